Context: an optimization exercise on an open-source flow, tuned for small area, a short achievable clock period and few clock cycles per item. The choices shown serve that exercise and are no tape-out recipe. At most, simulation tests tie the RTL to the original design; equivalence was not proved. The runs stand in the order in which they began. Some may have run side by side, so a run need not build on the results above it, and the first need not be the original design. The series may have gaps, and a smaller design here may also do less where the tests do not look. The RTL of runs 5 and 6 was laid out without a check of its function.

==> design.v <==
module dffhr (d, r, clk, q);
  parameter WIDTH = 1;
  input 			r;
  input 			clk;
  input 	[WIDTH-1:0] 	d;
  output 	[WIDTH-1:0] 	q;
  reg 		[WIDTH-1:0] 	q;
  always @ (posedge clk) 
    if ( r ) 
      q <= {WIDTH{1'b0}};
    else
      q <= d;
endmodule  
module sha1_round (cv_in, w, round, cv_out);
   input [159:0] cv_in;
   input [31:0]  w;
   input [6:0]   round;
   output [159:0] cv_out;
   reg [31:0]     k;
   reg [31:0]     f;
   wire [31:0]    a_shift;
   wire [31:0]    b_shift;
   wire [31:0]    add_result;
   wire [31:0]    a = cv_in[159:128];
   wire [31:0]    b = cv_in[127:96];
   wire [31:0]    c = cv_in[95:64];
   wire [31:0]    d = cv_in[63:32];
   wire [31:0]    e = cv_in[31:0];
   always @(round)
     begin
        k = 32'd0;
        if ((round >= 7'd0) && (round <= 7'd19))
          k = 32'h5A827999;
        if ((round >= 7'd20) && (round <= 7'd39))
          k = 32'h6ED9EBA1;
        if ((round >= 7'd40) && (round <= 7'd59))
          k = 32'h8F1BBCDC;
        if ((round >= 7'd60) && (round <= 7'd79))
          k = 32'hCA62C1D6;
     end  
   always @(round or b or c or d)
     begin
        f = 32'd0;
        if ((round >= 7'd0) && (round <= 7'd19))
          f = ((b & c) | (~b & d));
        if ((round >= 7'd20) && (round <= 7'd39))
          f = (b ^ c ^ d);
        if ((round >= 7'd40) && (round <= 7'd59))
          f = ((b & c) | (b & d) | (c & d));
        if ((round >= 7'd60) && (round <= 7'd79))
          f = (b ^ c ^ d);
     end  
   assign a_shift = {a[26:0], a[31:27]};
   assign b_shift = {b[1:0], b[31:2]};
   assign add_result = (a_shift + ((f + k) + (e + w)));
   assign cv_out = {add_result, a, b_shift, c, d};
endmodule  
module sha1_exec(clk, reset, start, data_in, load_in, cv, 
  use_prev_cv, busy, out_valid, cv_next);
   input clk, reset;     
   input start;
   input [31:0] data_in;
   input load_in;
   input [159:0] cv;
   input use_prev_cv;
   output        busy;
   output        out_valid;
   output [159:0] cv_next;  
   reg            busy;         
   reg            out_valid;    
   reg [6:0]      rnd_cnt_d;    
   wire [6:0]     rnd_cnt_q;    
   wire [159:0]   rnd_d;        
   wire [159:0]   rnd_q;
   wire [159:0]   sha1_round_wire;   
   wire [159:0]   cv_d;         
   wire [159:0]   cv_q;         
   wire [159:0]   cv_next_d;    
   wire [159:0]   cv_next_q;
   parameter      IDLE = 2'b00;
   parameter      CALC = 2'b01;
   parameter      VALID_OUT = 2'b10;
   parameter      VALID_OUT2 = 2'b11;
   wire [1:0]     state; 
   reg [1:0]      next_state;
   wire [511:0]   w_d;
   wire [511:0]   w_q;
   wire [511:0]   w_temp;
   wire [31:0]    w;    
   wire [31:0]    w_gen_temp = w_temp[511:480] ^ w_temp[447:416] ^ 
                  w_temp[255:224] ^ w_temp[95:64];  
   wire [31:0]    w_gen = {w_gen_temp[30:0], w_gen_temp[31]};
   assign         w_d = ((load_in == 1'b1) ? w_temp :
                  ((rnd_cnt_q < 7'd15) ? w_temp : 
                  {w_gen, w_temp[479:0]}));
   assign w_temp = (state == CALC) ? {w_q[479:0], w_q[511:480]} : 
     ((load_in == 1'b1) ? {w_q[479:0], data_in} : w_q);
   assign w = w_q[511:480];
   sha1_round sha1_round(.cv_in(rnd_q), .w(w), .round(rnd_cnt_q),
                           .cv_out(sha1_round_wire));
   assign         rnd_d = ((state == CALC) ? sha1_round_wire : 
     (use_prev_cv == 1'b1) ? cv_next_q : cv);
   assign         cv_d = ((state == CALC) ? cv_q : 
     (use_prev_cv == 1'b1) ? cv_next_q : cv);
   assign         cv_next_d = (state == VALID_OUT) ? 
                                ({cv_q[159:128] + rnd_q[159:128],
                                  cv_q[127:96] + rnd_q[127:96],
                                  cv_q[95:64] + rnd_q[95:64],
                                  cv_q[63:32] + rnd_q[63:32],
                                  cv_q[31:0] + rnd_q[31:0]}) :
                                  (cv_next_q);
   assign         cv_next = cv_next_q;
   always @(state or start or rnd_cnt_q)
     begin
        out_valid = 1'b0;       
        busy = 1'b0;
        rnd_cnt_d = 7'b0000000;
        case (state)
          IDLE : begin
             out_valid = 1'b0;
             rnd_cnt_d = 7'b0000000;
             if (start) begin
                busy = 1'b1;
                next_state = CALC;
             end
             else begin
                busy = 1'b1;
                next_state = IDLE;
             end
          end  
          CALC : begin
             busy = 1'b1;
             out_valid = 1'b0;
             if (start) begin
                next_state = IDLE;
                rnd_cnt_d = 7'd0000000;
             end
             else if (rnd_cnt_q == 7'd79) begin
                next_state = VALID_OUT;
                rnd_cnt_d = 7'd0000000;
             end
             else begin
                next_state = CALC;
                rnd_cnt_d = rnd_cnt_q + 7'd0000001;
             end
          end  
          VALID_OUT : begin
             busy = 1'b1;
             out_valid = 1'b0;       
             if (start) begin
                next_state = IDLE;
                rnd_cnt_d = 7'd0000000;
             end else begin
                next_state = VALID_OUT2;
             end
          end     
          VALID_OUT2 : begin
             busy = 1'b0;
             out_valid = 1'b1;
             if (start) begin
                next_state = CALC;
             end
             else begin
                next_state = IDLE;
             end
          end
          default : begin
             next_state = IDLE;
          end
        endcase
     end          
   dffhr #(7) rnd_cnt_reg (.d(rnd_cnt_d), .q(rnd_cnt_q),
                           .clk(clk), .r(reset));
   dffhr #(2) state_reg (.d(next_state), .q(state), 
                         .clk(clk), .r(reset)); 
   dffhr #(512) w_reg (.d(w_d), .q(w_q), .clk(clk), .r(reset));
   dffhr #(160) cv_reg (.d(cv_d), .q(cv_q), .clk(clk), .r(reset));
   dffhr #(160) rnd_reg (.d(rnd_d), .q(rnd_q), .clk(clk), .r(reset));
   dffhr #(160) cv_next_reg (.d(cv_next_d), .q(cv_next_q),
                             .clk(clk), .r(reset));   
endmodule  
==> run.sh <==
#!/bin/bash
# synth_recipe.tcl (not shown) runs the flow's synth.tcl, then flattens the netlist and writes it again
# the make line also repeats each setting of config.mk as NAME=value (left out here)
make -C /OpenROAD-flow-scripts/flow DESIGN_CONFIG=/design/flow/config.mk WORK_HOME=/design/flow/orfs CLKGATE_MAP_FILE= SYNTH_SCRIPT=/design/flow/synth_recipe.tcl finish
==> config.mk <==
export PLATFORM = sky130hd
export DESIGN_NAME = sha1_exec
export DESIGN_NICKNAME = sha1_exec
export VERILOG_FILES = /design/flow/design.v
export SDC_FILE = /design/flow/constraint.sdc
export NUM_CORES = 4
export LEC_CHECK = 0
export CAP_MARGIN = 20
export CORE_MARGIN = 2
export CORE_UTILIZATION = 40
export SLEW_MARGIN = 20
==> constraint.sdc <==
create_clock -name core_clock -period 8.0 [get_ports {clk}]
set_input_delay 1.6000 -clock core_clock [delete_from_list [all_inputs] [get_ports {clk}]]
set_output_delay 1.6000 -clock core_clock [all_outputs]
set_load 0.01 [all_outputs]
==> impl_metrics.csv, run 1 <==
group,metric,value,unit
status,status,"no timing/DRC/antenna violations",
setup_path,cp-start-kind,"flip-flop",
grt,grt_pass1_wl,245,mm
synth,syn_area,51200,sq um
flow_run,drv_cap,0,
clock_network,htreeDepth,3,
detailed_routing,final_antenna_net_count,0,
grt,gr-total-overflow,0,
timing,setup_viol,0,
timing,hold_viol,0,
setup_path,crit_start,"rnd_cnt_reg.q[2]$_SDFF_PP0_",
setup_path,crit_slowest_cell,"a222oi_1",
timing,relSlewSlack,0.242,
setup_path,cp-end-kind,"flip-flop",
synth,async_reset_ff_frac,0,
setup_path,path_max_fanout,18,
die,die_x,362,microns
layout,fin_nets,6905,
hold_path,hold_path_class,"flip-flop to flip-flop",
detailed_routing,finalWirelength,164,mm
synth,syn_nets,6753,
layout,drive_gt1_frac,0.0621,
clock_network,cts_tree,"done",
synth,ys_seq_area_frac,0.391,
synth,avgSynthCellArea,8.21,sq um
synth,yosysWarningCount,6,
detailed_routing,avgViaCountPerCell,5.27,
die,start_util,0.402,
synth,synthTopCellsByCount,"1148 x nand2_1, 1001 x dfxtp_1, 989 x a21oi_1, 442 x inv_1, 388 x nor2_1",
die,ios,359,
setup_path,r2r-end,"rnd_reg.q[157]$_SDFF_PP0_",
timing,worst_pin_slew,1.14,ns
timing,setup_tns,0,ns
timing,fmax,0.147,GHz
timing,final-max-slew-violation-count,0,
placement,io_buffers,358,
detailed_routing,drc,0,
setup_path,r2r.worst_path.cells,23,
detailed_routing,drt_pass1_iterations,6,
setup_path,critical-path-top-delay-family,"simple AND/OR/NAND/NOR gates",
clock_network,cts_resized,0,
detailed_routing,via_count,42896,
synth,synth_ff_type,"dfxtp_1",
grt,grtUsageTotal,0.243,
timing,period_minus_slack,6.82,ns
placement,dpl_cell_area,56000,sq um
die,die_h,362,microns
grt,antenna_found_initial,9,
setup_path,r2r_start,"rnd_cnt_reg.q[2]$_SDFF_PP0_",
setup_path,cp.depth,23,
clock_network,clkSinkCount,1001,
clock_network,clkTransAtPathRegs,0.06,ns
clock_network,clockBufferDepth,3,
clock_network,postCtsSetupRepairBufs,0,
setup_path,worstPathCellList,"nand3_1, o211ai_1, o21ai_0, nand2_1, nand2b_1, buf_4, a222oi_1, fa_1, inv_1, fa_1, inv_1, fa_1, inv_1, ha_1, and3_1, o31ai_1, a22oi_1, or3_1, or3_1, and3_1, or4_1, nand3_1, a21oi_1",
timing,finalCritPeriodShare,0.853,
layout,multiInputGateArea,28200,sq um
layout,area.growth.synth_to_final,16.4,%
synth,ys_types,89,
setup_path,arrival,7.37,ns
synth,yosysTopAreaCell,"dfxtp_1",
setup_path,max_stage_delay,0.68,ns
detailed_routing,first_iter_violations,3536,
placement,hpwl,120,mm
setup_path,crit_path_end,"rnd_reg.q[157]$_SDFF_PP0_",
placement,gp_congestion,0.949,
grt,grt_pass1_vias,40227,
synth,synth-seq-cells,1001,
setup_path,worst-setup-path-type,"flip-flop to flip-flop",
clock_network,insertion_delay,0.71,ns
synth,synth_edf_count,0,
timing,fin_skew,0.0418,ns
die,core,127000,sq um
grt,grt_max_degree,219,
synth,synth_cells,6234,
synth,ys_top_cells_by_area,"dfxtp_1 39%, a21oi_1 9.7%, nand2_1 8.4%",
layout,stdcell_area,59600,sq um
clock_network,root_buffer,"clkbuf_16",
synth,yosysTopAreaCellShare,0.391,
setup_path,required,8.55,ns
synth,yosysMostFrequentCell,"nand2_1",
setup_path,cp.buffers_inverters,4,
clock_network,postCtsHoldBufs,0,
layout,final.fill_count,12478,
die,rows,131,
setup_path,rrSetupSlack,1.18,ns
clock_network,cts_buffers,109,
layout,regArea,20000,sq um
die,dieArea,131000,sq um
detailed_routing,wl_per_cell,20.1,microns
timing,rsz0062_at_grt,"false",
## metrics by stage
stage                     std cells  hold WS (ns)  utilization  setup WS, ns
after floorplan                6234         0.431            -          2.38
after global placement         7937         0.438        0.440          1.33
after detailed placement       7937         0.443        0.440          1.20
after CTS                      8135         0.445        0.468          1.17
after global routing           8136         0.462        0.468         0.682
final                          8137         0.442        0.468          1.18
## sequential cells by signal (all words and copies together) (netlist names)
register,cells
state_reg.q,2
cv_reg.q,160
rnd_cnt_reg.q,7
rnd_reg.q,160
w_reg.q,512
cv_next_reg.q,160
## worst min-delay path by stage
stage	startpoint	end	cells after the start
6_report	w_reg.q[370]$_SDFFE_PP0P_	w_reg.q[402]$_SDFFE_PP0P_	2
5_1_grt	w_reg.q[120]$_SDFFE_PP0P_	w_reg.q[120]$_SDFFE_PP0P_	2
4_1_cts	w_reg.q[370]$_SDFFE_PP0P_	w_reg.q[402]$_SDFFE_PP0P_	2
3_5_place_dp	w_reg.q[262]$_SDFFE_PP0P_	w_reg.q[262]$_SDFFE_PP0P_	2
3_3_place_gp	w_reg.q[98]$_SDFFE_PP0P_	w_reg.q[98]$_SDFFE_PP0P_	2
2_1_floorplan	cv_reg.q[148]$_SDFFE_PP0N_	cv_reg.q[148]$_SDFFE_PP0N_	2
## layout make-up
type,count,area share
clock inverter,41,0.00705
sequential,1001,0.336
antenna,2,0.0000840
tap,1662,0.0349
timing repair buffer,397,0.0671
inverter,444,0.0280
multi-input combinational,4433,0.473
clock buffer,157,0.0537
## worst reg2reg max path: stages, from the launching register on
cell	delay (ns)
dfxtp_1	0.48
nand3_1	0.20
o211ai_1	0.18
o21ai_0	0.10
nand2_1	0.29
nand2b_1	0.58
buf_4	0.40
a222oi_1	0.68
fa_1	0.55
inv_1	0.08
fa_1	0.40
inv_1	0.08
fa_1	0.15
inv_1	0.04
ha_1	0.38
and3_1	0.22
o31ai_1	0.25
a22oi_1	0.15
or3_1	0.31
or3_1	0.33
and3_1	0.21
or4_1	0.41
nand3_1	0.10
a21oi_1	0.08
## cells by family after synthesis
| group | synth area share |
|---|---|
| buffers and inverters | 0.0589 |
| XOR/XNOR | 0.0515 |
| AND/OR/NAND/NOR | 0.151 |
| adder cells (fa/ha/maj) | 0.0972 |
| AO/OA/AOI/OAI | 0.195 |
| flip-flops | 0.391 |
| multiplexers | 0.0550 |
## placed cells by master (no fill, tap or decap), types with 15 or more instances in the layout
| master | Yosys | final |
|---|---|---|
| ha_1 | 196 | 194 |
| o21ai_1 | 15 | 15 |
| nor3_1 | 67 | 67 |
| nand2_1 | 1148 | 1148 |
| o21a_1 | 31 | 31 |
| fa_1 | 126 | 126 |
| xor2_1 | 117 | 117 |
| a21oi_1 | 989 | 989 |
| or3_1 | 35 | 35 |
| clkbuf_8 | 0 | 25 |
| dfxtp_1 | 1001 | 1001 |
| o21bai_1 | 155 | 155 |
| clkdlybuf4s50_1 | 0 | 355 |
| nand2b_1 | 24 | 23 |
| nor2b_1 | 60 | 60 |
| inv_1 | 442 | 442 |
| clkbuf_16 | 0 | 111 |
| mux2_2 | 137 | 137 |
| nor2_1 | 388 | 385 |
| a31oi_1 | 24 | 24 |
| nand3_1 | 37 | 37 |
| clkinv_2 | 0 | 19 |
| o211ai_1 | 20 | 20 |
| a211oi_1 | 71 | 71 |
| a311oi_1 | 36 | 36 |
| buf_4 | 1 | 29 |
| and3_1 | 22 | 22 |
| clkbuf_1 | 320 | 21 |
| mux2i_1 | 127 | 127 |
| xnor2_1 | 184 | 184 |
| o21ai_0 | 167 | 167 |
| a21o_1 | 56 | 56 |
## routing by layer
metal / vias to the layer above / GRT usage / wire length, microns
met3: 277 / 0.0328 / 7360
met4: 6 / 0.100 / 7120
li1: 21291 / - / -
met5: - / 0 / 43
met1: 20340 / 0.311 / 71500
met2: 982 / 0.410 / 77800
Testbench counts, summed over its fixed seeds: cycles 37,256, blocks 384.
Power of run 1 is not shown: the default activity estimate is doubtful for this run.
==> inputs of run 2 (changes only) <==
==> design.v (replaced) <==
module dffhr (d, r, clk, q);
  parameter WIDTH = 1;
  input 			r;
  input 			clk;
  input 	[WIDTH-1:0] 	d;
  output 	[WIDTH-1:0] 	q;
  reg 		[WIDTH-1:0] 	q;
  always @ (posedge clk) 
    if ( r ) 
      q <= {WIDTH{1'b0}};
    else
      q <= d;
endmodule  
module sha1_round (cv_in, w, round, cv_out);
   input [159:0] cv_in;
   input [31:0]  w;
   input [6:0]   round;
   output [159:0] cv_out;
   reg [31:0]     k;
   reg [31:0]     f;
   wire [31:0]    a_shift;
   wire [31:0]    b_shift;
   wire [31:0]    add_result;
   wire [31:0]    a = cv_in[159:128];
   wire [31:0]    b = cv_in[127:96];
   wire [31:0]    c = cv_in[95:64];
   wire [31:0]    d = cv_in[63:32];
   wire [31:0]    e = cv_in[31:0];
   always @(round)
     begin
        k = 32'd0;
        if ((round >= 7'd0) && (round <= 7'd19))
          k = 32'h5A827999;
        if ((round >= 7'd20) && (round <= 7'd39))
          k = 32'h6ED9EBA1;
        if ((round >= 7'd40) && (round <= 7'd59))
          k = 32'h8F1BBCDC;
        if ((round >= 7'd60) && (round <= 7'd79))
          k = 32'hCA62C1D6;
     end  
   always @(round or b or c or d)
     begin
        f = 32'd0;
        if ((round >= 7'd0) && (round <= 7'd19))
          f = ((b & c) | (~b & d));
        if ((round >= 7'd20) && (round <= 7'd39))
          f = (b ^ c ^ d);
        if ((round >= 7'd40) && (round <= 7'd59))
          f = ((b & c) | (b & d) | (c & d));
        if ((round >= 7'd60) && (round <= 7'd79))
          f = (b ^ c ^ d);
     end  
   assign a_shift = {a[26:0], a[31:27]};
   assign b_shift = {b[1:0], b[31:2]};
   assign add_result = (a_shift + ((f + k) + (e + w)));
   assign cv_out = {add_result, a, b_shift, c, d};
endmodule  
module sha1_exec(clk, reset, start, data_in, load_in, cv,
  use_prev_cv, busy, out_valid, cv_next);
   input clk, reset;
   input start;
   input [31:0] data_in;
   input load_in;
   input [159:0] cv;
   input use_prev_cv;
   output        busy;
   output        out_valid;
   output [159:0] cv_next;
   reg            run;         
   reg [6:0]      e;           
   reg            feed_q;      
   reg            valid_q, busy_q;
   reg            is0, is1, le15, ring_q, ysel_q, last_q;
   reg            g0, g1, g2;   
   wire           start_nc = start & ~use_prev_cv;
   wire           step = is0 | (le15 ? feed_q : run);
   reg [6:0]      e_n;
   reg            run_n;
   always @* begin
      run_n = run;
      e_n = e;
      if (start) begin
         run_n = 1'b1;
         if (start_nc) e_n = 7'd0;
         else if (step) e_n = e + 7'd1;
      end else if (last_q) begin
         run_n = 1'b0;
         e_n = 7'd0;
      end else if (step)
        e_n = e + 7'd1;
      if (reset) begin
         run_n = 1'b0;
         e_n = 7'd0;
      end
   end
   always @(posedge clk) begin
      run     <= run_n;
      e       <= e_n;
      is0     <= (e_n == 7'd0);
      is1     <= (e_n == 7'd1);
      le15    <= (e_n <= 7'd15);
      ring_q  <= (e_n >= 7'd78);
      ysel_q  <= (e_n >= 7'd81);
      last_q  <= (e_n == 7'd82);
      g0      <= (e_n <= 7'd20);
      g1      <= (e_n >= 7'd21) & (e_n <= 7'd40);
      g2      <= (e_n >= 7'd41) & (e_n <= 7'd60);
      if (reset) begin
         feed_q  <= 1'b0;
         valid_q <= 1'b0;
         busy_q  <= 1'b1;
      end else begin
         feed_q  <= load_in | (run & le15);
         valid_q <= last_q;
         busy_q  <= ~last_q;
      end
   end
   assign out_valid = valid_q;
   assign busy = busy_q;
   reg [511:0]    w_q;
   wire [31:0]    wx = w_q[511:480] ^ w_q[447:416] ^ w_q[255:224] ^ w_q[95:64];
   wire [31:0]    wgen = {wx[30:0], wx[31]};
   wire [31:0]    w_new = run ? (le15 ? w_q[511:480] : wgen) : data_in;
   always @(posedge clk)
     if (load_in | run)
       w_q <= {w_q[479:0], w_new};
   wire [31:0]    wt = w_q[31:0];
   reg [159:0]    h_q;
   wire [31:0]    h0 = h_q[159:128];
   wire [31:0]    h1 = h_q[127:96];
   wire [31:0]    h2 = h_q[95:64];
   wire [31:0]    h3 = h_q[63:32];
   wire [31:0]    h4 = h_q[31:0];
   reg [31:0]     a, b, c, d, F, P;
   wire [31:0]    b30 = {b[1:0], b[31:2]};
   wire [31:0]    fch  = (a & b30) | (~a & c);
   wire [31:0]    fpar = a ^ b30 ^ c;
   wire [31:0]    fmaj = (a & b30) | (a & c) | (b30 & c);
   wire [31:0]    f = g0 ? fch : (g2 ? fmaj : fpar);
   wire [31:0]    K = g0 ? 32'h5A827999 : g1 ? 32'h6ED9EBA1 :
                  g2 ? 32'h8F1BBCDC : 32'hCA62C1D6;
   wire [31:0]    p_n = d + K + wt;
   wire [31:0]    a_sum = {a[26:0], a[31:27]} + F + P;
   always @(posedge clk)
     if (step) begin
        if (is0) begin
           a <= h1;
           b <= {h2[29:0], h2[31:30]};
           c <= h3;
           d <= h4;
        end else begin
           a <= is1 ? h0 : a_sum;
           b <= a;
           c <= b30;
           d <= c;
        end
        F <= f;
        P <= p_n;
     end
   wire [31:0]    y = ysel_q ? a : {a[1:0], a[31:2]};
   wire [31:0]    r_sum = h4 + y;
   always @(posedge clk)
     if (start_nc)
       h_q <= cv;
     else if (ring_q)
       h_q <= {r_sum, h0, h1, h2, h3};
   assign cv_next = h_q;
endmodule  
==> run 2 against run 1 <==
Non-clock buffer count shrank 21. Clock skew is 0.020 ns lower. Worst setup slack improved by 2.1 ns. Core utilization up 1.9 points. Design area fell by 19%. Critical endpoint is now P[29]$_DFFE_PN_.
==> impl_metrics.csv, run 2 <==
group,metric,value,unit
timing,fmax,0.211,GHz
die,core,98600,sq um
clock_network,cts_resized,0,
die,ios,359,
detailed_routing,finalWirelength,98.1,mm
detailed_routing,via_count,22593,
detailed_routing,dr.max_layer_used,"met4",
synth,synth_edf_count,864,
layout,final.fill_count,8301,
layout,fin_nets,3325,
timing,hold_viol,0,
setup_path,cp-end-kind,"flip-flop",
synth,synth_top_family_by_area,"multiplexers",
layout,final_common_cell,"edfxtp_1",
placement,gp_congestion,0.861,
synth,synth-seq-cells,884,
detailed_routing,first_iter_violations,1889,
synth,synth_cells,2550,
timing,finalCritPeriodShare,0.593,
timing,setup_viol,0,
grt,gr-total-overflow,0,
synth,ys_seq_area_frac,0.662,
grt,grtUsageTotal,0.191,
clock_network,clockBufferDepth,3,
die,die_h,319,microns
timing,period_minus_slack,4.74,ns
timing,final-max-slew-violation-count,0,
hold_path,hold_path_class,"flip-flop to flip-flop",
layout,largest_register_ffs,512,
timing,relSlewSlack,0.278,
placement,hpwl,67.6,mm
layout,largest_register,"w_q",
clock_network,root_buffer,"clkbuf_16",
setup_path,worst-setup-path-type,"flip-flop to flip-flop",
grt,grt_pass1_vias,23291,
detailed_routing,wl_met1,44.9,mm
die,die_x,319,microns
synth,synth_mux_area_frac,0.0907,
grt,antenna_found_initial,0,
layout,finish.utilization,0.487,
synth,yosysWarningCount,1,
synth,yosysMostFrequentCell,"edfxtp_1",
synth,yosysTopAreaCell,"edfxtp_1",
synth,synth-compound-area-share,0.0724,
timing,setup_tns,0,ns
layout,stdcell_area,48000,sq um
timing,fin_skew,0.0214,ns
synth,syn_area,39800,sq um
synth,syn_nets,2936,
detailed_routing,drc,0,
layout,drive_gt1_frac,0.157,
timing,worst_pin_slew,1.08,ns
detailed_routing,avgViaCountPerCell,5.26,
status,status,"no timing/DRC/antenna violations",
grt,grt_pass1_wl,148,mm
detailed_routing,wl_per_cell,22.8,microns
clock_network,htreeDepth,3,
synth,synthTopCellsByCount,"864 x edfxtp_1, 285 x mux2_2, 147 x xnor2_1, 130 x nand2_1, 114 x a21oi_1",
clock_network,cts_buffers,95,
synth,synth-xor-area-share,0.0420,
flow_run,drv_cap,0,
die,dieArea,102000,sq um
clock_network,postCtsSetupRepairBufs,0,
detailed_routing,drt_pass1_iterations,5,
synth,yosysTopAreaCellShare,0.652,
setup_path,required,8.41,ns
layout,layoutNonFillerInstCount,4298,
clock_network,clkSinkCount,884,
die,rows,115,
grt,grt_max_degree,198,
placement,io_buffers,358,
detailed_routing,final_antenna_net_count,0,
layout,top_regs,"w_q: 512 flops, h_q: 160 flops",
placement,dpl_cell_area,44900,sq um
clock_network,cts_tree,"done",
layout,area.growth.synth_to_final,20.6,%
placement,dp_cells,4129,
die,start_util,0.404,
synth,ys_top_cells_by_area,"edfxtp_1 65%, mux2_2 8.1%, fa_1 4.4%",
setup_path,arrival,5.15,ns
detailed_routing,wl_met3,4.96,mm
clock_network,postCtsHoldBufs,0,
setup_path,path_max_fanout,8,
synth,synth_fa_ha_area_frac,0.0758,
synth,async_reset_ff_frac,0,
synth,ys_types,75,
setup_path,cp-start-kind,"flip-flop",
layout,insertedDiodeCount,0,
timing,rsz0062_at_grt,"false",
synth,synth-simple-area-share,0.0395,
clock_network,insertion_delay,0.66,ns
synth,avgSynthCellArea,15.6,sq um
layout,mostFrequentLayoutCells,"864 x edfxtp_1, 358 x clkdlybuf4s50_1, 285 x mux2_2",
clock_network,clkTransAtPathRegs,0.06,ns
detailed_routing,dr_wl_met2,46.4,mm
synth,synth_ff_type,"edfxtp_1",
[run 2: area by class of cell]
class	count	area, sq um	share of cell area
Multi-Input combinational cell	1487	12800	0.266
Timing Repair Buffer	376	3770	0.0785
Inverter	95	357	0.00743
Clock buffer	114	2470	0.0514
Sequential cell	884	26400	0.549
Clock inverter	55	677	0.0141
Tap cell	1287	1610	0.0335
[run 2: cells by family after synthesis]
| logic type | Yosys count |
|---|---|
| and+or+nand+nor | 333 |
| AOI/OAI and AO/OA | 449 |
| DFF | 884 |
| xor gates and xnor gates | 191 |
| buffers and inverters | 179 |
| adders and majority gates | 189 |
| muxes | 325 |
[run 2: worst max-delay path, stage by stage, from the launching register on]
cell and delay (ns):
dfxtp_1 0.36, nor2_1 0.73, and2_1 0.57, xor2_1 0.14, ha_1 0.21, a21o_1 0.15
ha_1 0.40, o21a_1 0.21, o21ai_0 0.19, a211o_1 0.18, a211o_1 0.10, o211ai_1 0.16
or4b_1 0.53, a31oi_2 0.27, o21bai_1 0.13, xor2_1 0.15
[run 2: path summary, 6_finish.rpt]
path | from | end | slack (ns) | cells after the start
worst min-delay path | w_q[57]$_DFFE_PP_ | w_q[89]$_DFFE_PP_ | 0.41 | 0
worst min register to register | w_q[57]$_DFFE_PP_ | w_q[89]$_DFFE_PP_ | 0.41 | 0
worst max-delay path | g1$_DFF_P_ | P[29]$_DFFE_PN_ | 3.26 | 15
worst max register to register | g1$_DFF_P_ | P[29]$_DFFE_PN_ | 3.26 | 15
[run 2: stage by stage]
step	setup slack (ns)	hold slack [ns]
after floorplan	1.62	0.400
after global placement	3.24	0.401
after detailed placement	3.22	0.405
after CTS	3.17	0.411
after global routing	3.05	0.418
final	3.26	0.411
[run 2: layer usage]
metal  vias up  GRT usage
met1     11433      0.272
li1      10392          -
met5         -          0
met2       649      0.307
met4         0     0.0450
met3       119     0.0315
Testbench counts for the RTL of run 2, summed over its fixed seeds: cycles 33,416, blocks 384.
Power of run 2 is not shown: the default activity estimate is doubtful for this run.
==> inputs of run 3 (changes only) <==
--- a/config.mk
+++ b/config.mk
@@ -7,2 +7,3 @@
 export LEC_CHECK = 0
+export ABC_CLOCK_PERIOD_IN_PS = 2500
 export CAP_MARGIN = 20
@@ -10,2 +11,3 @@
 export CORE_UTILIZATION = 40
+export SETUP_SLACK_MARGIN = 5
 export SLEW_MARGIN = 20
==> run 3 against run 2 <==
Global-route usage up 1.5 points. Final cell count rose by 7.5%. Via count up 8.3%. Area after synthesis unchanged. Register-to-register slack better by 0.99 ns. Critical endpoint unchanged. Die area unchanged. Non-clock buffer count up 320. Critical path type unchanged. Sequential share of layout area decreased by 4.4 points. Clock skew is 0.012 ns higher. Worst setup slack improved by 0.99 ns. Count of clock-buffer cells in the layout rose by 3. First-iteration DRC count up 3.0%.
==> impl_metrics.csv, run 3 <==
group,metric,value,unit
layout,final_common_cell,"edfxtp_1",
synth,ys_types,75,
synth,syn_nets,2936,
setup_path,required,8.41,ns
timing,period_minus_slack,3.75,ns
layout,area.growth.synth_to_final,31.1,%
setup_path,path_max_fanout,5,
detailed_routing,final_antenna_net_count,0,
timing,relSlewSlack,0.389,
grt,antenna_found_initial,5,
die,start_util,0.404,
detailed_routing,wl_per_cell,23.5,microns
die,rows,115,
layout,layoutNonFillerInstCount,4621,
synth,synth_cells,2550,
flow_run,drv_cap,0,
clock_network,htreeDepth,3,
timing,finalCritPeriodShare,0.469,
setup_path,worstPathCellList,"or3_4, xnor2_4, ha_4, ha_4, inv_2, fa_2, nor2b_2, o31a_1, o211ai_1, buf_4, a211o_1, o211ai_1, or4b_4, a31oi_4, o21bai_1, xor2_1",
timing,setup_viol,0,
setup_path,crit_slowest_cell,"or4b_4",
synth,synthTopCellsByCount,"864 x edfxtp_1, 285 x mux2_2, 147 x xnor2_1, 130 x nand2_1, 114 x a21oi_1",
synth,ys_top_cells_by_area,"edfxtp_1 65%, mux2_2 8.1%, fa_1 4.4%",
detailed_routing,drt_pass1_iterations,5,
grt,gr-total-overflow,0,
clock_network,cts_buffers,94,
clock_network,cts_tree,"done",
timing,setup_tns,0,ns
placement,dp_slack,3.46,ns
clock_network,clkSinkCount,884,
placement,hpwl,68.7,mm
synth,synth-seq-cells,884,
setup_path,arrival,4.16,ns
placement,io_buffers,358,
timing,fin_skew,0.0332,ns
layout,largest_register_ffs,512,
die,dieArea,102000,sq um
layout,drive_gt1_frac,0.309,
synth,yosysTopAreaCellShare,0.652,
detailed_routing,avgViaCountPerCell,5.29,
grt,grt_pass1_vias,25058,
clock_network,root_buffer,"clkbuf_16",
clock_network,insertion_delay,0.67,ns
timing,final-max-slew-violation-count,0,
layout,top_regs,"w_q: 512 flops, h_q: 160 flops",
synth,ys_seq_area_frac,0.662,
layout,mostFrequentLayoutCells,"864 x edfxtp_1, 278 x mux2_2, 271 x buf_4",
synth,yosysMostFrequentCell,"edfxtp_1",
synth,yosysWarningCount,1,
grt,grtUsageTotal,0.206,
die,core,98600,sq um
setup_path,worst-setup-path-type,"flip-flop to flip-flop",
timing,worst_pin_slew,0.916,ns
detailed_routing,via_count,24467,
setup_path,max_stage_delay,0.53,ns
synth,synth_ff_type,"edfxtp_1",
layout,largest_register,"w_q",
setup_path,cp-start-kind,"flip-flop",
placement,dpl_cell_area,45000,sq um
synth,synth_edf_count,864,
detailed_routing,first_iter_violations,1945,
status,status,"no timing/DRC/antenna violations",
setup_path,cp-end-kind,"flip-flop",
placement,gp_congestion,0.922,
synth,avgSynthCellArea,15.6,sq um
grt,grt_max_degree,108,
clock_network,clockBufferDepth,3,
layout,fin_nets,3648,
timing,hold_viol,0,
hold_path,hold_path_class,"flip-flop to flip-flop",
layout,stdcell_area,52200,sq um
synth,yosysTopAreaCell,"edfxtp_1",
detailed_routing,drc,0,
timing,fmax,0.267,GHz
clock_network,clkTransAtPathRegs,0.07,ns
timing,worst_slack,4.25,ns
synth,async_reset_ff_frac,0,
die,die_h,319,microns
placement,dp_cells,4129,
timing,rsz0062_at_grt,"true",
die,ios,359,
detailed_routing,finalWirelength,109,mm
synth,syn_area,39800,sq um
die,die_x,319,microns
grt,grt_pass1_wl,158,mm
==> run 3: repair_timing <==
| action | in CTS | in global routing |
|---|---|---|
| pin swaps | 88 | 101 |
| hold buffers | 0 | 0 |
| setup buffers | 263 | 52 |
| endpoints found under the setup margin | 1080 | 543 |
| gates cloned | 6 | 3 |
| resized for setup | 534 | 174 |
==> run 3: metal layers <==
layer  wire length [microns]  vias up  share of wire  track usage
met5                      13        -        0.00012            0
met4                    3940        2          0.036       0.0781
met3                    6250      193          0.058       0.0341
met2                   51700      863           0.48        0.333
met1                   46800    12355           0.43        0.279
li1                        -    11054              -            -
==> run 3: logic make-up (layout without fill, tap and decap cells) <==
kind of cell    Yosys count  count (layout)  share of synthesized area
other cells               0               1                          0
simple gates            333             336                     0.0395
compound gates          449             450                     0.0724
buf+inv                 179             958                     0.0175
fa+ha+maj               189             189                     0.0758
flops                   884             884                      0.662
mux                     325             325                     0.0907
xor+xnor                191             191                     0.0420
==> run 3: final cells by class <==
type / count / area, sq um
repair buffers: 696 / 6400
inverters: 95 / 362
fillers: 7917 / 46400
well taps: 1287 / 1610
flip-flops and latches: 884 / 26400
clock inverters: 50 / 488
clock buffers: 117 / 2490
diodes: 1 / 2.50
multi-input cells: 1491 / 14400
==> run 3: worst max-delay path: cells and delay by family, from the launching register on <==
family          cells  cell delay, ns
fa+ha+maj           3            0.59
flops               1            0.36
buf+inv             2            0.20
compound gates      6            1.04
simple gates        3            1.01
xor+xnor            2            0.31
==> run 3: final timing paths <==
path	to	slack [ns]	from	depth (start not counted)
worst min register to register	w_q[429]$_DFFE_PP_	0.41	w_q[397]$_DFFE_PP_	0
worst max register to register	P[29]$_DFFE_PN_	4.25	g2$_DFF_P_	16
worst min-delay path	w_q[429]$_DFFE_PP_	0.41	w_q[397]$_DFFE_PP_	0
worst max-delay path	P[29]$_DFFE_PN_	4.25	g2$_DFF_P_	16
==> run 3: metrics by stage <==
stage               hold WS [ns]  utilization
floorplan                  0.400            -
global placement           0.400        0.457
detailed placement         0.405        0.457
CTS                        0.414        0.518
global route               0.420        0.529
finish                     0.413        0.529
Power of run 3 is not shown: the default activity estimate is doubtful for this run.
==> inputs of run 4 (changes only) <==
--- a/config.mk
+++ b/config.mk
@@ -7,3 +7,3 @@
 export LEC_CHECK = 0
-export ABC_CLOCK_PERIOD_IN_PS = 2500
+export ABC_CLOCK_PERIOD_IN_PS = 3500
 export CAP_MARGIN = 20
@@ -11,3 +11,3 @@
 export CORE_UTILIZATION = 40
-export SETUP_SLACK_MARGIN = 5
+export SETUP_SLACK_MARGIN = 4
 export SLEW_MARGIN = 20
==> run 4 against run 3 <==
Still clean. Global-route usage shrank 0.81 points. Clock skew decreased by 0.0013 ns. Critical path depth unchanged. Wire length down 5.8%. Die area stayed put. Design area decreased by 6.5%. Fmax decreased by 6.9%. First-iteration DRC count grew 10%. Sequential share of layout area up 3.5 points. Worst setup slack got worse by 0.28 ns. Count of clock-buffer cells in the layout unchanged. Critical endpoint unchanged. Highest routed layer unchanged.
==> impl_metrics.csv, run 4 <==
group,metric,value,unit
status,status,"no timing/DRC/antenna violations",
setup_path,r2r_start,"g2$_DFF_P_",
placement,hpwl,68.0,mm
timing,setup_viol,0,
die,die_h,319,microns
clock_network,clkTransAtPathRegs,0.06,ns
flow_run,drv_cap,0,
grt,grtUsageTotal,0.198,
detailed_routing,via_count,23310,
clock_network,insertion_delay,0.68,ns
hold_path,hold_path_class,"flip-flop to flip-flop",
detailed_routing,finalWirelength,102,mm
detailed_routing,wl_per_cell,23.5,microns
timing,hold_viol,0,
clock_network,clkSinkCount,884,
placement,gp_congestion,0.916,
synth,syn_nets,2936,
timing,final-max-slew-violation-count,0,
die,start_util,0.404,
placement,io_buffers,358,
clock_network,postCtsHoldBufs,0,
layout,final_common_cell,"edfxtp_1",
synth,yosysWarningCount,1,
timing,worst_pin_slew,1.11,ns
setup_path,path_max_fanout,5,
synth,ys_types,75,
detailed_routing,drc,0,
synth,ys_seq_area_frac,0.662,
synth,yosysTopAreaCellShare,0.652,
layout,top_regs,"w_q: 512 flops, h_q: 160 flops",
grt,gr-total-overflow,0,
synth,async_reset_ff_frac,0,
synth,avgSynthCellArea,15.6,sq um
timing,whs,0.413,ns
placement,dp_slack,2.99,ns
setup_path,crit_start,"g2$_DFF_P_",
grt,grt_max_degree,225,
timing,fmax,0.248,GHz
detailed_routing,drt_pass1_iterations,6,
synth,synthTopCellsByCount,"864 x edfxtp_1, 285 x mux2_2, 147 x xnor2_1, 130 x nand2_1, 114 x a21oi_1",
clock_network,htreeDepth,3,
detailed_routing,final_antenna_net_count,0,
layout,largest_register_ffs,512,
layout,area.growth.synth_to_final,22.6,%
timing,worst_slack,3.97,ns
layout,fin_nets,3382,
layout,mostFrequentLayoutCells,"864 x edfxtp_1, 358 x clkdlybuf4s50_1, 285 x mux2_2",
synth,ys_top_cells_by_area,"edfxtp_1 65%, mux2_2 8.1%, fa_1 4.4%",
layout,largest_register,"w_q",
die,core,98600,sq um
timing,fin_skew,0.0319,ns
die,dieArea,102000,sq um
layout,insertedDiodeCount,0,
timing,period_minus_slack,4.03,ns
grt,grt_pass1_wl,153,mm
setup_path,cp-end-kind,"flip-flop",
timing,relSlewSlack,0.263,
die,rows,115,
grt,grt_pass1_vias,23829,
setup_path,required,8.41,ns
setup_path,worst-setup-path-type,"flip-flop to flip-flop",
die,die_x,319,microns
clock_network,cts_tree,"done",
timing,finalCritPeriodShare,0.504,
setup_path,arrival,4.44,ns
synth,synth_cells,2550,
detailed_routing,first_iter_violations,2141,
synth,yosysTopAreaCell,"edfxtp_1",
synth,synth_edf_count,864,
hold_path,hold_start,"w_q[50]$_DFFE_PP_",
synth,syn_area,39800,sq um
clock_network,clockBufferDepth,3,
die,ios,359,
grt,antenna_found_initial,5,
synth,yosysMostFrequentCell,"edfxtp_1",
clock_network,cts_buffers,94,
synth,synth_ff_type,"edfxtp_1",
timing,setup_tns,0,ns
setup_path,cp-start-kind,"flip-flop",
timing,rsz0062_at_grt,"true",
layout,drive_gt1_frac,0.185,
detailed_routing,avgViaCountPerCell,5.34,
synth,synth-seq-cells,884,
clock_network,root_buffer,"clkbuf_16",
## run 4: changes by cell type in the layout (fill, tap and decap cells not counted), moves of 22 or more
cell / before / now
buf_4: 271 / 59
clkdlybuf4s15_1: 78 / 0
ha_4: 34 / 0
dlygate4sd2_1: 48 / 0
clkdlybuf4s50_1: 195 / 358
a21oi_1: 86 / 112
buf_2: 22 / 0
o21ai_1: 29 / 6
o21ai_0: 74 / 110
buf_6: 56 / 2
ha_1: 62 / 96
## run 4: metrics by stage
| step | instances | instance area, sq um | utilization |
|---|---|---|---|
| finish | 4362 | 48800 | 0.495 |
| floorplan | 2550 | 39800 | - |
| detailed placement | 4127 | 44900 | 0.455 |
| global placement | 4127 | 44900 | 0.455 |
| CTS | 4333 | 48400 | 0.491 |
| global route | 4362 | 48800 | 0.495 |
## run 4: timing repair
action / CTS / global route
pin swaps: 12 / 21
endpoints found under the setup margin: 43 / 21
buffers inserted: 31 / 25
gates cloned: 0 / 2
resized for setup: 32 / 23
## run 4: final timing paths
check                       to  slack (ns)  depth (start not counted)
max reg2reg    P[29]$_DFFE_PN_        3.97                         16
max            P[29]$_DFFE_PN_        3.97                         16
min reg2reg  w_q[82]$_DFFE_PP_        0.41                          0
min          w_q[82]$_DFFE_PP_        0.41                          0
## run 4: cell type report
cell class	count	area (sq um)
multi-input combinational	1487	13000
clock buffer	117	2490
fill	8269	49800
inverter	95	357
tap	1287	1610
clock inverter	58	617
timing repair buffer	434	4370
sequential	884	26400
## run 4: cells by family after synthesis
logic type / synth area share
adders and majority gates: 0.0758
muxes: 0.0907
xor gates and xnor gates: 0.0420
buffers and inverters: 0.0175
and+or+nand+nor: 0.0395
AOI/OAI and AO/OA: 0.0724
DFF: 0.662
## run 4: routing by layer
layer	GRT usage	vias to the layer above	part of all wire
met1	0.277	11855	0.45
li1	-	10500	-
met5	0	-	0.00043
met2	0.321	786	0.48
met4	0.0454	6	0.020
met3	0.0369	163	0.057
## run 4: worst max-delay path: stages, from the launching register on
cell and delay [ns]:
dfxtp_4 0.37, buf_12 0.13, or3_4 0.38, xnor2_1 0.14, ha_1 0.30, ha_2 0.18, inv_2 0.05, fa_2 0.20
nor2b_1 0.06, o31a_1 0.27, o211ai_1 0.31, a211o_1 0.19, o211ai_1 0.16, or4b_4 0.54, a31oi_4 0.23, o21bai_1 0.10
xor2_1 0.14
Power of run 4 is not shown: the default activity estimate is doubtful for this run.
==> inputs of run 5 (changes only) <==
--- a/design.v
+++ b/design.v
@@ -13,46 +13,59 @@
 endmodule  
-module sha1_round (cv_in, w, round, cv_out);
-   input [159:0] cv_in;
-   input [31:0]  w;
-   input [6:0]   round;
-   output [159:0] cv_out;
-   reg [31:0]     k;
-   reg [31:0]     f;
-   wire [31:0]    a_shift;
-   wire [31:0]    b_shift;
-   wire [31:0]    add_result;
-   wire [31:0]    a = cv_in[159:128];
-   wire [31:0]    b = cv_in[127:96];
-   wire [31:0]    c = cv_in[95:64];
-   wire [31:0]    d = cv_in[63:32];
-   wire [31:0]    e = cv_in[31:0];
-   always @(round)
-     begin
-        k = 32'd0;
-        if ((round >= 7'd0) && (round <= 7'd19))
-          k = 32'h5A827999;
-        if ((round >= 7'd20) && (round <= 7'd39))
-          k = 32'h6ED9EBA1;
-        if ((round >= 7'd40) && (round <= 7'd59))
-          k = 32'h8F1BBCDC;
-        if ((round >= 7'd60) && (round <= 7'd79))
-          k = 32'hCA62C1D6;
-     end  
-   always @(round or b or c or d)
-     begin
-        f = 32'd0;
-        if ((round >= 7'd0) && (round <= 7'd19))
-          f = ((b & c) | (~b & d));
-        if ((round >= 7'd20) && (round <= 7'd39))
-          f = (b ^ c ^ d);
-        if ((round >= 7'd40) && (round <= 7'd59))
-          f = ((b & c) | (b & d) | (c & d));
-        if ((round >= 7'd60) && (round <= 7'd79))
-          f = (b ^ c ^ d);
-     end  
-   assign a_shift = {a[26:0], a[31:27]};
-   assign b_shift = {b[1:0], b[31:2]};
-   assign add_result = (a_shift + ((f + k) + (e + w)));
-   assign cv_out = {add_result, a, b_shift, c, d};
-endmodule  
+module sha1_add2 (x, y, s);
+   input [31:0]  x, y;
+   output [31:0] s;
+   wire [31:0] p0 = x ^ y;
+   wire [31:0] g0 = x & y;
+   wire [31:0] g1, p1, g2, p2, g3, p3, g4, p4, g5;
+   genvar i;
+   generate
+      for (i = 0; i < 32; i = i + 1) begin : l1
+         if (i < 1) begin
+            assign g1[i] = g0[i];  assign p1[i] = p0[i];
+         end else begin
+            assign g1[i] = g0[i] | (p0[i] & g0[i-1]);
+            assign p1[i] = p0[i] & p0[i-1];
+         end
+      end
+      for (i = 0; i < 32; i = i + 1) begin : l2
+         if (i < 2) begin
+            assign g2[i] = g1[i];  assign p2[i] = p1[i];
+         end else begin
+            assign g2[i] = g1[i] | (p1[i] & g1[i-2]);
+            assign p2[i] = p1[i] & p1[i-2];
+         end
+      end
+      for (i = 0; i < 32; i = i + 1) begin : l3
+         if (i < 4) begin
+            assign g3[i] = g2[i];  assign p3[i] = p2[i];
+         end else begin
+            assign g3[i] = g2[i] | (p2[i] & g2[i-4]);
+            assign p3[i] = p2[i] & p2[i-4];
+         end
+      end
+      for (i = 0; i < 32; i = i + 1) begin : l4
+         if (i < 8) begin
+            assign g4[i] = g3[i];  assign p4[i] = p3[i];
+         end else begin
+            assign g4[i] = g3[i] | (p3[i] & g3[i-8]);
+            assign p4[i] = p3[i] & p3[i-8];
+         end
+      end
+      for (i = 0; i < 32; i = i + 1) begin : l5
+         if (i < 16) begin
+            assign g5[i] = g4[i];
+         end else begin
+            assign g5[i] = g4[i] | (p4[i] & g4[i-16]);
+         end
+      end
+   endgenerate
+   assign s = p0 ^ {g5[30:0], 1'b0};
+endmodule
+module sha1_add3 (x, y, z, s);
+   input [31:0]  x, y, z;
+   output [31:0] s;
+   wire [31:0] cs_s = x ^ y ^ z;
+   wire [31:0] cs_c = (x & y) | (x & z) | (y & z);
+   sha1_add2 add (.x(cs_s), .y({cs_c[30:0], 1'b0}), .s(s));
+endmodule
 module sha1_exec(clk, reset, start, data_in, load_in, cv,
@@ -73,3 +86,3 @@
    reg            is0, is1, le15, ring_q, ysel_q, last_q;
-   reg            g0, g1, g2;   
+   reg            g0, g1, g2, g3;   
    wire           start_nc = start & ~use_prev_cv;
@@ -107,2 +120,3 @@
       g2      <= (e_n >= 7'd41) & (e_n <= 7'd60);
+      g3      <= (e_n >= 7'd61);
       if (reset) begin
@@ -139,6 +153,8 @@
    wire [31:0]    f = g0 ? fch : (g2 ? fmaj : fpar);
-   wire [31:0]    K = g0 ? 32'h5A827999 : g1 ? 32'h6ED9EBA1 :
-                  g2 ? 32'h8F1BBCDC : 32'hCA62C1D6;
-   wire [31:0]    p_n = d + K + wt;
-   wire [31:0]    a_sum = {a[26:0], a[31:27]} + F + P;
+   wire [31:0]    K = ({32{g0}} & 32'h5A827999) | ({32{g1}} & 32'h6ED9EBA1) |
+                  ({32{g2}} & 32'h8F1BBCDC) | ({32{g3}} & 32'hCA62C1D6);
+   wire [31:0]    p_n;
+   sha1_add3 add_p (.x(d), .y(wt), .z(K), .s(p_n));
+   wire [31:0]    a_sum;
+   sha1_add3 add_a (.x({a[26:0], a[31:27]}), .y(F), .z(P), .s(a_sum));
    always @(posedge clk)
@@ -160,3 +176,4 @@
    wire [31:0]    y = ysel_q ? a : {a[1:0], a[31:2]};
-   wire [31:0]    r_sum = h4 + y;
+   wire [31:0]    r_sum;
+   sha1_add2 add_r (.x(h4), .y(y), .s(r_sum));
    always @(posedge clk)
--- a/config.mk
+++ b/config.mk
@@ -7,3 +7,3 @@
 export LEC_CHECK = 0
-export ABC_CLOCK_PERIOD_IN_PS = 3500
+export ABC_CLOCK_PERIOD_IN_PS = 1500
 export CAP_MARGIN = 20
@@ -11,3 +11,3 @@
 export CORE_UTILIZATION = 40
-export SETUP_SLACK_MARGIN = 4
+export SETUP_SLACK_MARGIN = 5
 export SLEW_MARGIN = 20
==> run 5 against run 4 <==
Still clean on timing, DRC and antenna. Core utilization is 3.0 points higher. Final cell count is 13% higher. Count of clock-buffer cells in the layout is 7 lower. Register-to-register slack better by 0.43 ns. Non-clock buffer count is 245 higher. Hold slack worse by 0.0078 ns. Sequential share of layout area is 3.7 points lower. Global-route usage is 1.6 points higher. Via count is 11% higher. Critical path depth is 4 lower. Synthesized cell count is 13% higher. Fmax is 12% higher. Critical path type unchanged. Critical endpoint is now P[31]$_DFFE_PN_.
==> impl_metrics.csv, run 5 <==
group,metric,value,unit
setup_path,crit_start,"g2$_DFF_P_",
timing,finalCritPeriodShare,0.450,
synth,avgSynthCellArea,14.0,sq um
layout,final_common_cell,"edfxtp_1",
layout,fin_nets,3942,
timing,setup_viol,0,
status,status,"no timing/DRC/antenna violations",
timing,whs,0.405,ns
setup_path,cp-start-kind,"flip-flop",
layout,mostFrequentLayoutCells,"864 x edfxtp_1, 497 x nand2_1, 263 x buf_4",
synth,yosysWarningCount,1,
detailed_routing,wl_per_cell,23.0,microns
setup_path,path_max_fanout,4,
grt,antenna_found_initial,3,
synth,synthTopCellsByCount,"864 x edfxtp_1, 501 x nand2_1, 158 x mux2_2, 144 x xnor2_1, 137 x a21oi_1",
die,rows,116,
synth,synth_cells,2881,
synth,yosysTopAreaCell,"edfxtp_1",
synth,ys_types,68,
synth,yosysMostFrequentCell,"edfxtp_1",
setup_path,worstPathCellList,"buf_12, or2_4, fa_1, ha_1, o21a_1, o31a_1, o311ai_4, a21boi_2, o41a_1, a311o_1, a21oi_2, xnor2_1",
synth,async_reset_ff_frac,0,
setup_path,cp-end-kind,"flip-flop",
clock_network,clockBufferDepth,3,
die,core,99900,sq um
detailed_routing,avgViaCountPerCell,5.26,
grt,grtUsageTotal,0.214,
timing,rsz0062_at_grt,"true",
timing,worst_pin_slew,1.01,ns
synth,synth_ff_type,"edfxtp_1",
detailed_routing,final_antenna_net_count,0,
layout,largest_register_ffs,512,
detailed_routing,first_iter_violations,2289,
clock_network,root_buffer,"clkbuf_16",
setup_path,crit_slowest_cell,"o41a_1",
grt,gr-total-overflow,0,
grt,grt_max_degree,117,
setup_path,r2r.worst_path.cells,12,
placement,gp_congestion,0.866,
grt,grt_pass1_wl,163,mm
setup_path,crit_path_end,"P[31]$_DFFE_PN_",
timing,final-max-slew-violation-count,0,
setup_path,r2r_start,"g2$_DFF_P_",
setup_path,arrival,4.02,ns
hold_path,hold_path_class,"flip-flop to flip-flop",
timing,period_minus_slack,3.60,ns
grt,grt_pass1_vias,25210,
clock_network,cts_tree,"done",
clock_network,cts_buffers,94,
die,die_x,321,microns
layout,final.fill_count,8455,
clock_network,clkSinkCount,885,
synth,synth_edf_count,864,
placement,dpl_cell_area,45400,sq um
die,dieArea,103000,sq um
synth,syn_area,40200,sq um
timing,fin_skew,0.0283,ns
die,die_h,321,microns
timing,hold_viol,0,
timing,fmax,0.278,GHz
die,ios,359,
layout,area.growth.synth_to_final,30.3,%
placement,io_buffers,358,
setup_path,rrSetupSlack,4.40,ns
timing,setup_tns,0,ns
setup_path,worst-setup-path-type,"flip-flop to flip-flop",
clock_network,clkTransAtPathRegs,0.06,ns
synth,yosysTopAreaCellShare,0.646,
layout,drive_gt1_frac,0.253,
die,start_util,0.403,
setup_path,required,8.42,ns
synth,synth-seq-cells,885,
detailed_routing,via_count,25945,
detailed_routing,drc,0,
clock_network,insertion_delay,0.68,ns
detailed_routing,drt_pass1_iterations,5,
synth,ys_seq_area_frac,0.656,
layout,top_regs,"w_q: 512 flops, h_q: 160 flops",
clock_network,htreeDepth,3,
clock_network,postCtsHoldBufs,0,
layout,largest_register,"w_q",
flow_run,drv_cap,0,
timing,relSlewSlack,0.323,
layout,stdcell_area,52400,sq um
synth,syn_nets,3267,
synth,ys_top_cells_by_area,"edfxtp_1 65%, fa_1 4.7%, nand2_1 4.7%",
detailed_routing,finalWirelength,113,mm
setup_path,max_stage_delay,0.41,ns
setup_path,r2r-end,"P[31]$_DFFE_PN_",
placement,hpwl,70.6,mm
## run 5: changes by cell type in the layout (fill, tap and decap cells not counted), moves of 38 or more
cell,before,now
o21ai_0,110,69
buf_4,59,263
buf_6,2,40
clkdlybuf4s50_1,358,194
mux2_2,285,150
clkdlybuf4s15_1,0,89
nand2_1,129,497
## run 5: layer usage
layer | track usage | routed length (microns) | up-vias
met5 | 0 | 33 | -
met4 | 0.0600 | 3030 | 4
met3 | 0.0371 | 7170 | 168
met2 | 0.340 | 53100 | 893
met1 | 0.302 | 50000 | 12977
li1 | - | - | 11903
## run 5: worst max-delay path: cells and delay by family, from the launching register on
kind | cells | cell delay (ns)
AO/OA/AOI/OAI | 7 | 1.69
XOR/XNOR | 1 | 0.09
adder cells (fa/ha/maj) | 2 | 0.80
buffers and inverters | 1 | 0.14
flip-flops | 1 | 0.38
AND/OR/NAND/NOR | 1 | 0.26
## run 5: what timing repair did
action	CTS	global route
gates cloned	11	1
resized for setup	579	171
endpoints found under the setup margin	919	271
endpoints found under the hold margin	0	0
pin swaps	78	119
buffers inserted	240	52
## run 5: worst min path at each step
stage	from	endpoint	cells after the start
floorplan	w_q[96]$_DFFE_PP_	w_q[128]$_DFFE_PP_	0
global placement	w_q[271]$_DFFE_PP_	w_q[303]$_DFFE_PP_	0
detailed placement	w_q[106]$_DFFE_PP_	w_q[138]$_DFFE_PP_	0
CTS	w_q[381]$_DFFE_PP_	w_q[413]$_DFFE_PP_	0
global route	w_q[348]$_DFFE_PP_	w_q[380]$_DFFE_PP_	0
finish	w_q[381]$_DFFE_PP_	w_q[413]$_DFFE_PP_	0
## run 5: cell type report
| cell class | instances | area (sq um) | share of cell area |
|---|---|---|---|
| Sequential cell | 885 | 26400 | 0.504 |
| Multi-Input combinational cell | 1807 | 14700 | 0.280 |
| Timing Repair Buffer | 679 | 6240 | 0.119 |
| Clock buffer | 110 | 2450 | 0.0469 |
| Tap cell | 1298 | 1620 | 0.0310 |
| Clock inverter | 65 | 659 | 0.0126 |
| Inverter | 89 | 334 | 0.00638 |
| Antenna cell | 1 | 2.50 | 0.0000478 |
## run 5: per-stage QoR
stage / worst slack, ns / utilization / instances
floorplan: 2.26 / - / 2881
global placement: 3.52 / 0.455 / 4454
detailed placement: 3.51 / 0.455 / 4454
CTS: 4.36 / 0.514 / 4880
global route: 4.32 / 0.525 / 4933
finish: 4.40 / 0.525 / 4934
## run 5: kinds of logic after synthesis
family,synth area share
buf+inv,0.0181
fa+ha+maj,0.0764
mux,0.0547
flops,0.656
compound gates,0.0757
xor+xnor,0.0381
simple gates,0.0810
Power of run 5 is not shown: the default activity estimate is doubtful for this run.
==> inputs of run 6 (changes only) <==
--- a/config.mk
+++ b/config.mk
@@ -7,3 +7,3 @@
 export LEC_CHECK = 0
-export ABC_CLOCK_PERIOD_IN_PS = 1500
+export ABC_CLOCK_PERIOD_IN_PS = 2500
 export CAP_MARGIN = 20
==> run 6 against run 5 <==
Still clean. Core utilization is the same. Flip-flop and latch count is the same. Area after synthesis is the same. Worst setup slack is the same. Die area is the same. Fmax is the same. Global-route usage is the same. Wire length is the same. First-iteration DRC count is the same. Register-to-register slack is essentially flat. Sequential share of layout area is the same. Design area is the same. Critical endpoint unchanged.
==> impl_metrics.csv, run 6 <==
group,metric,value,unit
layout,top_regs,"w_q: 512 flops, h_q: 160 flops",
setup_path,crit_path_end,"P[31]$_DFFE_PN_",
detailed_routing,final_antenna_net_count,0,
setup_path,cp-start-kind,"flip-flop",
synth,synth_edf_count,864,
setup_path,crit_slowest_cell,"o41a_1",
setup_path,path_max_fanout,4,
clock_network,clkTransAtPathRegs,0.06,ns
timing,hold_viol,0,
timing,finalCritPeriodShare,0.450,
synth,async_reset_ff_frac,0,
synth,synth_cells,2881,
detailed_routing,drc,0,
synth,synth-seq-cells,885,
clock_network,root_buffer,"clkbuf_16",
detailed_routing,via_count,25945,
synth,yosysTopAreaCell,"edfxtp_1",
grt,grt_pass1_vias,25210,
synth,synth_ff_type,"edfxtp_1",
clock_network,clkSinkCount,885,
layout,fin_nets,3942,
synth,yosysTopAreaCellShare,0.646,
setup_path,r2r_start,"g2$_DFF_P_",
timing,final-max-slew-violation-count,0,
grt,antenna_found_initial,3,
layout,largest_register_ffs,512,
clock_network,htreeDepth,3,
status,status,"no timing/DRC/antenna violations",
synth,ys_seq_area_frac,0.656,
timing,period_minus_slack,3.60,ns
synth,synthTopCellsByCount,"864 x edfxtp_1, 501 x nand2_1, 158 x mux2_2, 144 x xnor2_1, 137 x a21oi_1",
layout,area.growth.synth_to_final,30.3,%
timing,rsz0062_at_grt,"true",
die,ios,359,
setup_path,crit_start,"g2$_DFF_P_",
clock_network,cts_tree,"done",
timing,setup_tns,0,ns
detailed_routing,first_iter_violations,2289,
synth,yosysWarningCount,1,
timing,fmax,0.278,GHz
timing,setup_viol,0,
grt,grt_pass1_wl,163,mm
setup_path,cp-end-kind,"flip-flop",
synth,ys_types,68,
synth,ys_top_cells_by_area,"edfxtp_1 65%, fa_1 4.7%, nand2_1 4.7%",
setup_path,arrival,4.02,ns
setup_path,cp.buffers_inverters,1,
synth,yosysMostFrequentCell,"edfxtp_1",
synth,syn_nets,3267,
synth,syn_area,40200,sq um
layout,mostFrequentLayoutCells,"864 x edfxtp_1, 497 x nand2_1, 263 x buf_4",
placement,hpwl,70.6,mm
detailed_routing,finalWirelength,113,mm
die,start_util,0.403,
die,dieArea,103000,sq um
setup_path,required,8.42,ns
clock_network,cts_buffers,94,
placement,gp_congestion,0.866,
detailed_routing,drt_pass1_iterations,5,
synth,avgSynthCellArea,14.0,sq um
detailed_routing,avgViaCountPerCell,5.26,
clock_network,clockBufferDepth,3,
setup_path,r2r.worst_path.cells,12,
setup_path,max_stage_delay,0.41,ns
timing,worst_pin_slew,1.01,ns
setup_path,r2r-end,"P[31]$_DFFE_PN_",
hold_path,hold_path_class,"flip-flop to flip-flop",
layout,drive_gt1_frac,0.253,
setup_path,rrSetupSlack,4.40,ns
grt,gr-total-overflow,0,
setup_path,worstPathCellList,"buf_12, or2_4, fa_1, ha_1, o21a_1, o31a_1, o311ai_4, a21boi_2, o41a_1, a311o_1, a21oi_2, xnor2_1",
layout,largest_register,"w_q",
placement,io_buffers,358,
grt,grt_max_degree,117,
die,core,99900,sq um
setup_path,worst-setup-path-type,"flip-flop to flip-flop",
die,rows,116,
timing,relSlewSlack,0.323,
layout,final.fill_count,8455,
clock_network,insertion_delay,0.68,ns
setup_path,critical-path-top-delay-family,"compound AO/OA/AOI/OAI gates",
clock_network,postCtsHoldBufs,0,
flow_run,drv_cap,0,
detailed_routing,wl_per_cell,23.0,microns
layout,final_common_cell,"edfxtp_1",
timing,fin_skew,0.0283,ns
die,die_x,321,microns
die,die_h,321,microns
grt,grtUsageTotal,0.214,
setup_path,cp.depth,12,
run 6: cell counts after synthesis:
Identical to the previous run, type by type.
run 6: timing repair:
item / 4_1_cts / 5_1_grt
setup buffers: 240 / 52
setup endpoints to repair: 919 / 271
hold endpoints to repair: 0 / 0
pin swaps: 78 / 119
resized for setup: 579 / 171
cloned: 11 / 1
run 6: layout make-up:
| class | count | area, sq um | share of cell area |
|---|---|---|---|
| Clock buffer | 110 | 2450 | 0.0469 |
| Sequential cell | 885 | 26400 | 0.504 |
| Clock inverter | 65 | 659 | 0.0126 |
| Multi-Input combinational cell | 1807 | 14700 | 0.280 |
| Inverter | 89 | 334 | 0.00638 |
| Timing Repair Buffer | 679 | 6240 | 0.119 |
| Tap cell | 1298 | 1620 | 0.0310 |
| Antenna cell | 1 | 2.50 | 0.0000478 |
run 6: cells by family (layout without fill, tap and decap cells):
kind of cell | Yosys count | count (layout) | synth area share
and+or+nand+nor | 762 | 767 | 0.0810
buffers and inverters | 194 | 943 | 0.0181
xor gates and xnor gates | 175 | 175 | 0.0381
adders and majority gates | 189 | 189 | 0.0764
other | 0 | 1 | 0
AOI/OAI and AO/OA | 476 | 476 | 0.0757
DFF | 885 | 885 | 0.656
muxes | 200 | 200 | 0.0547
run 6: per-stage QoR:
| stage | hold slack (ns) | utilization | instances | setup slack [ns] | cell area (sq um) |
|---|---|---|---|---|---|
| 3_5_place_dp | 0.405 | 0.455 | 4454 | 3.51 | 45400 |
| 5_1_grt | 0.416 | 0.525 | 4933 | 4.32 | 52400 |
| 6_report | 0.405 | 0.525 | 4934 | 4.40 | 52400 |
| 2_1_floorplan | 0.400 | - | 2881 | 2.26 | 40500 |
| 4_1_cts | 0.402 | 0.514 | 4880 | 4.36 | 51300 |
| 3_3_place_gp | 0.401 | 0.455 | 4454 | 3.52 | 45400 |
run 6: how the worst min path moves through the flow:
stage,from,end,cells past startpoint
2_1_floorplan,w_q[96]$_DFFE_PP_,w_q[128]$_DFFE_PP_,0
3_3_place_gp,w_q[271]$_DFFE_PP_,w_q[303]$_DFFE_PP_,0
3_5_place_dp,w_q[106]$_DFFE_PP_,w_q[138]$_DFFE_PP_,0
4_1_cts,w_q[381]$_DFFE_PP_,w_q[413]$_DFFE_PP_,0
5_1_grt,w_q[348]$_DFFE_PP_,w_q[380]$_DFFE_PP_,0
6_report,w_q[381]$_DFFE_PP_,w_q[413]$_DFFE_PP_,0
run 6: per-layer routing:
metal	routed length, microns	GRT usage	share of wire
met1	50000	0.302	0.44
met5	33	0	0.00029
met3	7170	0.0371	0.063
met2	53100	0.340	0.47
met4	3030	0.0600	0.027
Power of run 6 is not shown: the default activity estimate is doubtful for this run.
==> inputs of run 7 (changes only) <==
--- a/design.v
+++ b/design.v
@@ -87,38 +87,27 @@
    reg            g0, g1, g2, g3;   
+   reg            q1, q0, x12;      
    wire           start_nc = start & ~use_prev_cv;
    wire           step = is0 | (le15 ? feed_q : run);
-   reg [6:0]      e_n;
-   reg            run_n;
-   always @* begin
-      run_n = run;
-      e_n = e;
-      if (start) begin
-         run_n = 1'b1;
-         if (start_nc) e_n = 7'd0;
-         else if (step) e_n = e + 7'd1;
-      end else if (last_q) begin
-         run_n = 1'b0;
-         e_n = 7'd0;
-      end else if (step)
-        e_n = e + 7'd1;
+   wire [6:0]     e_adv = step ? e + 7'd1 : e;
+   wire           zero = reset | start_nc | last_q;
+   wire [6:0]     e_n = zero ? 7'd0 : e_adv;
+   always @(posedge clk) begin
+      e       <= e_n;
+      is0     <= zero | (e_adv == 7'd0);
+      is1     <= ~zero & (e_adv == 7'd1);
+      le15    <= zero | (e_adv <= 7'd15);
+      ring_q  <= ~zero & (e_adv >= 7'd78);
+      ysel_q  <= ~zero & (e_adv >= 7'd81);
+      last_q  <= ~zero & (e_adv == 7'd82);
+      g0      <= zero | (e_adv <= 7'd20);
+      g1      <= ~zero & (e_adv >= 7'd21) & (e_adv <= 7'd40);
+      g2      <= ~zero & (e_adv >= 7'd41) & (e_adv <= 7'd60);
+      g3      <= ~zero & (e_adv >= 7'd61);
+      q1      <= ~zero & (e_adv >= 7'd41);
+      q0      <= ~zero & (((e_adv >= 7'd21) & (e_adv <= 7'd40)) | (e_adv >= 7'd61));
+      x12     <= ~zero & (e_adv >= 7'd21) & (e_adv <= 7'd60);
       if (reset) begin
-         run_n = 1'b0;
-         e_n = 7'd0;
-      end
-   end
-   always @(posedge clk) begin
-      run     <= run_n;
-      e       <= e_n;
-      is0     <= (e_n == 7'd0);
-      is1     <= (e_n == 7'd1);
-      le15    <= (e_n <= 7'd15);
-      ring_q  <= (e_n >= 7'd78);
-      ysel_q  <= (e_n >= 7'd81);
-      last_q  <= (e_n == 7'd82);
-      g0      <= (e_n <= 7'd20);
-      g1      <= (e_n >= 7'd21) & (e_n <= 7'd40);
-      g2      <= (e_n >= 7'd41) & (e_n <= 7'd60);
-      g3      <= (e_n >= 7'd61);
-      if (reset) begin
+         run     <= 1'b0;
          feed_q  <= 1'b0;
+         have16  <= 1'b0;
          valid_q <= 1'b0;
@@ -126,3 +115,5 @@
       end else begin
+         run     <= start | (run & ~last_q);
          feed_q  <= load_in | (run & le15);
+         have16  <= ~start & ~run & ~le15 & (feed_q | have16);
          valid_q <= last_q;
@@ -133,10 +124,16 @@
    assign busy = busy_q;
-   reg [511:0]    w_q;
-   wire [31:0]    wx = w_q[511:480] ^ w_q[447:416] ^ w_q[255:224] ^ w_q[95:64];
+   reg [479:0]    wv;
+   reg [31:0]     dq;
+   reg            have16;      
+   wire [31:0]    wx = wv[479:448] ^ wv[415:384] ^ wv[223:192] ^ wv[63:32];
    wire [31:0]    wgen = {wx[30:0], wx[31]};
-   wire [31:0]    w_new = run ? (le15 ? w_q[511:480] : wgen) : data_in;
-   always @(posedge clk)
-     if (load_in | run)
-       w_q <= {w_q[479:0], w_new};
-   wire [31:0]    wt = w_q[31:0];
+   wire           push = run | (feed_q & le15);
+   wire           dq_hold = ~run & ~le15 & (feed_q | have16);
+   always @(posedge clk) begin
+      if (push)
+        wv <= {wv[447:0], dq};
+      if (~dq_hold)
+        dq <= run ? (le15 ? wv[479:448] : wgen) : data_in;
+   end
+   wire [31:0]    wt = dq;
    reg [159:0]    h_q;
@@ -153,4 +150,6 @@
    wire [31:0]    f = g0 ? fch : (g2 ? fmaj : fpar);
-   wire [31:0]    K = ({32{g0}} & 32'h5A827999) | ({32{g1}} & 32'h6ED9EBA1) |
-                  ({32{g2}} & 32'h8F1BBCDC) | ({32{g3}} & 32'hCA62C1D6);
+   wire [31:0]    K = {q1, ~g2, g1, g0, 1'b1, x12, 1'b1, g2,
+                      ~q1, q0, g3, x12, x12, 1'b0, ~g1, x12,
+                      ~g0, ~g2, ~g3, ~q0, ~g3, g2, g1, ~g2,
+                      1'b1, q1, g1, ~g1, ~q0, q1, g3, ~q1};
    wire [31:0]    p_n;
==> flow/run.sh (new file) <==
#!/bin/bash
# Layout flow: the standard ORFS flow (standard.sh, unchanged synthesis),
# with the input/output port buffers inserted as buf_1 instead of ORFS's
# default pick; the resizer upsizes them where timing needs it.
# The make output goes to flow_make.log here; each ORFS step keeps its own
# log under orfs/logs/.
set -euo pipefail
export BUFFER_PORTS_ARGS="-buffer_cell sky130_fd_sc_hd__buf_1"
bash standard.sh finish > flow_make.log 2>&1
==> standard.sh (new file) <==
#!/bin/bash
# synth_recipe.tcl (not shown) runs the flow's synth.tcl, then flattens the netlist and writes it again
# the make line also repeats each setting of config.mk as NAME=value (left out here)
make -C /OpenROAD-flow-scripts/flow DESIGN_CONFIG=/design/flow/config.mk WORK_HOME=/design/flow/orfs CLKGATE_MAP_FILE= SYNTH_SCRIPT=/design/flow/synth_recipe.tcl "${@:-finish}"
--- a/config.mk
+++ b/config.mk
@@ -7,3 +7,2 @@
 export LEC_CHECK = 0
-export ABC_CLOCK_PERIOD_IN_PS = 2500
 export CAP_MARGIN = 20
removed: run.sh
==> run 7 against run 6 <==
Worst setup slack better by 0.087 ns. Design area fell by 5.3%. Non-clock buffer count decreased by 134. Synthesized cell count up 0.69%. Final cell count down 2.2%. Critical endpoint is now h_q[155]$_DFFE_PP_. Highest routed layer is now met4.
==> impl_metrics.csv, run 7 <==
group,metric,value,unit
clock_network,cts_buffers,96,
layout,stdcell_area,49600,sq um
synth,synth_ff_type,"edfxtp_1",
grt,grt_pass1_vias,25038,
placement,dpl_cell_area,43400,sq um
die,core,100000,sq um
synth,synthTopCellsByCount,"864 x edfxtp_1, 525 x nand2_1, 160 x mux2_2, 149 x a21oi_1, 139 x xnor2_1",
timing,fin_skew,0.0254,ns
clock_network,htreeDepth,3,
detailed_routing,final_antenna_net_count,0,
timing,whs,0.402,ns
synth,syn_area,40300,sq um
synth,synth_cells,2901,
timing,final-max-slew-violation-count,0,
grt,antenna_found_initial,1,
layout,final_common_cell,"edfxtp_1",
grt,grt_max_degree,218,
timing,finalCritPeriodShare,0.439,
setup_path,arrival,3.89,ns
synth,ys_top_cells_by_area,"edfxtp_1 64%, nand2_1 4.9%, fa_1 4.6%",
die,dieArea,103000,sq um
layout,drive_gt1_frac,0.208,
hold_path,hold_path_class,"flip-flop to flip-flop",
detailed_routing,wl_per_cell,22.5,microns
synth,synth-seq-cells,889,
setup_path,crit_slowest_cell,"edfxtp_1",
synth,yosysTopAreaCellShare,0.643,
layout,fin_nets,3835,
setup_path,cp.buffers_inverters,1,
timing,hold_viol,0,
synth,synth_edf_count,864,
synth,async_reset_ff_frac,0,
synth,ys_types,79,
clock_network,postCtsHoldBufs,0,
die,rows,116,
setup_path,worstPathCellList,"buf_4, mux2_4, ha_4, and3_4, a41oi_4, a31oi_4, o311a_4, a2111o_1, a21oi_4, o21bai_1, mux2i_1, o211ai_1",
synth,yosysTopAreaCell,"edfxtp_1",
clock_network,root_buffer,"clkbuf_16",
synth,yosysMostFrequentCell,"edfxtp_1",
placement,hpwl,69.1,mm
clock_network,insertion_delay,0.68,ns
timing,setup_viol,0,
synth,yosysWarningCount,1,
layout,layoutNonFillerInstCount,4825,
detailed_routing,drt_pass1_iterations,5,
timing,setup_tns,0,ns
grt,gr-total-overflow,0,
clock_network,clockBufferDepth,3,
setup_path,path_max_fanout,4,
setup_path,critical-path-top-delay-family,"compound AO/OA/AOI/OAI gates",
grt,grtUsageTotal,0.205,
layout,top_regs,"wv: 480 flops, h_q: 160 flops",
grt,grt_pass1_wl,158,mm
layout,area.growth.synth_to_final,23.0,%
flow_run,drv_cap,0,
placement,gp_congestion,0.909,
setup_path,worst-setup-path-type,"flip-flop to flip-flop",
timing,worst_pin_slew,1.05,ns
timing,period_minus_slack,3.51,ns
placement,dp_cells,4475,
detailed_routing,drc,0,
detailed_routing,via_count,25524,
detailed_routing,first_iter_violations,2060,
setup_path,cp-start-kind,"flip-flop",
timing,fmax,0.285,GHz
synth,ys_seq_area_frac,0.656,
layout,mostFrequentLayoutCells,"864 x edfxtp_1, 521 x nand2_1, 347 x buf_1",
clock_network,cts_tree,"done",
die,ios,359,
placement,io_buffers,358,
timing,relSlewSlack,0.298,
status,status,"no timing/DRC/antenna violations",
synth,avgSynthCellArea,13.9,sq um
synth,syn_nets,3287,
detailed_routing,finalWirelength,109,mm
setup_path,max_stage_delay,0.53,ns
die,die_x,321,microns
clock_network,clkTransAtPathRegs,0.06,ns
layout,largest_register_ffs,480,
setup_path,required,8.38,ns
detailed_routing,avgViaCountPerCell,5.29,
die,die_h,321,microns
layout,final.fill_count,8506,
layout,largest_register,"wv",
timing,rsz0062_at_grt,"true",
die,start_util,0.403,
setup_path,cp-end-kind,"flip-flop",
clock_network,clkSinkCount,889,
run 7: layer usage:
metal  vias to the layer above  wire length, microns  global-route usage
li1                      11626                     -                   -
met1                     12748                 47900               0.289
met2                       957                 50400               0.321
met3                       193                  6710              0.0356
met4                         0                  3570              0.0678
met5                         -                     0                   0
run 7: cells by family (layout without fill, tap and decap cells):
logic type,count (synthesis),in the layout,share of synthesized area
adder cells (fa/ha/maj),189,189,0.0760
XOR/XNOR,181,181,0.0397
AND/OR/NAND/NOR,785,786,0.0841
flip-flops,889,889,0.656
multiplexers,202,202,0.0551
buffers and inverters,198,822,0.0185
other,0,1,0
AO/OA/AOI/OAI,457,457,0.0707
run 7: path summary, 6_finish.rpt:
check / from / to / slack (ns) / cells past startpoint
setup / recovery: a[6]$_DFFE_PN_ / h_q[155]$_DFFE_PP_ / 4.49 / 12
hold / removal: wv[23]$_DFFE_PP_ / wv[55]$_DFFE_PP_ / 0.40 / 0
setup reg to reg: a[6]$_DFFE_PN_ / h_q[155]$_DFFE_PP_ / 4.49 / 12
hold reg to reg: wv[23]$_DFFE_PP_ / wv[55]$_DFFE_PP_ / 0.40 / 0
run 7: area by class of cell:
class | count | area [sq um] | share of cell area
diodes | 1 | 2.50 | 0.0000505
clock buffers | 118 | 2550 | 0.0513
clock inverters | 57 | 636 | 0.0128
inverters | 100 | 402 | 0.00810
multi-input cells | 1815 | 14700 | 0.296
flip-flops and latches | 889 | 26500 | 0.534
well taps | 1298 | 1620 | 0.0327
repair buffers | 545 | 3220 | 0.0650
repair inverters | 2 | 17.5 | 0.000353
run 7: per-stage QoR:
step,utilization,setup slack (ns)
5_1_grt,0.496,4.39
3_3_place_gp,0.434,3.58
6_report,0.496,4.49
2_1_floorplan,-,3.75
3_5_place_dp,0.434,3.55
4_1_cts,0.487,4.54
run 7: repair_timing:
action | 4_1_cts | 5_1_grt
gates resized for setup | 222 | 121
pin swaps | 99 | 91
hold endpoints to repair | 0 | 0
endpoints found under the setup margin | 289 | 220
buffers inserted | 129 | 36
cloned | 5 | 2
Testbench counts for the RTL of run 7, summed over its fixed seeds: cycles 33,416, blocks 384.
Power of run 7 is not shown: the default activity estimate is doubtful for this run.
==> inputs of run 8 (changes only) <==
--- a/config.mk
+++ b/config.mk
@@ -10,2 +10,4 @@
 export CORE_UTILIZATION = 40
+export CTS_CLUSTER_DIAMETER = 70
+export CTS_CLUSTER_SIZE = 35
 export SETUP_SLACK_MARGIN = 5
==> run 8 against run 7 <==
Still clean. Via count decreased by 0.85%. Clock skew is 0.013 ns higher. Non-clock buffer count up 10. Hold slack gained 0.0044 ns. Die area is the same. Worst setup slack improved by 0.025 ns. Critical path type unchanged.
==> impl_metrics.csv, run 8 <==
group,metric,value,unit
layout,final_common_cell,"edfxtp_1",
hold_path,hold_path_class,"flip-flop to flip-flop",
hold_path,hold_start,"wv[336]$_DFFE_PP_",
timing,fin_skew,0.0385,ns
die,die_x,321,microns
timing,setup_viol,0,
timing,relSlewSlack,0.244,
setup_path,worstPathCellList,"fa_1, ha_2, inv_2, fa_2, nor2b_2, o21a_1, o21ai_2, a21oi_2, a21oi_4, o211ai_4, a311oi_2, and3_1, or3b_1",
clock_network,cts_tree,"done",
synth,async_reset_ff_frac,0,
grt,grt_max_degree,218,
timing,period_minus_slack,3.48,ns
timing,whs,0.407,ns
synth,yosysTopAreaCell,"edfxtp_1",
die,start_util,0.403,
setup_path,r2r_start,"a[28]$_DFFE_PN_",
layout,final.fill_count,8592,
detailed_routing,avgViaCountPerCell,5.32,
clock_network,cts_buffers,53,
setup_path,max_stage_delay,0.54,ns
synth,ys_top_cells_by_area,"edfxtp_1 64%, nand2_1 4.9%, fa_1 4.6%",
clock_network,clkSinkCount,889,
layout,fin_nets,3803,
synth,synth_ff_type,"edfxtp_1",
synth,synth_edf_count,864,
layout,multiInputGateArea,14700,sq um
detailed_routing,first_iter_violations,2207,
layout,stdcell_area,48600,sq um
synth,ys_seq_area_frac,0.656,
clock_network,insertion_delay,0.67,ns
setup_path,path_max_fanout,3,
synth,synthTopCellsByCount,"864 x edfxtp_1, 525 x nand2_1, 160 x mux2_2, 149 x a21oi_1, 139 x xnor2_1",
synth,yosysMostFrequentCell,"edfxtp_1",
setup_path,crit_slowest_cell,"fa_1",
synth,synth_cells,2901,
detailed_routing,drc,0,
synth,yosysWarningCount,1,
die,core,100000,sq um
clock_network,clockBufferDepth,3,
synth,yosysTopAreaCellShare,0.643,
timing,worst_pin_slew,1.13,ns
grt,grt_pass1_wl,157,mm
layout,top_regs,"wv: 480 flops, h_q: 160 flops",
setup_path,cp-start-kind,"flip-flop",
placement,dpl_cell_area,43400,sq um
detailed_routing,drt_pass1_iterations,5,
synth,avgSynthCellArea,13.9,sq um
timing,setup_tns,0,ns
detailed_routing,finalWirelength,108,mm
die,die_h,321,microns
clock_network,htreeDepth,2,
setup_path,worst-setup-path-type,"flip-flop to flip-flop",
timing,hold_viol,0,
detailed_routing,final_antenna_net_count,0,
layout,mostFrequentLayoutCells,"864 x edfxtp_1, 521 x nand2_1, 344 x buf_1",
synth,ys_types,79,
grt,gr-total-overflow,0,
grt,grtUsageTotal,0.203,
layout,insertedDiodeCount,0,
timing,rsz0062_at_grt,"true",
clock_network,clkTransAtPathRegs,0.10,ns
die,ios,359,
synth,syn_nets,3287,
synth,syn_area,40300,sq um
die,dieArea,103000,sq um
timing,fmax,0.287,GHz
status,status,"no timing/DRC/antenna violations",
setup_path,required,8.43,ns
setup_path,arrival,3.91,ns
layout,drive_gt1_frac,0.204,
layout,area.growth.synth_to_final,20.6,%
layout,regArea,26500,sq um
setup_path,cp-end-kind,"flip-flop",
layout,largest_register,"wv",
flow_run,drv_cap,0,
placement,io_buffers,358,
synth,synth-seq-cells,889,
die,rows,116,
layout,largest_register_ffs,480,
grt,grt_pass1_vias,24609,
timing,final-max-slew-violation-count,0,
layout,layoutNonFillerInstCount,4757,
detailed_routing,via_count,25307,
grt,antenna_found_initial,2,
detailed_routing,wl_per_cell,22.6,microns
placement,dp_cells,4475,
clock_network,root_buffer,"clkbuf_16",
placement,hpwl,69.1,mm
setup_path,crit_start,"a[28]$_DFFE_PN_",
placement,gp_congestion,0.909,
timing,finalCritPeriodShare,0.436,
run 8: cell types whose count changed in the layout (fill, tap and decap cells not counted), sizes merged:
| cell | previous run | this run |
|---|---|---|
| clkinv | 41 | 24 |
| inv | 103 | 120 |
| clkinvlp | 4 | 0 |
| bufinv | 11 | 2 |
| diode | 1 | 0 |
| nand2b | 20 | 21 |
| bufbuf | 4 | 3 |
| clkbuf | 122 | 57 |
| buf | 537 | 548 |
run 8: repair_timing:
| action | 4_1_cts | 5_1_grt |
|---|---|---|
| pin swaps | 103 | 83 |
| endpoints found under the hold margin | 0 | 0 |
| gates resized for setup | 236 | 127 |
| setup buffers | 135 | 41 |
| hold buffers | 0 | 0 |
| cloned | 4 | 3 |
| endpoints found under the setup margin | 299 | 185 |
run 8: metal layers:
metal / vias up / GRT usage / wire length [microns]
met5: - / 0 / 11
li1: 11546 / - / -
met1: 12697 / 0.290 / 48000
met2: 883 / 0.320 / 49900
met4: 2 / 0.0675 / 3510
met3: 179 / 0.0282 / 6360
run 8: cell type report:
class	count	share of cell area
clock buffer	53	0.0273
clock inverter	44	0.0150
inverter	100	0.00826
multi-input combinational	1816	0.302
sequential	889	0.545
tap	1298	0.0334
timing repair buffer	555	0.0688
timing repair inverter	2	0.000360
run 8: per-stage QoR:
| step | setup slack [ns] | util |
|---|---|---|
| floorplan | 3.75 | - |
| detailed placement | 3.55 | 0.434 |
| finish | 4.52 | 0.486 |
| global placement | 3.58 | 0.434 |
| global route | 4.38 | 0.486 |
| CTS | 4.54 | 0.477 |
run 8: cell families (layout without fill, tap and decap cells):
kind of cell             Yosys count  count (layout)  share of synthesized area
multiplexers                     202             202                     0.0551
buffers and inverters            198             754                     0.0185
adder cells (fa/ha/maj)          189             189                     0.0760
flip-flops                       889             889                      0.656
AND/OR/NAND/NOR                  785             787                     0.0841
XOR/XNOR                         181             181                     0.0397
AO/OA/AOI/OAI                    457             457                     0.0707
run 8: critical path: cells and delay by family (launching register included):
family | cells | cell delay [ns]
DFF | 1 | 0.51
adders and majority gates | 3 | 1.07
buffers and inverters | 1 | 0.04
and+or+nand+nor | 3 | 0.66
AOI/OAI and AO/OA | 6 | 0.96
run 8: final timing paths:
check / to / slack (ns) / cells past startpoint
worst max-delay path: a[31]$_DFFE_PN_ / 4.52 / 13
worst min-delay path: wv[368]$_DFFE_PP_ / 0.41 / 0
worst max register to register: a[31]$_DFFE_PN_ / 4.52 / 13
worst min register to register: wv[368]$_DFFE_PP_ / 0.41 / 0
Power of run 8 is not shown: the default activity estimate is doubtful for this run.
==> inputs of run 9 (changes only) <==
--- a/design.v
+++ b/design.v
@@ -178,6 +178,4 @@
    always @(posedge clk)
-     if (start_nc)
-       h_q <= cv;
-     else if (ring_q)
-       h_q <= {r_sum, h0, h1, h2, h3};
+     if (start_nc | ring_q)
+       h_q <= ring_q ? {r_sum, h0, h1, h2, h3} : cv;
    assign cv_next = h_q;
--- a/config.mk
+++ b/config.mk
@@ -7,2 +7,3 @@
 export LEC_CHECK = 0
+export ABC_AREA = 1
 export CAP_MARGIN = 20
@@ -10,4 +11,2 @@
 export CORE_UTILIZATION = 40
-export CTS_CLUSTER_DIAMETER = 70
-export CTS_CLUSTER_SIZE = 35
 export SETUP_SLACK_MARGIN = 5
==> run 9 against run 8 <==
Core utilization fell by 1.7 points. Die area rose by 3.2%. Critical path depth fell by 12. Design area fell by 0.16%. Final cell count rose by 20%. Largest cell class unchanged.
==> impl_metrics.csv, run 9 <==
group,metric,value,unit
status,status,"no timing/DRC/antenna violations",
timing,setup_tns,0,ns
timing,setup_viol,0,
timing,period_minus_slack,3.02,ns
layout,mostFrequentLayoutCells,"1259 x nand2_1, 864 x edfxtp_1, 352 x buf_1",
synth,syn_area,41600,sq um
synth,synthTopCellsByCount,"1277 x nand2_1, 864 x edfxtp_1, 345 x inv_1, 237 x nor2_1, 202 x o21ai_0",
die,ios,359,
setup_path,worstPathCellList,"buf_6",
die,die_x,327,microns
synth,avgSynthCellArea,10.9,sq um
detailed_routing,finalWirelength,117,mm
timing,fin_skew,0.0217,ns
synth,ys_types,42,
clock_network,clockBufferDepth,3,
setup_path,rrSetupSlack,5.08,ns
setup_path,crit_slowest_cell,"edfxtp_1",
timing,final-max-slew-violation-count,0,
layout,area.growth.synth_to_final,16.6,%
placement,hpwl,82.6,mm
layout,largest_register_ffs,480,
die,start_util,0.403,
detailed_routing,wl_met1,51.5,mm
grt,antenna_found_initial,0,
setup_path,cp-start-kind,"flip-flop",
synth,synth_cells,3817,
die,core,103000,sq um
clock_network,root_buffer,"clkbuf_16",
synth,ys_top_cells_by_area,"edfxtp_1 62%, nand2_1 12%, fa_1 4.5%",
timing,hold_viol,0,
timing,worst_pin_slew,1.14,ns
die,rows,118,
timing,finalCritPeriodShare,0.377,
clock_network,clkTransAtPathRegs,0.06,ns
setup_path,arrival,1.42,ns
layout,finish.utilization,0.470,
detailed_routing,drt_pass1_iterations,6,
setup_path,cp.buffers_inverters,1,
synth,synth_edf_count,864,
clock_network,clkSinkCount,889,
synth,synth-seq-cells,889,
detailed_routing,via_count,28913,
flow_run,drv_cap,0,
grt,grt_max_degree,182,
setup_path,cp-end-kind,"output port",
placement,gp_congestion,0.920,
detailed_routing,avgViaCountPerCell,5.07,
detailed_routing,dr_wl_met2,54.6,mm
layout,regArea,26500,sq um
detailed_routing,final_antenna_net_count,0,
synth,async_reset_ff_frac,0,
die,dieArea,107000,sq um
synth,yosysTopAreaCell,"edfxtp_1",
timing,relSlewSlack,0.234,
layout,top_regs,"wv: 480 flops, h_q: 160 flops",
layout,insertedDiodeCount,0,
detailed_routing,wl_met3,7.27,mm
detailed_routing,first_iter_violations,2630,
synth,yosysMostFrequentCell,"nand2_1",
synth,synth_ff_type,"edfxtp_1",
setup_path,max_stage_delay,0.54,ns
hold_path,hold_path_class,"flip-flop to flip-flop",
setup_path,critical-path-top-delay-family,"flip-flops",
synth,yosysTopAreaCellShare,0.623,
detailed_routing,drc,0,
detailed_routing,dr.max_layer_used,"met4",
detailed_routing,wl_per_cell,20.5,microns
setup_path,path_max_fanout,3,
synth,syn_nets,4203,
layout,final_common_cell,"nand2_1",
synth,yosysWarningCount,1,
clock_network,htreeDepth,3,
clock_network,cts_tree,"done",
layout,multiInputGateArea,13800,sq um
setup_path,required,6.40,ns
layout,fin_nets,4634,
placement,io_buffers,358,
grt,grt_pass1_wl,173,mm
clock_network,cts_buffers,95,
timing,rsz0062_at_grt,"true",
grt,gr-total-overflow,0,
synth,ys_seq_area_frac,0.635,
layout,largest_register,"wv",
setup_path,worst-setup-path-type,"flip-flop to output port",
clock_network,insertion_delay,0.67,ns
layout,drive_gt1_frac,0.0742,
grt,grtUsageTotal,0.215,
layout,final.fill_count,9634,
placement,dp_cells,5469,
grt,grt_pass1_vias,27798,
die,die_h,327,microns
layout,layoutNonFillerInstCount,5705,
timing,fmax,0.331,GHz
[run 9: cell count changes after synthesis, sizes merged, moves of 50 or more]
| cell | delta |
|---|---|
| nor2b | -50 |
| inv | +251 |
| nand3 | +133 |
| mux2 | -160 |
| nand2 | +756 |
| o21ai | +100 |
| nor2 | +149 |
[run 9: per-layer routing]
| metal | up-vias | track usage |
|---|---|---|
| met4 | 0 | 0.0715 |
| li1 | 13696 | - |
| met5 | - | 0 |
| met2 | 1030 | 0.346 |
| met3 | 183 | 0.0296 |
| met1 | 14004 | 0.302 |
[run 9: layout make-up]
type / count / share of cell area
tap: 1380 / 0.0356
inverter: 352 / 0.0276
multi-input combinational: 2475 / 0.285
sequential: 889 / 0.545
clock inverter: 57 / 0.0101
clock buffer: 117 / 0.0517
timing repair buffer: 435 / 0.0449
[run 9: final timing paths]
path | depth (start not counted) | start | end
worst max-delay path | 1 | h_q[11]$_DFFE_PP_ | cv_next[11]
worst min-delay path | 0 | wv[325]$_DFFE_PP_ | wv[357]$_DFFE_PP_
worst max register to register | 14 | a[3]$_DFFE_PN_ | a[26]$_DFFE_PN_
worst min register to register | 0 | wv[325]$_DFFE_PP_ | wv[357]$_DFFE_PP_
[run 9: kinds of logic (layout without fill, tap and decap cells)]
kind of cell / count (synthesis) / after routing / share of synthesized area
and+or+nand+nor: 1723 / 1726 / 0.164
buffers and inverters: 456 / 961 / 0.0415
DFF: 889 / 889 / 0.635
AOI/OAI and AO/OA: 408 / 408 / 0.0538
xor gates and xnor gates: 152 / 152 / 0.0322
adders and majority gates: 189 / 189 / 0.0736
[run 9: timing repair]
| item | 4_1_cts | 5_1_grt |
|---|---|---|
| resized for setup | 44 | 71 |
| hold buffers | 0 | 0 |
| pin swaps | 7 | 10 |
| buffers inserted | 37 | 19 |
| setup endpoints to repair | 833 | 345 |
| cloned | 5 | 1 |
[run 9: stage by stage]
step                      hold WS, ns  instance area [sq um]  setup WS [ns]
final                           0.411                  48500           4.98
after CTS                       0.412                  48100           4.93
after global routing            0.420                  48500           4.94
after global placement          0.400                  44500           3.66
after detailed placement        0.405                  44500           3.66
after floorplan                 0.400                  41700           3.33
Testbench counts for the RTL of run 9, summed over its fixed seeds: cycles 33,416, blocks 384.
Power of run 9 is not shown: the default activity estimate is doubtful for this run.
==> inputs of run 10 (changes only) <==
--- a/config.mk
+++ b/config.mk
@@ -11,2 +11,4 @@
 export CORE_UTILIZATION = 40
+export CTS_CLUSTER_DIAMETER = 150
+export CTS_CLUSTER_SIZE = 25
 export SETUP_SLACK_MARGIN = 5
==> run 10 against run 9 <==
Area after synthesis is the same. Count of clock-buffer cells in the layout fell by 59. First-iteration DRC count up 2.8%. Highest routed layer unchanged. Synthesized cell count unchanged. Fmax is 0.46% higher. Clock skew increased by 0.037 ns. Still clean. Largest cell class unchanged. Design area fell by 3.6%. Die area stayed put.
==> impl_metrics.csv, run 10 <==
group,metric,value,unit
hold_path,whs_path_depth,0,
grt,grtUsageTotal,0.212,
layout,stdcell_area,46800,sq um
placement,hpwl,82.6,mm
grt,grt_max_degree,182,
status,status,"no timing/DRC/antenna violations",
die,start_util,0.403,
layout,mostFrequentLayoutCells,"1262 x nand2_1, 864 x edfxtp_1, 353 x buf_1",
layout,top_regs,"wv: 480 flops, h_q: 160 flops",
die,core,103000,sq um
setup_path,worstPathCellList,"clkbuf_2",
hold_path,hold_path_class,"flip-flop to flip-flop",
synth,avgSynthCellArea,10.9,sq um
flow_run,drv_cap,0,
synth,synth_edf_count,864,
setup_path,r2r-end,"h_q[159]$_DFFE_PP_",
hold_path,min_to,"wv[216]$_DFFE_PP_",
setup_path,cp.depth,1,
setup_path,cp-end-kind,"output port",
setup_path,cp.buffers_inverters,1,
detailed_routing,via_count,28471,
synth,syn_nets,4203,
detailed_routing,finalWirelength,116,mm
die,die_x,327,microns
setup_path,arrival,1.41,ns
layout,final_common_cell,"nand2_1",
detailed_routing,first_iter_violations,2704,
placement,gp_congestion,0.920,
detailed_routing,drt_pass1_iterations,6,
timing,setup_tns,0,ns
clock_network,cts_tree,"done",
setup_path,crit_start,"h_q[27]$_DFFE_PP_",
clock_network,cts_buffers,41,
die,dieArea,107000,sq um
synth,ys_types,42,
detailed_routing,drc,0,
timing,setup_viol,0,
synth,yosysTopAreaCellShare,0.623,
synth,synth_ff_type,"edfxtp_1",
setup_path,crit_slowest_cell,"edfxtp_1",
synth,synth_cells,3817,
clock_network,clkSinkCount,889,
timing,fmax,0.333,GHz
timing,fin_skew,0.0582,ns
timing,relSlewSlack,0.370,
setup_path,path_max_fanout,3,
timing,rsz0062_at_grt,"true",
layout,largest_register,"wv",
setup_path,required,6.40,ns
synth,synthTopCellsByCount,"1277 x nand2_1, 864 x edfxtp_1, 345 x inv_1, 237 x nor2_1, 202 x o21ai_0",
synth,ys_top_cells_by_area,"edfxtp_1 62%, nand2_1 12%, fa_1 4.5%",
setup_path,max_stage_delay,0.56,ns
setup_path,critical-path-top-delay-family,"flip-flops",
synth,syn_area,41600,sq um
detailed_routing,final_antenna_net_count,0,
clock_network,insertion_delay,0.66,ns
timing,worst_pin_slew,0.946,ns
placement,io_buffers,358,
detailed_routing,avgViaCountPerCell,5.08,
layout,largest_register_ffs,480,
die,ios,359,
synth,ys_seq_area_frac,0.635,
synth,yosysMostFrequentCell,"nand2_1",
grt,grt_pass1_wl,170,mm
synth,async_reset_ff_frac,0,
synth,yosysWarningCount,1,
timing,period_minus_slack,3.01,ns
clock_network,htreeDepth,2,
timing,final-max-slew-violation-count,0,
detailed_routing,wl_per_cell,20.7,microns
die,rows,118,
die,die_h,327,microns
timing,hold_viol,0,
setup_path,cp-start-kind,"flip-flop",
layout,drive_gt1_frac,0.0556,
layout,area.growth.synth_to_final,12.4,%
clock_network,clkTransAtPathRegs,0.10,ns
timing,finalCritPeriodShare,0.376,
placement,dpl_cell_area,44500,sq um
setup_path,r2r.worst_path.cells,12,
setup_path,rrSetupSlack,5.07,ns
setup_path,r2r_start,"a[0]$_DFFE_PN_",
hold_path,hold_start,"wv[184]$_DFFE_PP_",
layout,fin_nets,4592,
grt,grt_pass1_vias,27247,
clock_network,root_buffer,"clkbuf_16",
synth,yosysTopAreaCell,"edfxtp_1",
grt,antenna_found_initial,1,
grt,gr-total-overflow,0,
setup_path,worst-setup-path-type,"flip-flop to output port",
synth,synth-seq-cells,889,
clock_network,clockBufferDepth,3,
==> run 10: cells by family after synthesis <==
group,after synthesis,share of synthesized area
compound gates,408,0.0538
xor+xnor,152,0.0322
fa+ha+maj,189,0.0736
buf+inv,456,0.0415
flops,889,0.635
simple gates,1723,0.164
==> run 10: worst max path at each step <==
stage | end | slack [ns]
final | cv_next[27] | 4.99
after global routing | a[24]$_DFFE_PN_ | 4.93
after CTS | a[24]$_DFFE_PN_ | 4.89
after detailed placement | q0$_DFF_P_ | 3.66
after global placement | q0$_DFF_P_ | 3.66
after floorplan | h_q[0]$_DFFE_PP_ | 3.33
==> run 10: layer usage <==
metal / routed length, microns / up-vias / part of all wire / GRT usage
met5: 0 / - / 0 / 0
met4: 3270 / 0 / 0.028 / 0.0596
met3: 6880 / 140 / 0.059 / 0.0253
met2: 54100 / 951 / 0.47 / 0.345
met1: 51800 / 13839 / 0.45 / 0.301
li1: - / 13541 / - / -
==> run 10: metrics by stage <==
stage / cells / setup slack (ns) / hold WS, ns / utilization
final: 5605 / 4.99 / 0.416 / 0.453
after global routing: 5604 / 4.93 / 0.425 / 0.453
after CTS: 5570 / 4.89 / 0.421 / 0.447
after detailed placement: 5469 / 3.66 / 0.405 / 0.431
after global placement: 5468 / 3.66 / 0.400 / 0.431
after floorplan: 3817 / 3.33 / 0.400 / -
==> run 10: cell type report <==
cell class              instances  area, sq um
diodes                          1         2.50
clock buffers                  58         1110
clock inverters                 3         55.1
fillers                      9786        56600
inverters                     352         1340
multi-input cells            2475        13800
flip-flops and latches        889        26500
well taps                    1380         1730
repair buffers                447         2290
==> run 10: what timing repair did <==
item	CTS	global route
hold buffers	0	0
setup buffers	35	32
setup endpoints to repair	826	367
pin swaps	7	7
resized for setup	42	62
cloned	5	1
Power of run 10 is not shown: the default activity estimate is doubtful for this run.
==> inputs of run 11 (changes only) <==
--- a/design.v
+++ b/design.v
@@ -16,3 +16,3 @@
    output [31:0] s;
-   wire [31:0] p0 = x ^ y;
+   wire [31:0] p = x ^ y;
    wire [31:0] g0 = x & y;
@@ -22,7 +22,7 @@
       for (i = 0; i < 32; i = i + 1) begin : l1
-         if (i < 1) begin
-            assign g1[i] = g0[i];  assign p1[i] = p0[i];
+         if (i & 1) begin
+            assign g1[i] = g0[i] | (p[i] & g0[i-1]);
+            assign p1[i] = p[i] & p[i-1];
          end else begin
-            assign g1[i] = g0[i] | (p0[i] & g0[i-1]);
-            assign p1[i] = p0[i] & p0[i-1];
+            assign g1[i] = g0[i];  assign p1[i] = p[i];
          end
@@ -30,7 +30,7 @@
       for (i = 0; i < 32; i = i + 1) begin : l2
-         if (i < 2) begin
+         if (i & 2) begin
+            assign g2[i] = g1[i] | (p1[i] & g1[((i >> 1) << 1) - 1]);
+            assign p2[i] = p1[i] & p1[((i >> 1) << 1) - 1];
+         end else begin
             assign g2[i] = g1[i];  assign p2[i] = p1[i];
-         end else begin
-            assign g2[i] = g1[i] | (p1[i] & g1[i-2]);
-            assign p2[i] = p1[i] & p1[i-2];
          end
@@ -38,7 +38,7 @@
       for (i = 0; i < 32; i = i + 1) begin : l3
-         if (i < 4) begin
+         if (i & 4) begin
+            assign g3[i] = g2[i] | (p2[i] & g2[((i >> 2) << 2) - 1]);
+            assign p3[i] = p2[i] & p2[((i >> 2) << 2) - 1];
+         end else begin
             assign g3[i] = g2[i];  assign p3[i] = p2[i];
-         end else begin
-            assign g3[i] = g2[i] | (p2[i] & g2[i-4]);
-            assign p3[i] = p2[i] & p2[i-4];
          end
@@ -46,7 +46,7 @@
       for (i = 0; i < 32; i = i + 1) begin : l4
-         if (i < 8) begin
+         if (i & 8) begin
+            assign g4[i] = g3[i] | (p3[i] & g3[((i >> 3) << 3) - 1]);
+            assign p4[i] = p3[i] & p3[((i >> 3) << 3) - 1];
+         end else begin
             assign g4[i] = g3[i];  assign p4[i] = p3[i];
-         end else begin
-            assign g4[i] = g3[i] | (p3[i] & g3[i-8]);
-            assign p4[i] = p3[i] & p3[i-8];
          end
@@ -54,6 +54,6 @@
       for (i = 0; i < 32; i = i + 1) begin : l5
-         if (i < 16) begin
+         if (i & 16) begin
+            assign g5[i] = g4[i] | (p4[i] & g4[15]);
+         end else begin
             assign g5[i] = g4[i];
-         end else begin
-            assign g5[i] = g4[i] | (p4[i] & g4[i-16]);
          end
@@ -61,3 +61,3 @@
    endgenerate
-   assign s = p0 ^ {g5[30:0], 1'b0};
+   assign s = p ^ {g5[30:0], 1'b0};
 endmodule
==> run 11 against run 10 <==
Hold slack got worse by 0.0040 ns. Critical path depth unchanged. Critical endpoint is now cv_next[146]. Area after synthesis fell by 3.3%. Die area down 3.3%. Largest cell class unchanged. Non-clock buffer count fell by 15. Via count decreased by 9.9%. Final cell count fell by 8.1%. Core utilization down 0.17 points.
==> impl_metrics.csv, run 11 <==
group,metric,value,unit
status,status,"no timing/DRC/antenna violations",
detailed_routing,avgViaCountPerCell,4.98,
synth,synth_edf_count,864,
synth,synth-seq-cells,889,
detailed_routing,wl_per_cell,19.0,microns
clock_network,clkTransAtPathRegs,0.10,ns
synth,avgSynthCellArea,11.7,sq um
die,core,99900,sq um
hold_path,whs_path_depth,0,
setup_path,critical-path-top-delay-family,"flip-flops",
synth,ys_top_cells_by_area,"edfxtp_1 64%, nand2_1 10%, fa_1 5.1%",
grt,busiest_layer,"met2",
setup_path,r2r_start,"a[4]$_DFFE_PN_",
clock_network,clkSinkCount,889,
timing,hold_viol,0,
layout,mostFrequentLayoutCells,"1096 x nand2_1, 864 x edfxtp_1, 356 x buf_1",
grt,met2_usage,0.285,
detailed_routing,drt_pass1_iterations,6,
timing,final-max-slew-violation-count,0,
layout,top_regs,"wv: 480 flops, h_q: 160 flops",
synth,ys_types,47,
setup_path,crit_slowest_cell,"edfxtp_1",
detailed_routing,finalWirelength,98.0,mm
setup_path,cp.buffers_inverters,1,
layout,area.growth.synth_to_final,11.8,%
placement,hpwl,65.8,mm
grt,grt_pass1_vias,24195,
synth,synthTopCellsByCount,"1106 x nand2_1, 864 x edfxtp_1, 283 x inv_1, 174 x o21ai_0, 173 x nor2_1",
timing,worst_slack,5.03,ns
timing,relSlewSlack,0.310,
setup_path,path_max_fanout,3,
clock_network,cts_buffers,41,
placement,io_buffers,358,
die,ios,359,
placement,dpl_cell_area,43000,sq um
die,start_util,0.403,
synth,yosysMostFrequentCell,"nand2_1",
detailed_routing,final_antenna_net_count,0,
grt,grt_max_degree,211,
clock_network,insertion_delay,0.64,ns
setup_path,worstPathCellList,"buf_1",
grt,grtUsageMet1,0.269,
grt,grtUsageTotal,0.184,
layout,stdcell_area,45000,sq um
detailed_routing,first_iter_violations,2272,
timing,rsz0062_at_grt,"true",
layout,largest_register_ffs,480,
synth,synth_cells,3450,
flow_run,drv_cap,0,
clock_network,clockBufferDepth,3,
layout,fin_nets,4214,
die,dieArea,103000,sq um
layout,layoutNonFillerInstCount,5149,
placement,dp_slack,4.37,ns
clock_network,root_buffer,"clkbuf_16",
setup_path,r2r.worst_path.cells,14,
grt,use_met3,0.0260,
synth,async_reset_ff_frac,0,
timing,fin_skew,0.0432,ns
timing,fmax,0.337,GHz
layout,final.fill_count,9270,
layout,final_common_cell,"nand2_1",
setup_path,cp-start-kind,"flip-flop",
placement,gp_congestion,0.856,
synth,yosysTopAreaCell,"edfxtp_1",
die,die_x,321,microns
placement,dp_cells,5019,
clock_network,cts_tree,"done",
hold_path,hold_path_class,"flip-flop to flip-flop",
timing,finalCritPeriodShare,0.371,
timing,setup_tns,0,ns
layout,largest_register,"wv",
grt,grt_pass1_wl,145,mm
setup_path,max_stage_delay,0.54,ns
layout,insertedDiodeCount,0,
synth,syn_nets,3845,
detailed_routing,drc,0,
hold_path,min_to,"wv[286]$_DFFE_PP_",
grt,gr-total-overflow,0,
clock_network,htreeDepth,2,
layout,drive_gt1_frac,0.0576,
hold_path,hold_start,"wv[254]$_DFFE_PP_",
synth,synth_ff_type,"edfxtp_1",
timing,period_minus_slack,2.97,ns
synth,yosysTopAreaCellShare,0.645,
synth,ys_seq_area_frac,0.657,
setup_path,rrSetupSlack,5.08,ns
setup_path,cp-end-kind,"output port",
synth,syn_area,40200,sq um
grt,antenna_found_initial,4,
detailed_routing,via_count,25655,
setup_path,required,6.40,ns
die,die_h,321,microns
timing,worst_pin_slew,1.03,ns
setup_path,arrival,1.37,ns
timing,setup_viol,0,
setup_path,worst-setup-path-type,"flip-flop to output port",
die,rows,116,
setup_path,r2r-end,"a[27]$_DFFE_PN_",
synth,yosysWarningCount,1,
-- run 11: cell types whose count changed in the layout (fill, tap and decap cells not counted), moves of 11 or more --
cell / before / now
nand2_1: 1262 / 1096
nor2_1: 234 / 169
inv_1: 340 / 277
o21ai_0: 195 / 168
xor2_1: 29 / 13
clkbuf_1: 16 / 31
nand4_1: 20 / 6
buf_4: 73 / 61
nand3_1: 135 / 123
xnor2_1: 121 / 109
fa_1: 91 / 102
inv_2: 7 / 18
-- run 11: what timing repair did --
| item | CTS | global route |
|---|---|---|
| gates resized for setup | 26 | 58 |
| pin swaps | 4 | 7 |
| endpoints found under the setup margin | 144 | 491 |
| cloned | 1 | 3 |
| hold buffers | 0 | 0 |
| buffers inserted | 26 | 25 |
-- run 11: logic make-up after synthesis --
family	after synthesis	share of synthesized area
DFF	889	0.657
xor gates and xnor gates	124	0.0275
buffers and inverters	405	0.0386
and+or+nand+nor	1462	0.144
AOI/OAI and AO/OA	372	0.0517
adders and majority gates	198	0.0808
-- run 11: per-layer routing --
layer	wire length, microns	share of wire	vias to the layer above
met3	5680	0.058	140
met5	24	0.00024	-
met2	44700	0.46	794
li1	-	-	12353
met1	44700	0.46	12364
met4	2940	0.030	4
-- run 11: layout make-up --
| type | count | area [sq um] | share of cell area |
|---|---|---|---|
| Inverter | 298 | 1130 | 0.0252 |
| Clock inverter | 3 | 33.8 | 0.000750 |
| Tap cell | 1298 | 1620 | 0.0361 |
| Multi-Input combinational cell | 2157 | 12500 | 0.278 |
| Clock buffer | 72 | 1140 | 0.0254 |
| Timing Repair Buffer | 432 | 2100 | 0.0466 |
| Sequential cell | 889 | 26500 | 0.588 |
-- run 11: worst max path at each step --
stage                        from                 end  slack, ns  depth (start not counted)
6_report       h_q[146]$_DFFE_PP_        cv_next[146]       5.03                          1
3_3_place_gp       ysel_q$_DFF_P_  h_q[145]$_DFFE_PP_       4.38                         13
3_5_place_dp       ysel_q$_DFF_P_  h_q[145]$_DFFE_PP_       4.37                         13
5_1_grt            a[1]$_DFFE_PN_     a[17]$_DFFE_PN_       4.91                         12
4_1_cts            ysel_q$_DFF_P_  h_q[145]$_DFFE_PP_       5.00                         13
2_1_floorplan               start    h_q[0]$_DFFE_PP_       3.33                          2
-- run 11: through the flow --
step,utilization,hold WS [ns]
after CTS,0.446,0.409
after floorplan,-,0.400
after global placement,0.431,0.400
after global routing,0.451,0.426
final,0.451,0.412
after detailed placement,0.431,0.405
Testbench counts for the RTL of run 11, summed over its fixed seeds: cycles 33,416, blocks 384.
Power of run 11 is not shown: the default activity estimate is doubtful for this run.
==> inputs of run 12 (changes only) <==
--- a/config.mk
+++ b/config.mk
@@ -10,5 +10,6 @@
 export CORE_MARGIN = 2
-export CORE_UTILIZATION = 40
-export CTS_CLUSTER_DIAMETER = 150
-export CTS_CLUSTER_SIZE = 25
+export CORE_UTILIZATION = 55
+export CTS_CLUSTER_DIAMETER = 100
+export CTS_CLUSTER_SIZE = 20
+export PLACE_DENSITY = 0.7
 export SETUP_SLACK_MARGIN = 5
==> run 12 against run 11 <==
Still clean on timing, DRC and antenna. Critical path depth rose by 12. Sequential share of layout area rose by 0.32 points. Via count rose by 3.0%. Global-route usage rose by 6.8 points. Fmax fell by 0.37%. Clock skew fell by 0.010 ns. Flip-flop and latch count did not move. Core utilization rose by 16 points. First-iteration DRC count rose by 19%. Wire length fell by 1.4%. Synthesized cell count did not move. Highest routed layer unchanged.
==> impl_metrics.csv, run 12 <==
group,metric,value,unit
layout,top_regs,"wv: 480 flops, h_q: 160 flops",
layout,mostFrequentLayoutCells,"1099 x nand2_1, 864 x edfxtp_1, 353 x buf_1",
synth,avgSynthCellArea,11.7,sq um
layout,fin_nets,4226,
clock_network,root_buffer,"clkbuf_16",
layout,final_common_cell,"nand2_1",
detailed_routing,drc,0,
status,status,"no timing/DRC/antenna violations",
synth,synth_cells,3450,
timing,worst_pin_slew,1.05,ns
layout,drive_gt1_frac,0.0580,
detailed_routing,finalWirelength,96.7,mm
timing,fin_skew,0.0331,ns
setup_path,worstPathCellList,"inv_2, fa_1, inv_1, ha_1, nand2_1, nor2_2, nand2_1, nor3b_1, nand2_1, nand3_1, nand3_1, nand2_1, nand2_1",
die,core,72700,sq um
setup_path,worst-setup-path-type,"flip-flop to flip-flop",
detailed_routing,dr.max_layer_used,"met5",
placement,io_buffers,358,
detailed_routing,wl_per_cell,20.1,microns
grt,grt_pass1_wl,144,mm
detailed_routing,drt_pass1_iterations,6,
synth,syn_area,40200,sq um
detailed_routing,via_count,26424,
flow_run,drv_cap,0,
grt,gr-total-overflow,0,
die,die_h,275,microns
grt,grtUsageTotal,0.252,
layout,area.growth.synth_to_final,11.2,%
timing,finalCritPeriodShare,0.372,
setup_path,r2r_start,"a[11]$_DFFE_PN_",
die,rows,99,
timing,period_minus_slack,2.98,ns
setup_path,crit_start,"a[11]$_DFFE_PN_",
detailed_routing,first_iter_violations,2704,
clock_network,clkSinkCount,889,
timing,hold_viol,0,
timing,setup_viol,0,
setup_path,cp_common_cell,"nand2_1",
detailed_routing,dr_wl_met2,43.6,mm
synth,yosysTopAreaCellShare,0.645,
synth,yosysMostFrequentCell,"nand2_1",
hold_path,whs_path_depth,0,
die,dieArea,75400,sq um
setup_path,crit_path_end,"a[25]$_DFFE_PN_",
clock_network,insertion_delay,0.65,ns
clock_network,clkTransAtPathRegs,0.09,ns
synth,ys_top_cells_by_area,"edfxtp_1 64%, nand2_1 10%, fa_1 5.1%",
setup_path,cp.buffers_inverters,2,
synth,synth_edf_count,864,
synth,ys_types,47,
synth,synthTopCellsByCount,"1106 x nand2_1, 864 x edfxtp_1, 283 x inv_1, 174 x o21ai_0, 173 x nor2_1",
setup_path,rrSetupSlack,5.02,ns
setup_path,cp.depth,13,
synth,ys_seq_area_frac,0.657,
setup_path,cp-start-kind,"flip-flop",
synth,synth-seq-cells,889,
synth,yosysWarningCount,1,
grt,grt_max_degree,224,
layout,insertedDiodeCount,0,
setup_path,crit_slowest_cell,"fa_1",
clock_network,clockBufferDepth,3,
detailed_routing,final_antenna_net_count,0,
hold_path,hold_path_class,"flip-flop to flip-flop",
setup_path,r2r-end,"a[25]$_DFFE_PN_",
setup_path,path_max_fanout,4,
synth,syn_nets,3845,
setup_path,r2r.worst_path.cells,13,
detailed_routing,avgViaCountPerCell,5.48,
detailed_routing,wl_met1,42.5,mm
detailed_routing,wl_met3,7.73,mm
layout,layoutNonFillerInstCount,4819,
timing,relSlewSlack,0.299,
placement,dp_cells,4681,
clock_network,cts_tree,"done",
die,die_x,275,microns
setup_path,max_stage_delay,0.51,ns
setup_path,critical-path-top-delay-family,"simple AND/OR/NAND/NOR gates",
clock_network,cts_buffers,50,
clock_network,htreeDepth,2,
timing,final-max-slew-violation-count,0,
timing,fmax,0.336,GHz
layout,largest_register_ffs,480,
synth,async_reset_ff_frac,0,
die,start_util,0.554,
die,ios,359,
placement,gp_congestion,0.909,
timing,setup_tns,0,ns
setup_path,arrival,3.36,ns
grt,grt_pass1_vias,24538,
layout,largest_register,"wv",
setup_path,cp-end-kind,"flip-flop",
grt,antenna_found_initial,1,
timing,rsz0062_at_grt,"true",
synth,yosysTopAreaCell,"edfxtp_1",
setup_path,required,8.38,ns
synth,synth_ff_type,"edfxtp_1",
placement,hpwl,64.2,mm
run 12: changes by cell type in the layout (fill, tap and decap cells not counted), moves of 4 or more:
| cell | previous run | this run |
|---|---|---|
| a21oi_1 | 88 | 92 |
| clkbuf_16 | 43 | 52 |
| nand2_2 | 17 | 13 |
| buf_6 | 1 | 5 |
run 12: area by class of cell:
class | count | area [sq um]
Clock inverter | 3 | 52.6
Multi-Input combinational cell | 2159 | 12500
Timing Repair Buffer | 433 | 2100
Sequential cell | 889 | 26500
Fill cell | 5698 | 27900
Clock buffer | 78 | 1360
Inverter | 298 | 1130
Tap cell | 959 | 1200
run 12: repair_timing:
| item | CTS | global route |
|---|---|---|
| setup buffers | 19 | 31 |
| endpoints found under the setup margin | 526 | 517 |
| cloned | 3 | 4 |
| pin swaps | 4 | 8 |
| hold buffers | 0 | 0 |
| resized for setup | 24 | 45 |
run 12: metrics by stage:
stage / cell area, sq um / hold WS, ns / utilization / setup WS, ns
after floorplan: 40300 / 0.400 / - / 3.33
after global placement: 42600 / 0.400 / 0.586 / 4.43
after detailed placement: 42600 / 0.405 / 0.586 / 4.38
after CTS: 44300 / 0.417 / 0.609 / 4.91
after global routing: 44800 / 0.411 / 0.616 / 4.86
final: 44800 / 0.408 / 0.616 / 5.02
run 12: worst reg2reg max path, cell delays in order, from the launching register on:
cell and delay [ns]:
edfxtp_1 0.47, inv_2 0.13, fa_1 0.51, inv_1 0.07, ha_1 0.27, nand2_1 0.10
nor2_2 0.20, nand2_1 0.15, nor3b_1 0.20, nand2_1 0.11, nand3_1 0.08, nand3_1 0.18
nand2_1 0.18, nand2_1 0.06
run 12: per-layer routing:
metal / up-vias / GRT usage
li1: 12379 / -
met1: 12719 / 0.385
met2: 1166 / 0.379
met3: 158 / 0.0389
met4: 2 / 0.0709
met5: - / 0
run 12: cells by family after synthesis:
logic type      synth area share
compound gates            0.0517
flops                      0.657
buf+inv                   0.0386
fa+ha+maj                 0.0808
simple gates               0.144
xor+xnor                  0.0275
run 12: worst min path at each step:
stage                      startpoint           endpoint  slack, ns
finish               wv[69]$_DFFE_PP_  wv[101]$_DFFE_PP_       0.41
global route        wv[175]$_DFFE_PP_  wv[207]$_DFFE_PP_       0.41
CTS                 wv[175]$_DFFE_PP_  wv[207]$_DFFE_PP_       0.42
detailed placement   wv[75]$_DFFE_PP_  wv[107]$_DFFE_PP_       0.40
global placement    wv[291]$_DFFE_PP_  wv[323]$_DFFE_PP_       0.40
floorplan            wv[68]$_DFFE_PP_  wv[100]$_DFFE_PP_       0.40
Power of run 12 is not shown: the default activity estimate is doubtful for this run.
==> inputs of run 13 (changes only) <==
--- a/config.mk
+++ b/config.mk
@@ -10,6 +10,6 @@
 export CORE_MARGIN = 2
-export CORE_UTILIZATION = 55
-export CTS_CLUSTER_DIAMETER = 100
-export CTS_CLUSTER_SIZE = 20
-export PLACE_DENSITY = 0.7
+export CORE_UTILIZATION = 40
+export CTS_CLUSTER_DIAMETER = 150
+export CTS_CLUSTER_SIZE = 25
+export GPL_ROUTABILITY_DRIVEN = 0
 export SETUP_SLACK_MARGIN = 5
==> run 13 against run 12 <==
Synthesized cell count is the same. Wire length grew 1.4%. Sequential share of layout area shrank 0.32 points. Worst setup slack gained 0.011 ns. Critical path depth shrank 12. Core utilization shrank 16 points. Area after synthesis is the same. Count of clock-buffer cells in the layout shrank 6. Largest cell class unchanged. Highest routed layer unchanged. Non-clock buffer count shrank 1. Hold slack gained 0.0034 ns. Design area grew 0.55%. Die area grew 37%.
==> impl_metrics.csv, run 13 <==
group,metric,value,unit
status,status,"no timing/DRC/antenna violations",
layout,final_common_cell,"nand2_1",
setup_path,rrSetupSlack,5.08,ns
clock_network,clockBufferDepth,3,
setup_path,cp-start-kind,"flip-flop",
layout,area.growth.synth_to_final,11.8,%
setup_path,crit_slowest_cell,"edfxtp_1",
layout,drive_gt1_frac,0.0576,
detailed_routing,avgViaCountPerCell,4.98,
setup_path,critical-path-top-delay-family,"flip-flops",
synth,synth_ff_type,"edfxtp_1",
detailed_routing,first_iter_violations,2272,
grt,gr-total-overflow,0,
synth,avgSynthCellArea,11.7,sq um
synth,yosysTopAreaCell,"edfxtp_1",
die,start_util,0.403,
layout,largest_register_ffs,480,
synth,yosysMostFrequentCell,"nand2_1",
synth,yosysTopAreaCellShare,0.645,
timing,fmax,0.337,GHz
detailed_routing,final_antenna_net_count,0,
timing,setup_viol,0,
layout,insertedDiodeCount,0,
synth,ys_top_cells_by_area,"edfxtp_1 64%, nand2_1 10%, fa_1 5.1%",
timing,final-max-slew-violation-count,0,
detailed_routing,drc,0,
placement,hpwl,65.8,mm
die,rows,116,
timing,worst_pin_slew,1.03,ns
synth,synth_cells,3450,
synth,synthTopCellsByCount,"1106 x nand2_1, 864 x edfxtp_1, 283 x inv_1, 174 x o21ai_0, 173 x nor2_1",
clock_network,cts_buffers,41,
layout,largest_register,"wv",
grt,antenna_found_initial,4,
setup_path,path_max_fanout,3,
detailed_routing,via_count,25655,
setup_path,arrival,1.37,ns
layout,top_regs,"wv: 480 flops, h_q: 160 flops",
synth,async_reset_ff_frac,0,
synth,synth-seq-cells,889,
die,die_x,321,microns
setup_path,required,6.40,ns
synth,ys_types,47,
hold_path,hold_path_class,"flip-flop to flip-flop",
timing,setup_tns,0,ns
grt,grt_max_degree,211,
setup_path,cp-end-kind,"output port",
clock_network,clkTransAtPathRegs,0.10,ns
synth,syn_area,40200,sq um
timing,fin_skew,0.0432,ns
timing,period_minus_slack,2.97,ns
detailed_routing,finalWirelength,98.0,mm
setup_path,max_stage_delay,0.54,ns
clock_network,insertion_delay,0.64,ns
detailed_routing,wl_per_cell,19.0,microns
die,die_h,321,microns
synth,syn_nets,3845,
placement,io_buffers,358,
clock_network,cts_tree,"done",
timing,relSlewSlack,0.310,
layout,mostFrequentLayoutCells,"1096 x nand2_1, 864 x edfxtp_1, 356 x buf_1",
timing,finalCritPeriodShare,0.371,
die,ios,359,
synth,yosysWarningCount,1,
synth,synth_edf_count,864,
detailed_routing,drt_pass1_iterations,6,
layout,fin_nets,4214,
setup_path,worst-setup-path-type,"flip-flop to output port",
clock_network,clkSinkCount,889,
timing,hold_viol,0,
timing,rsz0062_at_grt,"true",
grt,grtUsageTotal,0.184,
setup_path,cp.buffers_inverters,1,
clock_network,htreeDepth,2,
clock_network,postCtsHoldBufs,0,
grt,grt_pass1_wl,145,mm
synth,ys_seq_area_frac,0.657,
die,dieArea,103000,sq um
flow_run,drv_cap,0,
die,core,99900,sq um
grt,grt_pass1_vias,24195,
setup_path,worstPathCellList,"buf_1",
clock_network,root_buffer,"clkbuf_16",
==> run 13: cell counts after synthesis <==
No cell type changed its count.
==> run 13: repair_timing <==
| action | 4_1_cts | 5_1_grt |
|---|---|---|
| pin swaps | 4 | 7 |
| resized for setup | 26 | 58 |
| buffers inserted | 26 | 25 |
| gates cloned | 1 | 3 |
| setup endpoints to repair | 144 | 491 |
==> run 13: kinds of logic after synthesis <==
kind of cell | synth area share
simple gates | 0.144
flops | 0.657
buf+inv | 0.0386
compound gates | 0.0517
fa+ha+maj | 0.0808
xor+xnor | 0.0275
==> run 13: per-stage QoR <==
stage | utilization | std cells | cell area [sq um] | hold slack [ns] | worst slack, ns
after CTS | 0.446 | 5121 | 44500 | 0.409 | 5.00
final | 0.451 | 5149 | 45000 | 0.412 | 5.03
after floorplan | - | 3450 | 40300 | 0.400 | 3.33
after global routing | 0.451 | 5149 | 45000 | 0.426 | 4.91
after global placement | 0.431 | 5019 | 43000 | 0.400 | 4.38
after detailed placement | 0.431 | 5019 | 43000 | 0.405 | 4.37
==> run 13: path summary, 6_finish.rpt <==
| kind | to | start | cells past startpoint |
|---|---|---|---|
| min | wv[286]$_DFFE_PP_ | wv[254]$_DFFE_PP_ | 0 |
| min reg2reg | wv[286]$_DFFE_PP_ | wv[254]$_DFFE_PP_ | 0 |
| max reg2reg | a[27]$_DFFE_PN_ | a[4]$_DFFE_PN_ | 14 |
| max | cv_next[146] | h_q[146]$_DFFE_PP_ | 1 |
==> run 13: cell type report <==
class	count	area, sq um
fillers	9270	54800
flip-flops and latches	889	26500
multi-input cells	2157	12500
repair buffers	432	2100
well taps	1298	1620
clock buffers	72	1140
inverters	298	1130
clock inverters	3	33.8
==> run 13: routing by layer <==
layer / share of wire / up-vias / track usage
met5: 0.00024 / - / 0
met2: 0.46 / 794 / 0.285
li1: - / 12353 / -
met4: 0.030 / 4 / 0.0551
met3: 0.058 / 140 / 0.0260
met1: 0.46 / 12364 / 0.269
Power of run 13 is not shown: the default activity estimate is doubtful for this run.
==> inputs of run 14 (changes only) <==
==> flow/run.sh (replaced) <==
#!/bin/bash
# Layout flow: the standard ORFS flow (standard.sh, unchanged synthesis),
# with the input/output port buffers inserted as buf_1 instead of ORFS's
# default pick (the resizer upsizes them where timing needs it), and clock
# tree synthesis without dummy loads.
# The make output goes to flow_make.log here; each ORFS step keeps its own
# log under orfs/logs/.
set -euo pipefail
export BUFFER_PORTS_ARGS="-buffer_cell sky130_fd_sc_hd__buf_1"
export CTS_ARGS="-sink_clustering_enable -repair_clock_nets -sink_clustering_size 25 -sink_clustering_max_diameter 150 -dont_use_dummy_load"
bash standard.sh finish > flow_make.log 2>&1
--- a/config.mk
+++ b/config.mk
@@ -13,3 +13,2 @@
 export CTS_CLUSTER_SIZE = 25
-export GPL_ROUTABILITY_DRIVEN = 0
 export SETUP_SLACK_MARGIN = 5
==> run 14 against run 13 <==
Clock skew shrank 0.0070 ns. Via count decreased by 0.47%. Highest routed layer unchanged. Die area unchanged. Worst setup slack better by 0.017 ns.
==> impl_metrics.csv, run 14 <==
group,metric,value,unit
synth,syn_nets,3845,
synth,yosysMostFrequentCell,"nand2_1",
timing,fmax,0.339,GHz
layout,top_regs,"wv: 480 flops, h_q: 160 flops",
placement,dp_cells,5019,
clock_network,postCtsHoldBufs,0,
clock_network,clkSinkCount,889,
layout,final_common_cell,"nand2_1",
flow_run,drv_cap,0,
setup_path,crit_slowest_cell,"edfxtp_1",
layout,layoutNonFillerInstCount,5103,
layout,largest_register,"wv",
timing,relSlewSlack,0.305,
hold_path,min_to,"wv[451]$_DFFE_PP_",
setup_path,r2r.worst_path.cells,9,
synth,yosysTopAreaCell,"edfxtp_1",
detailed_routing,final_antenna_net_count,0,
synth,synthTopCellsByCount,"1106 x nand2_1, 864 x edfxtp_1, 283 x inv_1, 174 x o21ai_0, 173 x nor2_1",
grt,antenna_found_initial,4,
setup_path,r2r-end,"a[9]$_DFFE_PN_",
detailed_routing,first_iter_violations,2359,
die,die_x,321,microns
synth,ys_top_cells_by_area,"edfxtp_1 64%, nand2_1 10%, fa_1 5.1%",
clock_network,clkTransAtPathRegs,0.10,ns
status,status,"no timing/DRC/antenna violations",
hold_path,hold_path_class,"flip-flop to flip-flop",
synth,ys_seq_area_frac,0.657,
synth,yosysTopAreaCellShare,0.645,
synth,synth_ff_type,"edfxtp_1",
hold_path,whs_path_depth,0,
layout,regArea,26500,sq um
setup_path,cp.depth,1,
setup_path,arrival,1.35,ns
setup_path,rrSetupSlack,5.11,ns
setup_path,crit_start,"h_q[109]$_DFFE_PP_",
detailed_routing,drt_pass1_iterations,6,
layout,drive_gt1_frac,0.0523,
clock_network,htreeDepth,2,
die,start_util,0.403,
layout,multiInputGateArea,12500,sq um
timing,rsz0062_at_grt,"true",
placement,gp_congestion,0.856,
setup_path,critical-path-top-delay-family,"flip-flops",
setup_path,max_stage_delay,0.55,ns
timing,final-max-slew-violation-count,0,
grt,grtUsageTotal,0.184,
layout,area.growth.synth_to_final,11.2,%
timing,hold_viol,0,
synth,synth-seq-cells,889,
grt,grt_max_degree,211,
grt,grt_pass1_vias,24184,
die,die_h,321,microns
setup_path,required,6.40,ns
setup_path,cp.buffers_inverters,1,
clock_network,cts_buffers,41,
setup_path,cp-start-kind,"flip-flop",
timing,setup_viol,0,
clock_network,insertion_delay,0.62,ns
detailed_routing,via_count,25534,
timing,setup_tns,0,ns
die,rows,116,
synth,yosysWarningCount,1,
clock_network,cts_tree,"done",
timing,fin_skew,0.0362,ns
detailed_routing,avgViaCountPerCell,5.00,
synth,syn_area,40200,sq um
detailed_routing,drc,0,
timing,period_minus_slack,2.95,ns
timing,worst_pin_slew,1.04,ns
detailed_routing,wl_per_cell,19.1,microns
setup_path,path_max_fanout,3,
clock_network,root_buffer,"clkbuf_16",
synth,ys_types,47,
setup_path,worst-setup-path-type,"flip-flop to output port",
layout,fin_nets,4202,
setup_path,worstPathCellList,"buf_1",
synth,avgSynthCellArea,11.7,sq um
die,dieArea,103000,sq um
die,core,99900,sq um
layout,mostFrequentLayoutCells,"1096 x nand2_1, 864 x edfxtp_1, 357 x buf_1",
synth,synth_edf_count,864,
layout,insertedDiodeCount,0,
setup_path,r2r_start,"a[30]$_DFFE_PN_",
hold_path,hold_start,"wv[419]$_DFFE_PP_",
timing,finalCritPeriodShare,0.369,
grt,grt_pass1_wl,144,mm
die,ios,359,
placement,io_buffers,358,
detailed_routing,finalWirelength,97.3,mm
placement,hpwl,65.8,mm
layout,largest_register_ffs,480,
grt,gr-total-overflow,0,
synth,async_reset_ff_frac,0,
setup_path,cp-end-kind,"output port",
clock_network,clockBufferDepth,3,
layout,final.fill_count,9287,
synth,synth_cells,3450,
run 14: cell types whose count changed in the layout (fill, tap and decap cells not counted), sizes merged:
| cell | delta |
|---|---|
| nand2 | -1 |
| buf | -11 |
| inv | -2 |
| clkinv | -1 |
| clkbuf | -31 |
run 14: timing repair:
| action | in CTS | in global routing |
|---|---|---|
| resized for setup | 24 | 53 |
| cloned | 1 | 2 |
| pin swaps | 3 | 4 |
| endpoints found under the setup margin | 142 | 493 |
| hold endpoints to repair | 0 | 0 |
| buffers inserted | 24 | 16 |
run 14: cell families after synthesis:
| kind of cell | share of synthesized area |
|---|---|
| AO/OA/AOI/OAI | 0.0517 |
| flip-flops | 0.657 |
| XOR/XNOR | 0.0275 |
| buffers and inverters | 0.0386 |
| adder cells (fa/ha/maj) | 0.0808 |
| AND/OR/NAND/NOR | 0.144 |
run 14: worst max-delay path by stage:
stage | endpoint | slack [ns]
detailed placement | h_q[145]$_DFFE_PP_ | 4.37
global route | a[17]$_DFFE_PN_ | 4.91
global placement | h_q[145]$_DFFE_PP_ | 4.38
finish | cv_next[109] | 5.05
floorplan | h_q[0]$_DFFE_PP_ | 3.33
CTS | h_q[145]$_DFFE_PP_ | 5.00
run 14: layout make-up:
type                    count  area share
clock buffers              41      0.0229
inverters                 298      0.0253
well taps                1298      0.0363
flip-flops and latches    889       0.591
repair buffers            421      0.0451
multi-input cells        2156       0.279
run 14: layer usage:
metal / part of all wire / global-route usage
met5: 0.00025 / 0
met1: 0.46 / 0.269
met2: 0.46 / 0.286
met4: 0.031 / 0.0557
met3: 0.056 / 0.0237
run 14: per-stage QoR:
step	utilization	instance area, sq um	worst slack [ns]	hold WS [ns]
5_1_grt	0.448	44800	4.91	0.423
3_5_place_dp	0.431	43000	4.37	0.405
2_1_floorplan	-	40300	3.33	0.400
6_report	0.448	44800	5.05	0.410
4_1_cts	0.444	44300	5.00	0.415
3_3_place_gp	0.431	43000	4.38	0.400
Power of run 14 is not shown: the default activity estimate is doubtful for this run.
==> inputs of run 15 (changes only) <==
--- a/config.mk
+++ b/config.mk
@@ -13,2 +13,3 @@
 export CTS_CLUSTER_SIZE = 25
+export PLACE_DENSITY = 0.72
 export SETUP_SLACK_MARGIN = 5
==> run 15 against run 14 <==
Still clean on timing, DRC and antenna. Synthesized cell count unchanged. Count of clock-buffer cells in the layout unchanged. Critical path depth unchanged. Flip-flop and latch count did not move. Critical path type unchanged. Critical endpoint is now cv_next[105].
==> impl_metrics.csv, run 15 <==
group,metric,value,unit
setup_path,worst-setup-path-type,"flip-flop to output port",
detailed_routing,final_antenna_net_count,0,
synth,avgSynthCellArea,11.7,sq um
clock_network,clkTransAtPathRegs,0.11,ns
grt,antenna_found_initial,5,
timing,fin_skew,0.0406,ns
clock_network,postCtsHoldBufs,0,
clock_network,root_buffer,"clkbuf_16",
timing,setup_tns,0,ns
setup_path,crit_slowest_cell,"edfxtp_1",
timing,rsz0062_at_grt,"true",
setup_path,required,6.40,ns
detailed_routing,finalWirelength,96.2,mm
layout,area.growth.synth_to_final,11.0,%
grt,grt_max_degree,169,
timing,worst_pin_slew,1.10,ns
synth,syn_area,40200,sq um
detailed_routing,avgViaCountPerCell,5.08,
clock_network,cts_buffers,41,
synth,syn_nets,3845,
die,die_x,321,microns
detailed_routing,drt_pass1_iterations,5,
timing,setup_viol,0,
synth,synth_cells,3450,
timing,period_minus_slack,2.97,ns
synth,yosysTopAreaCellShare,0.645,
layout,top_regs,"wv: 480 flops, h_q: 160 flops",
layout,final.fill_count,8975,
die,start_util,0.403,
clock_network,insertion_delay,0.61,ns
synth,async_reset_ff_frac,0,
setup_path,max_stage_delay,0.56,ns
die,core,99900,sq um
hold_path,whs_path_depth,0,
grt,grtUsageTotal,0.181,
synth,synth-seq-cells,889,
placement,io_buffers,358,
synth,synthTopCellsByCount,"1106 x nand2_1, 864 x edfxtp_1, 283 x inv_1, 174 x o21ai_0, 173 x nor2_1",
placement,hpwl,65.6,mm
layout,final_common_cell,"nand2_1",
die,dieArea,103000,sq um
synth,ys_seq_area_frac,0.657,
synth,ys_top_cells_by_area,"edfxtp_1 64%, nand2_1 10%, fa_1 5.1%",
setup_path,cp.buffers_inverters,1,
synth,yosysMostFrequentCell,"nand2_1",
synth,yosysWarningCount,1,
setup_path,cp-start-kind,"flip-flop",
clock_network,htreeDepth,2,
clock_network,clockBufferDepth,3,
setup_path,critical-path-top-delay-family,"flip-flops",
status,status,"no timing/DRC/antenna violations",
timing,final-max-slew-violation-count,0,
detailed_routing,wl_per_cell,18.9,microns
die,die_h,321,microns
setup_path,arrival,1.37,ns
synth,synth_ff_type,"edfxtp_1",
detailed_routing,drc,0,
grt,grt_pass1_wl,144,mm
timing,relSlewSlack,0.268,
placement,gp_congestion,0.898,
setup_path,r2r.worst_path.cells,10,
flow_run,drv_cap,0,
detailed_routing,via_count,25913,
clock_network,clkSinkCount,889,
die,ios,359,
grt,grt_pass1_vias,24545,
setup_path,worstPathCellList,"buf_1",
layout,largest_register,"wv",
setup_path,cp.depth,1,
die,rows,116,
synth,ys_types,47,
clock_network,cts_tree,"done",
synth,yosysTopAreaCell,"edfxtp_1",
layout,drive_gt1_frac,0.0510,
detailed_routing,first_iter_violations,2586,
timing,finalCritPeriodShare,0.371,
setup_path,cp-end-kind,"output port",
timing,hold_viol,0,
timing,fmax,0.337,GHz
layout,mostFrequentLayoutCells,"1097 x nand2_1, 864 x edfxtp_1, 358 x buf_1",
synth,synth_edf_count,864,
setup_path,path_max_fanout,3,
layout,largest_register_ffs,480,
hold_path,hold_path_class,"flip-flop to flip-flop",
grt,gr-total-overflow,0,
layout,insertedDiodeCount,0,
layout,fin_nets,4199,
[run 15: timing repair]
| item | in CTS | in global routing |
|---|---|---|
| pin swaps | 5 | 4 |
| gates cloned | 3 | 0 |
| setup endpoints to repair | 441 | 83 |
| buffers inserted | 16 | 22 |
| gates resized for setup | 23 | 44 |
[run 15: cell type report]
class,count,area [sq um],share of cell area
inverters,298,1140,0.0254
clock buffers,41,1030,0.0230
well taps,1298,1620,0.0363
repair buffers,416,1970,0.0441
multi-input cells,2158,12500,0.279
flip-flops and latches,889,26500,0.592
[run 15: routing by layer]
layer / track usage / part of all wire
met5: 0 / 0.00053
met4: 0.0641 / 0.038
met3: 0.0276 / 0.072
met2: 0.284 / 0.45
met1: 0.257 / 0.44
[run 15: final timing paths]
path	from	to	slack, ns
min reg2reg	wv[367]$_DFFE_PP_	wv[399]$_DFFE_PP_	0.41
max	h_q[105]$_DFFE_PP_	cv_next[105]	5.03
min	wv[367]$_DFFE_PP_	wv[399]$_DFFE_PP_	0.41
max reg2reg	q0$_DFF_P_	P[17]$_DFFE_PN_	5.12
[run 15: logic make-up after synthesis]
| family | synth area share |
|---|---|
| and+or+nand+nor | 0.144 |
| buffers and inverters | 0.0386 |
| adders and majority gates | 0.0808 |
| AOI/OAI and AO/OA | 0.0517 |
| DFF | 0.657 |
| xor gates and xnor gates | 0.0275 |
[run 15: per-stage QoR]
| stage | hold slack [ns] | util | instance area (sq um) | std cells | setup WS (ns) |
|---|---|---|---|---|---|
| after floorplan | 0.400 | - | 40300 | 3450 | 3.33 |
| final | 0.409 | 0.447 | 44700 | 5100 | 5.03 |
| after global placement | 0.401 | 0.431 | 43000 | 5017 | 4.54 |
| after global routing | 0.424 | 0.447 | 44700 | 5100 | 4.97 |
| after detailed placement | 0.405 | 0.431 | 43000 | 5017 | 4.44 |
| after CTS | 0.419 | 0.444 | 44300 | 5077 | 5.02 |
Power of run 15 is not shown: the default activity estimate is doubtful for this run.
==> inputs of run 16 (changes only) <==
--- a/config.mk
+++ b/config.mk
@@ -10,6 +10,5 @@
 export CORE_MARGIN = 2
-export CORE_UTILIZATION = 40
+export CORE_UTILIZATION = 50
 export CTS_CLUSTER_DIAMETER = 150
 export CTS_CLUSTER_SIZE = 25
-export PLACE_DENSITY = 0.72
 export SETUP_SLACK_MARGIN = 5
==> run 16 against run 15 <==
First-iteration DRC count fell by 20%. Non-clock buffer count rose by 4. Synthesized cell count did not move. Design area fell by 0.47%. Worst setup slack improved by 0.013 ns. Fmax rose by 0.43%.
==> impl_metrics.csv, run 16 <==
group,metric,value,unit
status,status,"no timing/DRC/antenna violations",
timing,relSlewSlack,0.304,
layout,final_common_cell,"nand2_1",
grt,gr-total-overflow,0,
grt,grt_pass1_vias,24192,
layout,finish.utilization,0.555,
synth,synth_cells,3450,
die,start_util,0.502,
synth,syn_nets,3845,
setup_path,cp-start-kind,"flip-flop",
placement,io_buffers,358,
synth,yosysMostFrequentCell,"nand2_1",
setup_path,r2r_start,"P[2]$_DFFE_PN_",
timing,rsz0062_at_grt,"true",
layout,largest_register_ffs,480,
clock_network,cts_buffers,41,
layout,largest_register,"wv",
timing,setup_viol,0,
die,ios,359,
flow_run,drv_cap,0,
synth,synth_ff_type,"edfxtp_1",
detailed_routing,wl_per_cell,19.9,microns
layout,drive_gt1_frac,0.0541,
die,core,80200,sq um
detailed_routing,via_count,25719,
layout,mostFrequentLayoutCells,"1096 x nand2_1, 864 x edfxtp_1, 357 x buf_1",
timing,finalCritPeriodShare,0.370,
detailed_routing,final_antenna_net_count,0,
setup_path,cp-end-kind,"flip-flop",
detailed_routing,avgViaCountPerCell,5.28,
layout,regArea,26500,sq um
layout,insertedDiodeCount,0,
grt,grt_max_degree,204,
timing,worst_pin_slew,1.04,ns
hold_path,min_to,"wv[128]$_DFFE_PP_",
hold_path,hold_path_class,"flip-flop to flip-flop",
timing,period_minus_slack,2.96,ns
detailed_routing,drc,0,
detailed_routing,first_iter_violations,2064,
setup_path,arrival,3.40,ns
detailed_routing,drt_pass1_iterations,6,
clock_network,htreeDepth,2,
placement,hpwl,64.3,mm
grt,antenna_found_initial,1,
clock_network,cts_tree,"done",
detailed_routing,finalWirelength,96.6,mm
placement,gp_congestion,0.855,
layout,final.fill_count,7059,
die,rows,104,
clock_network,insertion_delay,0.61,ns
synth,ys_types,47,
die,die_x,288,microns
hold_path,whs_path_depth,0,
synth,async_reset_ff_frac,0,
synth,yosysWarningCount,1,
synth,synth-seq-cells,889,
timing,fin_skew,0.0593,ns
timing,hold_viol,0,
hold_path,hold_start,"wv[96]$_DFFE_PP_",
synth,yosysTopAreaCell,"edfxtp_1",
setup_path,required,8.45,ns
setup_path,r2r-end,"a[16]$_DFFE_PN_",
grt,grtUsageTotal,0.229,
clock_network,postCtsHoldBufs,0,
clock_network,clockBufferDepth,3,
synth,ys_seq_area_frac,0.657,
synth,avgSynthCellArea,11.7,sq um
setup_path,path_max_fanout,7,
die,die_h,288,microns
grt,grt_pass1_wl,144,mm
synth,ys_top_cells_by_area,"edfxtp_1 64%, nand2_1 10%, fa_1 5.1%",
timing,setup_tns,0,ns
clock_network,root_buffer,"clkbuf_16",
clock_network,clkSinkCount,889,
die,dieArea,82800,sq um
layout,area.growth.synth_to_final,10.5,%
layout,multiInputGateArea,12500,sq um
layout,top_regs,"wv: 480 flops, h_q: 160 flops",
setup_path,rrSetupSlack,5.04,ns
synth,syn_area,40200,sq um
setup_path,worst-setup-path-type,"flip-flop to flip-flop",
synth,yosysTopAreaCellShare,0.645,
layout,fin_nets,4204,
timing,final-max-slew-violation-count,0,
timing,fmax,0.338,GHz
clock_network,clkTransAtPathRegs,0.10,ns
synth,synthTopCellsByCount,"1106 x nand2_1, 864 x edfxtp_1, 283 x inv_1, 174 x o21ai_0, 173 x nor2_1",
synth,synth_edf_count,864,
setup_path,r2r.worst_path.cells,11,
run 16: cells by family after synthesis:
family | share of synthesized area
AND/OR/NAND/NOR | 0.144
flip-flops | 0.657
buffers and inverters | 0.0386
AO/OA/AOI/OAI | 0.0517
adder cells (fa/ha/maj) | 0.0808
XOR/XNOR | 0.0275
run 16: per-stage QoR:
stage | setup slack [ns] | area, sq um | hold slack (ns) | cells
floorplan | 3.33 | 40300 | 0.400 | 3450
global placement | 4.46 | 42700 | 0.400 | 4778
detailed placement | 4.39 | 42700 | 0.405 | 4778
CTS | 4.97 | 44100 | 0.408 | 4843
global route | 4.92 | 44500 | 0.413 | 4867
finish | 5.04 | 44500 | 0.408 | 4867
run 16: worst max-delay path by stage:
stage              startpoint                  to  slack (ns)  cells past startpoint
2_1_floorplan           start    h_q[0]$_DFFE_PP_        3.33                      2
3_3_place_gp   ysel_q$_DFF_P_  h_q[145]$_DFFE_PP_        4.46                     13
3_5_place_dp   ysel_q$_DFF_P_  h_q[145]$_DFFE_PP_        4.39                     13
4_1_cts        ysel_q$_DFF_P_  h_q[145]$_DFFE_PP_        4.97                     14
5_1_grt        a[2]$_DFFE_PN_     a[16]$_DFFE_PN_        4.92                     12
6_report       P[2]$_DFFE_PN_     a[16]$_DFFE_PN_        5.04                     11
run 16: worst max-delay path: stages (launching register included):
cell and delay [ns]:
edfxtp_1 0.50, fa_1 0.53, ha_1 0.29, nand3_1 0.08
nand3_1 0.13, nand2_1 0.11, nand2_2 0.09, nand2_2 0.13
nand2_4 0.11, fa_1 0.55, nand2_1 0.11, a21oi_2 0.19
run 16: metal layers:
metal / vias up / track usage / routed length, microns
met2: 849 / 0.348 / 43600
li1: 12294 / - / -
met1: 12477 / 0.355 / 45200
met4: 0 / 0.0506 / 1970
met3: 99 / 0.0286 / 5840
met5: - / 0 / 0
run 16: repair_timing:
action / in CTS / in global routing
pin swaps: 6 / 10
endpoints found under the setup margin: 630 / 304
resized for setup: 23 / 50
cloned: 4 / 2
setup buffers: 20 / 22
run 16: layout make-up:
type | instances | share of cell area
Sequential cell | 889 | 0.595
Multi-Input combinational cell | 2159 | 0.281
Timing Repair Buffer | 420 | 0.0452
Tap cell | 1060 | 0.0298
Inverter | 298 | 0.0255
Clock buffer | 41 | 0.0231
Power of run 16 is not shown: the default activity estimate is doubtful for this run.
==> inputs of run 17 (changes only) <==
--- a/design.v
+++ b/design.v
@@ -84,2 +84,4 @@
    reg            feed_q;      
+   reg            lost_q;      
+   reg            have16;      
    reg            valid_q, busy_q;
@@ -90,4 +92,7 @@
    wire           step = is0 | (le15 ? feed_q : run);
+   wire           pre = is0 | (is1 & ~feed_q & ~run);
+   wire           stall = ~run & ~is0 & ~is1 & ~(le15 & feed_q);
+   wire           start_rp = start & (~use_prev_cv | lost_q | stall);
    wire [6:0]     e_adv = step ? e + 7'd1 : e;
-   wire           zero = reset | start_nc | last_q;
+   wire           zero = reset | start_rp | last_q;
    wire [6:0]     e_n = zero ? 7'd0 : e_adv;
@@ -111,2 +116,3 @@
          feed_q  <= 1'b0;
+         lost_q  <= 1'b0;
          have16  <= 1'b0;
@@ -117,2 +123,3 @@
          feed_q  <= load_in | (run & le15);
+         lost_q  <= ~is0 & (lost_q | stall);
          have16  <= ~start & ~run & ~le15 & (feed_q | have16);
@@ -126,3 +133,2 @@
    reg [31:0]     dq;
-   reg            have16;      
    wire [31:0]    wx = wv[479:448] ^ wv[415:384] ^ wv[223:192] ^ wv[63:32];
@@ -158,18 +164,17 @@
    sha1_add3 add_a (.x({a[26:0], a[31:27]}), .y(F), .z(P), .s(a_sum));
-   always @(posedge clk)
-     if (step) begin
-        if (is0) begin
-           a <= h1;
-           b <= {h2[29:0], h2[31:30]};
-           c <= h3;
-           d <= h4;
-        end else begin
-           a <= is1 ? h0 : a_sum;
-           b <= a;
-           c <= b30;
-           d <= c;
-        end
-        F <= f;
-        P <= p_n;
-     end
+   always @(posedge clk) begin
+      if (pre) begin
+         a <= h1;
+         b <= {h2[29:0], h2[31:30]};
+         c <= h3;
+         d <= h4;
+      end else begin
+         a <= is1 ? h0 : a_sum;
+         b <= a;
+         c <= b30;
+         d <= c;
+      end
+      F <= f;
+      P <= p_n;
+   end
    wire [31:0]    y = ysel_q ? a : {a[1:0], a[31:2]};
--- a/config.mk
+++ b/config.mk
@@ -10,3 +10,3 @@
 export CORE_MARGIN = 2
-export CORE_UTILIZATION = 50
+export CORE_UTILIZATION = 40
 export CTS_CLUSTER_DIAMETER = 150
==> run 17 against run 16 <==
Critical endpoint is now cv_next[19]. Final cell count up 3.6%. Design area down 4.8%. Clock skew down 0.028 ns. Core utilization down 11 points. Worst setup slack worse by 0.0097 ns. Critical path type is now flip-flop to output port. Register-to-register slack better by 0.07 ns. Synthesized cell count about the same. Sequential share of layout area down 1.4 points. Hold slack better by 0.011 ns.
==> impl_metrics.csv, run 17 <==
group,metric,value,unit
status,status,"no timing/DRC/antenna violations",
clock_network,cts_tree,"done",
synth,yosysTopAreaCell,"edfxtp_1",
layout,drive_gt1_frac,0.0368,
synth,avgSynthCellArea,11.1,sq um
synth,yosysTopAreaCellShare,0.527,
synth,syn_area,38300,sq um
timing,setup_viol,0,
detailed_routing,wl_per_cell,18.3,microns
setup_path,crit_slowest_cell,"edfxtp_1",
timing,setup_tns,0,ns
timing,final-max-slew-violation-count,0,
detailed_routing,first_iter_violations,2131,
grt,grt_max_degree,213,
timing,hold_viol,0,
clock_network,htreeDepth,2,
layout,largest_register_ffs,480,
layout,mostFrequentLayoutCells,"1112 x nand2_1, 672 x edfxtp_1, 356 x buf_1",
clock_network,clkTransAtPathRegs,0.10,ns
layout,area.growth.synth_to_final,10.6,%
timing,worst_pin_slew,1.08,ns
synth,async_reset_ff_frac,0,
grt,grtUsageTotal,0.186,
layout,stdcell_area,42300,sq um
grt,grt_pass1_wl,141,mm
setup_path,r2r.worst_path.cells,13,
grt,grt_pass1_vias,23721,
synth,ys_seq_area_frac,0.641,
setup_path,cp-end-kind,"output port",
placement,io_buffers,358,
placement,dpl_cell_area,41000,sq um
detailed_routing,finalWirelength,92.5,mm
setup_path,cp.buffers_inverters,1,
die,start_util,0.404,
timing,finalCritPeriodShare,0.371,
setup_path,arrival,1.37,ns
synth,synth_cells,3453,
die,die_x,313,microns
synth,synth_ff_type,"edfxtp_1",
placement,gp_congestion,0.887,
timing,fin_skew,0.0315,ns
setup_path,worst-setup-path-type,"flip-flop to output port",
layout,top_regs,"wv: 480 flops, h_q: 160 flops",
synth,yosysWarningCount,1,
die,die_h,313,microns
detailed_routing,final_antenna_net_count,0,
detailed_routing,drt_pass1_iterations,5,
setup_path,required,6.40,ns
synth,ys_top_cells_by_area,"edfxtp_1 53%, dfxtp_1 11%, nand2_1 11%",
clock_network,clockBufferDepth,3,
synth,ys_types,40,
timing,period_minus_slack,2.97,ns
clock_network,clkSinkCount,890,
setup_path,cp-start-kind,"flip-flop",
placement,hpwl,63.9,mm
layout,fin_nets,4173,
detailed_routing,drc,0,
die,core,94900,sq um
setup_path,critical-path-top-delay-family,"flip-flops",
timing,rsz0062_at_grt,"true",
synth,synthTopCellsByCount,"1124 x nand2_1, 672 x edfxtp_1, 291 x inv_1, 218 x dfxtp_1",
clock_network,cts_buffers,41,
grt,gr-total-overflow,0,
clock_network,insertion_delay,0.60,ns
setup_path,worstPathCellList,"buf_1",
timing,relSlewSlack,0.277,
die,rows,113,
layout,final.fill_count,8885,
placement,dp_slack,4.06,ns
timing,fmax,0.337,GHz
synth,synth_edf_count,672,
flow_run,drv_cap,0,
detailed_routing,via_count,24764,
grt,antenna_found_initial,3,
setup_path,max_stage_delay,0.58,ns
clock_network,postCtsHoldBufs,0,
layout,largest_register,"wv",
layout,final_common_cell,"nand2_1",
hold_path,whs_path_depth,0,
die,dieArea,98200,sq um
detailed_routing,avgViaCountPerCell,4.91,
synth,yosysMostFrequentCell,"nand2_1",
clock_network,root_buffer,"clkbuf_16",
die,ios,359,
setup_path,cp.depth,1,
hold_path,hold_path_class,"flip-flop to flip-flop",
timing,whs,0.419,ns
timing,worst_slack,5.03,ns
synth,synth-seq-cells,890,
setup_path,path_max_fanout,3,
synth,syn_nets,3848,
## run 17: cell types whose count changed after synthesis, moves of 9 or more
cell / change
clkbuf_1: -11
dfxtp_1: +193
nand2_1: +18
a21oi_1: -9
inv_2: -10
buf_2: +14
nand2_2: -9
edfxtp_1: -192
## run 17: logic make-up (layout without fill, tap and decap cells)
kind of cell             after synthesis  in the layout  share of synthesized area
AO/OA/AOI/OAI                        363            363                     0.0527
XOR/XNOR                             126            126                     0.0288
adder cells (fa/ha/maj)              198            198                     0.0849
buffers and inverters                402            724                     0.0406
flip-flops                           890            890                      0.641
other                                  0              2                          0
AND/OR/NAND/NOR                     1474           1475                      0.152
## run 17: routing by layer
layer / track usage / share of wire / up-vias
li1: - / - / 12043
met1: 0.276 / 0.47 / 11927
met2: 0.295 / 0.46 / 698
met3: 0.0214 / 0.052 / 94
met4: 0.0413 / 0.020 / 2
met5: 0 / 0.00014 / -
## run 17: what timing repair did
item	in CTS	in global routing
setup endpoints to repair	503	106
resized for setup	29	36
setup buffers	1	9
cloned	2	0
pin swaps	2	5
## run 17: through the flow
stage	cells	utilization
floorplan	3453	-
global placement	4988	0.432
detailed placement	4988	0.432
CTS	5032	0.445
global route	5041	0.446
finish	5043	0.446
## run 17: final cells by class
type	instances	area (sq um)	share of cell area
Sequential cell	890	24600	0.581
Multi-Input combinational cell	2162	12300	0.291
Timing Repair Buffer	388	1690	0.0399
Tap cell	1265	1580	0.0374
Inverter	295	1130	0.0266
Clock buffer	41	1030	0.0242
Antenna cell	2	5.00	0.000118
## run 17: worst paths after layout
path | to | slack [ns] | from
worst min-delay path | wv[175]$_DFFE_PP_ | 0.42 | wv[143]$_DFFE_PP_
worst max-delay path | cv_next[19] | 5.03 | h_q[19]$_DFFE_PP_
worst max register to register | h_q[145]$_DFFE_PP_ | 5.11 | ysel_q$_DFF_P_
worst min register to register | wv[175]$_DFFE_PP_ | 0.42 | wv[143]$_DFFE_PP_
Testbench counts for the RTL of run 17, summed over its fixed seeds: cycles 33,416, blocks 384.
Power of run 17 is not shown: the default activity estimate is doubtful for this run.
==> inputs of run 18 (changes only) <==
--- a/design.v
+++ b/design.v
@@ -86,3 +86,3 @@
    reg            have16;      
-   reg            valid_q, busy_q;
+   reg            valid_q;
    reg            is0, is1, le15, ring_q, ysel_q, last_q;
@@ -119,3 +119,2 @@
          valid_q <= 1'b0;
-         busy_q  <= 1'b1;
       end else begin
@@ -126,3 +125,2 @@
          valid_q <= last_q;
-         busy_q  <= ~last_q;
       end
@@ -130,3 +128,3 @@
    assign out_valid = valid_q;
-   assign busy = busy_q;
+   assign busy = ~valid_q;
    reg [479:0]    wv;
--- a/config.mk
+++ b/config.mk
@@ -13,2 +13,3 @@
 export CTS_CLUSTER_SIZE = 25
+export PLACE_DENSITY = 0.72
 export SETUP_SLACK_MARGIN = 5
==> run 18 against run 17 <==
Non-clock buffer count shrank 3. Count of clock-buffer cells in the layout is the same. Via count grew 1.9%. Die area grew 0.19%. Flip-flop and latch count shrank 1. Design area grew 0.34%. Synthesized cell count grew 0.26%. Wire length is essentially flat. Clock skew grew 0.018 ns. Critical path type unchanged.
==> impl_metrics.csv, run 18 <==
group,metric,value,unit
timing,relSlewSlack,0.309,
synth,syn_area,38400,sq um
setup_path,path_max_fanout,3,
setup_path,crit_slowest_cell,"edfxtp_1",
timing,period_minus_slack,2.96,ns
layout,final_common_cell,"nand2_1",
clock_network,htreeDepth,2,
flow_run,drv_cap,0,
detailed_routing,drc,0,
hold_path,whs_path_depth,0,
grt,grt_max_degree,212,
synth,synth-seq-cells,889,
status,status,"no timing/DRC/antenna violations",
clock_network,cts_buffers,41,
setup_path,critical-path-top-delay-family,"flip-flops",
synth,ys_top_cells_by_area,"edfxtp_1 53%, dfxtp_1 11%, nand2_1 11%",
clock_network,postCtsHoldBufs,0,
synth,ys_seq_area_frac,0.639,
setup_path,arrival,1.36,ns
detailed_routing,avgViaCountPerCell,5.00,
die,core,95000,sq um
setup_path,cp-end-kind,"output port",
timing,rsz0062_at_grt,"true",
setup_path,cp.buffers_inverters,1,
placement,io_buffers,358,
detailed_routing,first_iter_violations,2422,
timing,hold_viol,0,
clock_network,insertion_delay,0.62,ns
timing,setup_tns,0,ns
synth,yosysTopAreaCell,"edfxtp_1",
timing,final-max-slew-violation-count,0,
setup_path,r2r.worst_path.cells,13,
timing,finalCritPeriodShare,0.370,
synth,yosysTopAreaCellShare,0.526,
die,ios,359,
synth,async_reset_ff_frac,0,
placement,gp_congestion,0.878,
die,start_util,0.404,
layout,drive_gt1_frac,0.0407,
timing,fmax,0.338,GHz
timing,worst_slack,5.04,ns
setup_path,worst-setup-path-type,"flip-flop to output port",
synth,avgSynthCellArea,11.1,sq um
die,dieArea,98400,sq um
layout,largest_register,"wv",
detailed_routing,drt_pass1_iterations,6,
placement,hpwl,64.0,mm
synth,synth_edf_count,672,
grt,grt_pass1_wl,138,mm
hold_path,hold_path_class,"flip-flop to flip-flop",
timing,fin_skew,0.0499,ns
synth,synth_cells,3462,
synth,syn_nets,3857,
timing,setup_viol,0,
layout,area.growth.synth_to_final,10.7,%
setup_path,max_stage_delay,0.56,ns
die,die_x,314,microns
clock_network,clkSinkCount,889,
synth,yosysMostFrequentCell,"nand2_1",
layout,fin_nets,4179,
synth,yosysWarningCount,1,
clock_network,cts_tree,"done",
clock_network,clkTransAtPathRegs,0.10,ns
layout,top_regs,"wv: 480 flops, h_q: 160 flops",
placement,dp_slack,4.05,ns
setup_path,cp-start-kind,"flip-flop",
die,die_h,314,microns
synth,synth_ff_type,"edfxtp_1",
grt,gr-total-overflow,0,
setup_path,cp.depth,1,
layout,mostFrequentLayoutCells,"1114 x nand2_1, 672 x edfxtp_1, 357 x buf_1",
clock_network,clockBufferDepth,3,
grt,grt_pass1_vias,23779,
setup_path,required,6.40,ns
setup_path,worstPathCellList,"buf_1",
layout,largest_register_ffs,480,
detailed_routing,final_antenna_net_count,0,
grt,grtUsageTotal,0.181,
synth,ys_types,42,
detailed_routing,wl_per_cell,18.3,microns
timing,worst_pin_slew,1.04,ns
clock_network,root_buffer,"clkbuf_16",
detailed_routing,finalWirelength,92.4,mm
grt,antenna_found_initial,2,
die,rows,113,
detailed_routing,via_count,25223,
synth,synthTopCellsByCount,"1125 x nand2_1, 672 x edfxtp_1, 289 x inv_1, 217 x dfxtp_1, 175 x o21ai_0",
## run 18: changes by cell type after synthesis, moves of 3 or more
cell / delta
buf_6: +3
clkbuf_1: -6
nor2_1: -7
buf_1: +3
or2_2: -3
inv_2: +7
nand2_2: +3
nor2_2: +4
buf_2: +3
## run 18: final timing paths
| check | startpoint | end | slack, ns |
|---|---|---|---|
| setup / recovery | h_q[19]$_DFFE_PP_ | cv_next[19] | 5.04 |
| hold / removal | wv[1]$_DFFE_PP_ | wv[33]$_DFFE_PP_ | 0.41 |
| setup reg to reg | ysel_q$_DFF_P_ | h_q[145]$_DFFE_PP_ | 5.09 |
| hold reg to reg | wv[1]$_DFFE_PP_ | wv[33]$_DFFE_PP_ | 0.41 |
## run 18: layer usage
layer	vias up	share of wire	global-route usage
met5	-	0.00013	0
met2	968	0.47	0.297
li1	12061	-	-
met1	12063	0.44	0.260
met4	2	0.022	0.0432
met3	129	0.062	0.0204
## run 18: worst reg2reg max path, delay by kind of cell (launching register included)
family,cells,cell delay (ns)
adders and majority gates,3,1.04
xor gates and xnor gates,1,0.14
DFF,1,0.44
and+or+nand+nor,6,0.62
AOI/OAI and AO/OA,2,0.21
buffers and inverters,1,0.17
## run 18: logic make-up (layout without fill, tap and decap cells)
kind of cell	after synthesis	after routing	share of synthesized area
other	0	1	0
XOR/XNOR	125	125	0.0290
adder cells (fa/ha/maj)	198	198	0.0847
AO/OA/AOI/OAI	365	365	0.0530
buffers and inverters	408	726	0.0416
flip-flops	889	889	0.639
AND/OR/NAND/NOR	1477	1479	0.152
## run 18: layout make-up
type	instances	area, sq um
well taps	1265	1580
flip-flops and latches	889	24600
inverters	300	1150
repair buffers	385	1720
fillers	8742	52500
diodes	1	2.50
clock buffers	41	1030
multi-input cells	2167	12400
## run 18: through the flow
| step | utilization | cells | hold slack (ns) | area, sq um |
|---|---|---|---|---|
| final | 0.447 | 5048 | 0.408 | 42500 |
| after global routing | 0.447 | 5047 | 0.419 | 42500 |
| after CTS | 0.445 | 5040 | 0.408 | 42200 |
| after detailed placement | 0.432 | 4995 | 0.405 | 41000 |
| after global placement | 0.432 | 4995 | 0.400 | 41000 |
| after floorplan | - | 3462 | 0.398 | 38400 |
## run 18: timing repair
action,4_1_cts,5_1_grt
setup endpoints to repair,470,252
setup buffers,2,3
cloned,2,3
pin swaps,2,6
resized for setup,37,38
Testbench counts for the RTL of run 18, summed over its fixed seeds: cycles 33,416, blocks 384.
Power of run 18 is not shown: the default activity estimate is doubtful for this run.
==> inputs of run 19 (changes only) <==
--- a/design.v
+++ b/design.v
@@ -87,3 +87,3 @@
    reg            valid_q;
-   reg            is0, is1, le15, ring_q, ysel_q, last_q;
+   reg            is0, is1, le15, ring_q, last_q, fold_q;
    reg            g0, g1, g2, g3;   
@@ -103,5 +103,5 @@
       le15    <= zero | (e_adv <= 7'd15);
-      ring_q  <= ~zero & (e_adv >= 7'd78);
-      ysel_q  <= ~zero & (e_adv >= 7'd81);
-      last_q  <= ~zero & (e_adv == 7'd82);
+      ring_q  <= ~zero & (e_adv >= 7'd77);
+      last_q  <= ~zero & (e_adv == 7'd81);
+      fold_q  <= ~zero & (e_adv == 7'd79);
       g0      <= zero | (e_adv <= 7'd20);
@@ -164,11 +164,11 @@
       if (pre) begin
-         a <= h1;
-         b <= {h2[29:0], h2[31:30]};
-         c <= h3;
-         d <= h4;
+         a <= h0;
+         b <= {h1[29:0], h1[31:30]};
+         c <= h2;
+         d <= h3;
       end else begin
-         a <= is1 ? h0 : a_sum;
+         a <= is1 ? h4 : a_sum;
          b <= a;
          c <= b30;
-         d <= c;
+         d <= fold_q ? h1 : c;    
       end
@@ -177,3 +177,3 @@
    end
-   wire [31:0]    y = ysel_q ? a : {a[1:0], a[31:2]};
+   wire [31:0]    y = last_q ? a : {a[1:0], a[31:2]};
    wire [31:0]    r_sum;
@@ -182,4 +182,5 @@
      if (start_nc | ring_q)
-       h_q <= ring_q ? {r_sum, h0, h1, h2, h3} : cv;
-   assign cv_next = h_q;
+       h_q <= ring_q ? {r_sum, h0, h1, h2, last_q ? a_sum : h3} :
+                       {cv[127:0], cv[159:128]};
+   assign cv_next = {h4, h0, h1, h2, h3};
 endmodule  
==> run 19 against run 18 <==
Sequential share of layout area shrank 0.86 points. Non-clock buffer count grew 14. Critical path depth increased by 12. Synthesized cell count grew 2.5%. Critical path type is now flip-flop to flip-flop. Highest routed layer unchanged.
==> impl_metrics.csv, run 19 <==
group,metric,value,unit
layout,area.growth.synth_to_final,10.8,%
clock_network,cts_buffers,41,
layout,fin_nets,4265,
layout,final_common_cell,"nand2_1",
setup_path,worst-setup-path-type,"flip-flop to flip-flop",
timing,finalCritPeriodShare,0.375,
synth,avgSynthCellArea,11.0,sq um
synth,ys_seq_area_frac,0.630,
detailed_routing,first_iter_violations,2524,
timing,period_minus_slack,3.00,ns
setup_path,path_max_fanout,6,
timing,fin_skew,0.0302,ns
placement,dpl_cell_area,41600,sq um
setup_path,max_stage_delay,0.44,ns
hold_path,hold_path_class,"flip-flop to flip-flop",
die,die_h,316,microns
synth,yosysTopAreaCellShare,0.518,
synth,synth_fa_ha_area_frac,0.0835,
clock_network,htreeDepth,2,
layout,largest_register_ffs,480,
detailed_routing,finalWirelength,101,mm
die,rows,114,
die,core,96600,sq um
detailed_routing,drc,0,
grt,grt_pass1_wl,149,mm
timing,setup_viol,0,
setup_path,rrSetupSlack,5.00,ns
setup_path,required,8.32,ns
setup_path,arrival,3.32,ns
placement,io_buffers,358,
grt,grt_max_degree,226,
status,status,"no timing/DRC/antenna violations",
timing,rsz0062_at_grt,"true",
grt,grt_pass1_vias,24825,
hold_path,min_to,"wv[345]$_DFFE_PP_",
die,ios,359,
synth,ys_top_cells_by_area,"edfxtp_1 52%, dfxtp_1 11%, nand2_1 9.6%",
synth,synth_edf_count,672,
synth,synth-compound-area-share,0.0699,
layout,largest_register,"wv",
timing,worst_slack,5.00,ns
synth,yosysTopAreaCell,"edfxtp_1",
hold_path,whs_path_depth,0,
placement,gp_congestion,0.890,
die,die_x,316,microns
layout,insertedDiodeCount,0,
clock_network,clockBufferDepth,3,
setup_path,cp_common_cell,"nand2_1",
timing,setup_tns,0,ns
die,dieArea,99800,sq um
layout,mostFrequentLayoutCells,"984 x nand2_1, 672 x edfxtp_1, 354 x buf_1",
synth,async_reset_ff_frac,0,
detailed_routing,via_count,26459,
flow_run,drv_cap,0,
detailed_routing,avgViaCountPerCell,5.14,
setup_path,cp-end-kind,"flip-flop",
clock_network,insertion_delay,0.60,ns
setup_path,cp-start-kind,"flip-flop",
synth,synth_cells,3547,
grt,gr-total-overflow,0,
timing,fmax,0.334,GHz
clock_network,cts_tree,"done",
synth,syn_area,38900,sq um
hold_path,hold_start,"wv[313]$_DFFE_PP_",
detailed_routing,wl_per_cell,19.6,microns
timing,final-max-slew-violation-count,0,
layout,stdcell_area,43100,sq um
grt,antenna_found_initial,5,
setup_path,crit_slowest_cell,"fa_1",
grt,grtUsageTotal,0.197,
setup_path,r2r.worst_path.cells,13,
setup_path,r2r_start,"last_q$_DFF_P_",
clock_network,root_buffer,"clkbuf_16",
timing,worst_pin_slew,1.10,ns
setup_path,r2r-end,"h_q[145]$_DFFE_PP_",
synth,syn_nets,3942,
placement,dp_slack,4.16,ns
synth,synth_ff_type,"edfxtp_1",
synth,synth_top_family_by_area,"simple AND/OR/NAND/NOR gates",
synth,synth-seq-cells,889,
clock_network,postCtsHoldBufs,0,
timing,relSlewSlack,0.267,
synth,synth_mux_area_frac,0,
placement,hpwl,70.3,mm
layout,drive_gt1_frac,0.0476,
synth,synth-simple-area-share,0.143,
clock_network,clkTransAtPathRegs,0.10,ns
clock_network,clkSinkCount,889,
timing,hold_viol,0,
layout,top_regs,"wv: 480 flops, h_q: 160 flops",
die,start_util,0.403,
detailed_routing,final_antenna_net_count,0,
synth,yosysMostFrequentCell,"nand2_1",
detailed_routing,drt_pass1_iterations,6,
synth,synth-xor-area-share,0.0279,
synth,ys_types,48,
synth,yosysWarningCount,1,
setup_path,worstPathCellList,"buf_12, buf_4, o21ai_0, ha_1, nand2_1, nand2_1, nand3_1, nand2_1, a21oi_1, nand2_4, fa_1, xnor2_2, o21ai_0",
synth,synthTopCellsByCount,"997 x nand2_1, 672 x edfxtp_1, 330 x inv_1, 246 x o21ai_0, 217 x dfxtp_1",
run 19: cell types whose count changed in the layout (fill, tap and decap cells not counted), moves of 13 or more:
cell      previous run  this run
nor2_1             170       198
a21oi_1             85       113
o211ai_1            35        54
o21ai_0            171       243
nand2_1           1114       984
inv_1              285       323
buf_4               14        27
run 19: worst max-delay path: cells and delay by family, from the launching register on:
kind                       cells  cell delay [ns]
adders and majority gates      2             0.79
AOI/OAI and AO/OA              3             0.67
and+or+nand+nor                5             0.45
DFF                            1             0.39
buffers and inverters          2             0.28
xor gates and xnor gates       1             0.14
run 19: cell families after synthesis:
| group | count (synthesis) |
|---|---|
| fa+ha+maj | 198 |
| flops | 889 |
| simple gates | 1389 |
| compound gates | 488 |
| buf+inv | 459 |
| xor+xnor | 124 |
run 19: final cells by class:
| class | instances | area [sq um] |
|---|---|---|
| multi-input combinational | 2200 | 12800 |
| clock buffer | 41 | 1030 |
| fill | 8835 | 53400 |
| tap | 1276 | 1600 |
| inverter | 339 | 1300 |
| timing repair buffer | 399 | 1830 |
| sequential | 889 | 24600 |
run 19: worst max-delay path by stage:
stage	startpoint	end	slack (ns)	cells after the start
after detailed placement	last_q$_DFF_P_	h_q[145]$_DFFE_PP_	4.16	10
after CTS	last_q$_DFF_P_	h_q[145]$_DFFE_PP_	4.93	10
final	last_q$_DFF_P_	h_q[145]$_DFFE_PP_	5.00	13
after global placement	last_q$_DFF_P_	h_q[145]$_DFFE_PP_	4.22	10
after global routing	last_q$_DFF_P_	h_q[145]$_DFFE_PP_	4.87	14
after floorplan	start	h_q[0]$_DFFE_PP_	3.33	2
run 19: metrics by stage:
| step | std cells | hold WS (ns) | util |
|---|---|---|---|
| global route | 5144 | 0.421 | 0.447 |
| CTS | 5129 | 0.415 | 0.444 |
| global placement | 5079 | 0.400 | 0.431 |
| detailed placement | 5079 | 0.405 | 0.431 |
| finish | 5144 | 0.414 | 0.447 |
| floorplan | 3547 | 0.400 | - |
run 19: routing by layer:
layer  part of all wire  GRT usage  vias to the layer above
met5            0.00021          0                        -
met4              0.033     0.0619                        4
met3              0.085     0.0302                      174
met2               0.44      0.298                     1171
met1               0.44      0.291                    12674
li1                   -          -                    12436
run 19: timing repair:
action / 4_1_cts / 5_1_grt
cloned: 1 / 1
resized for setup: 33 / 48
setup buffers: 8 / 12
setup endpoints to repair: 400 / 300
pin swaps: 2 / 4
Testbench counts for the RTL of run 19, summed over its fixed seeds: cycles 33,032, blocks 384.
Power of run 19 is not shown: the default activity estimate is doubtful for this run.
==> inputs of run 20 (changes only) <==
--- a/design.v
+++ b/design.v
@@ -88,2 +88,3 @@
    reg            is0, is1, le15, ring_q, last_q, fold_q;
+   reg            ysel_q;      
    reg            g0, g1, g2, g3;   
@@ -105,2 +106,3 @@
       last_q  <= ~zero & (e_adv == 7'd81);
+      ysel_q  <= ~zero & (e_adv == 7'd81);
       fold_q  <= ~zero & (e_adv == 7'd79);
@@ -177,3 +179,3 @@
    end
-   wire [31:0]    y = last_q ? a : {a[1:0], a[31:2]};
+   wire [31:0]    y = ysel_q ? a : {a[1:0], a[31:2]};
    wire [31:0]    r_sum;
--- a/config.mk
+++ b/config.mk
@@ -13,3 +13,2 @@
 export CTS_CLUSTER_SIZE = 25
-export PLACE_DENSITY = 0.72
 export SETUP_SLACK_MARGIN = 5
==> run 20 against run 19 <==
Synthesized cell count did not move. Final cell count did not move. Highest routed layer unchanged. Still clean. Non-clock buffer count fell by 3. Flip-flop and latch count did not move. Design area fell by 0.13%. Register-to-register slack improved by 0.09 ns. Critical path type is now flip-flop to output port. Largest cell class unchanged.
==> impl_metrics.csv, run 20 <==
group,metric,value,unit
status,status,"no timing/DRC/antenna violations",
synth,synth_ff_type,"edfxtp_1",
clock_network,clockBufferDepth,3,
hold_path,min_to,"wv[341]$_DFFE_PP_",
synth,syn_nets,3942,
synth,synth-xor-area-share,0.0279,
setup_path,arrival,1.34,ns
detailed_routing,avgViaCountPerCell,5.02,
layout,final_common_cell,"nand2_1",
layout,drive_gt1_frac,0.0502,
flow_run,drv_cap,0,
detailed_routing,final_antenna_net_count,0,
synth,yosysTopAreaCellShare,0.518,
grt,grt_max_degree,211,
setup_path,cp.buffers_inverters,1,
timing,fmax,0.340,GHz
clock_network,root_buffer,"clkbuf_16",
clock_network,cts_tree,"done",
die,start_util,0.403,
synth,yosysTopAreaCell,"edfxtp_1",
timing,relSlewSlack,0.243,
synth,yosysWarningCount,1,
die,dieArea,99800,sq um
setup_path,worstPathCellList,"buf_1",
synth,ys_types,48,
timing,finalCritPeriodShare,0.368,
synth,yosysMostFrequentCell,"nand2_1",
detailed_routing,wl_per_cell,19.6,microns
synth,synth-simple-area-share,0.143,
clock_network,clkSinkCount,889,
clock_network,postCtsHoldBufs,0,
synth,ys_seq_area_frac,0.630,
synth,synth_cells,3547,
synth,avgSynthCellArea,11.0,sq um
layout,largest_register,"wv",
synth,synthTopCellsByCount,"997 x nand2_1, 672 x edfxtp_1, 330 x inv_1, 246 x o21ai_0, 217 x dfxtp_1",
grt,gr-total-overflow,0,
layout,mostFrequentLayoutCells,"982 x nand2_1, 672 x edfxtp_1, 353 x buf_1",
placement,gp_congestion,0.856,
die,die_x,316,microns
setup_path,cp-end-kind,"output port",
synth,ys_top_cells_by_area,"edfxtp_1 52%, dfxtp_1 11%, nand2_1 9.6%",
layout,area.growth.synth_to_final,10.7,%
setup_path,critical-path-top-delay-family,"flip-flops",
setup_path,r2r.worst_path.cells,14,
grt,grt_pass1_wl,150,mm
timing,setup_tns,0,ns
timing,setup_viol,0,
detailed_routing,via_count,25808,
timing,period_minus_slack,2.94,ns
setup_path,cp.depth,1,
setup_path,max_stage_delay,0.55,ns
clock_network,clkTransAtPathRegs,0.10,ns
setup_path,r2r-end,"h_q[26]$_DFFE_PP_",
hold_path,whs_path_depth,0,
synth,synth_fa_ha_area_frac,0.0835,
die,rows,114,
setup_path,required,6.40,ns
setup_path,r2r_start,"a[12]$_DFF_P_",
setup_path,path_max_fanout,2,
grt,grt_pass1_vias,24187,
timing,hold_viol,0,
detailed_routing,drt_pass1_iterations,8,
detailed_routing,drc,0,
grt,antenna_found_initial,4,
synth,syn_area,38900,sq um
synth,synth_top_family_by_area,"simple AND/OR/NAND/NOR gates",
synth,synth_mux_area_frac,0,
setup_path,crit_slowest_cell,"edfxtp_1",
die,core,96600,sq um
layout,top_regs,"wv: 480 flops, h_q: 160 flops",
timing,fin_skew,0.0288,ns
placement,io_buffers,358,
synth,synth_edf_count,672,
die,die_h,316,microns
clock_network,insertion_delay,0.60,ns
timing,final-max-slew-violation-count,0,
hold_path,hold_path_class,"flip-flop to flip-flop",
clock_network,htreeDepth,2,
synth,synth-seq-cells,889,
clock_network,cts_buffers,41,
placement,hpwl,70.3,mm
layout,largest_register_ffs,480,
hold_path,hold_start,"wv[309]$_DFFE_PP_",
detailed_routing,finalWirelength,101,mm
grt,grtUsageTotal,0.199,
setup_path,rrSetupSlack,5.09,ns
synth,async_reset_ff_frac,0,
layout,fin_nets,4262,
die,ios,359,
detailed_routing,first_iter_violations,2320,
setup_path,worst-setup-path-type,"flip-flop to output port",
layout,final.fill_count,9044,
timing,rsz0062_at_grt,"true",
synth,synth-compound-area-share,0.0699,
setup_path,cp-start-kind,"flip-flop",
timing,worst_pin_slew,1.14,ns
[run 20: cell counts after synthesis]
No cell type changed its count.
[run 20: layout make-up]
| cell class | instances | area, sq um | share of cell area |
|---|---|---|---|
| clock buffer | 41 | 1030 | 0.0238 |
| timing repair buffer | 396 | 1730 | 0.0401 |
| sequential | 889 | 24600 | 0.571 |
| multi-input combinational | 2200 | 12800 | 0.298 |
| antenna | 3 | 7.51 | 0.000174 |
| inverter | 339 | 1300 | 0.0301 |
| tap | 1276 | 1600 | 0.0371 |
[run 20: worst max path at each step]
stage | startpoint | to | slack [ns]
after floorplan | start | h_q[0]$_DFFE_PP_ | 3.33
after global placement | ysel_q$_DFF_P_ | h_q[145]$_DFFE_PP_ | 4.16
after detailed placement | ysel_q$_DFF_P_ | h_q[145]$_DFFE_PP_ | 4.15
after CTS | ysel_q$_DFF_P_ | h_q[145]$_DFFE_PP_ | 4.93
after global routing | a[11]$_DFF_P_ | h_q[25]$_DFFE_PP_ | 4.92
final | h_q[47]$_DFFE_PP_ | cv_next[15] | 5.06
[run 20: cells by family after synthesis]
logic type / count (synthesis)
adder cells (fa/ha/maj): 198
AND/OR/NAND/NOR: 1389
XOR/XNOR: 124
AO/OA/AOI/OAI: 488
flip-flops: 889
buffers and inverters: 459
[run 20: worst register-to-register path: cells and delay by family (launching register included)]
family	cells	cell delay, ns
compound gates	1	0.24
flops	1	0.46
fa+ha+maj	2	0.83
simple gates	11	1.12
[run 20: what timing repair did]
action / CTS / global route
pin swaps: 1 / 6
gates cloned: 0 / 1
endpoints found under the setup margin: 491 / 415
resized for setup: 34 / 58
setup buffers: 8 / 10
[run 20: routing by layer]
layer  routed length [microns]  vias up  global-route usage
met3                      6650      114              0.0283
met2                     45000      826               0.302
met5                        11        -                   0
li1                          -    12434                   -
met1                     47000    12432               0.300
met4                      2140        2              0.0471
[run 20: stage by stage]
stage               std cells  utilization  hold WS, ns  area [sq um]  setup WS [ns]
finish                   5144        0.446        0.415         43100           5.06
global route             5141        0.446        0.427         43100           4.92
CTS                      5130        0.444        0.414         42800           4.93
detailed placement       5081        0.431        0.405         41600           4.15
global placement         5081        0.431        0.400         41600           4.16
floorplan                3547            -        0.400         39000           3.33
Testbench counts for the RTL of run 20, summed over its fixed seeds: cycles 33,032, blocks 384.
Power of run 20 is not shown: the default activity estimate is doubtful for this run.
==> inputs of run 21 (changes only) <==
--- a/design.v
+++ b/design.v
@@ -86,5 +86,4 @@
    reg            have16;      
-   reg            valid_q;
-   reg            is0, is1, le15, ring_q, last_q, fold_q;
-   reg            ysel_q;      
+   reg            valid_q, busy_q;
+   reg            is0, is1, le15, ring_q, ysel_q, last_q;
    reg            g0, g1, g2, g3;   
@@ -104,6 +103,5 @@
       le15    <= zero | (e_adv <= 7'd15);
-      ring_q  <= ~zero & (e_adv >= 7'd77);
-      last_q  <= ~zero & (e_adv == 7'd81);
-      ysel_q  <= ~zero & (e_adv == 7'd81);
-      fold_q  <= ~zero & (e_adv == 7'd79);
+      ring_q  <= ~zero & (e_adv >= 7'd78);
+      ysel_q  <= ~zero & (e_adv >= 7'd81);
+      last_q  <= ~zero & (e_adv == 7'd82);
       g0      <= zero | (e_adv <= 7'd20);
@@ -121,2 +119,3 @@
          valid_q <= 1'b0;
+         busy_q  <= 1'b1;
       end else begin
@@ -127,2 +126,3 @@
          valid_q <= last_q;
+         busy_q  <= ~last_q;
       end
@@ -130,3 +130,3 @@
    assign out_valid = valid_q;
-   assign busy = ~valid_q;
+   assign busy = busy_q;
    reg [479:0]    wv;
@@ -166,11 +166,11 @@
       if (pre) begin
-         a <= h0;
-         b <= {h1[29:0], h1[31:30]};
-         c <= h2;
-         d <= h3;
+         a <= h1;
+         b <= {h2[29:0], h2[31:30]};
+         c <= h3;
+         d <= h4;
       end else begin
-         a <= is1 ? h4 : a_sum;
+         a <= is1 ? h0 : a_sum;
          b <= a;
          c <= b30;
-         d <= fold_q ? h1 : c;    
+         d <= c;
       end
@@ -184,5 +184,4 @@
      if (start_nc | ring_q)
-       h_q <= ring_q ? {r_sum, h0, h1, h2, last_q ? a_sum : h3} :
-                       {cv[127:0], cv[159:128]};
-   assign cv_next = {h4, h0, h1, h2, h3};
+       h_q <= ring_q ? {r_sum, h0, h1, h2, h3} : cv;
+   assign cv_next = h_q;
 endmodule  
--- a/config.mk
+++ b/config.mk
@@ -15 +15,2 @@
 export SLEW_MARGIN = 20
+export TNS_END_PERCENT = 20
==> run 21 against run 20 <==
Via count decreased by 4.3%. Hold slack got worse by 0.0027 ns. Critical path depth increased by 11. Flip-flop and latch count increased by 1. Non-clock buffer count decreased by 14. Count of clock-buffer cells in the layout unchanged. Area after synthesis decreased by 1.7%. First-iteration DRC count decreased by 10%. Final cell count decreased by 2.1%. Synthesized cell count decreased by 2.7%. Core utilization decreased by 0.11 points. Design area decreased by 2.0%. Critical path type is now flip-flop to flip-flop. Critical endpoint is now a[17]$_DFF_P_. Highest routed layer unchanged.
==> impl_metrics.csv, run 21 <==
group,metric,value,unit
grt,grt_pass1_wl,140,mm
clock_network,insertion_delay,0.60,ns
die,die_h,313,microns
flow_run,drv_cap,0,
timing,setup_tns,0,ns
clock_network,cts_buffers,41,
layout,mostFrequentLayoutCells,"1117 x nand2_1, 672 x edfxtp_1, 358 x buf_1",
synth,yosysWarningCount,1,
layout,insertedDiodeCount,0,
detailed_routing,wl_met3,5.64,mm
detailed_routing,via_count,24697,
detailed_routing,first_iter_violations,2086,
grt,antenna_found_initial,2,
synth,ys_top_cells_by_area,"edfxtp_1 53%, dfxtp_1 11%, nand2_1 11%",
setup_path,worst-setup-path-type,"flip-flop to flip-flop",
synth,synth_edf_count,672,
timing,final-max-slew-violation-count,0,
layout,drive_gt1_frac,0.0292,
die,rows,113,
layout,largest_register,"wv",
clock_network,clockBufferDepth,3,
setup_path,worstPathCellList,"fa_1, ha_1, nand3_1, nand3_1, nand2_1, nand2_2, nand2_1, nand2_4, fa_1, xor2_1, nor2_1, o21ai_0",
detailed_routing,drt_pass1_iterations,8,
synth,ys_seq_area_frac,0.641,
hold_path,hold_path_class,"flip-flop to flip-flop",
die,start_util,0.404,
die,ios,359,
synth,avgSynthCellArea,11.1,sq um
timing,worst_pin_slew,0.975,ns
grt,gr-total-overflow,0,
synth,syn_nets,3848,
setup_path,path_max_fanout,15,
timing,setup_viol,0,
timing,period_minus_slack,3.00,ns
synth,async_reset_ff_frac,0,
timing,finalCritPeriodShare,0.375,
grt,grtUsageTotal,0.186,
synth,synth_cells,3453,
detailed_routing,wl_per_cell,18.4,microns
synth,yosysMostFrequentCell,"nand2_1",
layout,largest_register_ffs,480,
layout,area.growth.synth_to_final,10.3,%
placement,hpwl,64.3,mm
setup_path,crit_slowest_cell,"dfxtp_1",
setup_path,cp-end-kind,"flip-flop",
detailed_routing,final_antenna_net_count,0,
timing,fmax,0.333,GHz
setup_path,max_stage_delay,0.58,ns
timing,relSlewSlack,0.350,
detailed_routing,wl_met1,42.1,mm
detailed_routing,drc,0,
grt,grt_max_degree,211,
detailed_routing,dr_wl_met2,43.2,mm
die,dieArea,98200,sq um
synth,syn_area,38300,sq um
layout,fin_nets,4168,
timing,hold_viol,0,
synth,synth_ff_type,"edfxtp_1",
setup_path,cp-start-kind,"flip-flop",
synth,yosysTopAreaCell,"edfxtp_1",
clock_network,root_buffer,"clkbuf_16",
clock_network,clkSinkCount,890,
status,status,"no timing/DRC/antenna violations",
timing,fin_skew,0.0327,ns
clock_network,cts_tree,"done",
placement,gp_congestion,0.870,
synth,ys_types,40,
timing,rsz0062_at_grt,"true",
detailed_routing,finalWirelength,92.9,mm
clock_network,clkTransAtPathRegs,0.11,ns
clock_network,htreeDepth,2,
detailed_routing,dr.max_layer_used,"met5",
placement,io_buffers,358,
layout,top_regs,"wv: 480 flops, h_q: 160 flops",
setup_path,arrival,3.54,ns
synth,synthTopCellsByCount,"1124 x nand2_1, 672 x edfxtp_1, 291 x inv_1, 218 x dfxtp_1",
detailed_routing,avgViaCountPerCell,4.90,
grt,grt_pass1_vias,23840,
synth,synth-seq-cells,890,
synth,yosysTopAreaCellShare,0.527,
die,die_x,313,microns
die,core,94900,sq um
layout,final_common_cell,"nand2_1",
setup_path,required,8.53,ns
-- run 21: cell types whose count changed after synthesis, sizes merged, moves of 5 or more --
| cell | before | now |
|---|---|---|
| nand2 | 1004 | 1129 |
| a21oi | 121 | 91 |
| nand3 | 147 | 137 |
| inv | 339 | 295 |
| buf | 35 | 27 |
| o21ai | 250 | 178 |
| nor2 | 202 | 177 |
| clkbuf | 85 | 80 |
| o211ai | 55 | 36 |
-- run 21: per-stage QoR --
step	setup slack [ns]	hold WS, ns	util	cells	cell area, sq um
after global placement	4.12	0.401	0.432	4989	41000
after CTS	4.88	0.417	0.444	5033	42100
after detailed placement	4.04	0.405	0.432	4989	41000
final	5.00	0.412	0.445	5036	42200
after global routing	4.83	0.419	0.445	5036	42200
after floorplan	3.33	0.400	-	3453	38300
-- run 21: final cells by class --
cell class / instances / area, sq um
Clock buffer: 41 / 1030
Timing Repair Buffer: 382 / 1640
Tap cell: 1265 / 1580
Inverter: 295 / 1130
Fill cell: 8871 / 52600
Sequential cell: 890 / 24600
Multi-Input combinational cell: 2163 / 12300
-- run 21: per-layer routing --
metal / global-route usage / vias up
li1: - / 12029
met1: 0.263 / 11894
met2: 0.299 / 667
met3: 0.0315 / 103
met4: 0.0426 / 4
met5: 0 / -
-- run 21: kinds of logic after synthesis --
family / synth area share
compound gates: 0.0527
xor+xnor: 0.0288
fa+ha+maj: 0.0849
buf+inv: 0.0406
flops: 0.641
simple gates: 0.152
-- run 21: worst paths after layout --
check / end / slack [ns] / cells after the start / startpoint
setup / recovery: a[17]$_DFF_P_ / 5.00 / 12 / a[29]$_DFF_P_
hold / removal: wv[139]$_DFFE_PP_ / 0.41 / 0 / wv[107]$_DFFE_PP_
setup reg to reg: a[17]$_DFF_P_ / 5.00 / 12 / a[29]$_DFF_P_
hold reg to reg: wv[139]$_DFFE_PP_ / 0.41 / 0 / wv[107]$_DFFE_PP_
-- run 21: repair_timing --
item / 4_1_cts / 5_1_grt
cloned: 2 / 2
setup buffers: 1 / 0
endpoints found under the setup margin: 450 / 195
pin swaps: 2 / 0
hold buffers: 0 / 0
gates resized for setup: 24 / 8
-- run 21: worst max-delay path: cells and delay by family, from the launching register on --
kind | cells | cell delay, ns
AND/OR/NAND/NOR | 7 | 0.74
AO/OA/AOI/OAI | 1 | 0.15
flip-flops | 1 | 0.58
XOR/XNOR | 1 | 0.19
adder cells (fa/ha/maj) | 3 | 1.27
Testbench counts for the RTL of run 21, summed over its fixed seeds: cycles 33,416, blocks 384.
Power of run 21 is not shown: the default activity estimate is doubtful for this run.
==> inputs of run 22 (changes only) <==
--- a/config.mk
+++ b/config.mk
@@ -15,2 +15,2 @@
 export SLEW_MARGIN = 20
-export TNS_END_PERCENT = 20
+export TNS_END_PERCENT = 50
==> run 22 against run 21 <==
Via count rose by 1.3%. Count of clock-buffer cells in the layout unchanged. First-iteration DRC count shrank 7.0%. Design area is 0.31% higher. Wire length increased by 0.26%. Still clean. Synthesized cell count unchanged. Critical path depth down 11. Flip-flop and latch count did not move.
==> impl_metrics.csv, run 22 <==
group,metric,value,unit
placement,hpwl,64.7,mm
synth,yosysMostFrequentCell,"nand2_1",
grt,grt_pass1_wl,139,mm
layout,layoutNonFillerInstCount,5039,
layout,final.fill_count,8944,
timing,setup_tns,0,ns
clock_network,root_buffer,"clkbuf_16",
timing,fin_skew,0.0573,ns
layout,fin_nets,4171,
synth,ys_types,40,
detailed_routing,finalWirelength,93.1,mm
timing,relSlewSlack,0.267,
synth,ys_top_cells_by_area,"edfxtp_1 53%, dfxtp_1 11%, nand2_1 11%",
synth,yosysTopAreaCellShare,0.527,
clock_network,clockBufferDepth,3,
hold_path,hold_path_class,"flip-flop to flip-flop",
detailed_routing,via_count,25014,
clock_network,cts_tree,"done",
timing,finalCritPeriodShare,0.371,
synth,synthTopCellsByCount,"1124 x nand2_1, 672 x edfxtp_1, 291 x inv_1, 218 x dfxtp_1",
die,die_h,313,microns
grt,antenna_found_initial,0,
grt,grt_max_degree,210,
synth,yosysTopAreaCell,"edfxtp_1",
clock_network,postCtsHoldBufs,0,
synth,synth_ff_type,"edfxtp_1",
synth,ys_seq_area_frac,0.641,
detailed_routing,avgViaCountPerCell,4.96,
timing,fmax,0.337,GHz
timing,setup_viol,0,
layout,largest_register_ffs,480,
grt,grtUsageTotal,0.184,
timing,period_minus_slack,2.96,ns
setup_path,cp-start-kind,"flip-flop",
detailed_routing,wl_met3,4.73,mm
clock_network,clkSinkCount,890,
detailed_routing,wl_per_cell,18.5,microns
die,start_util,0.404,
layout,top_regs,"wv: 480 flops, h_q: 160 flops",
timing,whs,0.412,ns
synth,avgSynthCellArea,11.1,sq um
layout,multiInputGateArea,12300,sq um
setup_path,crit_slowest_cell,"edfxtp_1",
setup_path,cp.buffers_inverters,1,
clock_network,clkTransAtPathRegs,0.10,ns
clock_network,htreeDepth,2,
timing,worst_pin_slew,1.10,ns
layout,final_common_cell,"nand2_1",
timing,final-max-slew-violation-count,0,
setup_path,cp-end-kind,"output port",
setup_path,required,6.40,ns
detailed_routing,drt_pass1_iterations,5,
layout,insertedDiodeCount,0,
detailed_routing,first_iter_violations,1940,
setup_path,max_stage_delay,0.45,ns
setup_path,path_max_fanout,3,
detailed_routing,dr.max_layer_used,"met4",
status,status,"no timing/DRC/antenna violations",
synth,synth-seq-cells,890,
layout,regArea,24600,sq um
placement,io_buffers,358,
die,ios,359,
die,dieArea,98200,sq um
die,core,94900,sq um
setup_path,arrival,1.36,ns
setup_path,worst-setup-path-type,"flip-flop to output port",
synth,syn_nets,3848,
synth,async_reset_ff_frac,0,
clock_network,insertion_delay,0.61,ns
placement,dp_cells,4989,
timing,rsz0062_at_grt,"true",
grt,gr-total-overflow,0,
die,rows,113,
layout,largest_register,"wv",
synth,syn_area,38300,sq um
placement,gp_congestion,0.863,
detailed_routing,wl_met1,43.3,mm
layout,area.growth.synth_to_final,10.6,%
layout,mostFrequentLayoutCells,"1113 x nand2_1, 672 x edfxtp_1, 358 x buf_1",
timing,hold_viol,0,
clock_network,cts_buffers,41,
setup_path,critical-path-top-delay-family,"flip-flops",
grt,grt_pass1_vias,23361,
synth,synth_edf_count,672,
detailed_routing,final_antenna_net_count,0,
die,die_x,313,microns
setup_path,worstPathCellList,"buf_1",
detailed_routing,drc,0,
layout,drive_gt1_frac,0.0363,
detailed_routing,dr_wl_met2,43.4,mm
synth,synth_cells,3453,
synth,yosysWarningCount,1,
flow_run,drv_cap,0,
## run 22: cell counts after synthesis
Identical to the previous run, type by type.
## run 22: repair_timing
action | CTS | global route
setup buffers | 1 | 4
setup endpoints to repair | 588 | 301
cloned | 2 | 2
gates resized for setup | 31 | 27
pin swaps | 3 | 6
## run 22: cell type report
class | count | share of cell area
clock buffers | 41 | 0.0242
inverters | 295 | 0.0266
repair buffers | 386 | 0.0400
well taps | 1265 | 0.0374
flip-flops and latches | 890 | 0.580
multi-input cells | 2162 | 0.292
## run 22: worst paths after layout
check	from	to	slack, ns	cells past startpoint
worst max-delay path	h_q[43]$_DFFE_PP_	cv_next[43]	5.04	1
worst min-delay path	wv[116]$_DFFE_PP_	wv[148]$_DFFE_PP_	0.41	0
worst max register to register	a[11]$_DFF_P_	a[27]$_DFF_P_	5.19	15
worst min register to register	wv[116]$_DFFE_PP_	wv[148]$_DFFE_PP_	0.41	0
## run 22: cell families after synthesis
group,Yosys count,synth area share
AOI/OAI and AO/OA,363,0.0527
xor gates and xnor gates,126,0.0288
adders and majority gates,198,0.0849
buffers and inverters,402,0.0406
DFF,890,0.641
and+or+nand+nor,1474,0.152
## run 22: metrics by stage
step | utilization | setup WS [ns] | cell area [sq um]
after floorplan | - | 3.33 | 38400
after global placement | 0.432 | 4.14 | 41000
after CTS | 0.445 | 4.86 | 42200
final | 0.446 | 5.04 | 42400
after detailed placement | 0.432 | 4.11 | 41000
after global routing | 0.446 | 4.97 | 42400
## run 22: per-layer routing
metal	vias to the layer above	GRT usage
met2	691	0.295
met1	12190	0.270
met3	96	0.0230
met4	0	0.0384
met5	-	0
li1	12037	-
Power of run 22 is not shown: the default activity estimate is doubtful for this run.

[afterwards: timing with drivers on the ports]
No port has a modelled driver above. Below, the same layouts with a new extraction and two added sets of constraints. Step 1 sets driving cells, clkbuf_16 on the clock port and buf_2 on the other inputs (assumed; they add their load-dependent delay and slew). Step 2, shift: input delay + t, output delay - t, t = (earliest + latest rising clock arrival at the registers) / 2. This alone moves slack from input paths to output paths. a / b / c = ideal / step 1 / step 2; a / b = the first two.
| run | t, ns | setup WS [ns] | latest minus earliest clock arrival (ns) |
|---|---|---|---|
| run 1 | 0.767 | 1.180 / 1.180 / 1.180 | 0.050 / 0.050 |
| run 2 | 0.726 | 3.256 / 3.256 / 3.256 | 0.029 / 0.028 |
| run 3 | 0.720 | 4.248 / 4.248 / 4.248 | 0.033 / 0.033 |
| run 4 | 0.736 | 3.969 / 3.969 / 3.602 | 0.033 / 0.033 |
| run 5 | 0.731 | 4.403 / 4.403 / 4.365 | 0.032 / 0.032 |
| run 6 | 0.731 | 4.403 / 4.403 / 4.365 | 0.032 / 0.032 |
| run 7 | 0.736 | 4.491 / 4.491 / 4.350 | 0.029 / 0.029 |
| run 8 | 0.730 | 4.515 / 4.515 / 4.330 | 0.050 / 0.050 |
| run 9 | 0.732 | 4.980 / 4.908 / 4.461 | 0.033 / 0.033 |
| run 10 | 0.706 | 4.994 / 4.920 / 4.488 | 0.061 / 0.061 |
| run 11 | 0.683 | 5.031 / 4.963 / 4.630 | 0.045 / 0.045 |
| run 12 | 0.695 | 5.020 / 4.955 / 4.451 | 0.040 / 0.040 |
| run 13 | 0.683 | 5.031 / 4.963 / 4.630 | 0.045 / 0.045 |
| run 14 | 0.671 | 5.048 / 4.981 / 4.606 | 0.037 / 0.037 |
| run 15 | 0.655 | 5.031 / 4.965 / 4.528 | 0.043 / 0.043 |
| run 16 | 0.654 | 5.043 / 4.996 / 4.579 | 0.059 / 0.060 |
| run 17 | 0.661 | 5.034 / 4.960 / 4.574 | 0.033 / 0.033 |
| run 18 | 0.664 | 5.042 / 4.971 / 4.596 | 0.049 / 0.050 |
| run 19 | 0.651 | 5.002 / 4.968 / 4.530 | 0.030 / 0.031 |
| run 20 | 0.655 | 5.059 / 4.990 / 4.478 | 0.029 / 0.030 |
| run 21 | 0.659 | 4.999 / 4.943 / 4.515 | 0.035 / 0.035 |
| run 22 | 0.645 | 5.036 / 4.970 / 4.467 | 0.061 / 0.060 |
After both steps setup and hold are still met in every run listed. For run 20, which loses most, drivers alone change the setup slack by -0.069 ns; drivers and shift together by -0.581 ns.
